Source: an optimization exercise on an open RTL-to-GDS flow (aim: small area). Production flows keep margins and buffers that such runs may drop. Where RTL was checked, it was by simulation tests only, not by an equivalence proof against the original. Runs are listed by start time; runs that overlapped did not see each other's results, and the first one shown may already differ from the original design. The series may have gaps, and a smaller design here may also do less where the tests do not look. No functional check of the RTL was part of runs 3 to 6. Power figures rest on the tool's default switching activity, not on a simulated workload.

## flow/design.v

```verilog
module cmplx_mixer
#(
  parameter int pIDAT_W = 16 ,    
  parameter int pODAT_W = 17 ,    
  parameter int pK_W    = 2       
)
(
  input  logic                         iclk    ,
  input  logic                         ival    ,
  input  logic signed  [pIDAT_W-1 : 0] idat_re ,
  input  logic signed  [pIDAT_W-1 : 0] idat_im ,
  input  logic            [pK_W-1 : 0] ik      ,
  output logic         [pODAT_W-1 : 0] odat_re ,
  output logic         [pODAT_W-1 : 0] odat_im
);
  localparam int W = pODAT_W + 14;    
  logic signed [pIDAT_W-1 : 0] dat_re, dat_im;
  logic           [pK_W-1 : 0] k;
  logic        [pODAT_W-1 : 0] s2_re, s2_im, s3_re, s3_im;
  logic [W-1:0] re, im, sum, dif;
  assign re  = W'(dat_re);
  assign im  = W'(dat_im);
  assign sum = re + im;
  assign dif = im - re;
  logic [W-1:0] v_re, v_im;
  logic         n_re, n_im;
  generate
    if (pK_W == 2) begin : g8
      logic [W-1:0] as, at;
      assign as = (sum << 15) - (sum << 13) - (sum << 11) + (sum << 9) + (sum << 7) + (sum << 1);
      assign at = (dif << 15) - (dif << 13) - (dif << 11) + (dif << 9) + (dif << 7) + (dif << 1);
      always_comb begin
        case (k)
          2'd0: begin v_re = re << 15; n_re = 1'b0; v_im = im << 15; n_im = 1'b0; end
          2'd1: begin v_re = as;       n_re = 1'b0; v_im = at;       n_im = 1'b0; end
          2'd2: begin v_re = im << 15; n_re = 1'b0; v_im = re << 15; n_im = 1'b1; end
          default: begin v_re = at;    n_re = 1'b0; v_im = as;       n_im = 1'b1; end
        endcase
      end
    end
    else begin : g16
      logic [W-1:0] x, y, as, at;
      logic [W-1:0] p, q;    
      logic         qn;      
      logic [1:0] j;
      assign j  = k[1:0];
      assign x  = j[1] ? im : re;
      assign y  = j[1] ? re : im;
      logic [W-1:0] pbd, qbd;
      assign pbd = (x << 15) - (x << 11) - (x << 9) + (x << 6) + (x << 1)
                 + (y << 14) - (y << 12) + (y << 8) - (y << 2);
      assign qbd = (y << 15) - (y << 11) - (y << 9) + (y << 6) + (y << 1)
                 - (x << 14) + (x << 12) - (x << 8) + (x << 2);
      assign as = (sum << 15) - (sum << 13) - (sum << 11) + (sum << 9) + (sum << 7) + (sum << 1);
      assign at = (dif << 15) - (dif << 13) - (dif << 11) + (dif << 9) + (dif << 7) + (dif << 1);
      always_comb begin
        case (j)
          2'd0: begin p = re << 15; q = im << 15; qn = 1'b0; end
          2'd1: begin p = pbd;      q = qbd;      qn = 1'b0; end
          2'd2: begin p = as;       q = at;       qn = 1'b0; end
          default: begin p = pbd;   q = qbd;      qn = 1'b1; end
        endcase
        if (k[2]) begin
          v_re = q; n_re = qn;
          v_im = p; n_im = 1'b1;
        end
        else begin
          v_re = p; n_re = 1'b0;
          v_im = q; n_im = qn;
        end
      end
    end
  endgenerate
  logic [W-1:0] r_re, r_im;
  assign r_re = (v_re ^ {W{n_re}}) + W'(32'h2000) + W'(n_re);
  assign r_im = (v_im ^ {W{n_im}}) + W'(32'h2000) + W'(n_im);
  always_ff @(posedge iclk) begin
    if (ival) begin
      dat_re <= idat_re;
      dat_im <= idat_im;
      k      <= ik;
      s2_re  <= r_re[W-1:14];
      s2_im  <= r_im[W-1:14];
      s3_re  <= s2_re;
      s3_im  <= s2_im;
      odat_re <= s3_re;
      odat_im <= s3_im;
    end
  end
endmodule
`timescale 1ns / 1ps
module summComplex #(parameter DATA_FFT_SIZE = 16,
                     parameter SUB = 0  )(
    i_clk,
    i_en,
    i_data_in0_i,
    i_data_in0_q,
    i_data_in1_i,
    i_data_in1_q,
    o_data_out0_i,
    o_data_out0_q
    );
    input i_clk;
    input i_en;
    input [DATA_FFT_SIZE-1:0] i_data_in0_i;
    input [DATA_FFT_SIZE-1:0] i_data_in0_q;
    input [DATA_FFT_SIZE-1:0] i_data_in1_i;
    input [DATA_FFT_SIZE-1:0] i_data_in1_q;
    output reg [DATA_FFT_SIZE-1:0] o_data_out0_i;
    output reg [DATA_FFT_SIZE-1:0] o_data_out0_q;
    function [DATA_FFT_SIZE-1:0] rca;
        input [DATA_FFT_SIZE-1:0] a;
        input [DATA_FFT_SIZE-1:0] b_in;
        integer t;
        reg c;
        reg [DATA_FFT_SIZE-1:0] b;
        begin
            b = SUB ? ~b_in : b_in;
            c = SUB ? 1'b1 : 1'b0;
            for (t = 0; t < DATA_FFT_SIZE; t = t + 1)
            begin
                rca[t] = a[t] ^ b[t] ^ c;
                c = (a[t] & b[t]) | (a[t] & c) | (b[t] & c);
            end
        end
    endfunction
    always @(posedge i_clk)
    begin
        if(i_en)  o_data_out0_i <= rca(i_data_in0_i, i_data_in1_i);
        if(i_en)  o_data_out0_q <= rca(i_data_in0_q, i_data_in1_q);
    end
endmodule
`timescale 1ns / 1ps
module memForFFT #(parameter DATA_FFT_SIZE = 16,
                   parameter SIZE_BITS_ADDRES = 4  ,
                   parameter ONE_OUT = 0  )
    (
    i_clk,
    i_writeEn,
    i_readEn,
    i_sel,
    i_addr,
    i_addr_r,
    i_inData,
    o_outData,
    i_writeEn2,
    i_readEn2,
    i_addr2,
    i_addr_r2,
    i_inData2,
    o_outData2
    );
    input i_clk;
    input i_writeEn;
    input i_readEn;
    input i_sel;
    input [SIZE_BITS_ADDRES-1:0] i_addr;
    input [SIZE_BITS_ADDRES-1:0] i_addr_r;
    input [DATA_FFT_SIZE-1:0] i_inData;
    output reg [DATA_FFT_SIZE-1:0] o_outData;
    input i_writeEn2;
    input i_readEn2;
    input [SIZE_BITS_ADDRES-1:0] i_addr2;
    input [SIZE_BITS_ADDRES-1:0] i_addr_r2;
    input [DATA_FFT_SIZE-1:0] i_inData2;
    output reg [DATA_FFT_SIZE-1:0] o_outData2;
    reg [DATA_FFT_SIZE-1:0] data [2**SIZE_BITS_ADDRES-1:0];
    reg [DATA_FFT_SIZE-1:0] data2 [2**SIZE_BITS_ADDRES-1:0];
    always @(posedge i_clk)
    begin
        if(i_readEn)  o_outData <= (ONE_OUT && i_sel) ? data2[i_addr_r] : data[i_addr_r]; 
        if(i_writeEn) data[i_addr] <= i_inData; 
        if(i_readEn2 && !ONE_OUT)  o_outData2 <= data2[i_addr_r2]; 
        if(i_writeEn2) data2[i_addr2] <= i_inData2; 
    end
endmodule
`timescale 1ns / 1ps
module multComplexE #(parameter SIZE_DATA_FI = 2 ,
                      parameter DATA_FFT_SIZE = 16,
                      parameter FAST = "slow", 
                      parameter TYPE = "forvard", 
                      parameter COMPENS_FP = "false",  
                      parameter USE_ROUND = 1, 
                      parameter USE_DSP = 1 )(
    i_clk,
    i_reset,
    i_en,
    i_in_data_i,
    i_in_data_q,
    i_fi_deg,
    o_out_data_minus_i,
    o_out_data_minus_q,
    o_out_data_plus_i,
    o_out_data_plus_q,
    o_outValid
    );
    localparam _USE_ROUND = USE_ROUND==0 ? 0 : 1;
    localparam _USE_DSP = USE_DSP == 0 ? 0 : 1;
    input i_clk;
    input i_reset;
    input i_en;
    input [DATA_FFT_SIZE-1:0] i_in_data_i;
    input [DATA_FFT_SIZE-1:0] i_in_data_q;
    input [15:0] i_fi_deg;
    output [DATA_FFT_SIZE-1 + (COMPENS_FP=="add"?1:0) :0] o_out_data_minus_i;
    output [DATA_FFT_SIZE-1 + (COMPENS_FP=="add"?1:0) :0] o_out_data_minus_q;
    output [DATA_FFT_SIZE-1 + (COMPENS_FP=="add"?1:0) :0] o_out_data_plus_i;
    output [DATA_FFT_SIZE-1 + (COMPENS_FP=="add"?1:0) :0] o_out_data_plus_q;
    output reg o_outValid;
    assign o_out_data_plus_i = -o_out_data_minus_i;
    assign o_out_data_plus_q = -o_out_data_minus_q;
    genvar i;
    generate
    if(SIZE_DATA_FI > 2)
    begin
    reg mult;
    reg [SIZE_DATA_FI-2:0] in_k;    
    reg [DATA_FFT_SIZE-1:0] in_mult_data_i;
    reg [DATA_FFT_SIZE-1:0] in_mult_data_q;
    cmplx_mixer
    #(
      .pIDAT_W(DATA_FFT_SIZE) ,
      .pODAT_W(DATA_FFT_SIZE + (COMPENS_FP=="add"?1:0)) ,
      .pK_W(SIZE_DATA_FI-1)
    )
    cmplx_mult(
      .iclk(i_clk)    ,
      .ival(mult)    ,
      .idat_re(in_mult_data_i) ,
      .idat_im(in_mult_data_q) ,
      .ik(in_k) ,
      .odat_re(o_out_data_minus_i) ,
      .odat_im(o_out_data_minus_q)
    );
    reg [3:0] timer_4clock;
    always @(posedge i_clk)
    begin
        if(i_reset)
        begin
            timer_4clock <= 0;
            o_outValid <= 1'b0;
            mult <= 1'b0;
        end
        else
        begin
        if(mult | i_en)   begin if(timer_4clock < (3 + _USE_ROUND)) timer_4clock <= timer_4clock + 1;end
        else            timer_4clock <= 0;
        if(timer_4clock == (3 + _USE_ROUND))        o_outValid <= 1'b1;
        else                               o_outValid <= 1'b0;
        if(i_en)
        begin
            in_k <= i_fi_deg[SIZE_DATA_FI-2:0];
            in_mult_data_i <= i_in_data_i;
            in_mult_data_q <= i_in_data_q;
            if(!mult) mult <= 1'b1; 
            else if((timer_4clock == (3 + _USE_ROUND)) & (i_en == 1'b0)) mult <= 1'b0;
        end
        else if((timer_4clock == (3 + _USE_ROUND)) & (i_en == 1'b0)) mult <= 1'b0;
        end
    end
    end
    else if(SIZE_DATA_FI == 2)
    begin
        reg [DATA_FFT_SIZE-1:0] data_i;
        reg [DATA_FFT_SIZE-1:0] data_q;
        assign o_out_data_minus_i = data_i;
        assign o_out_data_minus_q = data_q;
        always @(posedge i_clk)
        begin
            if(i_en)
            begin
                if(TYPE == "forvard")
                begin
                    if(i_fi_deg[0]) data_i <= i_in_data_q;
                    else            data_i <= i_in_data_i;
                    if(i_fi_deg[0]) data_q <= -i_in_data_i;
                    else            data_q <= i_in_data_q;
                end
                else if(TYPE == "invers")
                begin
                    if(i_fi_deg[0]) data_i <= -i_in_data_q;
                    else            data_i <= i_in_data_i;
                    if(i_fi_deg[0]) data_q <= i_in_data_i;
                    else            data_q <= i_in_data_q;
                end
            end
        end
    end
    else
    begin
    assign o_out_data_minus_i = i_in_data_i;
    assign o_out_data_minus_q = i_in_data_q;
    end
    endgenerate
endmodule
`timescale 1ns / 1ps
module interconnect_two_sFFT_to_mFFT #(parameter SIZE_BUFFER = 1, 
                                       parameter SIZE_OUT_DATA_S_FFT = 16,
                                       parameter SIZE_OUT_DATA = 16,
                                       parameter TYPE = "forvard", 
                                       parameter COMPENS_FP = "false",  
                                       parameter FAST = "slow", 
                                       parameter USE_ROUND = 1, 
                                       parameter USE_DSP = 1, 
                                       parameter PARAPEL_THIS_FFT = 1)
    (
        i_clk,
        i_reset,
        i_data_from_secondFFT_chet_i,
        i_data_from_secondFFT_chet_q,
        i_data_from_secondFFT_Nchet_i,
        i_data_from_secondFFT_Nchet_q,
        i_flag_complete_chet,
        i_flag_complete_Nchet,
        o_resiveFromChet,
        o_resiveFromNChet,
        i_mutDone,
        o_out_summ_0__NFFT_2_i,
        o_out_summ_0__NFFT_2_q,
        o_out_summ_NFFT_2__NFFT_i,
        o_out_summ_NFFT_2__NFFT_q,
        o_counterMultData2,
        o_dataComplete
    );
    localparam NFFT = 1 << SIZE_BUFFER;
    input i_clk;
    input i_reset;
    input [SIZE_OUT_DATA_S_FFT-1:0] i_data_from_secondFFT_chet_i;
    input [SIZE_OUT_DATA_S_FFT-1:0] i_data_from_secondFFT_chet_q;
    input [SIZE_OUT_DATA_S_FFT-1:0] i_data_from_secondFFT_Nchet_i;
    input [SIZE_OUT_DATA_S_FFT-1:0] i_data_from_secondFFT_Nchet_q;
    input i_flag_complete_chet;
    input i_flag_complete_Nchet;
    output o_resiveFromChet;
    output reg o_resiveFromNChet;
    input i_mutDone;
    output [SIZE_OUT_DATA-1:0] o_out_summ_0__NFFT_2_i;
    output [SIZE_OUT_DATA-1:0] o_out_summ_0__NFFT_2_q;
    output [SIZE_OUT_DATA-1:0] o_out_summ_NFFT_2__NFFT_i;
    output [SIZE_OUT_DATA-1:0] o_out_summ_NFFT_2__NFFT_q;
    output reg [SIZE_BUFFER-1:0] o_counterMultData2;
    output o_dataComplete;
    reg enMult;
    reg [SIZE_OUT_DATA_S_FFT-1:0] multData_i;
    reg [SIZE_OUT_DATA_S_FFT-1:0] multData_q;
    reg [15:0] phi;    
    wire [SIZE_OUT_DATA-1:0] res_m_phi_i;
    wire [SIZE_OUT_DATA-1:0] res_m_phi_q;
    wire [SIZE_OUT_DATA-1:0] res_p_phi_i;
    wire [SIZE_OUT_DATA-1:0] res_p_phi_q;
    multComplexE #(.SIZE_DATA_FI(SIZE_BUFFER) , .DATA_FFT_SIZE(SIZE_OUT_DATA_S_FFT), .FAST(FAST), .TYPE(TYPE), .COMPENS_FP(COMPENS_FP), .USE_ROUND(USE_ROUND), .USE_DSP(USE_DSP))
    _multComplexE
        (
        .i_clk(i_clk),
        .i_reset(i_reset),
        .i_en(enMult),
        .i_in_data_i(multData_i),
        .i_in_data_q(multData_q),
        .i_fi_deg(phi),
        .o_out_data_minus_i(res_m_phi_i),
        .o_out_data_minus_q(res_m_phi_q),
        .o_out_data_plus_i(res_p_phi_i),
        .o_out_data_plus_q(res_p_phi_q),
        .o_outValid(o_dataComplete)
        );
    reg [SIZE_OUT_DATA-1:0] d1_res_m_phi_i;
    reg [SIZE_OUT_DATA-1:0] d1_res_m_phi_q;
    reg [SIZE_OUT_DATA-1:0] d1_res_p_phi_i;
    reg [SIZE_OUT_DATA-1:0] d1_res_p_phi_q;
    always @(posedge i_clk)
    begin
        d1_res_m_phi_i <= res_m_phi_i;
        d1_res_m_phi_q <= res_m_phi_q;
        d1_res_p_phi_i <= res_p_phi_i;
        d1_res_p_phi_q <= res_p_phi_q;
    end
    wire [SIZE_OUT_DATA-1:0] w_data_summ_chet_i;
    wire [SIZE_OUT_DATA-1:0] w_data_summ_chet_q;
    if((COMPENS_FP == "add") && (SIZE_OUT_DATA > SIZE_OUT_DATA_S_FFT))
    begin
        assign w_data_summ_chet_i[SIZE_OUT_DATA-1:1] = i_data_from_secondFFT_chet_i[SIZE_OUT_DATA_S_FFT-1:0];
        assign w_data_summ_chet_q[SIZE_OUT_DATA-1:1] = i_data_from_secondFFT_chet_q[SIZE_OUT_DATA_S_FFT-1:0];
        assign w_data_summ_chet_i[0] = 0;
        assign w_data_summ_chet_q[0] = 0;
    end
    else
    begin
        assign w_data_summ_chet_i = i_data_from_secondFFT_chet_i;
        assign w_data_summ_chet_q = i_data_from_secondFFT_chet_q;
    end
    summComplex #(.DATA_FFT_SIZE(SIZE_OUT_DATA))
    _summ0__NFFT_2(
        .i_clk(i_clk),
        .i_en( 1'b1),
        .i_data_in0_i(w_data_summ_chet_i),
        .i_data_in0_q(w_data_summ_chet_q),
        .i_data_in1_i(res_m_phi_i),
        .i_data_in1_q(res_m_phi_q),
        .o_data_out0_i(o_out_summ_0__NFFT_2_i),
        .o_data_out0_q(o_out_summ_0__NFFT_2_q)
    );
    summComplex #(.DATA_FFT_SIZE(SIZE_OUT_DATA), .SUB(1))
    _summNFFT_2__NFFT(
        .i_clk(i_clk),
        .i_en( 1'b1),
        .i_data_in0_i(w_data_summ_chet_i),
        .i_data_in0_q(w_data_summ_chet_q),
        .i_data_in1_i(res_m_phi_i),    
        .i_data_in1_q(res_m_phi_q),
        .o_data_out0_i(o_out_summ_NFFT_2__NFFT_i),
        .o_data_out0_q(o_out_summ_NFFT_2__NFFT_q)
    );
    reg old_flag_complete_chet;
    reg old_flag_complete_Nchet;
    reg d1_enMult;
    assign o_resiveFromChet = o_dataComplete | (!i_flag_complete_chet);
    always @(posedge i_clk) 
    begin : summFFT
        if(i_reset)
        begin
            o_resiveFromNChet <= 1'b1;
            enMult <= 1'b0;
            o_counterMultData2 <= 0;
            phi <= 0;
            d1_enMult <= 1'b0;
            old_flag_complete_chet <= 1'b0;
            old_flag_complete_Nchet <= 1'b0;
        end
        else
        begin
            d1_enMult <= enMult;
            old_flag_complete_chet <= i_flag_complete_chet;
            if(old_flag_complete_Nchet) phi <= phi + 1;
            else    phi <= 0;
            old_flag_complete_Nchet <= i_flag_complete_Nchet;
            if(i_flag_complete_Nchet | old_flag_complete_Nchet)
            begin
                multData_i <= i_data_from_secondFFT_Nchet_i;
                multData_q <= i_data_from_secondFFT_Nchet_q;
                enMult <= 1'b1;
            end
            else if(o_counterMultData2 == (NFFT/2-1)) enMult <= 1'b0;
            if(i_mutDone)         o_counterMultData2 <= 0;
            else
            begin
                if( o_dataComplete)
                    o_counterMultData2 <= o_counterMultData2 + 1;
                else    o_counterMultData2 <= 0;
            end
        end
    end
endmodule
`timescale 1ns / 1ps
module myFFT
    #(parameter SIZE_BUFFER = 1, 
      parameter DATA_FFT_SIZE = 16,
      parameter FAST = "slow", 
      parameter TYPE = "forvard", 
      parameter COMPENS_FP = "false",  
      parameter MIN_FFT_x4 = 1,   
      parameter USE_ROUND = 1, 
      parameter USE_DSP = 1, 
      parameter PARAREL_FFT = 9'b111111111  
    )
    (
        i_clk,
        i_reset,
        i_valid,
        i_data_in_i,
        i_data_in_q,
        o_data_out_i,
        o_data_out_q,
        o_complete,
        o_stateFFT,
        i_flag_ready_recive, 
        o_flag_wayt_data 
    );
    localparam NFFT = 1 << SIZE_BUFFER;
    localparam SIZE_OUT_DATA        = COMPENS_FP == "add" ? (DATA_FFT_SIZE + (SIZE_BUFFER > 2 ? SIZE_BUFFER - 2 : 0)) : DATA_FFT_SIZE;
    localparam SIZE_OUT_DATA_S_FFT  = COMPENS_FP == "add" ? (DATA_FFT_SIZE + (SIZE_BUFFER > 2 ? SIZE_BUFFER - 3 : 0)) : DATA_FFT_SIZE;
    localparam PARAREL_THIS_FFT = PARAREL_FFT[SIZE_BUFFER];
    input i_clk;
    input i_reset;
    input i_valid; 
    input [DATA_FFT_SIZE-1:0] i_data_in_i;
    input [DATA_FFT_SIZE-1:0] i_data_in_q;
    output   [SIZE_OUT_DATA-1:0] o_data_out_i;
    output   [SIZE_OUT_DATA-1:0] o_data_out_q;
    output reg o_complete;
    output [2:0] o_stateFFT;
    input i_flag_ready_recive;
    output   o_flag_wayt_data;
    reg [SIZE_BUFFER:0] counterReciveDataFFT;
    reg [SIZE_BUFFER:0] counterSendData;
    reg [2:0] state;
    assign o_stateFFT = state;
    localparam stateWaytData = 3'b000;
    localparam stateWriteData = 3'b001;
    localparam stateWaytFFT = 3'b010;
    localparam stateSummFFT = 4'b100;
    localparam stateComplete = 4'b111;
    genvar i;
    generate
    if((MIN_FFT_x4==1) && (NFFT == 4))  
    begin
        reg [DATA_FFT_SIZE-1:0] data_out_mas_i [3:0];
        reg [DATA_FFT_SIZE-1:0] data_out_mas_q [3:0];
        always @(posedge i_clk) 
        begin : FMS_FFT
            if(i_reset)   state <= stateWaytData;
            else
            begin
                case(state)
                stateWaytData : if((counterReciveDataFFT == 3) & i_valid)  state <= stateSummFFT;
                stateSummFFT:   state <= stateComplete;
                stateComplete : if((counterSendData == 3) & i_flag_ready_recive)   state <= stateWaytData; 
                endcase
            end
        end
        localparam numm_1 = TYPE=="forvard" ? 1 : TYPE=="invers" ? 3 : 1;
        localparam numm_3 = TYPE=="forvard" ? 3 : TYPE=="invers" ? 1 : 3;
        wire first = (counterReciveDataFFT[1:0] == 2'd0);
        wire [1:0] n = counterReciveDataFFT[1:0];
        wire [1:0] n_inv = (TYPE=="invers") ? -n : n;    
        function [DATA_FFT_SIZE:0] rot_op;    
            input [1:0] rot;
            input is_q;
            begin
                case (rot)
                2'd0: rot_op = {1'b0, is_q ? i_data_in_q : i_data_in_i};
                2'd1: rot_op = {is_q, is_q ? i_data_in_i : i_data_in_q};
                2'd2: rot_op = {1'b1, is_q ? i_data_in_q : i_data_in_i};
                default: rot_op = {~is_q, is_q ? i_data_in_i : i_data_in_q};
                endcase
            end
        endfunction
        function [DATA_FFT_SIZE-1:0] rca;
            input [DATA_FFT_SIZE-1:0] a;
            input [DATA_FFT_SIZE-1:0] b;
            input neg;
            integer t;
            reg c;
            reg bb;
            begin
                c = neg;
                for (t = 0; t < DATA_FFT_SIZE; t = t + 1)
                begin
                    bb = b[t] ^ neg;
                    rca[t] = a[t] ^ bb ^ c;
                    c = (a[t] & bb) | (a[t] & c) | (bb & c);
                end
            end
        endfunction
        reg [DATA_FFT_SIZE:0] op_i [3:0];
        reg [DATA_FFT_SIZE:0] op_q [3:0];
        integer m;
        always @(*)
        begin
            for (m = 0; m < 4; m = m + 1)
            begin
                op_i[m] = rot_op(m[1:0] * n_inv, 1'b0);
                op_q[m] = rot_op(m[1:0] * n_inv, 1'b1);
            end
        end
        always @(posedge i_clk) 
        begin : reciveDataFFT
            integer mm;
            if(i_reset)   counterReciveDataFFT <= 0;
            else
            begin
                if(counterReciveDataFFT < NFFT)
                begin
                    if(i_valid == 1'b1) 
                    begin
                        counterReciveDataFFT <= counterReciveDataFFT + 1;
                        for (mm = 0; mm < 4; mm = mm + 1)
                        begin
                            data_out_mas_i[mm] <= rca(first ? {DATA_FFT_SIZE{1'b0}} : data_out_mas_i[mm], op_i[mm][DATA_FFT_SIZE-1:0], op_i[mm][DATA_FFT_SIZE]);
                            data_out_mas_q[mm] <= rca(first ? {DATA_FFT_SIZE{1'b0}} : data_out_mas_q[mm], op_q[mm][DATA_FFT_SIZE-1:0], op_q[mm][DATA_FFT_SIZE]);
                        end
                    end
                end
                else counterReciveDataFFT <= 0;
            end
        end
        reg [DATA_FFT_SIZE-1:0] reg_data_out_i;
        reg [DATA_FFT_SIZE-1:0] reg_data_out_q;
        assign o_data_out_i = reg_data_out_i;
        assign o_data_out_q = reg_data_out_q;
        always @(posedge i_clk) 
        begin : sendDataFFT
            if(i_reset) counterSendData <= 0;
            else if(state == stateComplete)
            begin
                if((counterSendData < NFFT) & i_flag_ready_recive)
                begin : FLAG_RECIVE_FFT
                    counterSendData <= counterSendData + 1;
                    reg_data_out_i <= data_out_mas_i[counterSendData];
                    reg_data_out_q <= data_out_mas_q[counterSendData];
                end
            end
            else counterSendData <= 0;
        end
        reg reg_flag_wayt_data;
        assign o_flag_wayt_data = reg_flag_wayt_data;
        always @ (posedge i_clk)
        begin : flagReciveFFT
            if(i_reset)                                             reg_flag_wayt_data <= 1'b1;
            else if((counterReciveDataFFT == 3) & i_valid)          reg_flag_wayt_data <= 1'b0;
            else if((counterSendData == 3) & i_flag_ready_recive)   reg_flag_wayt_data <= 1'b1;
        end
        always @(posedge i_clk) 
        begin : flagComplete
            if(i_reset)                 o_complete <= 1'b0;
            else if(state == stateComplete)  o_complete <= 1'b1;
            else                        o_complete <= 1'b0;
        end
    end
    else
    begin
        wire [SIZE_OUT_DATA_S_FFT-1:0] data_from_secondFFT_chet_i;
        wire [SIZE_OUT_DATA_S_FFT-1:0] data_from_secondFFT_chet_q;
        wire [SIZE_OUT_DATA_S_FFT-1:0] data_from_secondFFT_Nchet_i;
        wire [SIZE_OUT_DATA_S_FFT-1:0] data_from_secondFFT_Nchet_q;
        wire flag_complete_chet;
        wire flag_complete_Nchet;
        reg _data_summ_out_mas_i_r_writeEn_c;
        reg [SIZE_BUFFER-2:0] _data_summ_out_mas_i_r_addr_c ;
        reg [SIZE_BUFFER-2:0] _data_summ_out_mas_i_r_addr_r_c ;
        reg [SIZE_OUT_DATA-1:0] _data_summ_out_mas_i_r_writeData_c;
        wire [SIZE_OUT_DATA-1:0] _data_summ_out_mas_i_r_readData_c;
        reg _data_summ_out_mas_i_r_writeEn_Nc;
        reg [SIZE_BUFFER-2:0] _data_summ_out_mas_i_r_addr_Nc ;
        reg [SIZE_BUFFER-2:0] _data_summ_out_mas_i_r_addr_r_Nc ;
        reg [SIZE_OUT_DATA-1:0] _data_summ_out_mas_i_r_writeData_Nc;
        wire [SIZE_OUT_DATA-1:0] _data_summ_out_mas_i_r_readData_Nc;
        localparam ONE_OUT = (NFFT < 16);
        wire sel_next;
        memForFFT #(.DATA_FFT_SIZE(SIZE_OUT_DATA), .SIZE_BITS_ADDRES(SIZE_BUFFER-1), .ONE_OUT(ONE_OUT))
        data_summ_out_mas_i_r
        (
            .i_clk(i_clk),
            .i_writeEn(_data_summ_out_mas_i_r_writeEn_c),
            .i_readEn(i_flag_ready_recive),
            .i_sel(sel_next),
            .i_addr(_data_summ_out_mas_i_r_addr_c),
            .i_addr_r(_data_summ_out_mas_i_r_addr_r_c),
            .i_inData(_data_summ_out_mas_i_r_writeData_c),
            .o_outData(_data_summ_out_mas_i_r_readData_c),
            .i_writeEn2(_data_summ_out_mas_i_r_writeEn_Nc),
            .i_readEn2(i_flag_ready_recive),
            .i_addr2(_data_summ_out_mas_i_r_addr_Nc),
            .i_addr_r2(_data_summ_out_mas_i_r_addr_r_Nc),
            .i_inData2(_data_summ_out_mas_i_r_writeData_Nc),
            .o_outData2(_data_summ_out_mas_i_r_readData_Nc)
        );
        reg _data_summ_out_mas_q_r_writeEn_c;
        reg [SIZE_BUFFER-2:0] _data_summ_out_mas_q_r_addr_c;
        reg [SIZE_BUFFER-2:0] _data_summ_out_mas_q_r_addr_r_c;
        reg [SIZE_OUT_DATA-1:0] _data_summ_out_mas_q_r_writeData_c;
        wire [SIZE_OUT_DATA-1:0] _data_summ_out_mas_q_r_readData_c;
        reg _data_summ_out_mas_q_r_writeEn_Nc;
        reg [SIZE_BUFFER-2:0] _data_summ_out_mas_q_r_addr_Nc;
        reg [SIZE_BUFFER-2:0] _data_summ_out_mas_q_r_addr_r_Nc;
        reg [SIZE_OUT_DATA-1:0] _data_summ_out_mas_q_r_writeData_Nc;
        wire [SIZE_OUT_DATA-1:0] _data_summ_out_mas_q_r_readData_Nc;
        memForFFT #(.DATA_FFT_SIZE(SIZE_OUT_DATA), .SIZE_BITS_ADDRES(SIZE_BUFFER-1), .ONE_OUT(ONE_OUT))
        data_summ_out_mas_q_r
        (
            .i_clk(i_clk),
            .i_writeEn(_data_summ_out_mas_q_r_writeEn_c),
            .i_readEn(i_flag_ready_recive),
            .i_sel(sel_next),
            .i_addr(_data_summ_out_mas_q_r_addr_c),
            .i_addr_r(_data_summ_out_mas_q_r_addr_r_c),
            .i_inData(_data_summ_out_mas_q_r_writeData_c),
            .o_outData(_data_summ_out_mas_q_r_readData_c),
            .i_writeEn2(_data_summ_out_mas_q_r_writeEn_Nc),
            .i_readEn2(i_flag_ready_recive),
            .i_addr2(_data_summ_out_mas_q_r_addr_Nc),
            .i_addr_r2(_data_summ_out_mas_q_r_addr_r_Nc),
            .i_inData2(_data_summ_out_mas_q_r_writeData_Nc),
            .o_outData2(_data_summ_out_mas_q_r_readData_Nc)
        );
        reg valid_data_chet;
        reg valid_data_Nchet;
        wire [2:0] stateFFTChet;
        wire [2:0] stateFFTNChet;
        reg [SIZE_BUFFER-1:0] counterMultData;
        wire [SIZE_BUFFER-1:0] counterMultData2;
        reg mutDone;
        wire resiveFromChet;
        wire resiveFromNChet;
        wire flag_wayt_data_chet;
        wire flag_wayt_data_Nchet;
        if(PARAREL_THIS_FFT)
        begin
            myFFT #(.SIZE_BUFFER(SIZE_BUFFER-1),.DATA_FFT_SIZE(DATA_FFT_SIZE), .FAST(FAST), .TYPE(TYPE),
                    .COMPENS_FP(COMPENS_FP), .MIN_FFT_x4(MIN_FFT_x4), .USE_ROUND(USE_ROUND), .USE_DSP(USE_DSP),
                    .PARAREL_FFT(PARAREL_FFT))
            dataChetn(
                .i_clk(i_clk),
                .i_reset(i_reset),
                .i_valid( (counterReciveDataFFT[0] == 1'b0) & (  1) & i_valid),
                .i_data_in_i(i_data_in_i),
                .i_data_in_q(i_data_in_q),
                .o_data_out_i(data_from_secondFFT_chet_i),
                .o_data_out_q(data_from_secondFFT_chet_q),
                .o_complete(flag_complete_chet),
                .o_stateFFT(stateFFTChet),
                .i_flag_ready_recive(resiveFromChet), 
                .o_flag_wayt_data(flag_wayt_data_chet) 
            );
            myFFT #(.SIZE_BUFFER(SIZE_BUFFER-1),.DATA_FFT_SIZE(DATA_FFT_SIZE), .FAST(FAST), .TYPE(TYPE),
                    .COMPENS_FP(COMPENS_FP), .MIN_FFT_x4(MIN_FFT_x4), .USE_ROUND(USE_ROUND), .USE_DSP(USE_DSP),
                    .PARAREL_FFT(PARAREL_FFT))
            dataNChetn(
                .i_clk(i_clk),
                .i_reset(i_reset),
                .i_valid( (counterReciveDataFFT[0] == 1'b1) & (  1)  & i_valid),
                .i_data_in_i(i_data_in_i),
                .i_data_in_q(i_data_in_q),
                .o_data_out_i(data_from_secondFFT_Nchet_i),
                .o_data_out_q(data_from_secondFFT_Nchet_q),
                .o_complete(flag_complete_Nchet),
                .o_stateFFT(stateFFTNChet),
                .i_flag_ready_recive(resiveFromNChet), 
                .o_flag_wayt_data(flag_wayt_data_Nchet) 
            );
        end
        reg reg_flag_wayt_data;
        assign o_flag_wayt_data = reg_flag_wayt_data;
        if(NFFT == 8)
        begin
            always @(posedge i_clk) 
            begin : flagWaytData
                if(i_reset)                  reg_flag_wayt_data <= 1'b1;
                else if(state == stateComplete)   reg_flag_wayt_data <= 1'b1;
                else if((counterReciveDataFFT == NFFT)  ) reg_flag_wayt_data <= 1'b0;
            end
        end
        else
        begin
            always @(posedge i_clk) 
            begin : flagWaytData
                if(i_reset)                              reg_flag_wayt_data <= 1'b1;
                else if((counterMultData2 ==  1) )   reg_flag_wayt_data <= 1'b1; 
                else if((counterReciveDataFFT == (NFFT-1)) & i_valid  ) reg_flag_wayt_data <= 1'b0;
            end
        end
        reg completeDoneChet;
        reg completeDoneNChet;
        wire stateToComplete = (counterMultData == (1)) | mutDone;
        always @(posedge i_clk) 
        begin : FMS_FFT
            if(i_reset)   state <= stateWaytData;
            else
            begin
                case(state)
                stateWaytData:  if(counterReciveDataFFT == NFFT)    state <= stateWaytFFT;  else if(stateToComplete)   state <= stateComplete;
                stateWaytFFT:   if(completeDoneChet & completeDoneNChet)   state <= stateWriteData; else if(stateToComplete)   state <= stateComplete;
                stateWriteData: if({flag_complete_chet, flag_complete_Nchet} == 2'b00)  state <= stateSummFFT ; else if(stateToComplete)   state <= stateComplete;
                stateSummFFT:   if(stateToComplete)     state <= stateComplete;
                stateComplete:  if((counterSendData == (NFFT-2)) & i_flag_ready_recive)   state <= stateWaytData;
                endcase
            end
        end
        always @(posedge i_clk)
        begin : waitCompleteSecondFFT
            if(i_reset)
            begin
                completeDoneChet <= 1'b0;
                completeDoneNChet <= 1'b0;
            end
            else
            begin
                if(state == stateSummFFT)
                begin
                    completeDoneChet <= 1'b0;
                    completeDoneNChet <= 1'b0;
                end
                else
                begin
                    if(flag_complete_chet)
                        completeDoneChet <= 1'b1;
                    if(flag_complete_Nchet)
                        completeDoneNChet <= 1'b1;
                end
            end
        end
            wire [SIZE_OUT_DATA-1:0] out_summ_0__NFFT_2_i;
            wire [SIZE_OUT_DATA-1:0] out_summ_0__NFFT_2_q;
            wire [SIZE_OUT_DATA-1:0] out_summ_NFFT_2__NFFT_i;
            wire [SIZE_OUT_DATA-1:0] out_summ_NFFT_2__NFFT_q;
            wire interconnect_dataComplete;
            interconnect_two_sFFT_to_mFFT #(   .SIZE_BUFFER(SIZE_BUFFER), 
                                               .SIZE_OUT_DATA_S_FFT(SIZE_OUT_DATA_S_FFT),
                                               .SIZE_OUT_DATA(SIZE_OUT_DATA),
                                               .TYPE(TYPE), 
                                               .COMPENS_FP(COMPENS_FP),  
                                               .FAST(FAST), 
                                               .USE_ROUND(USE_ROUND), 
                                               .USE_DSP(USE_DSP), 
                                               .PARAPEL_THIS_FFT(PARAREL_THIS_FFT))
            _interconnect_two_sFFT_to_mFFT(
                .i_clk(i_clk),
                .i_reset(i_reset),
                .i_data_from_secondFFT_chet_i(data_from_secondFFT_chet_i),
                .i_data_from_secondFFT_chet_q(data_from_secondFFT_chet_q),
                .i_data_from_secondFFT_Nchet_i(data_from_secondFFT_Nchet_i),
                .i_data_from_secondFFT_Nchet_q(data_from_secondFFT_Nchet_q),
                .i_flag_complete_chet(flag_complete_chet),
                .i_flag_complete_Nchet(flag_complete_Nchet),
                .o_resiveFromChet(resiveFromChet),
                .o_resiveFromNChet(resiveFromNChet),
                .i_mutDone(mutDone),
                .o_out_summ_0__NFFT_2_i(out_summ_0__NFFT_2_i),
                .o_out_summ_0__NFFT_2_q(out_summ_0__NFFT_2_q),
                .o_out_summ_NFFT_2__NFFT_i(out_summ_NFFT_2__NFFT_i),
                .o_out_summ_NFFT_2__NFFT_q(out_summ_NFFT_2__NFFT_q),
                .o_counterMultData2(counterMultData2),
                .o_dataComplete(interconnect_dataComplete)
            );
            always @(posedge i_clk) 
            begin : bufferingSummFFT
                if(mutDone | i_reset)
                begin
                    mutDone <= 1'b0;
                    counterMultData <= 0;
                    _data_summ_out_mas_i_r_writeEn_c <= 1'b0;
                    _data_summ_out_mas_i_r_writeEn_Nc <= 1'b0;
                    _data_summ_out_mas_q_r_writeEn_c <= 1'b0;
                    _data_summ_out_mas_q_r_writeEn_Nc <= 1'b0;
                end
                else if(interconnect_dataComplete == 0)
                begin
                    mutDone <= 1'b0;
                    counterMultData <= 0;
                    _data_summ_out_mas_i_r_writeEn_c <= 1'b0;
                    _data_summ_out_mas_i_r_writeEn_Nc <= 1'b0;
                    _data_summ_out_mas_q_r_writeEn_c <= 1'b0;
                    _data_summ_out_mas_q_r_writeEn_Nc <= 1'b0;
                end
                else
                begin
                    if(counterMultData2 > counterMultData)
                    begin
                        counterMultData <= counterMultData + 1;
                        if(counterMultData < NFFT/2)
                        begin
                        _data_summ_out_mas_i_r_addr_c <= counterMultData[SIZE_BUFFER-2:0];
                        _data_summ_out_mas_i_r_writeData_c <= out_summ_0__NFFT_2_i;
                        _data_summ_out_mas_i_r_writeEn_c <= 1'b1;
                        _data_summ_out_mas_q_r_addr_c <= counterMultData[SIZE_BUFFER-2:0];
                        _data_summ_out_mas_q_r_writeData_c <= out_summ_0__NFFT_2_q;
                        _data_summ_out_mas_q_r_writeEn_c <= 1'b1;
                        _data_summ_out_mas_i_r_addr_Nc <= counterMultData[SIZE_BUFFER-2:0];
                        _data_summ_out_mas_i_r_writeData_Nc <= out_summ_NFFT_2__NFFT_i;
                        _data_summ_out_mas_i_r_writeEn_Nc <= 1'b1;
                        _data_summ_out_mas_q_r_addr_Nc <= counterMultData[SIZE_BUFFER-2:0];
                        _data_summ_out_mas_q_r_writeData_Nc <= out_summ_NFFT_2__NFFT_q;
                        _data_summ_out_mas_q_r_writeEn_Nc <= 1'b1;
                        end
                    end
                    else
                    begin
                        _data_summ_out_mas_i_r_writeEn_c <= 1'b0;
                        _data_summ_out_mas_i_r_writeEn_Nc <= 1'b0;
                        _data_summ_out_mas_q_r_writeEn_c <= 1'b0;
                        _data_summ_out_mas_q_r_writeEn_Nc <= 1'b0;
                    end
                end
                if(counterMultData2 == NFFT/2)  mutDone <= 1'b1;
            end
        always @ (posedge i_clk) 
        begin : reciveFFT
            if(i_reset)
            begin
                counterReciveDataFFT <= 1'b0;
            end
            else
            begin
                if (( flag_wayt_data_Nchet) == 1'b0) counterReciveDataFFT <= 0;
                else if(counterReciveDataFFT < NFFT)
                begin
                    if(i_valid & o_flag_wayt_data) 
                    begin
                        counterReciveDataFFT <= counterReciveDataFFT + 1;
                    end
                end
            end
        end
        reg [SIZE_BUFFER:0] counterSendData2;
        reg flagTimerWrite; 
        wire [SIZE_BUFFER:0] counterSendData_inc = counterSendData + 1'b1;
        assign sel_next = i_reset ? 1'b0 :
                          (state == stateComplete) ? (i_flag_ready_recive & (counterSendData < NFFT) & flagTimerWrite ? counterSendData_inc[SIZE_BUFFER-1] : counterSendData[SIZE_BUFFER-1]) :
                          (i_flag_ready_recive ? 1'b0 : counterSendData[SIZE_BUFFER-1]);
        assign o_data_out_i = ONE_OUT ? _data_summ_out_mas_i_r_readData_c : counterSendData[SIZE_BUFFER-1] ? _data_summ_out_mas_i_r_readData_Nc : _data_summ_out_mas_i_r_readData_c;
        assign o_data_out_q = ONE_OUT ? _data_summ_out_mas_q_r_readData_c : counterSendData[SIZE_BUFFER-1] ? _data_summ_out_mas_q_r_readData_Nc : _data_summ_out_mas_q_r_readData_c;
        always @(posedge i_clk) 
        begin : sendDataFFT
            if(i_reset)
            begin
                counterSendData2 <= 1;
                counterSendData <= 0;
                _data_summ_out_mas_i_r_addr_r_c <= 0;
                _data_summ_out_mas_i_r_addr_r_Nc <= 0;
                _data_summ_out_mas_q_r_addr_r_c <= 0;
                _data_summ_out_mas_q_r_addr_r_Nc <= 0;
                flagTimerWrite <= 1'b0;
            end
            else if((state == stateComplete)  & i_flag_ready_recive)
            begin
                if(counterSendData < NFFT)
                begin
                    flagTimerWrite <= 1'b1;
                    if(counterSendData2 < NFFT) counterSendData2 <= counterSendData2 + 1;
                    if(flagTimerWrite)  counterSendData <= counterSendData + 1;
                    _data_summ_out_mas_i_r_addr_r_c <= counterSendData2[SIZE_BUFFER-2:0];
                    _data_summ_out_mas_i_r_addr_r_Nc <= counterSendData2[SIZE_BUFFER-2:0];
                    _data_summ_out_mas_q_r_addr_r_c <= counterSendData2[SIZE_BUFFER-2:0];
                    _data_summ_out_mas_q_r_addr_r_Nc <= counterSendData2[SIZE_BUFFER-2:0];
                end
            end
            else if(state != stateComplete) begin
                counterSendData2 <= 1;
                if(i_flag_ready_recive)   counterSendData <= 0;
                _data_summ_out_mas_i_r_addr_r_c <= 0;
                _data_summ_out_mas_i_r_addr_r_Nc <= 0;
                _data_summ_out_mas_q_r_addr_r_c <= 0;
                _data_summ_out_mas_q_r_addr_r_Nc <= 0;
                flagTimerWrite <= 1'b0;
            end
            else
            begin
            end
        end
        always @(posedge i_clk) 
        begin : flagComplete
            if(i_reset)                 o_complete <= 1'b0;
            else if(state == stateComplete   )  o_complete <= 1'b1;
            else                        o_complete <= 1'b0;
        end
    end
    endgenerate
endmodule
module myFFT16 (
    input         i_clk,
    input         i_reset,
    input         i_valid,
    input  [15:0] i_data_in_i,
    input  [15:0] i_data_in_q,
    output [17:0] o_data_out_i,
    output [17:0] o_data_out_q,
    output        o_complete,
    output [2:0]  o_stateFFT,
    input         i_flag_ready_recive,
    output        o_flag_wayt_data
);
    myFFT #(.SIZE_BUFFER(4), .DATA_FFT_SIZE(16), .FAST("slow"), .TYPE("forvard"),
            .COMPENS_FP("add"), .MIN_FFT_x4(1), .USE_ROUND(1), .USE_DSP(1),
            .PARAREL_FFT(9'b111111111))
    u_fft (
        .i_clk(i_clk),
        .i_reset(i_reset),
        .i_valid(i_valid),
        .i_data_in_i(i_data_in_i),
        .i_data_in_q(i_data_in_q),
        .o_data_out_i(o_data_out_i),
        .o_data_out_q(o_data_out_q),
        .o_complete(o_complete),
        .o_stateFFT(o_stateFFT),
        .i_flag_ready_recive(i_flag_ready_recive),
        .o_flag_wayt_data(o_flag_wayt_data)
    );
endmodule
```

## flow/run.sh

```bash
#!/bin/bash
# synth_recipe.tcl (not shown) runs the flow's synth.tcl, then flattens the netlist and writes it again
# the make line also repeats each setting of config.mk as NAME=value (left out here)
make -C /OpenROAD-flow-scripts/flow DESIGN_CONFIG=/design/flow/config.mk WORK_HOME=/design/flow/orfs CLKGATE_MAP_FILE= SYNTH_SCRIPT=/design/flow/synth_recipe.tcl finish
```

## flow/config.mk

```make
export PLATFORM = sky130hd
export DESIGN_NAME = myFFT16
export DESIGN_NICKNAME = myFFT16
export VERILOG_FILES = /design/flow/design.v
export SDC_FILE = /design/flow/constraint.sdc
export NUM_CORES = 4
export LEC_CHECK = 0
export CAP_MARGIN = 20
export CORE_MARGIN = 2
export CORE_UTILIZATION = 40
export SLEW_MARGIN = 20
```

## flow/constraint.sdc

```tcl
create_clock -name core_clock -period 10.0 [get_ports {i_clk}]
set_input_delay 2.0000 -clock core_clock [delete_from_list [all_inputs] [get_ports {i_clk}]]
set_output_delay 2.0000 -clock core_clock [all_outputs]
set_load 0.01 [all_outputs]
```

==> impl_metrics.ini, run 1 <==
[run_status]
status = timing/DRC/antenna clean

[global_route]
use_met2_pct = 30.1
grt_max_degree = 101
met3_usage_pct = 2.03
grt_use_met1_pct = 26.9
grt_pass1_vias = 97600
grt_overflow = 0
grt_usage_pct = 18.6
grt_pass1_wl_um = 619000
grt_antenna_before_repair = 10
grt_busiest_layer = met2

[clock_tree]
clkTransAtPathRegs_ps = 70
cts_sinks = 3066
root_buffer = clkbuf_16
numCtsBuffers = 310
post_cts_resize_count = 0
cts_setup_buffers = 0
insertion_delay_ps = 910
cts_hold_buf = 0
ctsHtreeMaxLevel = 5
clockBufferDepth = 4
cts_tree = done

[yosys]
synth_area_per_cell_um2 = 13.8
ys_seq_elements = 3066
ys_types = 112
ys_seq_area_share_pct = 51.7
syn-cell-area_um2 = 170000
async_flop_share_pct = 0
yosys_warnings = 23
synth_edf_count = 2661
synth_ff_type = edfxtp_1
syn_nets = 14300
syn_inst = 12300

[drt]
viasPerCell = 5.20
ant_nets = 0
via_count = 95800
drt_wl_total_um = 403000
drc = 0
first_iter_violations = 8281
dr.pass1.iters = 12
routedWlPerCell_um = 21.9

[sta]
hold_viol = 0
post-route-min-period_ps = 9210
worst-slew-pin-transition_ps = 1080
setup-tns-final_ps = 0
relSlewSlack_pct = 27.7
finalSetupViolations = 0
fmax_ghz = 0.109
slew_violations = 0
finClkSkew_ps = 53.6
rsz0062_at_grt = false
fin_crit_sh_pct = 92.1

[worst_hold_path]
holdPathStages = 0
hp-class = reg2reg

[placed_design]
portBuffers = 76
dp_cells = 17800
dp_hpwl_um = 283000
gp_congestion = 0.931

[floorplan]
start_util_pct = 40.2
die_h_um = 656
fp-row-count = 239
die_x_um = 656
coreArea_um2 = 424000
ioPinCount = 77
dieArea_um2 = 431000

[layout]
final_cells = 18400
area_growth_syn_to_layout_pct = 10.9
drive_above_1_share_pct = 10.8
nNetsFinal = 14400
fin_util_pct = 44.5

[critical_path]
worstPathArrival_ps = 9860
cp.buffers_inverters = 4
slowest_delay_ps = 560
crit_required_ps = 10660
r2r_cells = 32
worstSetupPathType = reg2reg
critPathCaptureType = register
rrSetupSlack_ps = 790
crit_path_start_kind = register
cp_slowest_cell = or4b_4
cpMostUsedCell = a21oi_1
critPathMaxFanout = 8
critPathTopFamily = compound AO/OA/AOI/OAI gates

[power]
p_leak_nw = 69.6
ir_drop_mv = 0.178
pwr_density_cell_nw_per_um2 = 146

[job]
drv_cap = 0
## cell usage in the layout, fill, tap and decap left out, types with 61 or more instances in the layout
| master | n |
|---|---|
| nor3_1 | 121 |
| nand2_1 | 386 |
| a21o_1 | 118 |
| a222oi_1 | 135 |
| buf_4 | 224 |
| clkbuf_1 | 71 |
| xnor2_1 | 596 |
| edfxtp_1 | 2661 |
| nor2_1 | 570 |
| o211ai_1 | 61 |
| o21ai_0 | 246 |
| nand2b_1 | 429 |
| a21oi_1 | 370 |
| clkbuf_16 | 316 |
| nor2b_1 | 75 |
| mux2_2 | 208 |
| nand3_1 | 123 |
| ha_1 | 673 |
| mux2i_1 | 380 |
| a211oi_1 | 63 |
| mux4_2 | 295 |
| fa_1 | 1225 |
| xor2_1 | 268 |
| inv_1 | 1538 |
| dfxtp_1 | 392 |
## metrics by stage
stage               hold slack (ps)  instance area [um2]  total power (W)  worst slack, ps
CTS                             380               189000           0.0279              733
detailed placement              389               178000           0.0161              411
finish                          387               189000           0.0276              792
global placement                385               178000           0.0160              468
global route                    401               189000           0.0287             95.2
floorplan                       383               170000           0.0156            -2090
## kinds of logic (layout without fill, tap and decap cells)
group           count (synthesis)  count (layout)  synth area share, %
compound gates               1530            1530                 6.27
xor+xnor                      865             865                 4.45
fa+ha+maj                    1909            1909                 19.4
buf+inv                      2022            2422                 4.49
flops                        3066            3066                 51.7
mux                           884             884                 7.52
other cells                     0               6                    0
simple gates                 2058            2058                 6.10
## layout make-up
cell class	count	area [um2]
fill	37900	235000
sequential	3066	88100
multi-input combinational	7246	74800
clock buffer	415	8560
tap	5663	7090
inverter	1546	5800
timing repair buffer	303	2400
clock inverter	158	1950
antenna	6	15.0
## worst reg2reg max path, delay by kind of cell (launching register included)
kind,cells,cell delay [ps]
compound gates,15,3100
xor+xnor,3,1040
fa+ha+maj,6,2560
buf+inv,4,550
flops,1,440
mux,1,230
simple gates,3,1060
## worst max path at each step
stage	depth (start not counted)	slack (ps)	end	from
6_report	32	790	register	register
5_1_grt	33	100	register	register
4_1_cts	32	730	register	register
3_5_place_dp	20	410	register	i_data_in_q[2]
3_3_place_gp	20	470	register	i_data_in_q[2]
2_1_floorplan	4	-2090	register	i_reset
## power by group
group	internal, W	total, W	switching (W)
sequential	0.0140	0.0141	0.0000816
combinational	0.000676	0.00165	0.000979
clock	0.00684	0.0119	0.00502
## Yosys cell counts, drive strengths merged, types with 25 or more instances
library cell / number / share of area, %
edfxtp: 2661 / 47
inv: 1543 / 3.4
fa: 1225 / 14
ha: 684 / 5.0
xnor2: 597 / 3.1
nor2: 589 / 1.3
nand2b: 429 / 1.6
dfxtp: 405 / 4.8
nand2: 386 / 0.85
mux2i: 380 / 2.2
a21oi: 376 / 1.1
clkbuf: 355 / 0.78
mux4: 295 / 3.9
o21ai: 270 / 0.79
xor2: 268 / 1.4
mux2: 209 / 1.4
a222oi: 135 / 0.79
nor3: 134 / 0.41
nand3: 124 / 0.37
buf: 121 / 0.30
a21o: 118 / 0.52
nor2b: 79 / 0.29
a211oi: 67 / 0.31
o211ai: 61 / 0.27
o21a: 59 / 0.26
a31oi: 56 / 0.21
and3: 50 / 0.18
o21bai: 45 / 0.20
nand4: 42 / 0.15
or3: 40 / 0.15
and2: 30 / 0.11
nor4: 30 / 0.11
o31ai: 28 / 0.13
or2: 27 / 0.099
a211o: 25 / 0.13
## layer usage
metal / vias to the layer above / wire [um]
met4: 0 / 10600
met3: 500 / 18300
met2: 2424 / 189000
li1: 43800 / -
met1: 49000 / 184000
met5: - / 0
==> run 2: too many edits to list; what changed since run 1 <==
flow/design.v: 977 -> 2809 lines; modules unchanged: 5
  cmplx_mixer8: new, 586 lines, not shown
  cmplx_mixer16: new, 1327 lines, shown in part
  multComplexE: edited, 118 -> 127 lines
  removed: cmplx_mixer
==> module cmplx_mixer16 as of run 2, first 46 of 1327 lines <==
module cmplx_mixer16
(
  input  logic          iclk    ,
  input  logic          ival    ,
  input  logic [16 : 0] idat_re ,
  input  logic [16 : 0] idat_im ,
  input  logic  [2 : 0] ik      ,
  output logic [17 : 0] odat_re ,
  output logic [17 : 0] odat_im
);
  logic [16:0] dat_re, dat_im;
  logic  [2:0] k;
  logic [17:0] r_re, r_im, s2_re, s2_im, s3_re, s3_im;
  wire nE = k[0] | k[1];
  wire BD = k[0];
  wire AA = k[1] & ~k[0];
  wire sw = (k == 3'd3) | (k == 3'd4) | (k == 3'd5) | (k == 3'd6);
  wire [16:0] u_re = sw ? dat_im : dat_re;
  wire [16:0] v_re = sw ? dat_re : dat_im;
  wire [16:0] u_im = sw ? dat_re : dat_im;
  wire [16:0] v_im = sw ? dat_im : dat_re;
  wire nu_re = (k == 3'd7);
  wire nv_re = (k == 3'd5) | (k == 3'd6);
  wire nu_im = k[2] | (k == 3'd3);
  wire nv_im = (k[1] | k[0]) & (k != 3'd3);
  wire p_re_w0 = (1'b1 & (u_re[0] ^ nu_re));
  wire p_re_w1 = (1'b1 & (u_re[1] ^ nu_re));
  wire p_re_w2 = (1'b1 & (u_re[2] ^ nu_re));
  wire p_re_w3 = (1'b1 & (u_re[3] ^ nu_re));
  wire p_re_w4 = (1'b1 & (u_re[4] ^ nu_re));
  wire p_re_w5 = (1'b1 & (u_re[5] ^ nu_re));
  wire p_re_w6 = (1'b1 & (u_re[6] ^ nu_re));
  wire p_re_w7 = (1'b1 & (u_re[7] ^ nu_re));
  wire p_re_w8 = (1'b1 & (u_re[8] ^ nu_re));
  wire p_re_w9 = (1'b1 & (u_re[9] ^ nu_re));
  wire p_re_w10 = (1'b1 & (u_re[10] ^ nu_re));
  wire p_re_w11 = (1'b1 & (u_re[11] ^ nu_re));
  wire p_re_w12 = (1'b1 & (u_re[12] ^ nu_re));
  wire p_re_w13 = (1'b1 & (u_re[13] ^ nu_re));
  wire p_re_w14 = (1'b1 & (u_re[14] ^ nu_re));
  wire p_re_w15 = (1'b1 & (u_re[15] ^ nu_re));
  wire p_re_w16 = ~((1'b1 & (u_re[16] ^ nu_re)));
  wire p_re_w17 = 1'b1 & nu_re;
  wire p_re_w18 = (nE & (u_re[0] ^ ~nu_re));
  wire p_re_w19 = (nE & (u_re[1] ^ ~nu_re));
  wire p_re_w20 = (nE & (u_re[2] ^ ~nu_re));
==> module multComplexE, changes in run 2 <==
@@ -40,21 +40,30 @@
     reg [SIZE_DATA_FI-2:0] in_k;    
     reg [DATA_FFT_SIZE-1:0] in_mult_data_i;
     reg [DATA_FFT_SIZE-1:0] in_mult_data_q;
-    cmplx_mixer
-    #(
-      .pIDAT_W(DATA_FFT_SIZE) ,
-      .pODAT_W(DATA_FFT_SIZE + (COMPENS_FP=="add"?1:0)) ,
-      .pK_W(SIZE_DATA_FI-1)
-    )
-    cmplx_mult(
-      .iclk(i_clk)    ,
-      .ival(mult)    ,
-      .idat_re(in_mult_data_i) ,
-      .idat_im(in_mult_data_q) ,
-      .ik(in_k) ,
-      .odat_re(o_out_data_minus_i) ,
-      .odat_im(o_out_data_minus_q)
-    );
+    if (SIZE_DATA_FI == 3)
+    begin : mix8
+        cmplx_mixer8 cmplx_mult(
+          .iclk(i_clk),
+          .ival(mult),
+          .idat_re(in_mult_data_i),
+          .idat_im(in_mult_data_q),
+          .ik(in_k),
+          .odat_re(o_out_data_minus_i),
+          .odat_im(o_out_data_minus_q)
+        );
+    end
+    else
+    begin : mix16
+        cmplx_mixer16 cmplx_mult(
+          .iclk(i_clk),
+          .ival(mult),
+          .idat_re(in_mult_data_i),
+          .idat_im(in_mult_data_q),
+          .ik(in_k),
+          .odat_re(o_out_data_minus_i),
+          .odat_im(o_out_data_minus_q)
+        );
+    end
     reg [3:0] timer_4clock;
     always @(posedge i_clk)
     begin
==> run 2 against run 1 <==
Compared with the run above: sequential cell count increased by 4; synthesized area decreased by 6.0%; final cell count decreased by 8.0%; still clean on timing, DRC and antenna; count of clock-buffer cells in the layout increased by 15; sequential power about the same; clock power about the same; combinational power increased by 7%; global-route usage decreased by 0.56 points; register-to-register slack improved by 530 ps; hold slack improved by 3.7 ps; highest routed layer is now met5; final area decreased by 5.4%; clock skew increased by 13 ps.
==> impl_metrics.ini, run 2 <==
[yosys]
yosysMostFrequentCell = edfxtp_1
yosys_warnings = 23
synth_edf_count = 2665
synth.area.top_cells = edfxtp_1 50%, fa_1 15%, dfxtp_1 5.1%, inv_1 3.9%, mux4_2 3.9%
synth_ff_type = edfxtp_1
ys_seq_area_share_pct = 55.1
ys_types = 93
ys_seq_elements = 3070
async_flop_share_pct = 0
synth_top_area_share_pct = 50.0
syn_inst = 11200
syn-cell-area_um2 = 160000
synthTopCellsByCount = 2665 x edfxtp_1, 1674 x inv_1, 1173 x fa_1
yosysTopAreaCell = edfxtp_1
syn_nets = 12900
synth_area_per_cell_um2 = 14.3

[clock_tree]
cts_hold_buf = 0
ctsHtreeMaxLevel = 5
cts_setup_buffers = 0
numCtsBuffers = 318
cts_sinks = 3070
insertion_delay_ps = 920
clkTransAtPathRegs_ps = 60
post_cts_resize_count = 0
root_buffer = clkbuf_16
cts_tree = done
clockBufferDepth = 4

[global_route]
grt_pass1_wl_um = 564000
grt_max_degree = 84
grt_usage_pct = 18.1
grt_overflow = 0
grt_pass1_vias = 91000
grt_antenna_before_repair = 10

[sta]
holdWs_ps = 390
worst-slew-pin-transition_ps = 1140
hold_viol = 0
fin_crit_sh_pct = 87.8
post-route-min-period_ps = 8780
fmax_ghz = 0.114
finalSetupViolations = 0
setup-tns-final_ps = 0
slew_violations = 0
rsz0062_at_grt = false
finClkSkew_ps = 66.8
relSlewSlack_pct = 23.7

[drt]
drt_wl_total_um = 366000
dr.pass1.iters = 7
via_count = 85400
wl_met3_um = 17200
first_iter_violations = 7082
dr_wl_met2_um = 180000
topRoutingLayerUsed = met5
routedWlPerCell_um = 21.6
ant_nets = 0
wl_met1_um = 159000
drc = 0
viasPerCell = 5.04

[power]
finalPower_w = 0.0281
p_leak_nw = 67.2
pwr_density_cell_nw_per_um2 = 157
ir_drop_mv = 0.146

[layout]
drive_above_1_share_pct = 11.6
final_common_cell = edfxtp_1
final_cell_mix = 2665 x edfxtp_1, 1674 x inv_1, 1173 x fa_1, 576 x xnor2_1, 574 x nor2_1
design_area_um2 = 179000
area_growth_syn_to_layout_pct = 11.6
nNetsFinal = 13100
fillers = 35200
fin_util_pct = 44.8

[placed_design]
dp_hpwl_um = 251000
post_dp_cell_area_um2 = 168000
gp_congestion = 0.884
portBuffers = 76

[floorplan]
start_util_pct = 40.1
fp-row-count = 232
die_x_um = 636
die_h_um = 636
dieArea_um2 = 405000
ioPinCount = 77
coreArea_um2 = 399000

[critical_path]
rrSetupSlack_ps = 1320
worstSetupPathType = in2reg
critPathMaxFanout = 19
crit_path_start_kind = primary input
r2r_cells = 20
crit_required_ps = 10630
worstPathArrival_ps = 9420
critPathCaptureType = register

[run_status]
status = timing/DRC/antenna clean

[job]
drv_cap = 0

[worst_hold_path]
hp-class = reg2reg
holdPathStages = 0
-- run 2: cell count changes after synthesis, sizes merged, moves of 33 or more --
cell    before   now
o21ai      270   152
a22oi       19    66
xor2       268   235
inv       1543  1680
fa        1225  1173
nand3      124    54
a21o       118    58
a211oi      67    29
a21oi      376   263
o21a        59    25
a31oi       56    22
nor3       134    69
ha         684   474
o211ai      61    12
-- run 2: area by class of cell --
| class | count | area (um2) | area share [%] |
|---|---|---|---|
| tap | 5265 | 6590 | 3.69 |
| inverter | 1681 | 6310 | 3.53 |
| clock inverter | 159 | 1940 | 1.09 |
| sequential | 3070 | 88200 | 49.4 |
| clock buffer | 430 | 8960 | 5.02 |
| timing repair buffer | 312 | 2500 | 1.40 |
| multi-input combinational | 6008 | 64100 | 35.9 |
| antenna | 1 | 2.50 | 0.00140 |
-- run 2: final timing paths --
check                  from  endpoint
min reg2reg        register  register
max reg2reg        register  register
max          i_data_in_q[1]  register
min                register  register
-- run 2: cell families after synthesis --
| logic type | synth area share [%] |
|---|---|
| fa+ha+maj | 18.4 |
| mux | 7.71 |
| buf+inv | 5.04 |
| xor+xnor | 4.44 |
| flops | 55.1 |
| simple gates | 5.42 |
| other cells | 0.00234 |
| compound gates | 3.92 |
-- run 2: stage by stage --
stage               setup WS [ps]  instances
global route                  989      16900
floorplan                   -2140      11200
detailed placement            365      16300
global placement              501      16300
CTS                          1300      16900
finish                       1220      16900
-- run 2: routing by layer --
metal	vias up	GRT usage [%]
met5	-	0
met4	2	4.85
met3	515	2.18
met2	2113	30.5
met1	44000	24.7
li1	38800	-
-- run 2: worst max-delay path: stages --
cell and delay (ps):
clkdlybuf4s50_1 530, buf_12 210, inv_1 130, mux2i_1 220, xnor2_1 140, fa_1 420
fa_1 400, fa_1 430, fa_1 400, fa_1 430, fa_1 420, fa_1 450
fa_1 420, fa_1 390, fa_1 390, fa_1 390, fa_1 390, fa_1 390
fa_1 390, xnor2_1 150, xnor2_1 220, xnor2_1 80
-- run 2: where the power goes --
group,total (W),leakage (nW),internal [W],switching (W)
combinational,0.00176,34.4,0.000702,0.00106
sequential,0.0141,27.5,0.0141,0.0000791
clock,0.0122,5.33,0.00718,0.00503
total,0.0281,67.2,0.0219,0.00617
==> inputs of run 3 (changes only) <==
--- a/flow/design.v
+++ b/flow/design.v
@@ -1988,13 +1988,15 @@
     input [DATA_FFT_SIZE-1:0] i_inData2;
     output reg [DATA_FFT_SIZE-1:0] o_outData2;
     reg [DATA_FFT_SIZE-1:0] data [2**SIZE_BITS_ADDRES-1:0];
-    reg [DATA_FFT_SIZE-1:0] data2 [2**SIZE_BITS_ADDRES-1:0];
+    reg [DATA_FFT_SIZE-1:1] data2 [2**SIZE_BITS_ADDRES-1:0];
+    wire [DATA_FFT_SIZE-1:0] rd2 = {data2[i_addr_r], data[i_addr_r][0]};
+    wire [DATA_FFT_SIZE-1:0] rd2_r2 = {data2[i_addr_r2], data[i_addr_r2][0]};
     always @(posedge i_clk)
     begin
-        if(i_readEn)  o_outData <= (ONE_OUT && i_sel) ? data2[i_addr_r] : data[i_addr_r]; 
+        if(i_readEn)  o_outData <= (ONE_OUT && i_sel) ? rd2 : data[i_addr_r]; 
         if(i_writeEn) data[i_addr] <= i_inData; 
-        if(i_readEn2 && !ONE_OUT)  o_outData2 <= data2[i_addr_r2]; 
-        if(i_writeEn2) data2[i_addr2] <= i_inData2; 
+        if(i_readEn2 && !ONE_OUT)  o_outData2 <= rd2_r2; 
+        if(i_writeEn2) data2[i_addr2] <= i_inData2[DATA_FFT_SIZE-1:1]; 
     end
 endmodule
 `timescale 1ns / 1ps
@@ -2175,7 +2177,8 @@
     reg enMult;
     reg [SIZE_OUT_DATA_S_FFT-1:0] multData_i;
     reg [SIZE_OUT_DATA_S_FFT-1:0] multData_q;
-    reg [15:0] phi;    
+    reg [SIZE_BUFFER-2:0] phi_r;    
+    wire [15:0] phi = {{(17-SIZE_BUFFER){1'b0}}, phi_r};
     wire [SIZE_OUT_DATA-1:0] res_m_phi_i;
     wire [SIZE_OUT_DATA-1:0] res_m_phi_q;
     wire [SIZE_OUT_DATA-1:0] res_p_phi_i;
@@ -2253,7 +2256,7 @@
             o_resiveFromNChet <= 1'b1;
             enMult <= 1'b0;
             o_counterMultData2 <= 0;
-            phi <= 0;
+            phi_r <= 0;
             d1_enMult <= 1'b0;
             old_flag_complete_chet <= 1'b0;
             old_flag_complete_Nchet <= 1'b0;
@@ -2262,8 +2265,8 @@
         begin
             d1_enMult <= enMult;
             old_flag_complete_chet <= i_flag_complete_chet;
-            if(old_flag_complete_Nchet) phi <= phi + 1;
-            else    phi <= 0;
+            if(old_flag_complete_Nchet) phi_r <= phi_r + 1'b1;
+            else    phi_r <= 0;
             old_flag_complete_Nchet <= i_flag_complete_Nchet;
             if(i_flag_complete_Nchet | old_flag_complete_Nchet)
             begin
@@ -2335,8 +2338,6 @@
     generate
     if((MIN_FFT_x4==1) && (NFFT == 4))  
     begin
-        reg [DATA_FFT_SIZE-1:0] data_out_mas_i [3:0];
-        reg [DATA_FFT_SIZE-1:0] data_out_mas_q [3:0];
         always @(posedge i_clk) 
         begin : FMS_FFT
             if(i_reset)   state <= stateWaytData;
@@ -2349,23 +2350,9 @@
                 endcase
             end
         end
-        localparam numm_1 = TYPE=="forvard" ? 1 : TYPE=="invers" ? 3 : 1;
-        localparam numm_3 = TYPE=="forvard" ? 3 : TYPE=="invers" ? 1 : 3;
-        wire first = (counterReciveDataFFT[1:0] == 2'd0);
-        wire [1:0] n = counterReciveDataFFT[1:0];
-        wire [1:0] n_inv = (TYPE=="invers") ? -n : n;    
-        function [DATA_FFT_SIZE:0] rot_op;    
-            input [1:0] rot;
-            input is_q;
-            begin
-                case (rot)
-                2'd0: rot_op = {1'b0, is_q ? i_data_in_q : i_data_in_i};
-                2'd1: rot_op = {is_q, is_q ? i_data_in_i : i_data_in_q};
-                2'd2: rot_op = {1'b1, is_q ? i_data_in_q : i_data_in_i};
-                default: rot_op = {~is_q, is_q ? i_data_in_i : i_data_in_q};
-                endcase
-            end
-        endfunction
+        reg [DATA_FFT_SIZE-1:0] s_i [3:0];
+        reg [DATA_FFT_SIZE-1:0] s_q [3:0];
+        reg [1:0] nL;    
         function [DATA_FFT_SIZE-1:0] rca;
             input [DATA_FFT_SIZE-1:0] a;
             input [DATA_FFT_SIZE-1:0] b;
@@ -2383,20 +2370,15 @@
                 end
             end
         endfunction
-        reg [DATA_FFT_SIZE:0] op_i [3:0];
-        reg [DATA_FFT_SIZE:0] op_q [3:0];
-        integer m;
-        always @(*)
-        begin
-            for (m = 0; m < 4; m = m + 1)
-            begin
-                op_i[m] = rot_op(m[1:0] * n_inv, 1'b0);
-                op_q[m] = rot_op(m[1:0] * n_inv, 1'b1);
-            end
-        end
+        wire [1:0] n = counterReciveDataFFT[1:0];
+        wire [DATA_FFT_SIZE-1:0] base_i = n[0] ? s_i[1] : s_i[0];
+        wire [DATA_FFT_SIZE-1:0] base_q = n[0] ? s_q[1] : s_q[0];
+        wire [DATA_FFT_SIZE-1:0] bp_i = rca(base_i, i_data_in_i, 1'b0);
+        wire [DATA_FFT_SIZE-1:0] bp_q = rca(base_q, i_data_in_q, 1'b0);
+        wire [DATA_FFT_SIZE-1:0] bm_i = rca(base_i, i_data_in_i, 1'b1);
+        wire [DATA_FFT_SIZE-1:0] bm_q = rca(base_q, i_data_in_q, 1'b1);
         always @(posedge i_clk) 
         begin : reciveDataFFT
-            integer mm;
             if(i_reset)   counterReciveDataFFT <= 0;
             else
             begin
@@ -2405,16 +2387,32 @@
                     if(i_valid == 1'b1) 
                     begin
                         counterReciveDataFFT <= counterReciveDataFFT + 1;
-                        for (mm = 0; mm < 4; mm = mm + 1)
-                        begin
-                            data_out_mas_i[mm] <= rca(first ? {DATA_FFT_SIZE{1'b0}} : data_out_mas_i[mm], op_i[mm][DATA_FFT_SIZE-1:0], op_i[mm][DATA_FFT_SIZE]);
-                            data_out_mas_q[mm] <= rca(first ? {DATA_FFT_SIZE{1'b0}} : data_out_mas_q[mm], op_q[mm][DATA_FFT_SIZE-1:0], op_q[mm][DATA_FFT_SIZE]);
-                        end
                     end
                 end
                 else counterReciveDataFFT <= 0;
             end
         end
+        always @(posedge i_clk)
+        begin : butterflies
+            if(!counterReciveDataFFT[2] & i_valid & !i_reset)
+            begin
+                nL <= n;
+                case (n)
+                2'd0: begin s_i[0] <= i_data_in_i; s_q[0] <= i_data_in_q; end
+                2'd1: begin s_i[1] <= i_data_in_i; s_q[1] <= i_data_in_q; end
+                2'd2: begin s_i[0] <= bp_i; s_q[0] <= bp_q; s_i[2] <= bm_i; s_q[2] <= bm_q; end
+                default: begin s_i[1] <= bp_i; s_q[1] <= bp_q; s_i[3] <= bm_i; s_q[3] <= bm_q; end
+                endcase
+            end
+        end
+        wire [1:0] rm = counterSendData[1:0];
+        wire use_q = (nL != 2'd0);
+        wire [DATA_FFT_SIZE-1:0] p_i = (rm[0] & nL[1]) ? s_i[2] : s_i[0];
+        wire [DATA_FFT_SIZE-1:0] p_q = (rm[0] & nL[1]) ? s_q[2] : s_q[0];
+        wire [DATA_FFT_SIZE-1:0] q_i = {DATA_FFT_SIZE{use_q}} & ((rm[0] & (nL == 2'd3)) ? s_i[3] : s_i[1]);
+        wire [DATA_FFT_SIZE-1:0] q_q = {DATA_FFT_SIZE{use_q}} & ((rm[0] & (nL == 2'd3)) ? s_q[3] : s_q[1]);
+        wire [DATA_FFT_SIZE-1:0] x_i = rca(p_i, rm[0] ? q_q : q_i, (rm == 2'd2) | (rm == 2'd3));
+        wire [DATA_FFT_SIZE-1:0] x_q = rca(p_q, rm[0] ? q_i : q_q, (rm == 2'd2) | (rm == 2'd1));
         reg [DATA_FFT_SIZE-1:0] reg_data_out_i;
         reg [DATA_FFT_SIZE-1:0] reg_data_out_q;
         assign o_data_out_i = reg_data_out_i;
@@ -2427,8 +2425,8 @@
                 if((counterSendData < NFFT) & i_flag_ready_recive)
                 begin : FLAG_RECIVE_FFT
                     counterSendData <= counterSendData + 1;
-                    reg_data_out_i <= data_out_mas_i[counterSendData];
-                    reg_data_out_q <= data_out_mas_q[counterSendData];
+                    reg_data_out_i <= x_i;
+                    reg_data_out_q <= x_q;
                 end
             end
             else counterSendData <= 0;
--- a/flow/config.mk
+++ b/flow/config.mk
@@ -7,5 +7,6 @@
 export LEC_CHECK = 0
 export CAP_MARGIN = 20
 export CORE_MARGIN = 2
-export CORE_UTILIZATION = 40
+export CORE_UTILIZATION = 55
+export CTS_BUF_LIST = sky130_fd_sc_hd__clkbuf_4
 export SLEW_MARGIN = 20
==> run 3 against run 2 <==
Compared with the run above: maximum frequency up 2.8%; sequential share of layout area is 2.1 points higher; core utilization up 16 points; setup slack improved by 240 ps; non-clock buffer count fell by 58; count of clock-buffer cells in the layout rose by 752; final area decreased by 3.7%; via count fell by 0.97%; die area is 29% lower; sequential power barely moved; final cell count decreased by 7.4%; synthesized cell count decreased by 5.1%.
==> impl_metrics.ini, run 3 <==
[worst_hold_path]
holdPathStages = 0
hp-class = reg2reg

[drt]
drt_wl_total_um = 349000
via_count = 84600
viasPerCell = 5.40
ant_nets = 0
dr.pass1.iters = 6
routedWlPerCell_um = 22.3
drc = 0
first_iter_violations = 5939

[critical_path]
worstSetupPathType = reg2reg
critPathCaptureType = register
crit_path_start_kind = register
worstPathArrival_ps = 9790
crit_required_ps = 11250
critPathMaxFanout = 21
r2r_cells = 23

[global_route]
grt_pass1_wl_um = 538000
grt_usage_pct = 24.7
grt_overflow = 0
grt_pass1_vias = 89900
grt_max_degree = 87
grt_antenna_before_repair = 4

[floorplan]
ioPinCount = 77
coreArea_um2 = 282000
die_x_um = 537
start_util_pct = 55.3
die_h_um = 537
fp-row-count = 195
dieArea_um2 = 288000

[sta]
finClkSkew_ps = 189
hold_viol = 0
finalSetupViolations = 0
rsz0062_at_grt = false
worst-slew-pin-transition_ps = 1210
setup-tns-final_ps = 0
slew_violations = 0
fmax_ghz = 0.117
post-route-min-period_ps = 8540
holdWs_ps = 310
relSlewSlack_pct = 17.3
fin_crit_sh_pct = 85.4

[yosys]
yosys_warnings = 21
syn_nets = 12200
synth_ff_type = edfxtp_1
syn-cell-area_um2 = 156000
yosysTopAreaCell = edfxtp_1
async_flop_share_pct = 0
synth_top_area_share_pct = 51.4
ys_seq_area_share_pct = 56.7
yosysMostFrequentCell = edfxtp_1
synth_edf_count = 2673
synthTopCellsByCount = 2673 x edfxtp_1, 1552 x inv_1, 1061 x fa_1
syn_inst = 10600
synth.area.top_cells = edfxtp_1 51%, fa_1 14%, dfxtp_1 5.2%, mux4_2 4.3%, ha_1 3.8%
ys_seq_elements = 3081
ys_types = 93
synth_area_per_cell_um2 = 14.7

[clock_tree]
cts_sinks = 3081
clockBufferDepth = 4
cts_hold_buf = 0
clkTransAtPathRegs_ps = 60
insertion_delay_ps = 1550
cts_tree = done
root_buffer = clkbuf_4
numCtsBuffers = 771
post_cts_resize_count = 0
ctsHtreeMaxLevel = 6
cts_setup_buffers = 0

[layout]
final_common_cell = edfxtp_1
final_cell_mix = 2673 x edfxtp_1, 1552 x inv_1, 1182 x clkbuf_4, 1061 x fa_1, 488 x mux2i_1
drive_above_1_share_pct = 19.3
area_growth_syn_to_layout_pct = 10.2
nNetsFinal = 12900

[run_status]
status = timing/DRC/antenna clean

[power]
pwr_density_cell_nw_per_um2 = 150
p_leak_nw = 67.0
ir_drop_mv = 0.109

[placed_design]
portBuffers = 76
gp_congestion = 0.938
dp_hpwl_um = 243000

[job]
drv_cap = 0
run 3: changes by cell type after synthesis, sizes merged, moves of 88 or more:
cell / previous run / this run
a21oi: 263 / 384
a222oi: 128 / 0
fa: 1173 / 1061
inv: 1680 / 1556
mux2: 194 / 421
mux2i: 386 / 492
nand2b: 423 / 76
nor2: 598 / 510
o21ai: 152 / 291
xnor2: 576 / 271
run 3: path summary, 6_finish.rpt:
path,slack [ps],endpoint,from
worst min register to register,310,register,register
worst max-delay path,1460,register,register
worst min-delay path,310,register,register
worst max register to register,1460,register,register
run 3: final cells by class:
type                    count  area, um2
diodes                      5       12.5
clock buffers            1182       8870
clock inverters           230       1470
fillers                 22000     110000
inverters                1558       5850
multi-input cells        5614      60500
flip-flops and latches   3081      88500
well taps                3743       4680
repair buffers            254       2100
run 3: stage by stage:
| step | util [%] | std cells | worst slack, ps | power, W | cell area (um2) |
|---|---|---|---|---|---|
| final | 60.9 | 15700 | 1460 | 0.0258 | 172000 |
| after global routing | 60.9 | 15700 | 1130 | 0.0270 | 172000 |
| after CTS | 60.9 | 15700 | 1530 | 0.0262 | 172000 |
| after detailed placement | 57.2 | 14200 | 792 | 0.0153 | 162000 |
| after global placement | 57.2 | 14200 | 826 | 0.0153 | 162000 |
| after floorplan | - | 10600 | 1730 | 0.0149 | 156000 |
run 3: routing by layer:
| layer | GRT usage [%] | part of all wire, % | vias up |
|---|---|---|---|
| li1 | - | - | 38900 |
| met1 | 33.7 | 43 | 43000 |
| met2 | 40.8 | 49 | 2170 |
| met3 | 3.92 | 5.1 | 504 |
| met4 | 7.66 | 2.7 | 2 |
| met5 | 0 | 0.0037 | - |
run 3: kinds of logic after synthesis:
kind of cell	share of synthesized area (%)
AOI/OAI and AO/OA	3.86
DFF	56.7
adders and majority gates	17.5
other	0.00240
muxes	10.5
xor gates and xnor gates	2.96
and+or+nand+nor	3.85
buffers and inverters	4.71
run 3: where the power goes:
group          switching (W)  leakage [nW]  internal (W)
sequential         0.0000395          27.5        0.0139
clock                0.00506          6.10       0.00574
combinational       0.000596          33.4      0.000437
run 3: critical path, stage by stage (launching register included):
cell and delay (ps):
edfxtp_1 370, and2_1 510, xnor2_4 880, buf_4 440, mux2i_1 120, buf_4 190
xnor2_1 810, and2_1 310, fa_1 180, inv_1 50, fa_1 490, inv_1 60
fa_1 390, fa_1 430, fa_1 500, ha_1 340, a211oi_1 240, nand2_1 90
a21oi_1 500, o21a_1 240, o211a_1 370, o311a_1 300, or4b_1 460, o211ai_1 100
==> inputs of run 4 (changes only) <==
--- a/flow/config.mk
+++ b/flow/config.mk
@@ -8,5 +8,7 @@
 export CAP_MARGIN = 20
 export CORE_MARGIN = 2
 export CORE_UTILIZATION = 55
-export CTS_BUF_LIST = sky130_fd_sc_hd__clkbuf_4
+export CTS_BUF_LIST = sky130_fd_sc_hd__clkbuf_16
+export CTS_CLUSTER_DIAMETER = 100
+export CTS_CLUSTER_SIZE = 30
 export SLEW_MARGIN = 20
==> run 4 against run 3 <==
Compared with the run above: still clean; count of clock-buffer cells in the layout is 1042 lower; first-iteration DRC count increased by 6.1%; clock power shrank 37%; sequential cell count unchanged; critical path depth stayed put; largest cell class unchanged.
==> impl_metrics.ini, run 4 <==
[global_route]
grt_overflow = 0
grt_antenna_before_repair = 3
grt_usage_pct = 24.1
grt_pass1_wl_um = 523000
grt_max_degree = 87
grt_pass1_vias = 83900

[clock_tree]
clockBufferDepth = 4
cts_setup_buffers = 0
post_cts_resize_count = 0
ctsHtreeMaxLevel = 4
clkTransAtPathRegs_ps = 100
cts_tree = done
cts_hold_buf = 0
insertion_delay_ps = 860
cts_sinks = 3081
numCtsBuffers = 137
root_buffer = clkbuf_16

[layout]
nNetsFinal = 12200
final_common_cell = edfxtp_1
design_area_um2 = 166000
drive_above_1_share_pct = 11.3
final_cell_mix = 2673 x edfxtp_1, 1616 x inv_1, 1061 x fa_1, 488 x mux2i_1, 485 x nor2_1
area_growth_syn_to_layout_pct = 6.34

[drt]
via_count = 80200
viasPerCell = 5.53
dr.pass1.iters = 6
first_iter_violations = 6301
ant_nets = 0
drc = 0
routedWlPerCell_um = 23.6
drt_wl_total_um = 341000

[yosys]
async_flop_share_pct = 0
synth_xor_area_share_pct = 2.96
syn-cell-area_um2 = 156000
syn_nets = 12200
synth-compound-area-share_pct = 3.86
yosysTopAreaCell = edfxtp_1
synth_ff_type = edfxtp_1
synthTopCellsByCount = 2673 x edfxtp_1, 1552 x inv_1, 1061 x fa_1
synth_area_per_cell_um2 = 14.7
synth_mux_area_share_pct = 10.5
synth_top_area_share_pct = 51.4
synth_top_family_by_area = adder cells
yosys_warnings = 21
synth_edf_count = 2673
synthSimpleGateAreaFrac_pct = 3.85
synthAdderAreaFrac_pct = 17.5
ys_seq_elements = 3081
yosysMostFrequentCell = edfxtp_1
synth.area.top_cells = edfxtp_1 51%, fa_1 14%, dfxtp_1 5.2%, mux4_2 4.3%, ha_1 3.8%
ys_seq_area_share_pct = 56.7
syn_inst = 10600
ys_types = 93

[power]
ir_drop_mv = 0.147
finalPower_w = 0.0218
p_leak_nw = 63.2
pwr_density_cell_nw_per_um2 = 131

[floorplan]
start_util_pct = 55.3
dieArea_um2 = 288000
die_h_um = 537
coreArea_um2 = 282000
die_x_um = 537
fp-row-count = 195
ioPinCount = 77

[worst_hold_path]
hp-class = reg2reg
holdPathStages = 0

[sta]
rsz0062_at_grt = false
finClkSkew_ps = 48.1
fin_crit_sh_pct = 85.9
setup_slack_ps = 1410
holdWs_ps = 381
fmax_ghz = 0.116
slew_violations = 0
post-route-min-period_ps = 8590
worst-slew-pin-transition_ps = 1220
finalSetupViolations = 0
hold_viol = 0
relSlewSlack_pct = 16.3
setup-tns-final_ps = 0

[critical_path]
worstSetupPathType = reg2reg
critPathMaxFanout = 21
critPathCaptureType = register
rrSetupSlack_ps = 1410
crit_required_ps = 10690
crit_path_start_kind = register
r2r_cells = 23
worstPathArrival_ps = 9280

[placed_design]
dp_hpwl_um = 243000
dp_slack_ps = 792
gp_congestion = 0.938
portBuffers = 76
post_dp_cell_area_um2 = 162000

[run_status]
status = timing/DRC/antenna clean

[job]
drv_cap = 0
-- run 4: cell families after synthesis --
logic type,after synthesis
multiplexers,1209
XOR/XNOR,526
adder cells (fa/ha/maj),1543
AO/OA/AOI/OAI,1011
AND/OR/NAND/NOR,1324
flip-flops,3081
buffers and inverters,1947
other,1
-- run 4: worst max path at each step --
stage                     depth (start not counted)           start  slack (ps)        to
final                                            23        register        1410  register
after floorplan                                   3         i_reset        1730  register
after global routing                             23        register        1140  register
after global placement                           20  i_data_in_q[0]         830  register
after detailed placement                         20  i_data_in_q[0]         790  register
after CTS                                        23        register        1520  register
-- run 4: power by group --
part	switching [W]	total, W	leakage [nW]	internal, W
Sequential	0.0000395	0.0140	27.5	0.0139
Combinational	0.000597	0.00103	33.3	0.000437
Clock	0.00404	0.00676	2.32	0.00272
-- run 4: metal layers --
| metal | vias up | global-route usage, % | wire (um) |
|---|---|---|---|
| met2 | 1552 | 40.4 | 168000 |
| met4 | 0 | 5.62 | 8800 |
| li1 | 36800 | - | - |
| met5 | - | 0 | 0 |
| met1 | 41500 | 34.1 | 151000 |
| met3 | 349 | 2.52 | 13700 |
-- run 4: stage by stage --
stage	instances	util, %
after floorplan	10600	-
after global placement	14200	57.2
after detailed placement	14200	57.2
after CTS	14500	58.8
after global routing	14500	58.8
final	14500	58.8
-- run 4: area by class of cell --
cell class,instances,area (um2)
clock inverters,104,805
multi-input cells,5614,60500
diodes,2,5.00
clock buffers,140,3500
repair buffers,253,2080
flip-flops and latches,3081,88500
inverters,1558,5850
fillers,22000,116000
well taps,3743,4680
-- run 4: worst max-delay path, stage by stage, from the launching register on --
cell and delay, ps:
edfxtp_1 390, and2_1 510, xnor2_4 870, buf_4 450
mux2i_1 120, buf_4 190, xnor2_1 820, and2_1 310
fa_1 180, inv_1 50, fa_1 490, inv_1 60
fa_1 380, fa_1 440, fa_1 500, ha_1 340
a211oi_1 240, nand2_1 90, a21oi_1 510, o21a_1 240
o211a_1 370, o311a_1 300, or4b_1 460, o211ai_1 100
==> inputs of run 5 (changes only) <==
--- a/flow/design.v
+++ b/flow/design.v
@@ -22,7 +22,7 @@
   logic [16:0] x_re, x_im;
   logic        odd, n_im;
   wire         n_re = 1'b0;
-  logic [16:0] r_re, r_im, s2_re, s2_im, s3_re, s3_im;
+  logic [16:0] t_re, t_im, r_re, r_im, s2_re, s2_im, s3_re, s3_im;
   wire p_re_w0 = (1'b1 & (x_re[0] ^ n_re));
   wire p_re_w1 = (1'b1 & (x_re[1] ^ n_re));
   wire p_re_w2 = (1'b1 & (x_re[2] ^ n_re));
@@ -40,96 +40,96 @@
   wire p_re_w14 = (1'b1 & (x_re[14] ^ n_re));
   wire p_re_w15 = (1'b1 & (x_re[15] ^ n_re));
   wire p_re_w16 = 1'b1 & n_re;
-  wire p_re_w17 = (odd & (x_re[0] ^ ~n_re));
-  wire p_re_w18 = (odd & (x_re[1] ^ ~n_re));
-  wire p_re_w19 = (odd & (x_re[2] ^ ~n_re));
-  wire p_re_w20 = (odd & (x_re[3] ^ ~n_re));
-  wire p_re_w21 = (odd & (x_re[4] ^ ~n_re));
-  wire p_re_w22 = (odd & (x_re[5] ^ ~n_re));
-  wire p_re_w23 = (odd & (x_re[6] ^ ~n_re));
-  wire p_re_w24 = (odd & (x_re[7] ^ ~n_re));
-  wire p_re_w25 = (odd & (x_re[8] ^ ~n_re));
-  wire p_re_w26 = (odd & (x_re[9] ^ ~n_re));
-  wire p_re_w27 = (odd & (x_re[10] ^ ~n_re));
-  wire p_re_w28 = (odd & (x_re[11] ^ ~n_re));
-  wire p_re_w29 = (odd & (x_re[12] ^ ~n_re));
-  wire p_re_w30 = (odd & (x_re[13] ^ ~n_re));
-  wire p_re_w31 = (odd & (x_re[14] ^ ~n_re));
-  wire p_re_w32 = (odd & (x_re[15] ^ ~n_re));
-  wire p_re_w33 = ~((odd & (x_re[16] ^ ~n_re)));
-  wire p_re_w34 = odd & ~n_re;
-  wire p_re_w35 = (odd & (x_re[0] ^ ~n_re));
-  wire p_re_w36 = (odd & (x_re[1] ^ ~n_re));
-  wire p_re_w37 = (odd & (x_re[2] ^ ~n_re));
-  wire p_re_w38 = (odd & (x_re[3] ^ ~n_re));
-  wire p_re_w39 = (odd & (x_re[4] ^ ~n_re));
-  wire p_re_w40 = (odd & (x_re[5] ^ ~n_re));
-  wire p_re_w41 = (odd & (x_re[6] ^ ~n_re));
-  wire p_re_w42 = (odd & (x_re[7] ^ ~n_re));
-  wire p_re_w43 = (odd & (x_re[8] ^ ~n_re));
-  wire p_re_w44 = (odd & (x_re[9] ^ ~n_re));
-  wire p_re_w45 = (odd & (x_re[10] ^ ~n_re));
-  wire p_re_w46 = (odd & (x_re[11] ^ ~n_re));
-  wire p_re_w47 = (odd & (x_re[12] ^ ~n_re));
-  wire p_re_w48 = (odd & (x_re[13] ^ ~n_re));
-  wire p_re_w49 = (odd & (x_re[14] ^ ~n_re));
-  wire p_re_w50 = (odd & (x_re[15] ^ ~n_re));
-  wire p_re_w51 = ~((odd & (x_re[16] ^ ~n_re)));
-  wire p_re_w52 = odd & ~n_re;
-  wire p_re_w53 = (odd & (x_re[0] ^ n_re));
-  wire p_re_w54 = (odd & (x_re[1] ^ n_re));
-  wire p_re_w55 = (odd & (x_re[2] ^ n_re));
-  wire p_re_w56 = (odd & (x_re[3] ^ n_re));
-  wire p_re_w57 = (odd & (x_re[4] ^ n_re));
-  wire p_re_w58 = (odd & (x_re[5] ^ n_re));
-  wire p_re_w59 = (odd & (x_re[6] ^ n_re));
-  wire p_re_w60 = (odd & (x_re[7] ^ n_re));
-  wire p_re_w61 = (odd & (x_re[8] ^ n_re));
-  wire p_re_w62 = (odd & (x_re[9] ^ n_re));
-  wire p_re_w63 = (odd & (x_re[10] ^ n_re));
-  wire p_re_w64 = (odd & (x_re[11] ^ n_re));
-  wire p_re_w65 = (odd & (x_re[12] ^ n_re));
-  wire p_re_w66 = (odd & (x_re[13] ^ n_re));
-  wire p_re_w67 = (odd & (x_re[14] ^ n_re));
-  wire p_re_w68 = (odd & (x_re[15] ^ n_re));
-  wire p_re_w69 = ~((odd & (x_re[16] ^ n_re)));
-  wire p_re_w70 = odd & n_re;
-  wire p_re_w71 = (odd & (x_re[0] ^ n_re));
-  wire p_re_w72 = (odd & (x_re[1] ^ n_re));
-  wire p_re_w73 = (odd & (x_re[2] ^ n_re));
-  wire p_re_w74 = (odd & (x_re[3] ^ n_re));
-  wire p_re_w75 = (odd & (x_re[4] ^ n_re));
-  wire p_re_w76 = (odd & (x_re[5] ^ n_re));
-  wire p_re_w77 = (odd & (x_re[6] ^ n_re));
-  wire p_re_w78 = (odd & (x_re[7] ^ n_re));
-  wire p_re_w79 = (odd & (x_re[8] ^ n_re));
-  wire p_re_w80 = (odd & (x_re[9] ^ n_re));
-  wire p_re_w81 = (odd & (x_re[10] ^ n_re));
-  wire p_re_w82 = (odd & (x_re[11] ^ n_re));
-  wire p_re_w83 = (odd & (x_re[12] ^ n_re));
-  wire p_re_w84 = (odd & (x_re[13] ^ n_re));
-  wire p_re_w85 = (odd & (x_re[14] ^ n_re));
-  wire p_re_w86 = (odd & (x_re[15] ^ n_re));
-  wire p_re_w87 = ~((odd & (x_re[16] ^ n_re)));
-  wire p_re_w88 = odd & n_re;
-  wire p_re_w89 = (odd & (x_re[0] ^ n_re));
-  wire p_re_w90 = (odd & (x_re[1] ^ n_re));
-  wire p_re_w91 = (odd & (x_re[2] ^ n_re));
-  wire p_re_w92 = (odd & (x_re[3] ^ n_re));
-  wire p_re_w93 = (odd & (x_re[4] ^ n_re));
-  wire p_re_w94 = (odd & (x_re[5] ^ n_re));
-  wire p_re_w95 = (odd & (x_re[6] ^ n_re));
-  wire p_re_w96 = (odd & (x_re[7] ^ n_re));
-  wire p_re_w97 = (odd & (x_re[8] ^ n_re));
-  wire p_re_w98 = (odd & (x_re[9] ^ n_re));
-  wire p_re_w99 = (odd & (x_re[10] ^ n_re));
-  wire p_re_w100 = (odd & (x_re[11] ^ n_re));
-  wire p_re_w101 = (odd & (x_re[12] ^ n_re));
-  wire p_re_w102 = (odd & (x_re[13] ^ n_re));
-  wire p_re_w103 = (odd & (x_re[14] ^ n_re));
-  wire p_re_w104 = (odd & (x_re[15] ^ n_re));
-  wire p_re_w105 = ~((odd & (x_re[16] ^ n_re)));
-  wire p_re_w106 = odd & n_re;
+  wire p_re_w17 = (1'b1 & (x_re[0] ^ ~n_re));
+  wire p_re_w18 = (1'b1 & (x_re[1] ^ ~n_re));
+  wire p_re_w19 = (1'b1 & (x_re[2] ^ ~n_re));
+  wire p_re_w20 = (1'b1 & (x_re[3] ^ ~n_re));
+  wire p_re_w21 = (1'b1 & (x_re[4] ^ ~n_re));
+  wire p_re_w22 = (1'b1 & (x_re[5] ^ ~n_re));
+  wire p_re_w23 = (1'b1 & (x_re[6] ^ ~n_re));
+  wire p_re_w24 = (1'b1 & (x_re[7] ^ ~n_re));
+  wire p_re_w25 = (1'b1 & (x_re[8] ^ ~n_re));
+  wire p_re_w26 = (1'b1 & (x_re[9] ^ ~n_re));
+  wire p_re_w27 = (1'b1 & (x_re[10] ^ ~n_re));
+  wire p_re_w28 = (1'b1 & (x_re[11] ^ ~n_re));
+  wire p_re_w29 = (1'b1 & (x_re[12] ^ ~n_re));
+  wire p_re_w30 = (1'b1 & (x_re[13] ^ ~n_re));
+  wire p_re_w31 = (1'b1 & (x_re[14] ^ ~n_re));
+  wire p_re_w32 = (1'b1 & (x_re[15] ^ ~n_re));
+  wire p_re_w33 = ~((1'b1 & (x_re[16] ^ ~n_re)));
+  wire p_re_w34 = 1'b1 & ~n_re;
+  wire p_re_w35 = (1'b1 & (x_re[0] ^ ~n_re));
+  wire p_re_w36 = (1'b1 & (x_re[1] ^ ~n_re));
+  wire p_re_w37 = (1'b1 & (x_re[2] ^ ~n_re));
+  wire p_re_w38 = (1'b1 & (x_re[3] ^ ~n_re));
+  wire p_re_w39 = (1'b1 & (x_re[4] ^ ~n_re));
+  wire p_re_w40 = (1'b1 & (x_re[5] ^ ~n_re));
+  wire p_re_w41 = (1'b1 & (x_re[6] ^ ~n_re));
+  wire p_re_w42 = (1'b1 & (x_re[7] ^ ~n_re));
+  wire p_re_w43 = (1'b1 & (x_re[8] ^ ~n_re));
+  wire p_re_w44 = (1'b1 & (x_re[9] ^ ~n_re));
+  wire p_re_w45 = (1'b1 & (x_re[10] ^ ~n_re));
+  wire p_re_w46 = (1'b1 & (x_re[11] ^ ~n_re));
+  wire p_re_w47 = (1'b1 & (x_re[12] ^ ~n_re));
+  wire p_re_w48 = (1'b1 & (x_re[13] ^ ~n_re));
+  wire p_re_w49 = (1'b1 & (x_re[14] ^ ~n_re));
+  wire p_re_w50 = (1'b1 & (x_re[15] ^ ~n_re));
+  wire p_re_w51 = ~((1'b1 & (x_re[16] ^ ~n_re)));
+  wire p_re_w52 = 1'b1 & ~n_re;
+  wire p_re_w53 = (1'b1 & (x_re[0] ^ n_re));
+  wire p_re_w54 = (1'b1 & (x_re[1] ^ n_re));
+  wire p_re_w55 = (1'b1 & (x_re[2] ^ n_re));
+  wire p_re_w56 = (1'b1 & (x_re[3] ^ n_re));
+  wire p_re_w57 = (1'b1 & (x_re[4] ^ n_re));
+  wire p_re_w58 = (1'b1 & (x_re[5] ^ n_re));
+  wire p_re_w59 = (1'b1 & (x_re[6] ^ n_re));
+  wire p_re_w60 = (1'b1 & (x_re[7] ^ n_re));
+  wire p_re_w61 = (1'b1 & (x_re[8] ^ n_re));
+  wire p_re_w62 = (1'b1 & (x_re[9] ^ n_re));
+  wire p_re_w63 = (1'b1 & (x_re[10] ^ n_re));
+  wire p_re_w64 = (1'b1 & (x_re[11] ^ n_re));
+  wire p_re_w65 = (1'b1 & (x_re[12] ^ n_re));
+  wire p_re_w66 = (1'b1 & (x_re[13] ^ n_re));
+  wire p_re_w67 = (1'b1 & (x_re[14] ^ n_re));
+  wire p_re_w68 = (1'b1 & (x_re[15] ^ n_re));
+  wire p_re_w69 = ~((1'b1 & (x_re[16] ^ n_re)));
+  wire p_re_w70 = 1'b1 & n_re;
+  wire p_re_w71 = (1'b1 & (x_re[0] ^ n_re));
+  wire p_re_w72 = (1'b1 & (x_re[1] ^ n_re));
+  wire p_re_w73 = (1'b1 & (x_re[2] ^ n_re));
+  wire p_re_w74 = (1'b1 & (x_re[3] ^ n_re));
+  wire p_re_w75 = (1'b1 & (x_re[4] ^ n_re));
+  wire p_re_w76 = (1'b1 & (x_re[5] ^ n_re));
+  wire p_re_w77 = (1'b1 & (x_re[6] ^ n_re));
+  wire p_re_w78 = (1'b1 & (x_re[7] ^ n_re));
+  wire p_re_w79 = (1'b1 & (x_re[8] ^ n_re));
+  wire p_re_w80 = (1'b1 & (x_re[9] ^ n_re));
+  wire p_re_w81 = (1'b1 & (x_re[10] ^ n_re));
+  wire p_re_w82 = (1'b1 & (x_re[11] ^ n_re));
+  wire p_re_w83 = (1'b1 & (x_re[12] ^ n_re));
+  wire p_re_w84 = (1'b1 & (x_re[13] ^ n_re));
+  wire p_re_w85 = (1'b1 & (x_re[14] ^ n_re));
+  wire p_re_w86 = (1'b1 & (x_re[15] ^ n_re));
+  wire p_re_w87 = ~((1'b1 & (x_re[16] ^ n_re)));
+  wire p_re_w88 = 1'b1 & n_re;
+  wire p_re_w89 = (1'b1 & (x_re[0] ^ n_re));
+  wire p_re_w90 = (1'b1 & (x_re[1] ^ n_re));
+  wire p_re_w91 = (1'b1 & (x_re[2] ^ n_re));
+  wire p_re_w92 = (1'b1 & (x_re[3] ^ n_re));
+  wire p_re_w93 = (1'b1 & (x_re[4] ^ n_re));
+  wire p_re_w94 = (1'b1 & (x_re[5] ^ n_re));
+  wire p_re_w95 = (1'b1 & (x_re[6] ^ n_re));
+  wire p_re_w96 = (1'b1 & (x_re[7] ^ n_re));
+  wire p_re_w97 = (1'b1 & (x_re[8] ^ n_re));
+  wire p_re_w98 = (1'b1 & (x_re[9] ^ n_re));
+  wire p_re_w99 = (1'b1 & (x_re[10] ^ n_re));
+  wire p_re_w100 = (1'b1 & (x_re[11] ^ n_re));
+  wire p_re_w101 = (1'b1 & (x_re[12] ^ n_re));
+  wire p_re_w102 = (1'b1 & (x_re[13] ^ n_re));
+  wire p_re_w103 = (1'b1 & (x_re[14] ^ n_re));
+  wire p_re_w104 = (1'b1 & (x_re[15] ^ n_re));
+  wire p_re_w105 = ~((1'b1 & (x_re[16] ^ n_re)));
+  wire p_re_w106 = 1'b1 & n_re;
   wire p_re_w107 = p_re_w17 ^ p_re_w34;
   wire p_re_w108 = p_re_w17 & p_re_w34;
   wire p_re_w109 = p_re_w0 ^ p_re_w16;
@@ -295,7 +295,7 @@
   wire [30:0] p_re_a = {p_re_w266, p_re_w264, p_re_w262, p_re_w260, p_re_w258, p_re_w256, p_re_w254, p_re_w252, p_re_w250, p_re_w248, p_re_w246, p_re_w244, p_re_w242, p_re_w240, p_re_w238, p_re_w236, p_re_w234, p_re_w232, p_re_w230, p_re_w228, p_re_w226, p_re_w224, p_re_w222, p_re_w95, p_re_w94, p_re_w93, p_re_w92, p_re_w91, p_re_w90, p_re_w89, 1'b0};
   wire [30:0] p_re_b = {p_re_w267, p_re_w265, p_re_w263, p_re_w261, p_re_w259, p_re_w257, p_re_w255, p_re_w253, p_re_w251, p_re_w249, p_re_w247, p_re_w245, p_re_w243, p_re_w241, p_re_w239, p_re_w237, p_re_w235, p_re_w233, p_re_w231, p_re_w229, p_re_w227, p_re_w225, p_re_w223, p_re_w221, 1'b0, 1'b0, 1'b0, 1'b0, 1'b0, p_re_w106, 1'b0};
   wire [30:0] p_re_s = p_re_a + p_re_b;
-  assign r_re = p_re_s[30:14];
+  assign t_re = p_re_s[30:14];
   wire p_im_w0 = (1'b1 & (x_im[0] ^ n_im));
   wire p_im_w1 = (1'b1 & (x_im[1] ^ n_im));
   wire p_im_w2 = (1'b1 & (x_im[2] ^ n_im));
@@ -313,96 +313,96 @@
   wire p_im_w14 = (1'b1 & (x_im[14] ^ n_im));
   wire p_im_w15 = (1'b1 & (x_im[15] ^ n_im));
   wire p_im_w16 = 1'b1 & n_im;
-  wire p_im_w17 = (odd & (x_im[0] ^ ~n_im));
-  wire p_im_w18 = (odd & (x_im[1] ^ ~n_im));
-  wire p_im_w19 = (odd & (x_im[2] ^ ~n_im));
-  wire p_im_w20 = (odd & (x_im[3] ^ ~n_im));
-  wire p_im_w21 = (odd & (x_im[4] ^ ~n_im));
-  wire p_im_w22 = (odd & (x_im[5] ^ ~n_im));
-  wire p_im_w23 = (odd & (x_im[6] ^ ~n_im));
-  wire p_im_w24 = (odd & (x_im[7] ^ ~n_im));
-  wire p_im_w25 = (odd & (x_im[8] ^ ~n_im));
-  wire p_im_w26 = (odd & (x_im[9] ^ ~n_im));
-  wire p_im_w27 = (odd & (x_im[10] ^ ~n_im));
-  wire p_im_w28 = (odd & (x_im[11] ^ ~n_im));
-  wire p_im_w29 = (odd & (x_im[12] ^ ~n_im));
-  wire p_im_w30 = (odd & (x_im[13] ^ ~n_im));
-  wire p_im_w31 = (odd & (x_im[14] ^ ~n_im));
-  wire p_im_w32 = (odd & (x_im[15] ^ ~n_im));
-  wire p_im_w33 = ~((odd & (x_im[16] ^ ~n_im)));
-  wire p_im_w34 = odd & ~n_im;
-  wire p_im_w35 = (odd & (x_im[0] ^ ~n_im));
-  wire p_im_w36 = (odd & (x_im[1] ^ ~n_im));
-  wire p_im_w37 = (odd & (x_im[2] ^ ~n_im));
-  wire p_im_w38 = (odd & (x_im[3] ^ ~n_im));
-  wire p_im_w39 = (odd & (x_im[4] ^ ~n_im));
-  wire p_im_w40 = (odd & (x_im[5] ^ ~n_im));
-  wire p_im_w41 = (odd & (x_im[6] ^ ~n_im));
-  wire p_im_w42 = (odd & (x_im[7] ^ ~n_im));
-  wire p_im_w43 = (odd & (x_im[8] ^ ~n_im));
-  wire p_im_w44 = (odd & (x_im[9] ^ ~n_im));
-  wire p_im_w45 = (odd & (x_im[10] ^ ~n_im));
-  wire p_im_w46 = (odd & (x_im[11] ^ ~n_im));
-  wire p_im_w47 = (odd & (x_im[12] ^ ~n_im));
-  wire p_im_w48 = (odd & (x_im[13] ^ ~n_im));
-  wire p_im_w49 = (odd & (x_im[14] ^ ~n_im));
-  wire p_im_w50 = (odd & (x_im[15] ^ ~n_im));
-  wire p_im_w51 = ~((odd & (x_im[16] ^ ~n_im)));
-  wire p_im_w52 = odd & ~n_im;
-  wire p_im_w53 = (odd & (x_im[0] ^ n_im));
-  wire p_im_w54 = (odd & (x_im[1] ^ n_im));
-  wire p_im_w55 = (odd & (x_im[2] ^ n_im));
-  wire p_im_w56 = (odd & (x_im[3] ^ n_im));
-  wire p_im_w57 = (odd & (x_im[4] ^ n_im));
-  wire p_im_w58 = (odd & (x_im[5] ^ n_im));
-  wire p_im_w59 = (odd & (x_im[6] ^ n_im));
-  wire p_im_w60 = (odd & (x_im[7] ^ n_im));
-  wire p_im_w61 = (odd & (x_im[8] ^ n_im));
-  wire p_im_w62 = (odd & (x_im[9] ^ n_im));
-  wire p_im_w63 = (odd & (x_im[10] ^ n_im));
-  wire p_im_w64 = (odd & (x_im[11] ^ n_im));
-  wire p_im_w65 = (odd & (x_im[12] ^ n_im));
-  wire p_im_w66 = (odd & (x_im[13] ^ n_im));
-  wire p_im_w67 = (odd & (x_im[14] ^ n_im));
-  wire p_im_w68 = (odd & (x_im[15] ^ n_im));
-  wire p_im_w69 = ~((odd & (x_im[16] ^ n_im)));
-  wire p_im_w70 = odd & n_im;
-  wire p_im_w71 = (odd & (x_im[0] ^ n_im));
-  wire p_im_w72 = (odd & (x_im[1] ^ n_im));
-  wire p_im_w73 = (odd & (x_im[2] ^ n_im));
-  wire p_im_w74 = (odd & (x_im[3] ^ n_im));
-  wire p_im_w75 = (odd & (x_im[4] ^ n_im));
-  wire p_im_w76 = (odd & (x_im[5] ^ n_im));
-  wire p_im_w77 = (odd & (x_im[6] ^ n_im));
-  wire p_im_w78 = (odd & (x_im[7] ^ n_im));
-  wire p_im_w79 = (odd & (x_im[8] ^ n_im));
-  wire p_im_w80 = (odd & (x_im[9] ^ n_im));
-  wire p_im_w81 = (odd & (x_im[10] ^ n_im));
-  wire p_im_w82 = (odd & (x_im[11] ^ n_im));
-  wire p_im_w83 = (odd & (x_im[12] ^ n_im));
-  wire p_im_w84 = (odd & (x_im[13] ^ n_im));
-  wire p_im_w85 = (odd & (x_im[14] ^ n_im));
-  wire p_im_w86 = (odd & (x_im[15] ^ n_im));
-  wire p_im_w87 = ~((odd & (x_im[16] ^ n_im)));
-  wire p_im_w88 = odd & n_im;
-  wire p_im_w89 = (odd & (x_im[0] ^ n_im));
-  wire p_im_w90 = (odd & (x_im[1] ^ n_im));
-  wire p_im_w91 = (odd & (x_im[2] ^ n_im));
-  wire p_im_w92 = (odd & (x_im[3] ^ n_im));
-  wire p_im_w93 = (odd & (x_im[4] ^ n_im));
-  wire p_im_w94 = (odd & (x_im[5] ^ n_im));
-  wire p_im_w95 = (odd & (x_im[6] ^ n_im));
-  wire p_im_w96 = (odd & (x_im[7] ^ n_im));
-  wire p_im_w97 = (odd & (x_im[8] ^ n_im));
-  wire p_im_w98 = (odd & (x_im[9] ^ n_im));
-  wire p_im_w99 = (odd & (x_im[10] ^ n_im));
-  wire p_im_w100 = (odd & (x_im[11] ^ n_im));
-  wire p_im_w101 = (odd & (x_im[12] ^ n_im));
-  wire p_im_w102 = (odd & (x_im[13] ^ n_im));
-  wire p_im_w103 = (odd & (x_im[14] ^ n_im));
-  wire p_im_w104 = (odd & (x_im[15] ^ n_im));
-  wire p_im_w105 = ~((odd & (x_im[16] ^ n_im)));
-  wire p_im_w106 = odd & n_im;
+  wire p_im_w17 = (1'b1 & (x_im[0] ^ ~n_im));
+  wire p_im_w18 = (1'b1 & (x_im[1] ^ ~n_im));
+  wire p_im_w19 = (1'b1 & (x_im[2] ^ ~n_im));
+  wire p_im_w20 = (1'b1 & (x_im[3] ^ ~n_im));
+  wire p_im_w21 = (1'b1 & (x_im[4] ^ ~n_im));
+  wire p_im_w22 = (1'b1 & (x_im[5] ^ ~n_im));
+  wire p_im_w23 = (1'b1 & (x_im[6] ^ ~n_im));
+  wire p_im_w24 = (1'b1 & (x_im[7] ^ ~n_im));
+  wire p_im_w25 = (1'b1 & (x_im[8] ^ ~n_im));
+  wire p_im_w26 = (1'b1 & (x_im[9] ^ ~n_im));
+  wire p_im_w27 = (1'b1 & (x_im[10] ^ ~n_im));
+  wire p_im_w28 = (1'b1 & (x_im[11] ^ ~n_im));
+  wire p_im_w29 = (1'b1 & (x_im[12] ^ ~n_im));
+  wire p_im_w30 = (1'b1 & (x_im[13] ^ ~n_im));
+  wire p_im_w31 = (1'b1 & (x_im[14] ^ ~n_im));
+  wire p_im_w32 = (1'b1 & (x_im[15] ^ ~n_im));
+  wire p_im_w33 = ~((1'b1 & (x_im[16] ^ ~n_im)));
+  wire p_im_w34 = 1'b1 & ~n_im;
+  wire p_im_w35 = (1'b1 & (x_im[0] ^ ~n_im));
+  wire p_im_w36 = (1'b1 & (x_im[1] ^ ~n_im));
+  wire p_im_w37 = (1'b1 & (x_im[2] ^ ~n_im));
+  wire p_im_w38 = (1'b1 & (x_im[3] ^ ~n_im));
+  wire p_im_w39 = (1'b1 & (x_im[4] ^ ~n_im));
+  wire p_im_w40 = (1'b1 & (x_im[5] ^ ~n_im));
+  wire p_im_w41 = (1'b1 & (x_im[6] ^ ~n_im));
+  wire p_im_w42 = (1'b1 & (x_im[7] ^ ~n_im));
+  wire p_im_w43 = (1'b1 & (x_im[8] ^ ~n_im));
+  wire p_im_w44 = (1'b1 & (x_im[9] ^ ~n_im));
+  wire p_im_w45 = (1'b1 & (x_im[10] ^ ~n_im));
+  wire p_im_w46 = (1'b1 & (x_im[11] ^ ~n_im));
+  wire p_im_w47 = (1'b1 & (x_im[12] ^ ~n_im));
+  wire p_im_w48 = (1'b1 & (x_im[13] ^ ~n_im));
+  wire p_im_w49 = (1'b1 & (x_im[14] ^ ~n_im));
+  wire p_im_w50 = (1'b1 & (x_im[15] ^ ~n_im));
+  wire p_im_w51 = ~((1'b1 & (x_im[16] ^ ~n_im)));
+  wire p_im_w52 = 1'b1 & ~n_im;
+  wire p_im_w53 = (1'b1 & (x_im[0] ^ n_im));
+  wire p_im_w54 = (1'b1 & (x_im[1] ^ n_im));
+  wire p_im_w55 = (1'b1 & (x_im[2] ^ n_im));
+  wire p_im_w56 = (1'b1 & (x_im[3] ^ n_im));
+  wire p_im_w57 = (1'b1 & (x_im[4] ^ n_im));
+  wire p_im_w58 = (1'b1 & (x_im[5] ^ n_im));
+  wire p_im_w59 = (1'b1 & (x_im[6] ^ n_im));
+  wire p_im_w60 = (1'b1 & (x_im[7] ^ n_im));
+  wire p_im_w61 = (1'b1 & (x_im[8] ^ n_im));
+  wire p_im_w62 = (1'b1 & (x_im[9] ^ n_im));
+  wire p_im_w63 = (1'b1 & (x_im[10] ^ n_im));
+  wire p_im_w64 = (1'b1 & (x_im[11] ^ n_im));
+  wire p_im_w65 = (1'b1 & (x_im[12] ^ n_im));
+  wire p_im_w66 = (1'b1 & (x_im[13] ^ n_im));
+  wire p_im_w67 = (1'b1 & (x_im[14] ^ n_im));
+  wire p_im_w68 = (1'b1 & (x_im[15] ^ n_im));
+  wire p_im_w69 = ~((1'b1 & (x_im[16] ^ n_im)));
+  wire p_im_w70 = 1'b1 & n_im;
+  wire p_im_w71 = (1'b1 & (x_im[0] ^ n_im));
+  wire p_im_w72 = (1'b1 & (x_im[1] ^ n_im));
+  wire p_im_w73 = (1'b1 & (x_im[2] ^ n_im));
+  wire p_im_w74 = (1'b1 & (x_im[3] ^ n_im));
+  wire p_im_w75 = (1'b1 & (x_im[4] ^ n_im));
+  wire p_im_w76 = (1'b1 & (x_im[5] ^ n_im));
+  wire p_im_w77 = (1'b1 & (x_im[6] ^ n_im));
+  wire p_im_w78 = (1'b1 & (x_im[7] ^ n_im));
+  wire p_im_w79 = (1'b1 & (x_im[8] ^ n_im));
+  wire p_im_w80 = (1'b1 & (x_im[9] ^ n_im));
+  wire p_im_w81 = (1'b1 & (x_im[10] ^ n_im));
+  wire p_im_w82 = (1'b1 & (x_im[11] ^ n_im));
+  wire p_im_w83 = (1'b1 & (x_im[12] ^ n_im));
+  wire p_im_w84 = (1'b1 & (x_im[13] ^ n_im));
+  wire p_im_w85 = (1'b1 & (x_im[14] ^ n_im));
+  wire p_im_w86 = (1'b1 & (x_im[15] ^ n_im));
+  wire p_im_w87 = ~((1'b1 & (x_im[16] ^ n_im)));
+  wire p_im_w88 = 1'b1 & n_im;
+  wire p_im_w89 = (1'b1 & (x_im[0] ^ n_im));
+  wire p_im_w90 = (1'b1 & (x_im[1] ^ n_im));
+  wire p_im_w91 = (1'b1 & (x_im[2] ^ n_im));
+  wire p_im_w92 = (1'b1 & (x_im[3] ^ n_im));
+  wire p_im_w93 = (1'b1 & (x_im[4] ^ n_im));
+  wire p_im_w94 = (1'b1 & (x_im[5] ^ n_im));
+  wire p_im_w95 = (1'b1 & (x_im[6] ^ n_im));
+  wire p_im_w96 = (1'b1 & (x_im[7] ^ n_im));
+  wire p_im_w97 = (1'b1 & (x_im[8] ^ n_im));
+  wire p_im_w98 = (1'b1 & (x_im[9] ^ n_im));
+  wire p_im_w99 = (1'b1 & (x_im[10] ^ n_im));
+  wire p_im_w100 = (1'b1 & (x_im[11] ^ n_im));
+  wire p_im_w101 = (1'b1 & (x_im[12] ^ n_im));
+  wire p_im_w102 = (1'b1 & (x_im[13] ^ n_im));
+  wire p_im_w103 = (1'b1 & (x_im[14] ^ n_im));
+  wire p_im_w104 = (1'b1 & (x_im[15] ^ n_im));
+  wire p_im_w105 = ~((1'b1 & (x_im[16] ^ n_im)));
+  wire p_im_w106 = 1'b1 & n_im;
   wire p_im_w107 = p_im_w17 ^ p_im_w34;
   wire p_im_w108 = p_im_w17 & p_im_w34;
   wire p_im_w109 = p_im_w0 ^ p_im_w16;
@@ -568,7 +568,10 @@
   wire [30:0] p_im_a = {p_im_w266, p_im_w264, p_im_w262, p_im_w260, p_im_w258, p_im_w256, p_im_w254, p_im_w252, p_im_w250, p_im_w248, p_im_w246, p_im_w244, p_im_w242, p_im_w240, p_im_w238, p_im_w236, p_im_w234, p_im_w232, p_im_w230, p_im_w228, p_im_w226, p_im_w224, p_im_w222, p_im_w95, p_im_w94, p_im_w93, p_im_w92, p_im_w91, p_im_w90, p_im_w89, 1'b0};
   wire [30:0] p_im_b = {p_im_w267, p_im_w265, p_im_w263, p_im_w261, p_im_w259, p_im_w257, p_im_w255, p_im_w253, p_im_w251, p_im_w249, p_im_w247, p_im_w245, p_im_w243, p_im_w241, p_im_w239, p_im_w237, p_im_w235, p_im_w233, p_im_w231, p_im_w229, p_im_w227, p_im_w225, p_im_w223, p_im_w221, 1'b0, 1'b0, 1'b0, 1'b0, 1'b0, p_im_w106, 1'b0};
   wire [30:0] p_im_s = p_im_a + p_im_b;
-  assign r_im = p_im_s[30:14];
+  assign t_im = p_im_s[30:14];
+  wire [15:0] x_im_neg = ~x_im[15:0] + 16'd1;
+  assign r_re = odd ? t_re : {x_re[15:0], 1'b0};
+  assign r_im = odd ? t_im : {(n_im ? x_im_neg : x_im[15:0]), 1'b0};
   always_ff @(posedge iclk) begin
     if (ival) begin
       x_re  <= x_re_d;
==> flow/config.mk (replaced) <==
export PLATFORM = sky130hd
export DESIGN_NAME = myFFT16
export DESIGN_NICKNAME = myFFT16
export VERILOG_FILES = /design/flow/design.v
export SDC_FILE = /design/flow/constraint.sdc
export NUM_CORES = 4
export LEC_CHECK = 0
export CAP_MARGIN = 0
export CORE_MARGIN = 2
export CORE_UTILIZATION = 60
export CTS_BUF_LIST = sky130_fd_sc_hd__clkbuf_8
export CTS_CLUSTER_DIAMETER = 60
export CTS_CLUSTER_SIZE = 16
export SLEW_MARGIN = 0
==> run 5 against run 4 <==
Compared with the run above: clock skew increased by 100 ps; non-clock buffer count increased by 7; still clean on timing, DRC and antenna; count of clock-buffer cells in the layout increased by 106; total power decreased by 0.99%.
==> impl_metrics.ini, run 5 <==
[sta]
fmax_ghz = 0.116
relSlewSlack_pct = 15.3
slew_violations = 0
worst-slew-pin-transition_ps = 1230
rsz0062_at_grt = false
post-route-min-period_ps = 8600
fin_crit_sh_pct = 86.0
hold_viol = 0
finalSetupViolations = 0
finClkSkew_ps = 150
setup-tns-final_ps = 0

[worst_hold_path]
hp-class = reg2reg
holdPathStages = 0

[layout]
final_common_cell = edfxtp_1
nNetsFinal = 12100
seqCellArea_um2 = 88500
final_cell_mix = 2673 x edfxtp_1, 1603 x inv_1, 1053 x fa_1, 486 x ha_1, 456 x mux2i_1
drive_above_1_share_pct = 12.3
fillers = 18800
multi_input_area_um2 = 59900
area_growth_syn_to_layout_pct = 6.30

[clock_tree]
cts_tree = done
clockBufferDepth = 4
clkTransAtPathRegs_ps = 100
post_cts_resize_count = 0
cts_sinks = 3081
ctsHtreeMaxLevel = 4
cts_hold_buf = 0
root_buffer = clkbuf_8
insertion_delay_ps = 1060
numCtsBuffers = 238
cts_setup_buffers = 0

[power]
p_leak_nw = 62.4
finalPower_w = 0.0216
ir_drop_mv = 0.140
pwr_density_cell_nw_per_um2 = 131

[critical_path]
cpMostUsedCell = fa_1
critPathTopFamily = adder cells
rrSetupSlack_ps = 1420
worstPathArrival_ps = 9330
slowest_delay_ps = 790
cp.buffers_inverters = 1
worstSetupPathType = in2reg
path_cells = clkdlybuf4s50_1 > ha_1 > fa_1 > fa_1 > fa_1 > fa_1 > fa_1 > fa_1 > fa_1 > fa_1 > fa_1 > fa_1 > fa_1 > fa_1 > fa_1 > fa_1 > xor2_1 > nor2_1 > xor2_1
r2r_cells = 28
crit_path_start_kind = primary input
critPathMaxFanout = 11
cp_slowest_cell = clkdlybuf4s50_1
crit_required_ps = 10730
critPathCaptureType = register

[global_route]
grt_pass1_vias = 83800
met3_usage_pct = 3.74
grt_pass1_wl_um = 514000
grt_overflow = 0
use_met2_pct = 41.6
grt_antenna_before_repair = 8
grt_use_met1_pct = 36.9
grt_usage_pct = 25.9
grt_busiest_layer = met2
grt_max_degree = 82

[drt]
drc = 0
first_iter_violations = 6249
viasPerCell = 5.66
drt_wl_total_um = 334000
via_count = 79700
dr.pass1.iters = 6
ant_nets = 0
routedWlPerCell_um = 23.7

[yosys]
async_flop_share_pct = 0
ys_seq_area_share_pct = 57.0
yosys_warnings = 21
synth_edf_count = 2673
syn_inst = 10400
syn-cell-area_um2 = 155000
synthTopCellsByCount = 2673 x edfxtp_1, 1462 x inv_1, 1053 x fa_1
synth_ff_type = edfxtp_1
syn_nets = 11900
ys_seq_elements = 3081
ys_types = 93
yosysTopAreaCell = edfxtp_1
synth_top_area_share_pct = 51.8
synth.area.top_cells = edfxtp_1 52%, fa_1 14%, dfxtp_1 5.3%, mux4_2 4.6%, ha_1 3.9%
synth_area_per_cell_um2 = 14.9
yosysMostFrequentCell = edfxtp_1

[floorplan]
coreArea_um2 = 257000
dieArea_um2 = 262000
die_h_um = 512
start_util_pct = 60.3
fp-row-count = 186
die_x_um = 512
ioPinCount = 77

[job]
drv_cap = 0

[placed_design]
gp_congestion = 0.927
dp_hpwl_um = 235000
portBuffers = 76

[run_status]
status = timing/DRC/antenna clean
## run 5: cell types whose count changed in the layout (fill, tap and decap cells not counted), sizes merged, moves of 20 or more
| cell | change |
|---|---|
| nand2b | -25 |
| xnor2 | +81 |
| and2 | -35 |
| clkbuf | +106 |
| mux2i | -36 |
| nor2 | -46 |
| nand2 | -40 |
| a21oi | -20 |
## run 5: logic make-up after synthesis
group / after synthesis / share of synthesized area (%)
DFF: 3081 / 57.0
buffers and inverters: 1834 / 4.46
adders and majority gates: 1540 / 17.5
and+or+nand+nor: 1185 / 3.43
muxes: 1173 / 10.4
AOI/OAI and AO/OA: 954 / 3.69
xor gates and xnor gates: 606 / 3.42
other: 1 / 0.00242
## run 5: area by class of cell
| class | instances | share of cell area (%) |
|---|---|---|
| Inverter | 1468 | 3.34 |
| Sequential cell | 3081 | 53.7 |
| Clock buffer | 246 | 2.05 |
| Antenna cell | 7 | 0.0106 |
| Tap cell | 3384 | 2.57 |
| Timing Repair Buffer | 260 | 1.29 |
| Clock inverter | 191 | 0.682 |
| Multi-Input combinational cell | 5459 | 36.4 |
## run 5: worst max-delay path by stage
stage / from / endpoint / slack (ps) / depth (start not counted)
2_1_floorplan: i_reset / register / 1560 / 4
3_3_place_gp: i_data_in_q[0] / register / 450 / 19
3_5_place_dp: i_data_in_q[0] / register / 430 / 19
4_1_cts: register / register / 1520 / 28
5_1_grt: register / register / 1000 / 26
6_report: i_data_in_q[0] / register / 1400 / 19
## run 5: per-layer routing
layer | vias up | wire length, um
met1 | 40900 | 145000
li1 | 36300 | -
met5 | - | 0
met2 | 2043 | 159000
met4 | 0 | 12100
met3 | 462 | 18200
## run 5: where the power goes
part / switching (W) / internal [W]
clock network: 0.00405 / 0.00250
registers: 0.0000391 / 0.0139
logic: 0.000588 / 0.000438
total: 0.00468 / 0.0169
## run 5: per-stage QoR
stage	cell area, um2	utilization (%)	hold WS (ps)	worst slack (ps)	cells
floorplan	155000	-	383	1560	10400
global placement	160000	62.4	386	448	13700
detailed placement	160000	62.4	389	435	13700
CTS	165000	64.1	291	1520	14100
global route	165000	64.1	295	1000	14100
finish	165000	64.2	309	1400	14100
==> inputs of run 6 (changes only) <==
--- a/flow/config.mk
+++ b/flow/config.mk
@@ -8,7 +8,7 @@
 export CAP_MARGIN = 0
 export CORE_MARGIN = 2
 export CORE_UTILIZATION = 60
-export CTS_BUF_LIST = sky130_fd_sc_hd__clkbuf_8
-export CTS_CLUSTER_DIAMETER = 60
-export CTS_CLUSTER_SIZE = 16
+export CTS_BUF_LIST = sky130_fd_sc_hd__clkbuf_16
+export CTS_CLUSTER_DIAMETER = 80
+export CTS_CLUSTER_SIZE = 22
 export SLEW_MARGIN = 0
==> run 6 against run 5 <==
Compared with the run above: still clean on timing, DRC and antenna; first-iteration DRC count rose by 4.8%; largest cell class unchanged; count of clock-buffer cells in the layout fell by 76; critical path type unchanged; final cell count fell by 0.89%; combinational power barely moved.
==> impl_metrics.ini, run 6 <==
[run_status]
status = timing/DRC/antenna clean

[layout]
design_area_um2 = 166000
nNetsFinal = 12000
area_growth_syn_to_layout_pct = 6.81
final_cell_mix = 2673 x edfxtp_1, 1557 x inv_1, 1053 x fa_1, 486 x ha_1, 456 x mux2i_1
final_common_cell = edfxtp_1
drive_above_1_share_pct = 11.7

[clock_tree]
cts_tree = done
numCtsBuffers = 169
clockBufferDepth = 3
insertion_delay_ps = 890
post_cts_resize_count = 0
cts_sinks = 3081
cts_hold_buf = 0
cts_setup_buffers = 0
clkTransAtPathRegs_ps = 90
root_buffer = clkbuf_16
ctsHtreeMaxLevel = 4

[critical_path]
crit_path_start_kind = primary input
r2r_cells = 28
path_cells = clkdlybuf4s50_1 > ha_1 > fa_1 > fa_1 > fa_1 > fa_1 > fa_1 > fa_1 > fa_1 > fa_1 > fa_1 > fa_1 > fa_1 > fa_1 > fa_1 > fa_1 > xor2_1 > nor2_1 > xor2_1
slowest_delay_ps = 780
crit_required_ps = 10570
rrSetupSlack_ps = 1370
cp.buffers_inverters = 1
cpMostUsedCell = fa_1
cp_slowest_cell = clkdlybuf4s50_1
worstPathArrival_ps = 9320
critPathMaxFanout = 11
worstSetupPathType = in2reg
critPathCaptureType = register
critPathTopFamily = adder cells

[yosys]
synth_edf_count = 2673
yosysTopAreaCell = edfxtp_1
ys_seq_elements = 3081
synth_ff_type = edfxtp_1
syn_inst = 10400
synthTopCellsByCount = 2673 x edfxtp_1, 1462 x inv_1, 1053 x fa_1
ys_types = 93
ys_seq_area_share_pct = 57.0
yosysMostFrequentCell = edfxtp_1
syn-cell-area_um2 = 155000
synth_top_area_share_pct = 51.8
synth.area.top_cells = edfxtp_1 52%, fa_1 14%, dfxtp_1 5.3%, mux4_2 4.6%, ha_1 3.9%
synth_area_per_cell_um2 = 14.9
syn_nets = 11900
async_flop_share_pct = 0
yosys_warnings = 21

[sta]
finClkSkew_ps = 89.9
post-route-min-period_ps = 8740
fmax_ghz = 0.114
worst-slew-pin-transition_ps = 1270
fin_crit_sh_pct = 87.4
slew_violations = 0
finalSetupViolations = 0
rsz0062_at_grt = false
hold_viol = 0
setup-tns-final_ps = 0
relSlewSlack_pct = 15.4

[drt]
first_iter_violations = 6550
drt_wl_total_um = 333000
routedWlPerCell_um = 23.8
via_count = 79500
viasPerCell = 5.69
drc = 0
dr.pass1.iters = 6
ant_nets = 0

[placed_design]
portBuffers = 76
post_dp_cell_area_um2 = 160000
dp_hpwl_um = 235000
gp_congestion = 0.927

[global_route]
grt_usage_pct = 25.9
grt_pass1_wl_um = 515000
grt_pass1_vias = 83500
grt_overflow = 0
grt_antenna_before_repair = 7
grt_max_degree = 82

[floorplan]
start_util_pct = 60.3
coreArea_um2 = 257000
ioPinCount = 77
dieArea_um2 = 262000
die_h_um = 512
fp-row-count = 186
die_x_um = 512

[worst_hold_path]
holdPathStages = 0
hp-class = reg2reg

[power]
pwr_density_cell_nw_per_um2 = 135
ir_drop_mv = 0.217
p_leak_nw = 62.5

[job]
drv_cap = 0
-- run 6: cell families after synthesis --
family | Yosys count | synth area share [%]
DFF | 3081 | 57.0
buffers and inverters | 1834 | 4.46
adders and majority gates | 1540 | 17.5
and+or+nand+nor | 1185 | 3.43
muxes | 1173 | 10.4
AOI/OAI and AO/OA | 954 | 3.69
xor gates and xnor gates | 606 | 3.42
other | 1 | 0.00242
-- run 6: worst max path at each step --
stage                to  slack, ps      startpoint  cells after the start
2_1_floorplan  register       1560         i_reset                      4
3_3_place_gp   register        450  i_data_in_q[0]                     19
3_5_place_dp   register        430  i_data_in_q[0]                     19
4_1_cts        register       1350  i_data_in_q[0]                     19
5_1_grt        register       1000        register                     26
6_report       register       1260  i_data_in_q[0]                     19
-- run 6: final cells by class --
type                            count  area (um2)
Antenna cell                        5        12.5
Clock buffer                      170        4250
Clock inverter                    144        1040
Fill cell                       18700       91300
Inverter                         1468        5510
Multi-Input combinational cell   5459       59900
Sequential cell                  3081       88500
Tap cell                         3384        4230
Timing Repair Buffer              260        2120
-- run 6: worst register-to-register path: cells and delay by family, from the launching register on --
kind,cells,cell delay (ps)
adders and majority gates,7,3450
AOI/OAI and AO/OA,9,2120
buffers and inverters,6,1190
and+or+nand+nor,4,670
DFF,1,570
xor gates and xnor gates,2,370
-- run 6: report_power, final --
group          internal (W)  switching [W]
Sequential           0.0139      0.0000390
Clock               0.00323        0.00414
Combinational      0.000438       0.000587
-- run 6: per-layer routing --
layer	track usage, %	wire length (um)
met1	37.4	146000
met2	42.3	161000
met3	3.17	16200
met4	6.66	9140
met5	0	0
-- run 6: metrics by stage --
stage	hold slack, ps	power [W]	worst slack [ps]	utilization [%]	cells
global route	393	0.0231	1000	64.5	14000
floorplan	383	0.0149	1560	-	10400
finish	368	0.0224	1260	64.5	14000
detailed placement	389	0.0153	435	62.4	13700
global placement	386	0.0153	448	62.4	13700
CTS	364	0.0226	1350	64.4	14000
==> inputs of run 7 (changes only) <==
--- a/flow/design.v
+++ b/flow/design.v
@@ -603,11 +603,11 @@
   wire nE = k[0] | k[1];
   wire BD = k[0];
   wire AA = k[1] & ~k[0];
-  wire sw = (k == 3'd3) | (k == 3'd4) | (k == 3'd5) | (k == 3'd6);
-  wire [16:0] u_re = sw ? dat_im : dat_re;
-  wire [16:0] v_re = sw ? dat_re : dat_im;
-  wire [16:0] u_im = sw ? dat_re : dat_im;
-  wire [16:0] v_im = sw ? dat_im : dat_re;
+  wire sw_d = (ik == 3'd3) | (ik == 3'd4) | (ik == 3'd5) | (ik == 3'd6);
+  wire [16:0] u_re = dat_re;
+  wire [16:0] v_re = dat_im;
+  wire [16:0] u_im = dat_im;
+  wire [16:0] v_im = dat_re;
   wire nu_re = (k == 3'd7);
   wire nv_re = (k == 3'd5) | (k == 3'd6);
   wire nu_im = k[2] | (k == 3'd3);
@@ -1902,8 +1902,8 @@
   assign r_im = p_im_s[31:14];
   always_ff @(posedge iclk) begin
     if (ival) begin
-      dat_re <= idat_re;
-      dat_im <= idat_im;
+      dat_re <= sw_d ? idat_im : idat_re;
+      dat_im <= sw_d ? idat_re : idat_im;
       k      <= ik;
       s2_re  <= r_re;
       s2_im  <= r_im;
--- a/flow/config.mk
+++ b/flow/config.mk
@@ -8,7 +8,7 @@
 export CAP_MARGIN = 0
 export CORE_MARGIN = 2
 export CORE_UTILIZATION = 60
-export CTS_BUF_LIST = sky130_fd_sc_hd__clkbuf_16
-export CTS_CLUSTER_DIAMETER = 80
-export CTS_CLUSTER_SIZE = 22
+export CTS_BUF_LIST = sky130_fd_sc_hd__clkbuf_8
+export CTS_CLUSTER_DIAMETER = 60
+export CTS_CLUSTER_SIZE = 16
 export SLEW_MARGIN = 0
==> run 7 against run 6 <==
Compared with the run above: critical path type unchanged; global-route usage barely moved; count of clock-buffer cells in the layout rose by 79; die area barely moved; register-to-register slack improved by 430 ps; largest power group unchanged.
==> impl_metrics.ini, run 7 <==
[yosys]
synth_edf_count = 2673
synth_mux_area_share_pct = 10.5
yosysTopAreaCell = edfxtp_1
synthTopCellsByCount = 2673 x edfxtp_1, 1461 x inv_1, 1052 x fa_1
syn_nets = 12000
synth_ff_type = edfxtp_1
ys_seq_elements = 3081
syn-cell-area_um2 = 155000
synth.area.top_cells = edfxtp_1 52%, fa_1 14%, dfxtp_1 5.3%, mux4_2 4.5%, ha_1 3.9%
ys_types = 92
async_flop_share_pct = 0
syn_inst = 10400
yosysMostFrequentCell = edfxtp_1
ys_seq_area_share_pct = 57.0
synth_area_per_cell_um2 = 14.9
synth_xor_area_share_pct = 3.51
synthSimpleGateAreaFrac_pct = 3.32
synth_top_family_by_area = adder cells
synth_top_area_share_pct = 51.7
yosys_warnings = 21
synth-compound-area-share_pct = 3.69
synthAdderAreaFrac_pct = 17.5

[power]
power.internal_w = 0.0170
p_leak_nw = 62.3
ir_drop_mv = 0.168
power_frac_comb_pct = 4.8
seqPwrFrac_pct = 64.2
switching_share_pct = 21.8
pwr_density_cell_nw_per_um2 = 132
switching_power_w = 0.00474
p_clk_share_pct = 31.0

[drt]
routedWlPerCell_um = 24.0
ant_nets = 0
first_iter_violations = 6299
drc = 0
via_count = 79800
drt_wl_total_um = 337000
viasPerCell = 5.68
dr.pass1.iters = 5

[critical_path]
critPathCaptureType = register
critPathMaxFanout = 10
path_cells = clkdlybuf4s50_1 > ha_1 > fa_1 > fa_1 > fa_1 > fa_1 > fa_1 > fa_1 > fa_1 > fa_1 > fa_1 > fa_1 > fa_1 > fa_1 > fa_1 > fa_1 > xor2_1 > nor2_1 > xor2_1
cp_slowest_cell = clkdlybuf4s50_1
slowest_delay_ps = 780
crit_path_start_kind = primary input
crit_required_ps = 10750
worstSetupPathType = in2reg
cpMostUsedCell = fa_1
worstPathArrival_ps = 9290

[global_route]
grt_pass1_vias = 83800
grt_max_degree = 90
grt_usage_pct = 26.0
grt_overflow = 0
grt_antenna_before_repair = 7
grt_pass1_wl_um = 515000

[layout]
design_area_um2 = 165000
final_cells = 14100
final_common_cell = edfxtp_1
area_growth_syn_to_layout_pct = 6.17
final_cell_mix = 2673 x edfxtp_1, 1584 x inv_1, 1052 x fa_1, 480 x ha_1, 460 x nor2_1
fin_util_pct = 64.1
drive_above_1_share_pct = 12.4
nNetsFinal = 12000

[clock_tree]
ctsHtreeMaxLevel = 4
clkTransAtPathRegs_ps = 100
cts_sinks = 3081
cts_setup_buffers = 0
cts_hold_buf = 0
cts_tree = done
root_buffer = clkbuf_8
numCtsBuffers = 241
post_cts_resize_count = 0
clockBufferDepth = 4
insertion_delay_ps = 1100

[worst_hold_path]
hp-class = reg2reg

[sta]
fin_crit_sh_pct = 85.4
hold_viol = 0
fmax_ghz = 0.117
setup-tns-final_ps = 0
post-route-min-period_ps = 8540
holdWs_ps = 327
rsz0062_at_grt = false
finClkSkew_ps = 118
relSlewSlack_pct = 17.2
finalSetupViolations = 0
slew_violations = 0
worst-slew-pin-transition_ps = 1240

[floorplan]
fp-row-count = 186
coreArea_um2 = 257000
dieArea_um2 = 263000
die_h_um = 513
start_util_pct = 60.4
die_x_um = 513
ioPinCount = 77

[placed_design]
gp_congestion = 0.914
dp_hpwl_um = 237000
dp_cells = 13600
post_dp_cell_area_um2 = 160000
portBuffers = 76

[run_status]
status = timing/DRC/antenna clean

[job]
drv_cap = 0
==> run 7: cell types whose count changed in the layout (fill, tap and decap cells not counted), sizes merged, moves of 11 or more <==
| cell | before | now |
|---|---|---|
| inv | 1578 | 1598 |
| nand2 | 335 | 300 |
| mux2i | 456 | 440 |
| a21oi | 364 | 379 |
| clkbuf | 170 | 249 |
| nor3 | 80 | 60 |
| mux2 | 403 | 440 |
| and2 | 37 | 24 |
| xnor2 | 352 | 307 |
| a21o | 50 | 71 |
| or3 | 18 | 29 |
| xor2 | 254 | 314 |
| nor2 | 464 | 485 |
| buf | 189 | 162 |
==> run 7: cells by family (layout without fill, tap and decap cells) <==
kind of cell / Yosys count / after routing
other cells: 1 / 3
simple gates: 1145 / 1145
mux: 1189 / 1189
compound gates: 964 / 964
xor+xnor: 621 / 621
fa+ha+maj: 1533 / 1533
buf+inv: 1855 / 2132
flops: 3081 / 3081
==> run 7: path summary, 6_finish.rpt <==
kind / slack, ps / cells after the start / end / startpoint
worst max-delay path: 1460 / 19 / register / i_data_in_i[0]
worst min-delay path: 330 / 0 / register / register
worst max register to register: 1800 / 24 / register / register
worst min register to register: 330 / 0 / register / register
==> run 7: layout make-up <==
type	count	area (um2)
fillers	18700	92200
flip-flops and latches	3081	88500
multi-input cells	5453	60000
inverters	1462	5490
well taps	3384	4230
clock buffers	249	3430
repair buffers	230	1880
clock inverters	191	1230
diodes	2	5.00
==> run 7: power by group through the flow <==
stage | Clock (W) | Sequential (W) | Combinational [W]
finish | 0.00674 | 0.0140 | 0.00104
global route | 0.00738 | 0.0140 | 0.00116
CTS | 0.00694 | 0.0140 | 0.00105
detailed placement | 0 | 0.0143 | 0.00104
global placement | 0 | 0.0143 | 0.00100
floorplan | 0 | 0.0142 | 0.000677
==> run 7: worst max-delay path: cells and delay by family <==
family / cells / cell delay (ps)
buffers and inverters: 1 / 780
xor gates and xnor gates: 2 / 370
adders and majority gates: 15 / 6040
and+or+nand+nor: 1 / 70
==> run 7: metal layers <==
metal	vias up	share of wire, %	GRT usage, %
met5	-	0.0024	0
met4	2	2.6	6.61
met3	443	4.3	2.58
met2	1754	49	43.4
met1	41400	44	36.9
li1	36200	-	-
==> run 7: through the flow <==
| stage | power, W | worst slack [ps] |
|---|---|---|
| 2_1_floorplan | 0.0149 | 1730 |
| 3_3_place_gp | 0.0153 | 484 |
| 3_5_place_dp | 0.0153 | 434 |
| 4_1_cts | 0.0220 | 1590 |
| 5_1_grt | 0.0225 | 1280 |
| 6_report | 0.0217 | 1460 |
==> inputs of run 8 (changes only) <==
--- a/flow/config.mk
+++ b/flow/config.mk
@@ -7,8 +7,10 @@
 export LEC_CHECK = 0
 export CAP_MARGIN = 0
 export CORE_MARGIN = 2
-export CORE_UTILIZATION = 60
+export CORE_UTILIZATION = 70
 export CTS_BUF_LIST = sky130_fd_sc_hd__clkbuf_8
 export CTS_CLUSTER_DIAMETER = 60
 export CTS_CLUSTER_SIZE = 16
+export GPL_ROUTABILITY_DRIVEN = 0
+export GPL_TIMING_DRIVEN = 0
 export SLEW_MARGIN = 0
==> run 8 against run 7 <==
Compared with the run above: critical path type is now reg2reg; largest power group unchanged; largest cell class unchanged; sequential power hardly changed; clock power fell by 5.2%; wire length increased by 2.6%; maximum frequency is 11% lower; non-clock buffer count increased by 356; die area shrank 14%; setup slack worse by 1100 ps.
==> impl_metrics.ini, run 8 <==
[critical_path]
cpMostUsedCell = fa_1
critPathMaxFanout = 10
crit_required_ps = 10830
critPathCaptureType = register
worstSetupPathType = reg2reg
worstPathArrival_ps = 10460
crit_path_start_kind = register
rrSetupSlack_ps = 370
r2r_cells = 25
slowest_delay_ps = 700
cp_slowest_cell = clkbuf_1

[floorplan]
coreArea_um2 = 220000
fp-row-count = 172
die_h_um = 475
start_util_pct = 70.5
die_x_um = 475
dieArea_um2 = 225000
ioPinCount = 77

[layout]
nNetsFinal = 12400
area_growth_syn_to_layout_pct = 7.03
multi_input_area_um2 = 60000
final_cells = 14000
seqCellArea_um2 = 88400
drive_above_1_share_pct = 11.4
fin_util_pct = 75.5
design_area_um2 = 166000
final_common_cell = edfxtp_1
final_cell_mix = 2673 x edfxtp_1, 1602 x inv_1, 1052 x fa_1, 480 x ha_1, 462 x nor2_1
fillers = 13400

[yosys]
async_flop_share_pct = 0
synthTopCellsByCount = 2673 x edfxtp_1, 1461 x inv_1, 1052 x fa_1
synth_ff_type = edfxtp_1
syn_inst = 10400
synth_area_per_cell_um2 = 14.9
synth.area.top_cells = edfxtp_1 52%, fa_1 14%, dfxtp_1 5.3%, mux4_2 4.5%, ha_1 3.9%
ys_types = 92
ys_seq_area_share_pct = 57.0
synth_top_area_share_pct = 51.7
syn_nets = 12000
ys_seq_elements = 3081
yosys_warnings = 21
yosysTopAreaCell = edfxtp_1
syn-cell-area_um2 = 155000
yosysMostFrequentCell = edfxtp_1
synth_edf_count = 2673

[global_route]
grt_busiest_layer = met2
grt_pass1_wl_um = 528000
grt_pass1_vias = 88100
grt_antenna_before_repair = 9
use_met2_pct = 52.1
grt_max_degree = 75
met3_usage_pct = 4.66
grt_overflow = 0
grt_use_met1_pct = 42.5
grt_usage_pct = 31.6

[sta]
relSlewSlack_pct = 5.38
worst-slew-pin-transition_ps = 1410
finalSetupViolations = 0
setup-tns-final_ps = 0
hold_viol = 0
rsz0062_at_grt = false
slew_violations = 0
post-route-min-period_ps = 9630
fin_crit_sh_pct = 96.3
holdWs_ps = 370
fmax_ghz = 0.104
finClkSkew_ps = 78.6

[drt]
via_count = 83800
dr.pass1.iters = 6
routedWlPerCell_um = 24.7
ant_nets = 0
drt_wl_total_um = 345000
first_iter_violations = 7587
viasPerCell = 6.00
drc = 0

[power]
p_leak_nw = 62.8
switching_power_w = 0.00466
seqPwrFrac_pct = 65.2
ir_drop_mv = 0.158
p_clk_share_pct = 29.8
switching_share_pct = 21.7
power.internal_w = 0.0168
power_frac_comb_pct = 5.0
pwr_density_cell_nw_per_um2 = 129

[placed_design]
dp_cells = 13500
post_dp_cell_area_um2 = 162000
dp_hpwl_um = 260000
portBuffers = 76

[clock_tree]
ctsHtreeMaxLevel = 4
clockBufferDepth = 3
insertion_delay_ps = 1090
numCtsBuffers = 223
cts_tree = done
cts_hold_buf = 0
cts_sinks = 3081
root_buffer = clkbuf_8
clkTransAtPathRegs_ps = 100

[worst_hold_path]
hp-class = reg2reg
holdPathStages = 0

[job]
drv_cap = 0

[run_status]
status = timing/DRC/antenna clean
-- run 8: cell types whose count changed in the layout (fill, tap and decap cells not counted), sizes merged --
cell,change
clkbuf,+264
clkinv,-16
inv,+25
dlygate4sd3,+1
diode,+1
clkinvlp,-5
bufinv,-3
buf,+74
clkdlybuf4s50,-6
-- run 8: worst max path at each step --
stage	slack (ps)	startpoint	endpoint
final	370	register	register
after floorplan	1730	i_reset	register
after detailed placement	-130	i_data_in_q[0]	register
after global routing	30	register	register
after global placement	-4020	i_reset	register
after CTS	270	register	register
-- run 8: routing by layer --
metal,up-vias,share of wire [%]
met3,815,6.7
met2,3364,49
li1,36900,-
met4,10,5.0
met5,-,0.021
met1,42700,39
-- run 8: final cells by class --
type	instances	share of cell area, %
flip-flops and latches	3081	53.3
multi-input cells	5453	36.1
inverters	1462	3.30
well taps	2958	2.23
clock buffers	226	1.87
repair buffers	193	1.55
plain buffers	393	0.916
clock inverters	192	0.741
diodes	3	0.00452
-- run 8: kinds of logic (layout without fill, tap and decap cells) --
group / Yosys count / count (layout) / synth area share, %
XOR/XNOR: 621 / 621 / 3.51
other: 1 / 4 / 0.00242
AND/OR/NAND/NOR: 1145 / 1145 / 3.32
flip-flops: 3081 / 3081 / 57.0
multiplexers: 1189 / 1189 / 10.5
buffers and inverters: 1855 / 2466 / 4.52
AO/OA/AOI/OAI: 964 / 964 / 3.69
adder cells (fa/ha/maj): 1533 / 1533 / 17.5
-- run 8: critical path: cells and delay by family (launching register included) --
kind	cells	cell delay, ps
DFF	1	440
buffers and inverters	5	1810
xor gates and xnor gates	4	720
adders and majority gates	15	5820
and+or+nand+nor	1	590
-- run 8: power groups by stage --
stage	clock (W)	combinational, W	sequential, W
6_report	0.00639	0.00106	0.0140
5_1_grt	0.00695	0.00118	0.0140
4_1_cts	0.00652	0.00106	0.0140
3_5_place_dp	0	0.00106	0.0143
3_3_place_gp	0	0.000989	0.0143
2_1_floorplan	0	0.000677	0.0142
-- run 8: what timing repair did --
action,CTS,global route
hold endpoints to repair,0,0
gates resized for setup,0,4
setup endpoints to repair,0,2
setup buffers,0,0
-- run 8: through the flow --
| step | power [W] | worst slack, ps |
|---|---|---|
| 2_1_floorplan | 0.0149 | 1730 |
| 3_5_place_dp | 0.0153 | -128 |
| 3_3_place_gp | 0.0152 | -4020 |
| 4_1_cts | 0.0215 | 271 |
| 6_report | 0.0214 | 374 |
| 5_1_grt | 0.0221 | 33.5 |
==> inputs of run 9 (changes only) <==
==> flow/flow/run.sh (new file) <==
#!/bin/bash
set -e
export CTS_ARGS="-sink_clustering_enable -repair_clock_nets -dont_use_dummy_load -sink_clustering_size 16 -sink_clustering_max_diameter 60 -buf_list sky130_fd_sc_hd__clkbuf_8"
bash standard.sh > standard.log 2>&1
==> flow/standard.sh (new file) <==
#!/bin/bash
# synth_recipe.tcl (not shown) runs the flow's synth.tcl, then flattens the netlist and writes it again
# the make line also repeats each setting of config.mk as NAME=value (left out here)
make -C /OpenROAD-flow-scripts/flow DESIGN_CONFIG=/design/flow/config.mk WORK_HOME=/design/flow/orfs CLKGATE_MAP_FILE= SYNTH_SCRIPT=/design/flow/synth_recipe.tcl "${@:-finish}"
--- a/flow/config.mk
+++ b/flow/config.mk
@@ -7,10 +7,8 @@
 export LEC_CHECK = 0
 export CAP_MARGIN = 0
 export CORE_MARGIN = 2
-export CORE_UTILIZATION = 70
+export CORE_UTILIZATION = 60
 export CTS_BUF_LIST = sky130_fd_sc_hd__clkbuf_8
 export CTS_CLUSTER_DIAMETER = 60
 export CTS_CLUSTER_SIZE = 16
-export GPL_ROUTABILITY_DRIVEN = 0
-export GPL_TIMING_DRIVEN = 0
 export SLEW_MARGIN = 0
removed: flow/run.sh
==> run 9 against run 8 <==
Compared with the run above: clock skew up 71 ps; critical path depth down 6; final area down 1.6%; largest power group unchanged; core utilization down 12 points; wire length down 2.8%; hold slack worse by 40 ps; final cell count down 0.76%.
==> impl_metrics.ini, run 9 <==
[floorplan]
fp-row-count = 186
die_x_um = 513
die_h_um = 513
start_util_pct = 60.4
dieArea_um2 = 263000
ioPinCount = 77
coreArea_um2 = 257000

[placed_design]
dp_hpwl_um = 237000
gp_congestion = 0.914
portBuffers = 76

[worst_hold_path]
holdPathStages = 0
hp-class = reg2reg

[yosys]
syn-cell-area_um2 = 155000
synthTopCellsByCount = 2673 x edfxtp_1, 1461 x inv_1, 1052 x fa_1
synth_edf_count = 2673
syn_inst = 10400
ys_seq_elements = 3081
async_flop_share_pct = 0
synth_area_per_cell_um2 = 14.9
yosysMostFrequentCell = edfxtp_1
yosys_warnings = 21
synth.area.top_cells = edfxtp_1 52%, fa_1 14%, dfxtp_1 5.3%, mux4_2 4.5%, ha_1 3.9%
yosysTopAreaCell = edfxtp_1
syn_nets = 12000
ys_seq_area_share_pct = 57.0
ys_types = 92
synth_top_area_share_pct = 51.7
synth_ff_type = edfxtp_1

[clock_tree]
cts_tree = done
insertion_delay_ps = 1090
clkTransAtPathRegs_ps = 90
cts_hold_buf = 0
numCtsBuffers = 241
cts_setup_buffers = 0
root_buffer = clkbuf_8
post_cts_resize_count = 0
clockBufferDepth = 4
cts_sinks = 3081
ctsHtreeMaxLevel = 4

[run_status]
status = timing/DRC/antenna clean

[layout]
final_cell_mix = 2673 x edfxtp_1, 1460 x inv_1, 1052 x fa_1, 480 x ha_1, 460 x nor2_1
drive_above_1_share_pct = 12.0
final_common_cell = edfxtp_1
nNetsFinal = 12000
fin_util_pct = 63.6
area_growth_syn_to_layout_pct = 5.31
fillers = 18800

[sta]
fin_crit_sh_pct = 85.6
rsz0062_at_grt = false
relSlewSlack_pct = 17.0
hold_viol = 0
fmax_ghz = 0.117
holdWs_ps = 330
finClkSkew_ps = 150
finalSetupViolations = 0
setup-tns-final_ps = 0
slew_violations = 0
worst-slew-pin-transition_ps = 1250
post-route-min-period_ps = 8560

[global_route]
grt_usage_pct = 25.9
grt_antenna_before_repair = 9
grt_max_degree = 90
grt_pass1_wl_um = 514000
grt_pass1_vias = 83600
grt_overflow = 0

[job]
drv_cap = 0

[critical_path]
worstSetupPathType = in2reg
critPathCaptureType = register
r2r_cells = 22
crit_required_ps = 10720
rrSetupSlack_ps = 1800
crit_path_start_kind = primary input
critPathMaxFanout = 10
worstPathArrival_ps = 9280

[power]
p_leak_nw = 61.2
pwr_density_cell_nw_per_um2 = 128
ir_drop_mv = 0.124

[drt]
routedWlPerCell_um = 24.2
drt_wl_total_um = 336000
dr.pass1.iters = 8
first_iter_violations = 5905
drc = 0
ant_nets = 0
via_count = 79400
viasPerCell = 5.73
-- run 9: where the power goes --
group	internal, W	switching [W]	total [W]
registers	0.0139	0.0000380	0.0140
logic	0.000440	0.000599	0.00104
clock network	0.00214	0.00375	0.00589
-- run 9: worst max-delay path by stage --
stage          slack [ps]  endpoint  depth (start not counted)            from
6_report             1440  register                         19  i_data_in_i[0]
2_1_floorplan        1730  register                          3         i_reset
3_3_place_gp          480  register                         19  i_data_in_i[0]
5_1_grt              1250  register                         19  i_data_in_i[0]
3_5_place_dp          430  register                         19  i_data_in_i[0]
4_1_cts              1580  register                         19  i_data_in_i[0]
-- run 9: cell families (layout without fill, tap and decap cells) --
logic type	after synthesis	after routing	synth area share (%)
XOR/XNOR	621	621	3.51
adder cells (fa/ha/maj)	1533	1533	17.5
buffers and inverters	1855	1933	4.52
flip-flops	3081	3081	57.0
other	1	5	0.00242
multiplexers	1189	1189	10.5
AO/OA/AOI/OAI	964	964	3.69
AND/OR/NAND/NOR	1145	1145	3.32
-- run 9: cell type report --
| class | count | area (um2) | share of cell area (%) |
|---|---|---|---|
| Sequential cell | 3081 | 88500 | 54.2 |
| Multi-Input combinational cell | 5453 | 60000 | 36.7 |
| Inverter | 1462 | 5490 | 3.36 |
| Tap cell | 3384 | 4230 | 2.59 |
| Clock buffer | 241 | 3320 | 2.03 |
| Timing Repair Buffer | 230 | 1880 | 1.15 |
| Antenna cell | 4 | 10.0 | 0.00613 |
-- run 9: worst max-delay path, stage by stage --
cell             delay (ps)
clkdlybuf4s50_1         790
ha_1                    430
fa_1                    380
fa_1                    390
fa_1                    390
fa_1                    420
fa_1                    400
fa_1                    400
fa_1                    390
fa_1                    420
fa_1                    410
fa_1                    400
fa_1                    410
fa_1                    410
fa_1                    410
fa_1                    390
xor2_1                  220
nor2_1                   70
xor2_1                  150
-- run 9: per-layer routing --
layer  vias to the layer above  GRT usage (%)  share of wire, %
met1                     41200           36.8                44
li1                      36000              -                 -
met2                      1758           43.3                49
met4                         2           6.42               2.6
met5                         -              0            0.0024
met3                       452           2.64               4.3
-- run 9: stage by stage --
stage / total power, W / setup WS, ps / instances / instance area (um2)
finish: 0.0209 / 1440 / 13900 / 163000
global route: 0.0216 / 1250 / 13900 / 163000
CTS: 0.0211 / 1580 / 13900 / 163000
detailed placement: 0.0153 / 434 / 13600 / 160000
global placement: 0.0153 / 484 / 13600 / 160000
floorplan: 0.0149 / 1730 / 10400 / 155000
==> inputs of run 10 (changes only) <==
--- a/flow/design.v
+++ b/flow/design.v
@@ -8,9 +8,18 @@
   output logic [16 : 0] odat_re ,
   output logic [16 : 0] odat_im
 );
+  function automatic [16:0] rca(input [16:0] a, input [16:0] b, input neg);
+    logic c, bb;
+    c = neg;
+    for (int t = 0; t < 17; t++) begin
+      bb = b[t] ^ neg;
+      rca[t] = a[t] ^ bb ^ c;
+      c = (a[t] & bb) | (a[t] & c) | (bb & c);
+    end
+  endfunction
   logic [16:0] sum, dif, x_re_d, x_im_d;
-  assign sum = {idat_re[15], idat_re} + {idat_im[15], idat_im};
-  assign dif = {idat_im[15], idat_im} - {idat_re[15], idat_re};
+  assign sum = rca({idat_re[15], idat_re}, {idat_im[15], idat_im}, 1'b0);
+  assign dif = rca({idat_im[15], idat_im}, {idat_re[15], idat_re}, 1'b1);
   always_comb begin
     case (ik)
       2'd0: begin x_re_d = {idat_re[15], idat_re}; x_im_d = {idat_im[15], idat_im}; end
==> run 10 against run 9 <==
Compared with the run above: still clean on timing, DRC and antenna; non-clock buffer count decreased by 2; core utilization about the same; combinational power barely moved; synthesized cell count is 0.43% higher; critical path type is now reg2reg.
==> impl_metrics.ini, run 10 <==
[yosys]
yosysTopAreaCell = edfxtp_1
syn-cell-area_um2 = 155000
synth_ff_type = edfxtp_1
ys_seq_elements = 3081
ys_types = 89
synthSimpleGateAreaFrac_pct = 3.38
yosysMostFrequentCell = edfxtp_1
synth_edf_count = 2673
synth_top_family_by_area = adder cells
yosys_warnings = 21
synth_mux_area_share_pct = 10.1
synth-compound-area-share_pct = 3.87
synth.area.top_cells = edfxtp_1 52%, fa_1 14%, dfxtp_1 5.3%, mux4_2 4.2%, inv_1 3.6%
synth_top_area_share_pct = 51.8
synth_xor_area_share_pct = 3.23
synthAdderAreaFrac_pct = 17.7
synth_area_per_cell_um2 = 14.9
syn_inst = 10400
async_flop_share_pct = 0
ys_seq_area_share_pct = 57.0
synthTopCellsByCount = 2673 x edfxtp_1, 1496 x inv_1, 1110 x fa_1
syn_nets = 12000

[drt]
dr.pass1.iters = 6
via_count = 79600
drc = 0
drt_wl_total_um = 336000
ant_nets = 0
first_iter_violations = 5966
routedWlPerCell_um = 24.2
viasPerCell = 5.72

[sta]
hold_viol = 0
setup_slack_ps = 1530
relSlewSlack_pct = 17.1
slew_violations = 0
rsz0062_at_grt = false
post-route-min-period_ps = 8470
fmax_ghz = 0.118
finClkSkew_ps = 154
setup-tns-final_ps = 0
worst-slew-pin-transition_ps = 1240
fin_crit_sh_pct = 84.7
holdWs_ps = 341
finalSetupViolations = 0

[clock_tree]
cts_sinks = 3081
clkTransAtPathRegs_ps = 90
cts_hold_buf = 0
clockBufferDepth = 4
insertion_delay_ps = 1020
cts_tree = done
post_cts_resize_count = 0
numCtsBuffers = 240
cts_setup_buffers = 0
root_buffer = clkbuf_8
ctsHtreeMaxLevel = 4

[floorplan]
ioPinCount = 77
dieArea_um2 = 262000
die_x_um = 512
start_util_pct = 60.3
fp-row-count = 186
die_h_um = 512
coreArea_um2 = 257000

[global_route]
grt_max_degree = 84
grt_pass1_wl_um = 515000
grt_usage_pct = 26.0
grt_antenna_before_repair = 9
grt_overflow = 0
grt_pass1_vias = 84400

[critical_path]
critPathCaptureType = register
worstSetupPathType = reg2reg
crit_path_start_kind = register
crit_required_ps = 10790
critPathMaxFanout = 3
worstPathArrival_ps = 9260
rrSetupSlack_ps = 1530

[placed_design]
portBuffers = 76
post_dp_cell_area_um2 = 160000
gp_congestion = 0.921
dp_hpwl_um = 238000
dp_slack_ps = 762

[layout]
area_growth_syn_to_layout_pct = 5.35
design_area_um2 = 163000
final_common_cell = edfxtp_1
nNetsFinal = 12100
drive_above_1_share_pct = 11.7
final_cell_mix = 2673 x edfxtp_1, 1496 x inv_1, 1110 x fa_1, 463 x nor2_1, 437 x mux2_2

[job]
drv_cap = 0

[power]
finalPower_w = 0.0209
pwr_density_cell_nw_per_um2 = 128
ir_drop_mv = 0.137
p_leak_nw = 61.0

[run_status]
status = timing/DRC/antenna clean

[worst_hold_path]
hp-class = reg2reg
## run 10: path summary, 6_finish.rpt
path              startpoint  cells after the start       end
setup / recovery    register                     19  register
hold / removal      register                      0  register
setup reg to reg    register                     19  register
hold reg to reg     register                      0  register
## run 10: logic make-up after synthesis
logic type,Yosys count
compound gates,1028
xor+xnor,571
fa+ha+maj,1533
buf+inv,1890
flops,3081
mux,1150
other cells,1
simple gates,1180
## run 10: metrics by stage
stage / cells / utilization (%)
floorplan: 10400 / -
global placement: 13700 / 62.3
detailed placement: 13700 / 62.3
CTS: 13900 / 63.6
global route: 13900 / 63.6
finish: 13900 / 63.6
## run 10: critical path, stage by stage (launching register included)
cell,delay (ps)
edfxtp_1,420
inv_1,100
ha_1,140
inv_1,50
fa_1,450
fa_1,470
fa_1,470
fa_1,470
fa_1,480
fa_1,460
fa_1,460
fa_1,460
fa_1,470
fa_1,460
fa_1,460
fa_1,480
fa_1,490
fa_1,490
fa_1,500
mux4_2,480
## run 10: per-layer routing
metal | part of all wire, % | global-route usage (%) | routed length [um]
met1 | 43 | 36.5 | 145000
met2 | 49 | 43.5 | 165000
met3 | 4.7 | 3.13 | 15900
met4 | 3.0 | 7.05 | 9980
met5 | 0.0039 | 0 | 13
## run 10: power breakdown
group	internal (W)	switching, W
Combinational	0.000442	0.000605
Clock	0.00213	0.00372
Sequential	0.0139	0.0000387
Total	0.0165	0.00437
## run 10: cell type report
class                   count  area, um2
flip-flops and latches   3081      88500
well taps                3384       4230
diodes                      5       12.5
fillers                 19000      93600
multi-input cells        5463      59800
repair buffers            228       1890
inverters                1502       5640
clock buffers             240       3300
==> inputs of run 11 (changes only) <==
==> flow/flow/run.sh (replaced) <==
#!/bin/bash
set -e
export CTS_ARGS="-sink_clustering_enable -repair_clock_nets -dont_use_dummy_load -sink_clustering_size 24 -sink_clustering_max_diameter 80 -buf_list sky130_fd_sc_hd__clkbuf_16"
bash standard.sh > standard.log 2>&1
--- a/flow/config.mk
+++ b/flow/config.mk
@@ -8,7 +8,7 @@
 export CAP_MARGIN = 0
 export CORE_MARGIN = 2
 export CORE_UTILIZATION = 60
-export CTS_BUF_LIST = sky130_fd_sc_hd__clkbuf_8
-export CTS_CLUSTER_DIAMETER = 60
-export CTS_CLUSTER_SIZE = 16
+export CTS_BUF_LIST = sky130_fd_sc_hd__clkbuf_16
+export CTS_CLUSTER_DIAMETER = 80
+export CTS_CLUSTER_SIZE = 24
 export SLEW_MARGIN = 0
==> run 11 against run 10 <==
Compared with the run above: non-clock buffer count is the same; final cell count decreased by 0.60%; combinational power is essentially flat; first-iteration DRC count up 4.2%; sequential cell count did not move; clock skew fell by 25 ps; synthesized cell count stayed put; synthesized area unchanged; count of clock-buffer cells in the layout shrank 82; total power grew 3.2%; final area increased by 0.40%; largest cell class unchanged; highest routed layer unchanged.
==> impl_metrics.ini, run 11 <==
[run_status]
status = timing/DRC/antenna clean

[layout]
drive_above_1_share_pct = 11.0
area_growth_syn_to_layout_pct = 5.76
fin_util_pct = 63.8
final_common_cell = edfxtp_1
nNetsFinal = 12000
final_cell_mix = 2673 x edfxtp_1, 1496 x inv_1, 1110 x fa_1, 463 x nor2_1, 437 x mux2_2
final_cells = 13800

[yosys]
synthSimpleGateAreaFrac_pct = 3.38
yosysMostFrequentCell = edfxtp_1
yosys_warnings = 21
ys_seq_area_share_pct = 57.0
synthTopCellsByCount = 2673 x edfxtp_1, 1496 x inv_1, 1110 x fa_1
synthAdderAreaFrac_pct = 17.7
synth_ff_type = edfxtp_1
syn-cell-area_um2 = 155000
synth_area_per_cell_um2 = 14.9
yosysTopAreaCell = edfxtp_1
synth-compound-area-share_pct = 3.87
synth_xor_area_share_pct = 3.23
synth.area.top_cells = edfxtp_1 52%, fa_1 14%, dfxtp_1 5.3%, mux4_2 4.2%, inv_1 3.6%
synth_edf_count = 2673
synth_top_area_share_pct = 51.8
synth_mux_area_share_pct = 10.1
synth_top_family_by_area = adder cells
async_flop_share_pct = 0
syn_inst = 10400
ys_seq_elements = 3081
syn_nets = 12000
ys_types = 89

[global_route]
use_met2_pct = 43.3
grt_use_met1_pct = 36.6
grt_usage_pct = 25.9
grt_busiest_layer = met2
grt_pass1_wl_um = 512000
met3_usage_pct = 2.94
grt_pass1_vias = 83500
grt_antenna_before_repair = 9
grt_overflow = 0
grt_max_degree = 84

[sta]
rsz0062_at_grt = false
finClkSkew_ps = 129
relSlewSlack_pct = 16.9
setup-tns-final_ps = 0
finalSetupViolations = 0
fin_crit_sh_pct = 85.7
hold_viol = 0
setup_slack_ps = 1430
slew_violations = 0
post-route-min-period_ps = 8570
holdWs_ps = 339
worst-slew-pin-transition_ps = 1250
fmax_ghz = 0.117

[floorplan]
ioPinCount = 77
coreArea_um2 = 257000
dieArea_um2 = 262000
start_util_pct = 60.3
fp-row-count = 186
die_h_um = 512
die_x_um = 512

[power]
p_leak_nw = 61.3
pwr_density_cell_nw_per_um2 = 131
ir_drop_mv = 0.156

[clock_tree]
post_cts_resize_count = 0
numCtsBuffers = 158
clkTransAtPathRegs_ps = 90
root_buffer = clkbuf_16
clockBufferDepth = 3
insertion_delay_ps = 880
cts_setup_buffers = 0
cts_sinks = 3081
cts_tree = done
cts_hold_buf = 0
ctsHtreeMaxLevel = 4

[worst_hold_path]
hp-class = reg2reg

[critical_path]
worstPathArrival_ps = 9130
worstSetupPathType = reg2reg
critPathCaptureType = register
critPathMaxFanout = 3
crit_required_ps = 10550
crit_path_start_kind = register

[job]
drv_cap = 0

[drt]
via_count = 79100
routedWlPerCell_um = 24.2
drc = 0
viasPerCell = 5.73
drt_wl_total_um = 335000
first_iter_violations = 6215
dr.pass1.iters = 7
ant_nets = 0

[placed_design]
portBuffers = 76
dp_hpwl_um = 238000
gp_congestion = 0.921
dp_slack_ps = 762
dp_cells = 13700
## run 11: cell counts after synthesis
Identical to the previous run, type by type.
## run 11: cell families after synthesis
kind of cell	after synthesis
compound gates	1028
xor+xnor	571
fa+ha+maj	1533
buf+inv	1890
flops	3081
mux	1150
other cells	1
simple gates	1180
## run 11: layer usage
metal	up-vias	wire length, um
li1	35900	-
met1	41000	146000
met2	1815	164000
met3	387	14600
met4	2	9840
met5	-	13
## run 11: metrics by stage
step / total power [W] / instance area [um2]
after floorplan: 0.0149 / 155000
after global placement: 0.0153 / 160000
after detailed placement: 0.0153 / 160000
after CTS: 0.0217 / 164000
after global routing: 0.0223 / 164000
final: 0.0215 / 164000
## run 11: final timing paths
kind	endpoint	slack (ps)	from	depth (start not counted)
worst max-delay path	register	1430	register	19
worst max register to register	register	1430	register	19
worst min register to register	register	340	register	0
worst min-delay path	register	340	register	0
## run 11: area by class of cell
| class | count | area [um2] |
|---|---|---|
| Multi-Input combinational cell | 5463 | 59800 |
| Inverter | 1502 | 5640 |
| Tap cell | 3384 | 4230 |
| Fill cell | 18900 | 93000 |
| Clock buffer | 158 | 3950 |
| Timing Repair Buffer | 228 | 1890 |
| Antenna cell | 3 | 7.51 |
| Sequential cell | 3081 | 88500 |
## run 11: where the power goes
group          switching [W]  internal [W]  leakage, nW
clock                0.00371       0.00281         1.95
sequential         0.0000385        0.0139         27.5
combinational       0.000606      0.000442         31.8
## run 11: critical path: stages, from the launching register on
cell	delay, ps
edfxtp_1	420
inv_1	100
ha_1	150
inv_1	50
fa_1	450
fa_1	470
fa_1	470
fa_1	470
fa_1	480
fa_1	460
fa_1	460
fa_1	460
fa_1	470
fa_1	460
fa_1	460
fa_1	470
fa_1	490
fa_1	490
fa_1	500
mux4_2	490
==> inputs of run 12 (changes only) <==
--- a/flow/design.v
+++ b/flow/design.v
@@ -1950,8 +1950,8 @@
         reg c;
         reg [DATA_FFT_SIZE-1:0] b;
         begin
-            b = SUB ? ~b_in : b_in;
-            c = SUB ? 1'b1 : 1'b0;
+            b = b_in;
+            c = 1'b0;
             for (t = 0; t < DATA_FFT_SIZE; t = t + 1)
             begin
                 rca[t] = a[t] ^ b[t] ^ c;
@@ -1961,8 +1961,8 @@
     endfunction
     always @(posedge i_clk)
     begin
-        if(i_en)  o_data_out0_i <= rca(i_data_in0_i, i_data_in1_i);
-        if(i_en)  o_data_out0_q <= rca(i_data_in0_q, i_data_in1_q);
+        if(i_en)  o_data_out0_i <= SUB ? ~rca(~i_data_in0_i, i_data_in1_i) : rca(i_data_in0_i, i_data_in1_i);
+        if(i_en)  o_data_out0_q <= SUB ? ~rca(~i_data_in0_q, i_data_in1_q) : rca(i_data_in0_q, i_data_in1_q);
     end
 endmodule
 `timescale 1ns / 1ps
@@ -2001,11 +2001,23 @@
     output reg [DATA_FFT_SIZE-1:0] o_outData2;
     reg [DATA_FFT_SIZE-1:0] data [2**SIZE_BITS_ADDRES-1:0];
     reg [DATA_FFT_SIZE-1:1] data2 [2**SIZE_BITS_ADDRES-1:0];
-    wire [DATA_FFT_SIZE-1:0] rd2 = {data2[i_addr_r], data[i_addr_r][0]};
-    wire [DATA_FFT_SIZE-1:0] rd2_r2 = {data2[i_addr_r2], data[i_addr_r2][0]};
+    localparam D = 2**SIZE_BITS_ADDRES;
+    reg [DATA_FFT_SIZE-1:0] rd1, rd2_r2;
+    integer k;
+    always @(*)
+    begin
+        rd1 = {DATA_FFT_SIZE{1'b0}};
+        rd2_r2 = {DATA_FFT_SIZE{1'b0}};
+        for (k = 0; k < D; k = k + 1)
+        begin
+            rd1 = rd1 | ({DATA_FFT_SIZE{(i_addr_r == k) & !(ONE_OUT && i_sel)}} & data[k])
+                      | ({DATA_FFT_SIZE{(i_addr_r == k) &  (ONE_OUT && i_sel)}} & {data2[k], data[k][0]});
+            rd2_r2 = rd2_r2 | ({DATA_FFT_SIZE{i_addr_r2 == k}} & {data2[k], data[k][0]});
+        end
+    end
     always @(posedge i_clk)
     begin
-        if(i_readEn)  o_outData <= (ONE_OUT && i_sel) ? rd2 : data[i_addr_r]; 
+        if(i_readEn)  o_outData <= rd1; 
         if(i_writeEn) data[i_addr] <= i_inData; 
         if(i_readEn2 && !ONE_OUT)  o_outData2 <= rd2_r2; 
         if(i_writeEn2) data2[i_addr2] <= i_inData2[DATA_FFT_SIZE-1:1]; 
@@ -2387,8 +2399,8 @@
         wire [DATA_FFT_SIZE-1:0] base_q = n[0] ? s_q[1] : s_q[0];
         wire [DATA_FFT_SIZE-1:0] bp_i = rca(base_i, i_data_in_i, 1'b0);
         wire [DATA_FFT_SIZE-1:0] bp_q = rca(base_q, i_data_in_q, 1'b0);
-        wire [DATA_FFT_SIZE-1:0] bm_i = rca(base_i, i_data_in_i, 1'b1);
-        wire [DATA_FFT_SIZE-1:0] bm_q = rca(base_q, i_data_in_q, 1'b1);
+        wire [DATA_FFT_SIZE-1:0] bm_i = ~rca(~base_i, i_data_in_i, 1'b0);    
+        wire [DATA_FFT_SIZE-1:0] bm_q = ~rca(~base_q, i_data_in_q, 1'b0);
         always @(posedge i_clk) 
         begin : reciveDataFFT
             if(i_reset)   counterReciveDataFFT <= 0;
==> flow/flow/run.sh (replaced) <==
#!/bin/bash
set -e
export CTS_ARGS="-sink_clustering_enable -repair_clock_nets -dont_use_dummy_load -sink_clustering_size 16 -sink_clustering_max_diameter 60 -buf_list sky130_fd_sc_hd__clkbuf_8"
bash standard.sh > standard.log 2>&1
--- a/flow/config.mk
+++ b/flow/config.mk
@@ -8,7 +8,7 @@
 export CAP_MARGIN = 0
 export CORE_MARGIN = 2
 export CORE_UTILIZATION = 60
-export CTS_BUF_LIST = sky130_fd_sc_hd__clkbuf_16
-export CTS_CLUSTER_DIAMETER = 80
-export CTS_CLUSTER_SIZE = 24
+export CTS_BUF_LIST = sky130_fd_sc_hd__clkbuf_8
+export CTS_CLUSTER_DIAMETER = 60
+export CTS_CLUSTER_SIZE = 16
 export SLEW_MARGIN = 0
==> run 12 against run 11 <==
Compared with the run above: sequential power hardly changed; setup slack better by 95 ps; first-iteration DRC count grew 4.0%; clock skew increased by 38 ps; die area shrank 2.3%; sequential cell count is 7 lower; clock power fell by 12%; combinational power barely moved; largest power group unchanged.
==> impl_metrics.ini, run 12 <==
[run_status]
status = timing/DRC/antenna clean

[layout]
final_cell_mix = 2673 x edfxtp_1, 1469 x inv_1, 1110 x fa_1, 465 x mux2i_1, 453 x nor2_1
area_growth_syn_to_layout_pct = 5.27
design_area_um2 = 159000
final_common_cell = edfxtp_1
drive_above_1_share_pct = 7.83
nNetsFinal = 12200

[yosys]
yosys_warnings = 21
synthTopCellsByCount = 2673 x edfxtp_1, 1470 x inv_1, 1110 x fa_1
synth_top_area_share_pct = 53.0
yosysMostFrequentCell = edfxtp_1
ys_seq_elements = 3074
syn_nets = 12200
ys_types = 72
ys_seq_area_share_pct = 58.3
synth_edf_count = 2673
synth_ff_type = edfxtp_1
synth_area_per_cell_um2 = 14.3
yosysTopAreaCell = edfxtp_1
synth.area.top_cells = edfxtp_1 53%, fa_1 15%, dfxtp_1 5.3%, inv_1 3.6%, ha_1 3.5%
syn_inst = 10600
syn-cell-area_um2 = 151000
async_flop_share_pct = 0

[sta]
rsz0062_at_grt = false
worst-slew-pin-transition_ps = 1140
finClkSkew_ps = 167
relSlewSlack_pct = 23.1
hold_viol = 0
setup-tns-final_ps = 0
fmax_ghz = 0.118
setup_slack_ps = 1520
finalSetupViolations = 0
slew_violations = 0
post-route-min-period_ps = 8480
fin_crit_sh_pct = 84.8

[clock_tree]
insertion_delay_ps = 1050
cts_hold_buf = 0
clockBufferDepth = 3
cts_tree = done
cts_sinks = 3074
root_buffer = clkbuf_8
ctsHtreeMaxLevel = 4
clkTransAtPathRegs_ps = 90
numCtsBuffers = 229
cts_setup_buffers = 0
post_cts_resize_count = 0

[drt]
via_count = 80500
routedWlPerCell_um = 24.5
first_iter_violations = 6463
ant_nets = 0
viasPerCell = 5.76
drc = 0
drt_wl_total_um = 342000
dr.pass1.iters = 5

[critical_path]
worstPathArrival_ps = 9170
crit_path_start_kind = register
crit_required_ps = 10690
critPathCaptureType = register
worstSetupPathType = reg2reg
rrSetupSlack_ps = 1520
critPathMaxFanout = 3

[global_route]
grt_pass1_wl_um = 523000
grt_overflow = 0
grt_usage_pct = 27.1
grt_pass1_vias = 84400
grt_antenna_before_repair = 12
grt_max_degree = 90

[floorplan]
start_util_pct = 60.3
dieArea_um2 = 257000
fp-row-count = 184
die_h_um = 506
ioPinCount = 77
coreArea_um2 = 251000
die_x_um = 506

[placed_design]
dp_slack_ps = 1120
portBuffers = 76
gp_congestion = 0.922
post_dp_cell_area_um2 = 156000
dp_hpwl_um = 238000

[power]
pwr_density_cell_nw_per_um2 = 130
p_leak_nw = 59.8
ir_drop_mv = 0.145

[worst_hold_path]
hp-class = reg2reg

[job]
drv_cap = 0
## run 12: cell types whose count changed after synthesis, sizes merged, moves of 44 or more
cell,delta
nand2,+78
nand4,+92
mux2i,+44
a22oi,+419
mux4,-240
clkbuf,+78
mux2,-164
## run 12: worst max-delay path, stage by stage (launching register included)
cell and delay, ps:
edfxtp_1 440, inv_1 110, ha_1 160, inv_1 60, fa_1 440, fa_1 460, fa_1 460, fa_1 460
fa_1 460, fa_1 460, fa_1 460, fa_1 460, fa_1 470, fa_1 460, fa_1 460, fa_1 460
fa_1 470, fa_1 470, fa_1 520, mux4_2 480
## run 12: per-layer routing
metal / part of all wire, % / track usage, % / vias to the layer above
met3: 5.3 / 3.52 / 419
met4: 2.4 / 6.32 / 10
li1: - / - / 36500
met1: 43 / 38.3 / 41500
met5: 0.019 / 0 / -
met2: 49 / 45.3 / 2093
## run 12: cells by family (layout without fill, tap and decap cells)
group	Yosys count	after routing	share of synthesized area, %
DFF	3074	3074	58.3
buffers and inverters	1900	1929	4.72
adders and majority gates	1532	1532	18.2
and+or+nand+nor	1382	1382	4.17
AOI/OAI and AO/OA	1346	1346	5.53
muxes	790	790	5.88
xor gates and xnor gates	564	564	3.26
other	1	8	0.00248
## run 12: path summary, 6_finish.rpt
| kind | startpoint | to | depth (start not counted) |
|---|---|---|---|
| max | register | register | 19 |
| min | register | register | 0 |
| max reg2reg | register | register | 19 |
| min reg2reg | register | register | 0 |
## run 12: through the flow
stage	total power, W	utilization [%]	instances	hold WS [ps]
2_1_floorplan	0.0149	-	10600	348
3_3_place_gp	0.0152	62.2	13700	357
3_5_place_dp	0.0153	62.2	13700	360
4_1_cts	0.0209	63.5	14000	335
5_1_grt	0.0214	63.5	14000	358
6_report	0.0207	63.5	14000	318
## run 12: area by class of cell
type,count,area [um2]
diodes,7,17.5
inverters,1475,5540
repair buffers,225,1840
well taps,3348,4190
flip-flops and latches,3074,88300
fillers,18700,91700
clock buffers,229,3150
multi-input cells,5615,56400
## run 12: power breakdown
| part | internal [W] | switching [W] |
|---|---|---|
| Sequential | 0.0139 | 0.0000327 |
| Clock | 0.00203 | 0.00370 |
| Combinational | 0.000426 | 0.000600 |
| Total | 0.0164 | 0.00433 |
==> inputs of run 13 (changes only) <==
--- a/flow/design.v
+++ b/flow/design.v
@@ -2397,8 +2397,8 @@
         wire [1:0] n = counterReciveDataFFT[1:0];
         wire [DATA_FFT_SIZE-1:0] base_i = n[0] ? s_i[1] : s_i[0];
         wire [DATA_FFT_SIZE-1:0] base_q = n[0] ? s_q[1] : s_q[0];
-        wire [DATA_FFT_SIZE-1:0] bp_i = rca(base_i, i_data_in_i, 1'b0);
-        wire [DATA_FFT_SIZE-1:0] bp_q = rca(base_q, i_data_in_q, 1'b0);
+        wire [DATA_FFT_SIZE-1:0] bp_i = rca({DATA_FFT_SIZE{n[1]}} & base_i, i_data_in_i, 1'b0);
+        wire [DATA_FFT_SIZE-1:0] bp_q = rca({DATA_FFT_SIZE{n[1]}} & base_q, i_data_in_q, 1'b0);
         wire [DATA_FFT_SIZE-1:0] bm_i = ~rca(~base_i, i_data_in_i, 1'b0);    
         wire [DATA_FFT_SIZE-1:0] bm_q = ~rca(~base_q, i_data_in_q, 1'b0);
         always @(posedge i_clk) 
@@ -2421,22 +2421,24 @@
             if(!counterReciveDataFFT[2] & i_valid & !i_reset)
             begin
                 nL <= n;
-                case (n)
-                2'd0: begin s_i[0] <= i_data_in_i; s_q[0] <= i_data_in_q; end
-                2'd1: begin s_i[1] <= i_data_in_i; s_q[1] <= i_data_in_q; end
-                2'd2: begin s_i[0] <= bp_i; s_q[0] <= bp_q; s_i[2] <= bm_i; s_q[2] <= bm_q; end
-                default: begin s_i[1] <= bp_i; s_q[1] <= bp_q; s_i[3] <= bm_i; s_q[3] <= bm_q; end
-                endcase
+                if (n[0]) begin s_i[1] <= bp_i; s_q[1] <= bp_q; end
+                else      begin s_i[0] <= bp_i; s_q[0] <= bp_q; end
+                if (n == 2'd2) begin s_i[2] <= bm_i; s_q[2] <= bm_q; end
+                if (n == 2'd3) begin s_i[3] <= bm_i; s_q[3] <= bm_q; end
             end
         end
         wire [1:0] rm = counterSendData[1:0];
         wire use_q = (nL != 2'd0);
         wire [DATA_FFT_SIZE-1:0] p_i = (rm[0] & nL[1]) ? s_i[2] : s_i[0];
         wire [DATA_FFT_SIZE-1:0] p_q = (rm[0] & nL[1]) ? s_q[2] : s_q[0];
-        wire [DATA_FFT_SIZE-1:0] q_i = {DATA_FFT_SIZE{use_q}} & ((rm[0] & (nL == 2'd3)) ? s_i[3] : s_i[1]);
-        wire [DATA_FFT_SIZE-1:0] q_q = {DATA_FFT_SIZE{use_q}} & ((rm[0] & (nL == 2'd3)) ? s_q[3] : s_q[1]);
-        wire [DATA_FFT_SIZE-1:0] x_i = rca(p_i, rm[0] ? q_q : q_i, (rm == 2'd2) | (rm == 2'd3));
-        wire [DATA_FFT_SIZE-1:0] x_q = rca(p_q, rm[0] ? q_i : q_q, (rm == 2'd2) | (rm == 2'd1));
+        wire q3 = rm[0] & (nL == 2'd3);
+        wire sel1i = use_q & !rm[0];           
+        wire sel1q = use_q & rm[0] & !q3;      
+        wire sel3  = use_q & q3;               
+        wire [DATA_FFT_SIZE-1:0] o_i = ({DATA_FFT_SIZE{sel1i}} & s_i[1]) | ({DATA_FFT_SIZE{sel1q}} & s_q[1]) | ({DATA_FFT_SIZE{sel3}} & s_q[3]);
+        wire [DATA_FFT_SIZE-1:0] o_q = ({DATA_FFT_SIZE{sel1i}} & s_q[1]) | ({DATA_FFT_SIZE{sel1q}} & s_i[1]) | ({DATA_FFT_SIZE{sel3}} & s_i[3]);
+        wire [DATA_FFT_SIZE-1:0] x_i = rca(p_i, o_i, (rm == 2'd2) | (rm == 2'd3));
+        wire [DATA_FFT_SIZE-1:0] x_q = rca(p_q, o_q, (rm == 2'd2) | (rm == 2'd1));
         reg [DATA_FFT_SIZE-1:0] reg_data_out_i;
         reg [DATA_FFT_SIZE-1:0] reg_data_out_q;
         assign o_data_out_i = reg_data_out_i;
==> run 13 against run 12 <==
Compared with the run above: clock skew down 12 ps; sequential share of layout area grew 1.2 points; critical path depth did not move; die area fell by 2.2%; setup slack gained 53 ps; global-route usage decreased by 0.16 points; via count shrank 3.2%; non-clock buffer count up 9; sequential power about the same; critical path type unchanged; highest routed layer unchanged.
==> impl_metrics.ini, run 13 <==
[clock_tree]
clockBufferDepth = 3
cts_setup_buffers = 0
cts_sinks = 3074
numCtsBuffers = 228
root_buffer = clkbuf_8
post_cts_resize_count = 0
insertion_delay_ps = 1070
cts_tree = done
ctsHtreeMaxLevel = 4
clkTransAtPathRegs_ps = 100
cts_hold_buf = 0

[placed_design]
dp_hpwl_um = 229000
gp_congestion = 0.932
dp_slack_ps = 624
portBuffers = 76
dp_cells = 13200

[sta]
relSlewSlack_pct = 18.9
setup-tns-final_ps = 0
fmax_ghz = 0.119
slew_violations = 0
worst-slew-pin-transition_ps = 1220
finClkSkew_ps = 155
rsz0062_at_grt = false
finalSetupViolations = 0
setup_slack_ps = 1570
fin_crit_sh_pct = 84.3
hold_viol = 0
post-route-min-period_ps = 8430

[drt]
dr.pass1.iters = 5
ant_nets = 0
drt_wl_total_um = 333000
routedWlPerCell_um = 24.8
first_iter_violations = 6537
via_count = 78000
viasPerCell = 5.80
drc = 0

[global_route]
grt_overflow = 0
grt_pass1_wl_um = 506000
use_met2_pct = 45.1
grt_max_degree = 90
grt_busiest_layer = met2
grt_use_met1_pct = 37.5
grt_pass1_vias = 81700
grt_antenna_before_repair = 5
met3_usage_pct = 3.72
grt_usage_pct = 27.0

[worst_hold_path]
hp-class = reg2reg

[layout]
final_cells = 13500
drive_above_1_share_pct = 6.22
fillers = 18100
nNetsFinal = 11800
final_cell_mix = 2673 x edfxtp_1, 1345 x inv_1, 1110 x fa_1, 546 x a22oi_1, 418 x mux2i_1
final_common_cell = edfxtp_1
area_growth_syn_to_layout_pct = 5.43

[yosys]
synth_edf_count = 2673
syn_inst = 10200
ys_seq_elements = 3074
synth_top_area_share_pct = 54.2
synthTopCellsByCount = 2673 x edfxtp_1, 1345 x inv_1, 1110 x fa_1
ys_types = 79
syn_nets = 11700
yosysTopAreaCell = edfxtp_1
async_flop_share_pct = 0
yosys_warnings = 21
synth_area_per_cell_um2 = 14.6
ys_seq_area_share_pct = 59.6
synth.area.top_cells = edfxtp_1 54%, fa_1 15%, dfxtp_1 5.4%, ha_1 3.5%, inv_1 3.4%
yosysMostFrequentCell = edfxtp_1
syn-cell-area_um2 = 148000
synth_ff_type = edfxtp_1

[critical_path]
critPathCaptureType = register
cp_slowest_cell = fa_1
crit_required_ps = 10690
cpMostUsedCell = fa_1
critPathTopFamily = adder cells
worstPathArrival_ps = 9120
slowest_delay_ps = 500
worstSetupPathType = reg2reg
crit_path_start_kind = register
critPathMaxFanout = 3
path_cells = inv_1 > ha_1 > inv_1 > fa_1 > fa_1 > fa_1 > fa_1 > fa_1 > fa_1 > fa_1 > fa_1 > fa_1 > fa_1 > fa_1 > fa_1 > fa_1 > fa_1 > fa_1 > mux4_2
cp.buffers_inverters = 2

[floorplan]
coreArea_um2 = 246000
die_h_um = 501
ioPinCount = 77
die_x_um = 501
dieArea_um2 = 251000
start_util_pct = 60.3
fp-row-count = 182

[power]
pwr_density_cell_nw_per_um2 = 131
ir_drop_mv = 0.140
p_leak_nw = 58.7

[run_status]
status = timing/DRC/antenna clean

[job]
drv_cap = 0
[run 13: path summary, 6_finish.rpt]
path	startpoint	end	slack (ps)	cells past startpoint
hold / removal	register	register	270	0
setup reg to reg	register	register	1570	19
setup / recovery	register	register	1570	19
hold reg to reg	register	register	270	0
[run 13: where the power goes]
group	total [W]	internal, W	switching (W)	leakage (nW)
sequential	0.0139	0.0139	0.0000278	27.5
combinational	0.000813	0.000304	0.000509	29.6
clock	0.00569	0.00202	0.00367	1.64
total	0.0204	0.0162	0.00421	58.7
[run 13: layout make-up]
cell class / instances / area (um2) / area share [%]
tap: 3220 / 4030 / 2.58
antenna: 8 / 20.0 / 0.0128
multi-input combinational: 5344 / 53700 / 34.4
timing repair buffer: 234 / 1940 / 1.24
inverter: 1347 / 5060 / 3.24
sequential: 3074 / 88300 / 56.6
clock buffer: 228 / 3140 / 2.01
[run 13: kinds of logic after synthesis]
logic type                 after synthesis  synth area share, %
DFF                                   3074                 59.6
buffers and inverters                 1741                 4.43
adders and majority gates             1522                 18.5
AOI/OAI and AO/OA                     1369                 5.94
and+or+nand+nor                       1357                 4.44
xor gates and xnor gates               554                 3.28
muxes                                  541                 3.82
other                                    1              0.00253
[run 13: layer usage]
metal  part of all wire (%)  wire length (um)  vias up
met1                     42            142000    40100
met4                    2.8              9450        2
li1                       -                 -    35300
met2                     49            164000     2156
met5                 0.0024                 8        -
met3                    5.4             18100      437
[run 13: per-stage QoR]
| step | power (W) | hold slack (ps) | area (um2) | utilization, % |
|---|---|---|---|---|
| floorplan | 0.0147 | 348 | 148000 | - |
| global placement | 0.0150 | 360 | 153000 | 62.3 |
| detailed placement | 0.0150 | 361 | 153000 | 62.3 |
| CTS | 0.0206 | 260 | 156000 | 63.5 |
| global route | 0.0211 | 278 | 156000 | 63.6 |
| finish | 0.0204 | 266 | 156000 | 63.6 |
[run 13: worst register-to-register path, stage by stage (launching register included)]
cell and delay (ps):
edfxtp_1 440, inv_1 100, ha_1 150, inv_1 60, fa_1 440, fa_1 460, fa_1 480, fa_1 460
fa_1 460, fa_1 460, fa_1 460, fa_1 460, fa_1 460, fa_1 460, fa_1 480, fa_1 470
fa_1 460, fa_1 460, fa_1 500, mux4_2 470
==> inputs of run 14 (changes only) <==
--- a/flow/design.v
+++ b/flow/design.v
@@ -2395,10 +2395,10 @@
             end
         endfunction
         wire [1:0] n = counterReciveDataFFT[1:0];
-        wire [DATA_FFT_SIZE-1:0] base_i = n[0] ? s_i[1] : s_i[0];
-        wire [DATA_FFT_SIZE-1:0] base_q = n[0] ? s_q[1] : s_q[0];
-        wire [DATA_FFT_SIZE-1:0] bp_i = rca({DATA_FFT_SIZE{n[1]}} & base_i, i_data_in_i, 1'b0);
-        wire [DATA_FFT_SIZE-1:0] bp_q = rca({DATA_FFT_SIZE{n[1]}} & base_q, i_data_in_q, 1'b0);
+        wire [DATA_FFT_SIZE-1:0] base_i = ({DATA_FFT_SIZE{n == 2'd2}} & s_i[0]) | ({DATA_FFT_SIZE{n == 2'd3}} & s_i[1]);
+        wire [DATA_FFT_SIZE-1:0] base_q = ({DATA_FFT_SIZE{n == 2'd2}} & s_q[0]) | ({DATA_FFT_SIZE{n == 2'd3}} & s_q[1]);
+        wire [DATA_FFT_SIZE-1:0] bp_i = rca(base_i, i_data_in_i, 1'b0);
+        wire [DATA_FFT_SIZE-1:0] bp_q = rca(base_q, i_data_in_q, 1'b0);
         wire [DATA_FFT_SIZE-1:0] bm_i = ~rca(~base_i, i_data_in_i, 1'b0);    
         wire [DATA_FFT_SIZE-1:0] bm_q = ~rca(~base_q, i_data_in_q, 1'b0);
         always @(posedge i_clk) 
==> run 14 against run 13 <==
Compared with the run above: critical path type unchanged; final area is essentially flat; maximum frequency down 0.58%; clock power hardly changed.
==> impl_metrics.ini, run 14 <==
[run_status]
status = timing/DRC/antenna clean

[global_route]
grt_max_degree = 82
grt_usage_pct = 27.1
grt_pass1_wl_um = 509000
grt_pass1_vias = 82100
grt_overflow = 0
grt_antenna_before_repair = 8

[drt]
via_count = 78700
dr.pass1.iters = 6
drt_wl_total_um = 334000
ant_nets = 0
drc = 0
viasPerCell = 5.85
first_iter_violations = 6534
routedWlPerCell_um = 24.8

[yosys]
synth_ff_type = edfxtp_1
synth_edf_count = 2673
syn-cell-area_um2 = 148000
synth.area.top_cells = edfxtp_1 54%, fa_1 15%, dfxtp_1 5.4%, inv_1 3.8%, ha_1 3.5%
synth_top_area_share_pct = 54.2
synthTopCellsByCount = 2673 x edfxtp_1, 1484 x inv_1, 1110 x fa_1
synth_area_per_cell_um2 = 14.6
ys_seq_area_share_pct = 59.6
ys_seq_elements = 3074
yosysTopAreaCell = edfxtp_1
syn_inst = 10200
yosys_warnings = 21
yosysMostFrequentCell = edfxtp_1
async_flop_share_pct = 0
ys_types = 82
syn_nets = 11700

[placed_design]
dp_cells = 13200
portBuffers = 76
dp_hpwl_um = 228000
gp_congestion = 0.918
post_dp_cell_area_um2 = 153000
dp_slack_ps = 729

[clock_tree]
ctsHtreeMaxLevel = 4
cts_sinks = 3074
post_cts_resize_count = 0
clkTransAtPathRegs_ps = 90
cts_tree = done
clockBufferDepth = 3
insertion_delay_ps = 1090
numCtsBuffers = 227
cts_setup_buffers = 0
root_buffer = clkbuf_8
cts_hold_buf = 0

[floorplan]
dieArea_um2 = 251000
coreArea_um2 = 246000
fp-row-count = 182
start_util_pct = 60.3
ioPinCount = 77
die_h_um = 501
die_x_um = 501

[sta]
rsz0062_at_grt = false
finalSetupViolations = 0
fmax_ghz = 0.118
worst-slew-pin-transition_ps = 1210
fin_crit_sh_pct = 84.7
setup_slack_ps = 1530
setup-tns-final_ps = 0
hold_viol = 0
relSlewSlack_pct = 19.5
finClkSkew_ps = 210
slew_violations = 0
post-route-min-period_ps = 8470

[layout]
nNetsFinal = 11800
area_growth_syn_to_layout_pct = 5.36
drive_above_1_share_pct = 6.18
final_cells = 13500
design_area_um2 = 156000
final_cell_mix = 2673 x edfxtp_1, 1483 x inv_1, 1110 x fa_1, 552 x a22oi_1, 407 x ha_1
final_common_cell = edfxtp_1
fillers = 18200

[critical_path]
crit_path_start_kind = register
crit_required_ps = 10780
critPathMaxFanout = 3
worstSetupPathType = reg2reg
critPathCaptureType = register
worstPathArrival_ps = 9250

[worst_hold_path]
hp-class = reg2reg

[power]
pwr_density_cell_nw_per_um2 = 130
finalPower_w = 0.0203
p_leak_nw = 58.5
ir_drop_mv = 0.134

[job]
drv_cap = 0
[run 14: cell types whose count changed after synthesis, moves of 11 or more]
cell      previous run  this run
o21ai_0            295       266
a22o_1               1       120
mux2_2             115        96
nand2b_1            50        35
inv_1             1345      1484
nand2_1            316       293
buf_1               52        41
nor2_1             440       410
mux2i_1            418       331
o21bai_1             9        22
and2_1              46        19
a21o_1              37        50
nor2b_1            128        31
[run 14: cells by family (layout without fill, tap and decap cells)]
kind of cell / after synthesis / after routing / synth area share (%)
AO/OA/AOI/OAI: 1516 / 1516 / 6.83
flip-flops: 3074 / 3074 / 59.6
buffers and inverters: 1879 / 1941 / 4.79
other: 1 / 9 / 0.00253
adder cells (fa/ha/maj): 1522 / 1522 / 18.5
AND/OR/NAND/NOR: 1186 / 1186 / 3.79
multiplexers: 443 / 443 / 3.21
XOR/XNOR: 551 / 551 / 3.26
[run 14: worst paths after layout]
path            start       end  slack (ps)  depth (start not counted)
max          register  register        1530                         19
min          register  register         270                          0
max reg2reg  register  register        1530                         19
min reg2reg  register  register         270                          0
[run 14: through the flow]
step           hold WS [ps]  util, %
2_1_floorplan           348        -
3_3_place_gp            369     62.2
3_5_place_dp            364     62.2
4_1_cts                 250     63.5
5_1_grt                 241     63.5
6_report                270     63.5
[run 14: area by class of cell]
cell class                      count  area (um2)  area share [%]
Antenna cell                        8        20.0          0.0128
Clock buffer                      227        3120            2.00
Inverter                         1484        5570            3.57
Multi-Input combinational cell   5219       53100            34.0
Sequential cell                  3074       88300            56.6
Tap cell                         3220        4030            2.58
Timing Repair Buffer              230        1910            1.23
[run 14: worst max-delay path, cell delays in order (launching register included)]
cell      delay [ps]
edfxtp_1         430
inv_1             90
ha_1             150
inv_1             60
fa_1             450
fa_1             460
fa_1             460
fa_1             460
fa_1             460
fa_1             460
fa_1             460
fa_1             470
fa_1             480
fa_1             470
fa_1             460
fa_1             480
fa_1             480
fa_1             470
fa_1             510
mux4_2           480
[run 14: power breakdown]
part / internal, W / total, W / switching (W)
clock: 0.00201 / 0.00568 / 0.00367
combinational: 0.000251 / 0.000697 / 0.000445
sequential: 0.0139 / 0.0139 / 0.0000251
[run 14: routing by layer]
layer  track usage [%]  share of wire (%)
met2              45.5                 50
met3              3.11                5.3
met1              37.9                 42
met5                 0             0.0042
met4              7.08                2.6
==> inputs of run 15 (changes only) <==
--- a/flow/config.mk
+++ b/flow/config.mk
@@ -11,4 +11,5 @@
 export CTS_BUF_LIST = sky130_fd_sc_hd__clkbuf_8
 export CTS_CLUSTER_DIAMETER = 60
 export CTS_CLUSTER_SIZE = 16
+export PLACE_DENSITY = 0.75
 export SLEW_MARGIN = 0
==> run 15 against run 14 <==
Compared with the run above: still clean on timing, DRC and antenna; synthesized cell count stayed put; maximum frequency is 0.45% lower; critical path depth stayed put; first-iteration DRC count is 21% higher; wire length is 1.3% lower; final area hardly changed; synthesized area stayed put; via count is 1.2% higher; global-route usage is 0.44 points lower; total power is 0.20% lower; clock power hardly changed; hold slack better by 58 ps; largest cell class unchanged; largest power group unchanged.
==> impl_metrics.ini, run 15 <==
[yosys]
syn_inst = 10200
yosys_warnings = 21
syn-cell-area_um2 = 148000
synth_top_area_share_pct = 54.2
ys_seq_elements = 3074
ys_types = 82
syn_nets = 11700
yosysTopAreaCell = edfxtp_1
synthTopCellsByCount = 2673 x edfxtp_1, 1484 x inv_1, 1110 x fa_1
ys_seq_area_share_pct = 59.6
async_flop_share_pct = 0
synth_ff_type = edfxtp_1
synth.area.top_cells = edfxtp_1 54%, fa_1 15%, dfxtp_1 5.4%, inv_1 3.8%, ha_1 3.5%
synth_area_per_cell_um2 = 14.6
yosysMostFrequentCell = edfxtp_1
synth_edf_count = 2673

[power]
p_clk_share_pct = 27.9
switching_share_pct = 20.3
power.internal_w = 0.0161
p_leak_nw = 58.5
switching_power_w = 0.00411
power_frac_comb_pct = 3.3
ir_drop_mv = 0.136
seqPwrFrac_pct = 68.7
pwr_density_cell_nw_per_um2 = 130

[critical_path]
path_cells = inv_1 > ha_1 > inv_1 > fa_1 > fa_1 > fa_1 > fa_1 > fa_1 > fa_1 > fa_1 > fa_1 > fa_1 > fa_1 > fa_1 > fa_1 > fa_1 > fa_1 > fa_1 > mux4_2
crit_required_ps = 10720
rrSetupSlack_ps = 1490
crit_path_start_kind = register
cpMostUsedCell = fa_1
critPathMaxFanout = 3
worstPathArrival_ps = 9230
slowest_delay_ps = 510
cp.buffers_inverters = 2
worstSetupPathType = reg2reg
critPathTopFamily = adder cells
critPathCaptureType = register
cp_slowest_cell = fa_1
r2r_cells = 19

[drt]
via_count = 79700
viasPerCell = 5.92
drt_wl_total_um = 330000
drc = 0
dr.pass1.iters = 6
ant_nets = 0
first_iter_violations = 7884
routedWlPerCell_um = 24.5

[floorplan]
die_h_um = 501
start_util_pct = 60.3
ioPinCount = 77
die_x_um = 501
dieArea_um2 = 251000
coreArea_um2 = 246000
fp-row-count = 182

[layout]
nNetsFinal = 11800
final_cell_mix = 2673 x edfxtp_1, 1484 x inv_1, 1110 x fa_1, 552 x a22oi_1, 409 x ha_1
drive_above_1_share_pct = 6.09
multi_input_area_um2 = 53000
final_common_cell = edfxtp_1
design_area_um2 = 156000
area_growth_syn_to_layout_pct = 5.34
fillers = 17400
seqCellArea_um2 = 88300

[run_status]
status = timing/DRC/antenna clean

[clock_tree]
cts_setup_buffers = 0
cts_hold_buf = 0
clkTransAtPathRegs_ps = 100
clockBufferDepth = 3
ctsHtreeMaxLevel = 4
cts_sinks = 3074
numCtsBuffers = 226
root_buffer = clkbuf_8
post_cts_resize_count = 0
insertion_delay_ps = 1070
cts_tree = done

[global_route]
grt_usage_pct = 26.6
grt_antenna_before_repair = 7
grt_overflow = 0
grt_pass1_vias = 83900
grt_max_degree = 89
grt_pass1_wl_um = 504000

[worst_hold_path]
hp-class = reg2reg
holdPathStages = 0

[sta]
fin_crit_sh_pct = 85.1
setup-tns-final_ps = 0
worst-slew-pin-transition_ps = 1160
relSlewSlack_pct = 22.2
finalSetupViolations = 0
slew_violations = 0
hold_viol = 0
fmax_ghz = 0.117
post-route-min-period_ps = 8510
finClkSkew_ps = 141
holdWs_ps = 328
rsz0062_at_grt = false

[job]
drv_cap = 0

[placed_design]
post_dp_cell_area_um2 = 153000
gp_congestion = 0.933
dp_hpwl_um = 228000
portBuffers = 76
## run 15: worst max-delay path by stage
stage                          end  slack, ps  cells past startpoint
after floorplan           register       1470                     16
after global placement    register        680                     18
after detailed placement  register        630                     18
after CTS                 register       1410                     19
after global routing      register       1120                     19
final                     register       1490                     19
## run 15: layer usage
metal  part of all wire, %  vias to the layer above  wire, um  track usage (%)
met3                   6.2                      586     20300             3.53
li1                      -                    35400         -                -
met4                   4.2                        2     13700             10.0
met5                0.0039                        -        13                0
met1                    40                    40900    131000             35.2
met2                    50                     2803    165000             45.2
## run 15: power groups by stage
stage | registers, W | clock network [W] | logic [W]
after floorplan | 0.0142 | 0 | 0.000404
after global placement | 0.0142 | 0 | 0.000644
after detailed placement | 0.0142 | 0 | 0.000673
after CTS | 0.0139 | 0.00577 | 0.000676
after global routing | 0.0139 | 0.00621 | 0.000748
final | 0.0139 | 0.00566 | 0.000678
## run 15: logic make-up after synthesis
| kind of cell | Yosys count | share of synthesized area, % |
|---|---|---|
| buf+inv | 1879 | 4.79 |
| other cells | 1 | 0.00253 |
| fa+ha+maj | 1522 | 18.5 |
| simple gates | 1186 | 3.79 |
| xor+xnor | 551 | 3.26 |
| flops | 3074 | 59.6 |
| compound gates | 1516 | 6.83 |
| mux | 443 | 3.21 |
## run 15: area by class of cell
cell class              count  area share [%]
diodes                      8          0.0128
clock buffers             226            1.99
well taps                3220            2.58
repair buffers            227            1.21
flip-flops and latches   3074            56.6
inverters                1484            3.57
multi-input cells        5219            34.0
## run 15: stage by stage
step / util (%) / total power [W] / std cells / setup WS [ps]
after floorplan: - / 0.0146 / 10200 / 1470
after global placement: 62.2 / 0.0148 / 13200 / 681
after detailed placement: 62.2 / 0.0149 / 13200 / 629
after CTS: 63.5 / 0.0204 / 13500 / 1410
after global routing: 63.5 / 0.0209 / 13500 / 1120
final: 63.5 / 0.0202 / 13500 / 1490
==> inputs of run 16 (changes only) <==
==> flow/flow/run.sh (replaced) <==
#!/bin/bash
set -e
export CTS_ARGS="-sink_clustering_enable -repair_clock_nets -dont_use_dummy_load -sink_clustering_size 10 -sink_clustering_max_diameter 50 -buf_list sky130_fd_sc_hd__clkbuf_4"
bash standard.sh > standard.log 2>&1
--- a/flow/config.mk
+++ b/flow/config.mk
@@ -8,8 +8,7 @@
 export CAP_MARGIN = 0
 export CORE_MARGIN = 2
 export CORE_UTILIZATION = 60
-export CTS_BUF_LIST = sky130_fd_sc_hd__clkbuf_8
-export CTS_CLUSTER_DIAMETER = 60
-export CTS_CLUSTER_SIZE = 16
-export PLACE_DENSITY = 0.75
+export CTS_BUF_LIST = sky130_fd_sc_hd__clkbuf_4
+export CTS_CLUSTER_DIAMETER = 50
+export CTS_CLUSTER_SIZE = 10
 export SLEW_MARGIN = 0
==> run 16 against run 15 <==
Compared with the run above: final area fell by 0.15%; maximum frequency barely moved; clock power fell by 3%; register-to-register slack barely moved; synthesized cell count did not move; combinational power rose by 3%; still clean on timing, DRC and antenna; via count fell by 0.23%; wire length rose by 2.0%; sequential cell count did not move.
==> impl_metrics.ini, run 16 <==
[layout]
nNetsFinal = 11900
final_common_cell = edfxtp_1
final_cell_mix = 2673 x edfxtp_1, 1483 x inv_1, 1110 x fa_1, 552 x a22oi_1, 407 x ha_1
area_growth_syn_to_layout_pct = 5.17
final_cells = 13600
drive_above_1_share_pct = 7.54

[clock_tree]
cts_setup_buffers = 0
ctsHtreeMaxLevel = 5
cts_tree = done
cts_sinks = 3074
root_buffer = clkbuf_4
cts_hold_buf = 0
numCtsBuffers = 378
post_cts_resize_count = 0
insertion_delay_ps = 1490
clkTransAtPathRegs_ps = 100
clockBufferDepth = 4

[drt]
ant_nets = 0
first_iter_violations = 6683
viasPerCell = 5.84
drt_wl_total_um = 336000
drc = 0
dr.pass1.iters = 6
routedWlPerCell_um = 24.7
via_count = 79500

[worst_hold_path]
hp-class = reg2reg
holdPathStages = 0

[critical_path]
path_cells = inv_1 > ha_1 > inv_1 > fa_1 > fa_1 > fa_1 > fa_1 > fa_1 > fa_1 > fa_1 > fa_1 > fa_1 > fa_1 > fa_1 > fa_1 > fa_1 > fa_1 > fa_1 > mux4_2
cp.buffers_inverters = 2
rrSetupSlack_ps = 1490
crit_path_start_kind = register
critPathTopFamily = adder cells
worstSetupPathType = reg2reg
critPathCaptureType = register
slowest_delay_ps = 530
r2r_cells = 19
crit_required_ps = 11000
cpMostUsedCell = fa_1
worstPathArrival_ps = 9510
critPathMaxFanout = 3
cp_slowest_cell = fa_1

[sta]
post-route-min-period_ps = 8510
setup-tns-final_ps = 0
fmax_ghz = 0.117
rsz0062_at_grt = false
setup_slack_ps = 1490
relSlewSlack_pct = 20.4
hold_viol = 0
fin_crit_sh_pct = 85.1
finalSetupViolations = 0
finClkSkew_ps = 227
worst-slew-pin-transition_ps = 1190
slew_violations = 0

[global_route]
grt_pass1_wl_um = 513000
grt_overflow = 0
grt_antenna_before_repair = 8
grt_usage_pct = 27.3
grt_max_degree = 82
grt_pass1_vias = 83500

[yosys]
synthTopCellsByCount = 2673 x edfxtp_1, 1484 x inv_1, 1110 x fa_1
yosysTopAreaCell = edfxtp_1
syn_nets = 11700
ys_seq_area_share_pct = 59.6
yosysMostFrequentCell = edfxtp_1
synth_ff_type = edfxtp_1
synth_area_per_cell_um2 = 14.6
ys_seq_elements = 3074
syn-cell-area_um2 = 148000
syn_inst = 10200
synth_edf_count = 2673
synth.area.top_cells = edfxtp_1 54%, fa_1 15%, dfxtp_1 5.4%, inv_1 3.8%, ha_1 3.5%
synth_top_area_share_pct = 54.2
async_flop_share_pct = 0
ys_types = 82
yosys_warnings = 21

[floorplan]
die_x_um = 501
fp-row-count = 182
coreArea_um2 = 246000
dieArea_um2 = 251000
start_util_pct = 60.3
die_h_um = 501
ioPinCount = 77

[power]
p_leak_nw = 58.6
pwr_density_cell_nw_per_um2 = 129
finalPower_w = 0.0201
ir_drop_mv = 0.102

[run_status]
status = timing/DRC/antenna clean

[placed_design]
dp_hpwl_um = 228000
portBuffers = 76
gp_congestion = 0.918
dp_slack_ps = 729
dp_cells = 13200

[job]
drv_cap = 0
[run 16: worst reg2reg max path: cells and delay by family (launching register included)]
kind | cells | cell delay, ps
adders and majority gates | 16 | 7170
muxes | 1 | 470
DFF | 1 | 430
buffers and inverters | 2 | 150
[run 16: worst max path at each step]
stage                               from        to  slack (ps)  depth (start not counted)
after floorplan           i_data_in_i[1]  register        1470                         16
after global placement    i_data_in_q[0]  register         730                         18
after detailed placement  i_data_in_q[0]  register         730                         18
after CTS                       register  register        1430                         19
after global routing            register  register        1140                         19
final                           register  register        1490                         19
[run 16: cell type report]
type	count	area (um2)
inverter	1484	5570
timing repair buffer	230	1910
sequential	3074	88300
antenna	10	25.0
multi-input combinational	5219	53100
tap	3220	4030
clock buffer	378	2840
fill	18400	90000
[run 16: cells by family (layout without fill, tap and decap cells)]
group           count (synthesis)  in the layout  synth area share (%)
mux                           443            443                  3.21
xor+xnor                      551            551                  3.26
flops                        3074           3074                  59.6
simple gates                 1186           1186                  3.79
other cells                     1             11               0.00253
buf+inv                      1879           2092                  4.79
fa+ha+maj                    1522           1522                  18.5
compound gates               1516           1516                  6.83
[run 16: stage by stage]
stage	hold slack [ps]	util [%]	area [um2]
floorplan	348	-	148000
global placement	369	62.2	153000
detailed placement	364	62.2	153000
CTS	233	63.4	156000
global route	229	63.4	156000
finish	267	63.4	156000
[run 16: report_power, final]
part | internal [W] | switching (W) | total [W]
sequential | 0.0139 | 0.0000249 | 0.0139
combinational | 0.000251 | 0.000445 | 0.000695
clock | 0.00174 | 0.00376 | 0.00550
[run 16: layer usage]
layer  wire length [um]  track usage (%)
met1             142000             37.7
met2             167000             45.7
met3              17800             3.52
met4               9380             7.78
met5                 12                0
==> inputs of run 17 (changes only) <==
==> flow/flow/run.sh (replaced) <==
#!/bin/bash
set -e
export CTS_ARGS="-sink_clustering_enable -repair_clock_nets -dont_use_dummy_load -sink_clustering_size 16 -sink_clustering_max_diameter 60 -buf_list sky130_fd_sc_hd__clkbuf_8"
bash standard.sh > standard.log 2>&1
--- a/flow/config.mk
+++ b/flow/config.mk
@@ -8,7 +8,9 @@
 export CAP_MARGIN = 0
 export CORE_MARGIN = 2
 export CORE_UTILIZATION = 60
-export CTS_BUF_LIST = sky130_fd_sc_hd__clkbuf_4
-export CTS_CLUSTER_DIAMETER = 50
-export CTS_CLUSTER_SIZE = 10
+export CTS_BUF_LIST = sky130_fd_sc_hd__clkbuf_8
+export CTS_CLUSTER_DIAMETER = 60
+export CTS_CLUSTER_SIZE = 16
+export GPL_TIMING_DRIVEN = 0
+export PLACE_DENSITY = 0.75
 export SLEW_MARGIN = 0
==> run 17 against run 16 <==
Compared with the run above: still clean; sequential share of layout area decreased by 0.77 points; register-to-register slack got worse by 1100 ps; core utilization increased by 0.87 points; final cell count increased by 1.3%; via count increased by 3.9%; synthesized area unchanged; wire length increased by 5.1%; sequential power about the same; critical path type unchanged; largest power group unchanged.
==> impl_metrics.ini, run 17 <==
[sta]
fmax_ghz = 0.104
holdWs_ps = 306
setup_slack_ps = 378
finClkSkew_ps = 168
setup-tns-final_ps = 0
worst-slew-pin-transition_ps = 1300
rsz0062_at_grt = false
post-route-min-period_ps = 9620
hold_viol = 0
finalSetupViolations = 0
fin_crit_sh_pct = 96.2
relSlewSlack_pct = 13.1
slew_violations = 0

[floorplan]
die_h_um = 501
start_util_pct = 60.3
dieArea_um2 = 251000
coreArea_um2 = 246000
fp-row-count = 182
die_x_um = 501
ioPinCount = 77

[drt]
dr.pass1.iters = 6
routedWlPerCell_um = 25.6
ant_nets = 0
drt_wl_total_um = 353000
viasPerCell = 5.99
drc = 0
first_iter_violations = 8408
via_count = 82600

[placed_design]
dp_slack_ps = -107
dp_cells = 13600
dp_hpwl_um = 264000
portBuffers = 74
post_dp_cell_area_um2 = 155000
gp_congestion = 0.966

[yosys]
synth_ff_type = edfxtp_1
yosysMostFrequentCell = edfxtp_1
syn_nets = 11700
synth_top_area_share_pct = 54.2
synthTopCellsByCount = 2673 x edfxtp_1, 1484 x inv_1, 1110 x fa_1
ys_seq_elements = 3074
syn-cell-area_um2 = 148000
syn_inst = 10200
async_flop_share_pct = 0
yosysTopAreaCell = edfxtp_1
ys_types = 82
yosys_warnings = 21
synth_area_per_cell_um2 = 14.6
synth.area.top_cells = edfxtp_1 54%, fa_1 15%, dfxtp_1 5.4%, inv_1 3.8%, ha_1 3.5%
ys_seq_area_share_pct = 59.6
synth_edf_count = 2673

[global_route]
grt_usage_pct = 28.5
grt_overflow = 0
grt_pass1_vias = 86100
grt_pass1_wl_um = 530000
grt_antenna_before_repair = 10
grt_max_degree = 82

[layout]
final_common_cell = edfxtp_1
fillers = 17400
area_growth_syn_to_layout_pct = 6.62
nNetsFinal = 12100
drive_above_1_share_pct = 5.32
final_cell_mix = 2673 x edfxtp_1, 1483 x inv_1, 1110 x fa_1, 552 x a22oi_1, 412 x ha_1
design_area_um2 = 158000
final_cells = 13800

[worst_hold_path]
hp-class = reg2reg

[critical_path]
worstPathArrival_ps = 10280
cpMostUsedCell = fa_1
critPathCaptureType = register
crit_required_ps = 10660
worstSetupPathType = reg2reg
crit_path_start_kind = register
slowest_delay_ps = 710
cp_slowest_cell = edfxtp_1
critPathMaxFanout = 10

[clock_tree]
cts_sinks = 3074
cts_hold_buf = 0
clkTransAtPathRegs_ps = 90
cts_tree = done
root_buffer = clkbuf_8
ctsHtreeMaxLevel = 4
insertion_delay_ps = 1030
clockBufferDepth = 3
numCtsBuffers = 220
cts_setup_buffers = 0
post_cts_resize_count = 0

[power]
pwr_density_cell_nw_per_um2 = 128
p_leak_nw = 59.0
ir_drop_mv = 0.127

[job]
drv_cap = 0

[run_status]
status = timing/DRC/antenna clean
run 17: cell counts after synthesis:
Identical to the previous run, type by type.
run 17: path summary, 6_finish.rpt:
kind,start,endpoint,slack (ps),cells after the start
hold reg to reg,register,register,310,0
setup / recovery,register,register,380,28
hold / removal,register,register,310,0
setup reg to reg,register,register,380,28
run 17: final cells by class:
| type | count | area, um2 | share of cell area [%] |
|---|---|---|---|
| clock buffer | 220 | 3030 | 1.92 |
| buffer | 395 | 1530 | 0.969 |
| inverter | 1484 | 5570 | 3.53 |
| tap | 3220 | 4030 | 2.55 |
| timing repair buffer | 177 | 2440 | 1.55 |
| sequential | 3074 | 88300 | 55.9 |
| multi-input combinational | 5219 | 53000 | 33.5 |
| antenna | 5 | 12.5 | 0.00793 |
run 17: critical path, delay by kind of cell (launching register included):
kind | cells | cell delay [ps]
adder cells (fa/ha/maj) | 7 | 2960
buffers and inverters | 8 | 2520
AO/OA/AOI/OAI | 9 | 2310
flip-flops | 1 | 710
AND/OR/NAND/NOR | 2 | 560
XOR/XNOR | 2 | 270
run 17: metrics by stage:
stage	util, %	power (W)
2_1_floorplan	-	0.0146
3_3_place_gp	62.2	0.0149
3_5_place_dp	63.0	0.0149
4_1_cts	64.2	0.0203
5_1_grt	64.3	0.0208
6_report	64.3	0.0202
run 17: metal layers:
metal | part of all wire [%] | track usage, % | vias up
met5 | 0.011 | 0 | -
met4 | 4.7 | 11.6 | 6
met3 | 7.6 | 3.85 | 783
met2 | 49 | 47.3 | 3766
met1 | 39 | 38.3 | 42000
li1 | - | - | 36000
run 17: where the power goes:
part           leakage [nW]  internal (W)  switching [W]
sequential             27.5        0.0139      0.0000280
combinational          30.0      0.000247       0.000453
clock                  1.58       0.00195        0.00363
run 17: kinds of logic (layout without fill, tap and decap cells):
logic type	count (synthesis)	count (layout)	synth area share [%]
DFF	3074	3074	59.6
buffers and inverters	1879	2276	4.79
adders and majority gates	1522	1522	18.5
AOI/OAI and AO/OA	1516	1516	6.83
and+or+nand+nor	1186	1186	3.79
xor gates and xnor gates	551	551	3.26
muxes	443	443	3.21
other	1	6	0.00253
==> inputs of run 18 (changes only) <==
--- a/flow/design.v
+++ b/flow/design.v
@@ -1943,7 +1943,7 @@
     input [DATA_FFT_SIZE-1:0] i_data_in1_q;
     output reg [DATA_FFT_SIZE-1:0] o_data_out0_i;
     output reg [DATA_FFT_SIZE-1:0] o_data_out0_q;
-    function [DATA_FFT_SIZE-1:0] rca;
+    function automatic [DATA_FFT_SIZE-1:0] rca;
         input [DATA_FFT_SIZE-1:0] a;
         input [DATA_FFT_SIZE-1:0] b_in;
         integer t;
@@ -2374,10 +2374,10 @@
                 endcase
             end
         end
-        reg [DATA_FFT_SIZE-1:0] s_i [3:0];
-        reg [DATA_FFT_SIZE-1:0] s_q [3:0];
+        reg [DATA_FFT_SIZE-1:0] s_i0, s_i1, s_i2, s_i3;
+        reg [DATA_FFT_SIZE-1:0] s_q0, s_q1, s_q2, s_q3;
         reg [1:0] nL;    
-        function [DATA_FFT_SIZE-1:0] rca;
+        function automatic [DATA_FFT_SIZE-1:0] rca;
             input [DATA_FFT_SIZE-1:0] a;
             input [DATA_FFT_SIZE-1:0] b;
             input neg;
@@ -2395,8 +2395,8 @@
             end
         endfunction
         wire [1:0] n = counterReciveDataFFT[1:0];
-        wire [DATA_FFT_SIZE-1:0] base_i = ({DATA_FFT_SIZE{n == 2'd2}} & s_i[0]) | ({DATA_FFT_SIZE{n == 2'd3}} & s_i[1]);
-        wire [DATA_FFT_SIZE-1:0] base_q = ({DATA_FFT_SIZE{n == 2'd2}} & s_q[0]) | ({DATA_FFT_SIZE{n == 2'd3}} & s_q[1]);
+        wire [DATA_FFT_SIZE-1:0] base_i = ({DATA_FFT_SIZE{n == 2'd2}} & s_i0) | ({DATA_FFT_SIZE{n == 2'd3}} & s_i1);
+        wire [DATA_FFT_SIZE-1:0] base_q = ({DATA_FFT_SIZE{n == 2'd2}} & s_q0) | ({DATA_FFT_SIZE{n == 2'd3}} & s_q1);
         wire [DATA_FFT_SIZE-1:0] bp_i = rca(base_i, i_data_in_i, 1'b0);
         wire [DATA_FFT_SIZE-1:0] bp_q = rca(base_q, i_data_in_q, 1'b0);
         wire [DATA_FFT_SIZE-1:0] bm_i = ~rca(~base_i, i_data_in_i, 1'b0);    
@@ -2421,22 +2421,22 @@
             if(!counterReciveDataFFT[2] & i_valid & !i_reset)
             begin
                 nL <= n;
-                if (n[0]) begin s_i[1] <= bp_i; s_q[1] <= bp_q; end
-                else      begin s_i[0] <= bp_i; s_q[0] <= bp_q; end
-                if (n == 2'd2) begin s_i[2] <= bm_i; s_q[2] <= bm_q; end
-                if (n == 2'd3) begin s_i[3] <= bm_i; s_q[3] <= bm_q; end
+                if (n[0]) begin s_i1 <= bp_i; s_q1 <= bp_q; end
+                else      begin s_i0 <= bp_i; s_q0 <= bp_q; end
+                if (n == 2'd2) begin s_i2 <= bm_i; s_q2 <= bm_q; end
+                if (n == 2'd3) begin s_i3 <= bm_i; s_q3 <= bm_q; end
             end
         end
         wire [1:0] rm = counterSendData[1:0];
         wire use_q = (nL != 2'd0);
-        wire [DATA_FFT_SIZE-1:0] p_i = (rm[0] & nL[1]) ? s_i[2] : s_i[0];
-        wire [DATA_FFT_SIZE-1:0] p_q = (rm[0] & nL[1]) ? s_q[2] : s_q[0];
+        wire [DATA_FFT_SIZE-1:0] p_i = (rm[0] & nL[1]) ? s_i2 : s_i0;
+        wire [DATA_FFT_SIZE-1:0] p_q = (rm[0] & nL[1]) ? s_q2 : s_q0;
         wire q3 = rm[0] & (nL == 2'd3);
         wire sel1i = use_q & !rm[0];           
         wire sel1q = use_q & rm[0] & !q3;      
         wire sel3  = use_q & q3;               
-        wire [DATA_FFT_SIZE-1:0] o_i = ({DATA_FFT_SIZE{sel1i}} & s_i[1]) | ({DATA_FFT_SIZE{sel1q}} & s_q[1]) | ({DATA_FFT_SIZE{sel3}} & s_q[3]);
-        wire [DATA_FFT_SIZE-1:0] o_q = ({DATA_FFT_SIZE{sel1i}} & s_q[1]) | ({DATA_FFT_SIZE{sel1q}} & s_i[1]) | ({DATA_FFT_SIZE{sel3}} & s_i[3]);
+        wire [DATA_FFT_SIZE-1:0] o_i = ({DATA_FFT_SIZE{sel1i}} & s_i1) | ({DATA_FFT_SIZE{sel1q}} & s_q1) | ({DATA_FFT_SIZE{sel3}} & s_q3);
+        wire [DATA_FFT_SIZE-1:0] o_q = ({DATA_FFT_SIZE{sel1i}} & s_q1) | ({DATA_FFT_SIZE{sel1q}} & s_i1) | ({DATA_FFT_SIZE{sel3}} & s_i3);
         wire [DATA_FFT_SIZE-1:0] x_i = rca(p_i, o_i, (rm == 2'd2) | (rm == 2'd3));
         wire [DATA_FFT_SIZE-1:0] x_q = rca(p_q, o_q, (rm == 2'd2) | (rm == 2'd1));
         reg [DATA_FFT_SIZE-1:0] reg_data_out_i;
--- a/flow/config.mk
+++ b/flow/config.mk
@@ -11,6 +11,4 @@
 export CTS_BUF_LIST = sky130_fd_sc_hd__clkbuf_8
 export CTS_CLUSTER_DIAMETER = 60
 export CTS_CLUSTER_SIZE = 16
-export GPL_TIMING_DRIVEN = 0
-export PLACE_DENSITY = 0.75
 export SLEW_MARGIN = 0
==> run 18 against run 17 <==
Compared with the run above: still clean; setup slack better by 1100 ps; via count down 4.7%; first-iteration DRC count down 22%.
==> impl_metrics.ini, run 18 <==
[run_status]
status = timing/DRC/antenna clean

[critical_path]
path_cells = inv_1 > ha_1 > inv_1 > fa_1 > fa_1 > fa_1 > fa_1 > fa_1 > fa_1 > fa_1 > fa_1 > fa_1 > fa_1 > fa_1 > fa_1 > fa_1 > fa_1 > fa_1 > mux4_2
crit_required_ps = 10780
slowest_delay_ps = 510
critPathCaptureType = register
critPathMaxFanout = 3
r2r_cells = 19
crit_path_start_kind = register
rrSetupSlack_ps = 1530
cpMostUsedCell = fa_1
critPathTopFamily = adder cells
worstPathArrival_ps = 9250
cp.buffers_inverters = 2
cp_slowest_cell = fa_1
worstSetupPathType = reg2reg

[drt]
ant_nets = 0
drc = 0
dr.pass1.iters = 6
via_count = 78700
first_iter_violations = 6534
routedWlPerCell_um = 24.8
drt_wl_total_um = 334000
viasPerCell = 5.85

[floorplan]
dieArea_um2 = 251000
die_h_um = 501
fp-row-count = 182
start_util_pct = 60.3
coreArea_um2 = 246000
ioPinCount = 77
die_x_um = 501

[placed_design]
dp_slack_ps = 729
dp_hpwl_um = 228000
gp_congestion = 0.918
portBuffers = 76

[clock_tree]
ctsHtreeMaxLevel = 4
cts_tree = done
cts_hold_buf = 0
root_buffer = clkbuf_8
clkTransAtPathRegs_ps = 90
numCtsBuffers = 227
post_cts_resize_count = 0
insertion_delay_ps = 1090
clockBufferDepth = 3
cts_sinks = 3074
cts_setup_buffers = 0

[yosys]
yosysMostFrequentCell = edfxtp_1
syn_inst = 10200
ys_seq_area_share_pct = 59.6
async_flop_share_pct = 0
synth_ff_type = edfxtp_1
syn_nets = 11700
synth.area.top_cells = edfxtp_1 54%, fa_1 15%, dfxtp_1 5.4%, inv_1 3.8%, ha_1 3.5%
syn-cell-area_um2 = 148000
yosysTopAreaCell = edfxtp_1
yosys_warnings = 19
ys_seq_elements = 3074
synth_top_area_share_pct = 54.2
ys_types = 82
synth_area_per_cell_um2 = 14.6
synthTopCellsByCount = 2673 x edfxtp_1, 1484 x inv_1, 1110 x fa_1
synth_edf_count = 2673

[global_route]
grt_pass1_wl_um = 509000
grt_max_degree = 82
grt_overflow = 0
grt_antenna_before_repair = 8
grt_usage_pct = 27.1
grt_pass1_vias = 82100

[layout]
area_growth_syn_to_layout_pct = 5.36
nNetsFinal = 11800
drive_above_1_share_pct = 6.18
final_cell_mix = 2673 x edfxtp_1, 1483 x inv_1, 1110 x fa_1, 552 x a22oi_1, 407 x ha_1
fin_util_pct = 63.5
final_common_cell = edfxtp_1

[sta]
fin_crit_sh_pct = 84.7
finClkSkew_ps = 210
fmax_ghz = 0.118
hold_viol = 0
setup_slack_ps = 1530
slew_violations = 0
relSlewSlack_pct = 19.5
worst-slew-pin-transition_ps = 1210
setup-tns-final_ps = 0
post-route-min-period_ps = 8470
finalSetupViolations = 0
rsz0062_at_grt = false
holdWs_ps = 270

[power]
pwr_density_cell_nw_per_um2 = 130
switching_power_w = 0.00414
p_leak_nw = 58.5
power_frac_comb_pct = 3.4
seqPwrFrac_pct = 68.6
switching_share_pct = 20.4
ir_drop_mv = 0.134
p_clk_share_pct = 28.0
finalPower_w = 0.0203
power.internal_w = 0.0162

[job]
drv_cap = 0

[worst_hold_path]
hp-class = reg2reg
holdPathStages = 0
## run 18: cell counts after synthesis
No cell type changed its count.
## run 18: worst max-delay path by stage
stage	startpoint	end	depth (start not counted)
after floorplan	i_data_in_i[1]	register	16
after global placement	i_data_in_q[0]	register	18
after detailed placement	i_data_in_q[0]	register	18
after CTS	register	register	19
after global routing	register	register	19
final	register	register	19
## run 18: worst reg2reg max path, stage by stage, from the launching register on
cell and delay [ps]:
edfxtp_1 430, inv_1 90, ha_1 150, inv_1 60
fa_1 450, fa_1 460, fa_1 460, fa_1 460
fa_1 460, fa_1 460, fa_1 460, fa_1 470
fa_1 480, fa_1 470, fa_1 460, fa_1 480
fa_1 480, fa_1 470, fa_1 510, mux4_2 480
## run 18: power by group through the flow
stage               clock, W  sequential, W  combinational (W)
global route         0.00627         0.0139           0.000771
CTS                  0.00585         0.0139           0.000700
finish               0.00568         0.0139           0.000697
floorplan                  0         0.0142           0.000404
global placement           0         0.0142           0.000676
detailed placement         0         0.0142           0.000697
## run 18: cells by family (layout without fill, tap and decap cells)
kind of cell	after synthesis	after routing	synth area share [%]
AND/OR/NAND/NOR	1186	1186	3.79
XOR/XNOR	551	551	3.26
multiplexers	443	443	3.21
adder cells (fa/ha/maj)	1522	1522	18.5
other	1	9	0.00253
flip-flops	3074	3074	59.6
buffers and inverters	1879	1941	4.79
AO/OA/AOI/OAI	1516	1516	6.83
## run 18: per-stage QoR
stage	cell area, um2	instances
global placement	153000	13200
floorplan	148000	10200
CTS	156000	13500
global route	156000	13500
detailed placement	153000	13200
finish	156000	13500
## run 18: metal layers
| layer | wire, um | GRT usage [%] | vias up |
|---|---|---|---|
| met5 | 14 | 0 | - |
| met4 | 8730 | 7.08 | 2 |
| met3 | 17700 | 3.11 | 432 |
| met2 | 166000 | 45.5 | 2234 |
| met1 | 142000 | 37.9 | 40700 |
| li1 | - | - | 35300 |
## run 18: cell type report
type                            count  area, um2
Antenna cell                        8       20.0
Multi-Input combinational cell   5219      53100
Clock buffer                      227       3120
Timing Repair Buffer              230       1910
Inverter                         1484       5570
Tap cell                         3220       4030
Sequential cell                  3074      88300
Fill cell                       18200      89700
==> inputs of run 19 (changes only) <==
--- a/flow/design.v
+++ b/flow/design.v
@@ -2429,8 +2429,9 @@
         end
         wire [1:0] rm = counterSendData[1:0];
         wire use_q = (nL != 2'd0);
-        wire [DATA_FFT_SIZE-1:0] p_i = (rm[0] & nL[1]) ? s_i2 : s_i0;
-        wire [DATA_FFT_SIZE-1:0] p_q = (rm[0] & nL[1]) ? s_q2 : s_q0;
+        wire selp2 = rm[0] & nL[1];
+        wire [DATA_FFT_SIZE-1:0] p_i = ({DATA_FFT_SIZE{selp2}} & s_i2) | ({DATA_FFT_SIZE{!selp2}} & s_i0);
+        wire [DATA_FFT_SIZE-1:0] p_q = ({DATA_FFT_SIZE{selp2}} & s_q2) | ({DATA_FFT_SIZE{!selp2}} & s_q0);
         wire q3 = rm[0] & (nL == 2'd3);
         wire sel1i = use_q & !rm[0];           
         wire sel1q = use_q & rm[0] & !q3;      
==> run 19 against run 18 <==
Compared with the run above: critical path depth unchanged; via count fell by 0.72%; non-clock buffer count is 3 lower; first-iteration DRC count rose by 6.7%; total power is 0.27% higher; clock power grew 1%; still clean on timing, DRC and antenna; die area is 0.15% lower; global-route usage fell by 0.084 points.
==> impl_metrics.ini, run 19 <==
[placed_design]
dp_hpwl_um = 227000
gp_congestion = 0.919
dp_slack_ps = 753
portBuffers = 76

[critical_path]
worstSetupPathType = reg2reg
crit_path_start_kind = register
critPathCaptureType = register
crit_required_ps = 10770
rrSetupSlack_ps = 1530
critPathMaxFanout = 3
worstPathArrival_ps = 9240
r2r_cells = 19

[drt]
dr.pass1.iters = 7
dr_wl_met2_um = 166000
viasPerCell = 5.81
routedWlPerCell_um = 24.8
wl_met1_um = 141000
drt_wl_total_um = 333000
topRoutingLayerUsed = met5
via_count = 78200
first_iter_violations = 6973
ant_nets = 0
wl_met3_um = 16400
drc = 0

[layout]
area_growth_syn_to_layout_pct = 5.42
final_common_cell = edfxtp_1
drive_above_1_share_pct = 6.09
final_cell_mix = 2673 x edfxtp_1, 1485 x inv_1, 1110 x fa_1, 552 x a22oi_1, 405 x ha_1
multi_input_area_um2 = 52900
seqCellArea_um2 = 88300
nNetsFinal = 11800
fillers = 18200

[yosys]
synthTopCellsByCount = 2673 x edfxtp_1, 1486 x inv_1, 1110 x fa_1
ys_seq_elements = 3074
synth_top_area_share_pct = 54.3
syn_nets = 11700
synth_area_per_cell_um2 = 14.5
synth.area.top_cells = edfxtp_1 54%, fa_1 15%, dfxtp_1 5.4%, inv_1 3.8%, ha_1 3.5%
syn-cell-area_um2 = 148000
synth_ff_type = edfxtp_1
async_flop_share_pct = 0
yosys_warnings = 19
yosysTopAreaCell = edfxtp_1
ys_seq_area_share_pct = 59.7
syn_inst = 10200
yosysMostFrequentCell = edfxtp_1
ys_types = 74
synth_edf_count = 2673

[power]
power.internal_w = 0.0162
power_frac_comb_pct = 3.4
switching_power_w = 0.00417
seqPwrFrac_pct = 68.4
pwr_density_cell_nw_per_um2 = 131
switching_share_pct = 20.5
finalPower_w = 0.0203
p_clk_share_pct = 28.2
p_leak_nw = 58.4
ir_drop_mv = 0.130

[floorplan]
start_util_pct = 60.2
die_h_um = 500
ioPinCount = 77
dieArea_um2 = 250000
die_x_um = 500
fp-row-count = 182
coreArea_um2 = 245000

[sta]
hold_viol = 0
fin_crit_sh_pct = 84.7
relSlewSlack_pct = 21.7
finalSetupViolations = 0
finClkSkew_ps = 184
holdWs_ps = 321
setup-tns-final_ps = 0
worst-slew-pin-transition_ps = 1170
rsz0062_at_grt = false
post-route-min-period_ps = 8470
fmax_ghz = 0.118
slew_violations = 0
setup_slack_ps = 1530

[clock_tree]
post_cts_resize_count = 0
clockBufferDepth = 3
cts_tree = done
root_buffer = clkbuf_8
ctsHtreeMaxLevel = 4
insertion_delay_ps = 1070
cts_sinks = 3074
cts_setup_buffers = 0
clkTransAtPathRegs_ps = 100
numCtsBuffers = 230
cts_hold_buf = 0

[global_route]
grt_antenna_before_repair = 7
grt_usage_pct = 27.0
grt_pass1_wl_um = 506000
grt_overflow = 0
grt_pass1_vias = 82200
grt_max_degree = 87

[run_status]
status = timing/DRC/antenna clean

[worst_hold_path]
hp-class = reg2reg

[job]
drv_cap = 0
==> run 19: cell count changes after synthesis, moves of 5 or more <==
cell	change
nor2_1	+19
o21a_1	+8
o21bai_1	-7
and3_1	-7
a21oi_1	-7
buf_2	-12
nand3_1	-7
a21boi_0	+5
or3_1	+5
clkbuf_1	+6
or4_1	+6
xnor2_1	-7
buf_1	+10
nor3_1	+8
==> run 19: cell type report <==
type                       instances  area share [%]
antenna                            6         0.00963
timing repair buffer             227            1.21
tap                             3220            2.58
multi-input combinational       5206            33.9
inverter                        1486            3.58
sequential                      3074            56.7
clock buffer                     230            2.03
==> run 19: per-layer routing <==
| layer | GRT usage, % | vias up |
|---|---|---|
| li1 | - | 35300 |
| met4 | 7.54 | 4 |
| met1 | 37.2 | 40300 |
| met3 | 3.19 | 496 |
| met5 | 0 | - |
| met2 | 45.7 | 2070 |
==> run 19: cell families after synthesis <==
group	after synthesis	share of synthesized area [%]
DFF	3074	59.7
buffers and inverters	1882	4.79
adders and majority gates	1522	18.5
AOI/OAI and AO/OA	1488	6.69
and+or+nand+nor	1209	3.85
xor gates and xnor gates	544	3.22
muxes	442	3.21
other	1	0.00254
==> run 19: critical path: stages, from the launching register on <==
cell      delay [ps]
edfxtp_1         430
inv_1            100
ha_1             140
inv_1             50
fa_1             440
fa_1             460
fa_1             460
fa_1             470
fa_1             460
fa_1             460
fa_1             470
fa_1             460
fa_1             470
fa_1             470
fa_1             470
fa_1             460
fa_1             480
fa_1             460
fa_1             500
mux4_2           470
==> run 19: metrics by stage <==
| stage | instances | area [um2] | utilization [%] |
|---|---|---|---|
| final | 13400 | 156000 | 63.5 |
| after detailed placement | 13200 | 153000 | 62.2 |
| after floorplan | 10200 | 148000 | - |
| after global routing | 13400 | 156000 | 63.5 |
| after global placement | 13200 | 153000 | 62.2 |
| after CTS | 13400 | 156000 | 63.5 |
==> run 19: worst min path at each step <==
| stage | from | to | slack (ps) | depth (start not counted) |
|---|---|---|---|---|
| 2_1_floorplan | register | register | 350 | 0 |
| 3_3_place_gp | register | register | 390 | 0 |
| 3_5_place_dp | register | register | 390 | 0 |
| 4_1_cts | register | register | 320 | 0 |
| 5_1_grt | register | register | 320 | 0 |
| 6_report | register | register | 320 | 0 |
==> run 19: power groups by stage <==
| stage | registers [W] | clock network (W) | logic, W |
|---|---|---|---|
| after floorplan | 0.0142 | 0 | 0.000404 |
| after global placement | 0.0142 | 0 | 0.000674 |
| after detailed placement | 0.0142 | 0 | 0.000695 |
| after CTS | 0.0139 | 0.00591 | 0.000699 |
| after global routing | 0.0139 | 0.00634 | 0.000765 |
| final | 0.0139 | 0.00574 | 0.000694 |

[static timing again, ports no longer ideal]
The flow's constraints put no driver on any port. The routed layouts listed below were extracted and timed again, unchanged, in two steps. Step 1 sets driving cells, clkbuf_16 on the clock port and buf_2 on the other inputs (assumed; they add their load-dependent delay and slew). Step 2 times the ports against the registers' clock, not the clock port: input delays grow and output delays shrink by t, the midpoint of the rising clock arrivals with the driver on. Three values: ideal, step 1, step 2; two values: the first two.
| run | t (ns) | slack for setup (ns) | worst setup path after step 2 | worst register clock-pin slew, ns | pins driven straight from the clock port |
|---|---|---|---|---|---|
| run 1 | 0.989 | 0.792 / 0.792 / 0.424 | input to register | 0.07 / 0.07 | 1 |
| run 2 | 0.995 | 1.217 / 1.295 / 0.300 | input to register | 0.07 / 0.07 | 1 |
| run 3 | 1.543 | 1.456 / 1.456 / 0.758 | input to register | 0.08 / 0.08 | 1 |
| run 4 | 0.935 | 1.410 / 1.410 / 0.808 | input to register | 0.12 / 0.12 | 1 |
| run 5 | 1.084 | 1.395 / 1.420 / 0.382 | input to register | 0.11 / 0.11 | 1 |
| run 6 | 0.949 | 1.259 / 1.333 / 0.385 | input to register | 0.10 / 0.10 | 1 |
| run 7 | 1.135 | 1.464 / 1.520 / 0.385 | input to register | 0.11 / 0.11 | 1 |
| run 8 | 1.132 | 0.374 / 0.374 / -0.184 | input to register | 0.12 / 0.12 | 1 |
| run 9 | 1.099 | 1.440 / 1.499 / 0.400 | input to register | 0.11 / 0.11 | 1 |
| run 10 | 1.073 | 1.527 / 1.527 / 0.708 | input to register | 0.10 / 0.10 | 1 |
| run 11 | 0.900 | 1.426 / 1.426 / 0.632 | input to register | 0.10 / 0.10 | 1 |
| run 12 | 1.091 | 1.521 / 1.521 / 1.025 | input to register | 0.11 / 0.11 | 1 |
| run 13 | 1.058 | 1.574 / 1.574 / 0.732 | input to register | 0.11 / 0.11 | 1 |
| run 14 | 1.067 | 1.525 / 1.525 / 0.589 | input to register | 0.11 / 0.11 | 1 |
| run 15 | 1.082 | 1.487 / 1.487 / 0.510 | input to register | 0.11 / 0.11 | 1 |
| run 16 | 1.441 | 1.486 / 1.486 / 0.616 | input to register | 0.12 / 0.12 | 1 |
| run 17 | 1.041 | 0.378 / 0.378 / -0.058 | input to register | 0.11 / 0.11 | 1 |
| run 18 | 1.067 | 1.525 / 1.525 / 0.589 | input to register | 0.11 / 0.11 | 1 |
| run 19 | 1.069 | 1.531 / 1.531 / 0.635 | input to register | 0.11 / 0.11 | 1 |
Met with ideal ports but missed after step 2: setup timing in run 8 and run 17. The setup slack of run 7, which loses most, moves by +0.056 ns with the drivers and by -1.079 ns with both steps.
